This design comes from an exercise in tuning for small area on the open sky130 flow, not from production work. Where RTL was checked, it was by simulation tests only, not by an equivalence proof against the original. Order is by start time. A run may have started before the one above it ended, and the first run may already hold edits. The series may have gaps, and a smaller design here may also do less where the tests do not look. Function not checked in runs 1 and 11: the RTL went through the layout flow alone. The clock cells of run 8 come from the design's own scripts or RTL, not from TritonCTS. No driver is modelled on the clock port, so clock power and skew are understated where the tree is cut down; a real chip needs a root buffer or a tree.

**design.v**
```verilog
module clkdiv(
  input mclk,  
  input rst,
  output reg clkout,  
  output reg clkout_2Hz,
  output tick_1Hz,    
  output tick_2Hz     
);
reg[19:0] rCnt;
reg[19:0] rCnt_2;
assign tick_1Hz = (rCnt[19:0] >= 20'h7_a120) & ~clkout;
assign tick_2Hz = (rCnt_2[19:0] >= 20'h3_d090) & ~clkout_2Hz;
always @(posedge mclk)	 
begin
  if (rst) begin
    rCnt[19:0] <= 20'h0_0000;
    clkout <= 1'b0;
  end
  else if (rCnt[19:0] >= 20'h7_a120) begin	 
    rCnt[19:0] <= 20'h0_0000;
    clkout <= ~clkout;
  end
else begin
  rCnt[19:0] <= rCnt[19:0] + 20'h0_0001;
     end
end
always @(posedge mclk)	 
begin
  if (rst) begin
    rCnt_2[19:0] <= 20'h0_0000;
    clkout_2Hz <= 1'b0;
  end
  else if (rCnt_2[19:0] >= 20'h3_d090) begin	 
    rCnt_2[19:0] <= 20'h0_0000;
    clkout_2Hz <= ~clkout_2Hz;
  end
else begin
  rCnt_2[19:0] <= rCnt_2[19:0] + 20'h0_0001;
     end
end
endmodule
module switch_interface(
input  mclk,
input  rst,
input [3:0]switch_in,
output reg [3:0] switch,
output [3:0] switch_rise	 
);
reg [3:0] dff1;
reg [3:0] dff2;
reg [3:0] dff3;
reg [3:0] switch_nxt;
wire [3:0] posswitch_DET;
wire [3:0] negswitch_DET;
always@(posedge mclk)
begin
 if (rst) begin
  dff1[3:0] <= 4'b0000;
  dff2[3:0] <= 4'b0000;
  dff3[3:0] <= 4'b0000;
 end
 else begin
  dff1[3:0] <= switch_in[3:0];
  dff2[3:0] <= dff1[3:0];
  dff3[3:0] <= dff2[3:0];
 end
end
assign posswitch_DET[3:0] = ~dff3[3:0] & dff2[3:0];  
assign negswitch_DET[3:0] = dff3[3:0] & ~dff2[3:0];  
always @(*)
begin
  switch_nxt = switch;
  if (posswitch_DET[0]) begin           
     switch_nxt[0] = 1'b1;
  end
  else if (posswitch_DET[1]) begin
     switch_nxt[1] = 1'b1;
  end
  else if (posswitch_DET[2]) begin
     switch_nxt[2] = 1'b1;
  end
  else if (posswitch_DET[3]) begin
     switch_nxt[3] = 1'b1;
  end
  else if (negswitch_DET[0]) begin
	  switch_nxt[0] = 1'b0;
  end
  else if (negswitch_DET[1]) begin
	  switch_nxt[1] = 1'b0;
  end
  else if (negswitch_DET[2]) begin
	  switch_nxt[2] = 1'b0;
  end
  else if (negswitch_DET[3]) begin
	  switch_nxt[3] = 1'b0;
  end
end
assign switch_rise = rst ? 4'b0000 : (switch_nxt & ~switch);
always @(posedge mclk)
begin
  if (rst)
    switch <= 4'b0000;
  else
    switch <= switch_nxt;
end
endmodule
module State_machine(
input  wire mclk,
input  wire rst,
input  wire [3:0] switch_rise,
output  [1:0] state
);
reg [1:0] STATE;
assign state[1:0] = STATE[1:0];
always @(posedge mclk)
begin
  if (rst)
    STATE[1:0] <= 2'b00;
  else if (switch_rise[0]) begin
  if (STATE[1:0] >= 2'b10) begin      
    STATE[1:0] <= 2'b00;
  end   
  else begin 
    STATE[1:0] <= STATE[1:0] + 2'b01;
  end
  end
end
endmodule
module counter(
input wire mclk,
input wire rst,
input wire tick,  
input wire[18:0] timeset,
input wire [1:0] state,
output [18:0] present_time
);
reg[3:0] sec;
reg[2:0] second10;
reg[3:0] minute;
reg[2:0] minute10;
reg[3:0] hour;
reg hour10;
assign present_time[18]    = hour10;
assign present_time[17:14] = hour[3:0];
assign present_time[13:11] = minute10[2:0];
assign present_time[10:7]  = minute[3:0];
assign present_time[6:4]   = second10[2:0];
assign present_time[3:0]   = sec[3:0];
always@(posedge mclk)
begin
if (rst) begin
sec      <= 4'b0000;
second10 <= 3'b000;
minute   <= 4'b0000;
minute10 <= 3'b000;
hour     <= 4'b0000;
hour10   <= 1'b0;
end
else if (tick) begin
if(state[1:0] == 2'b01) begin 
hour10        <= timeset[18];
hour[3:0]     <= timeset[17:14];
minute10[2:0] <= timeset[13:11];
minute[3:0]   <= timeset[10:7];
second10[2:0] <= timeset[6:4];
sec[3:0]      <= timeset[3:0];
end
else begin
if(state[1:0] == 2'b00) begin
sec <= sec + 4'b0001;
if (sec == 4'b1001) begin  
sec      <= 4'b0000;
second10 <= second10 + 3'b001;
end
if (second10 == 3'b101 && sec == 4'b1001) begin  
second10 <= 3'b000;
minute   <= minute + 4'b0001;
end
if (minute == 4'b1001 && second10 == 3'b101 && sec == 4'b1001) begin  
minute   <= 4'b0000;
minute10 <= minute10 + 3'b001;
end
if (minute10 == 3'b101 && minute == 4'b1001 && second10 == 3'b101 && sec == 4'b1001) begin  
minute10 <= 3'b000;
hour     <= hour + 4'b0001;
end
if (hour == 4'b1001 && minute10 == 3'b101 && minute == 4'b1001 && second10 == 3'b101 && sec == 4'b1001) begin  
hour     <= 4'b0000;
hour10   <= hour10 + 1'b1;
end
if (hour10==1'b1 && hour == 4'b0001 && minute10 == 3'b101 && minute == 4'b1001 && second10 == 3'b101 && sec == 4'b1001) begin  
sec      <= 4'b0000;
second10 <= 3'b000;
minute   <= 4'b0000;
minute10 <= 3'b000;
hour     <= 4'b0000;
hour10   <= 1'b0;
end
end
end
end
end
endmodule
module time_set(
input wire mclk,
input wire rst,
input wire [3:0] switch_rise,
input wire [1:0] STATE,
output [18:0] timeset,
output [2:0] set_state	 
);
reg[3:0] SET_sec;
reg[2:0] SET_second10;
reg[3:0] SET_min;
reg[2:0] SET_minute10;
reg[3:0] SET_hour;
reg  SET_hour10;
reg[2:0]  S_STATE;
assign timeset[3:0] = SET_sec[3:0];
assign timeset[6:4] = SET_second10[2:0];
assign timeset[10:7] = SET_min[3:0];
assign timeset[13:11] = SET_minute10[2:0];
assign timeset[17:14] = SET_hour[3:0];
assign timeset[18] = SET_hour10;
assign set_state[2:0] = S_STATE[2:0];
always @ (posedge mclk)	 
begin
  if (rst)
    S_STATE [2:0] <= 3'b000;
  else if(switch_rise[1] && STATE [1:0] == 2'b01)
    begin
      S_STATE [2:0] <= S_STATE [2:0] + 3'b001;
      if(S_STATE [2:0] == 3'b110)
        begin
          S_STATE [2:0] <= 3'b000;
        end
    end
end
always @ (posedge mclk)	 
  begin
    if (rst) begin
      SET_sec <= 4'b0000;
      SET_second10 <= 3'b000;
      SET_min <= 4'b0000;
      SET_minute10 <= 3'b000;
      SET_hour <= 4'b0000;
      SET_hour10 <= 1'b0;
    end
    else if(switch_rise[2] && STATE [1:0] == 2'b01)
      begin
        if(S_STATE == 3'b000)
          begin
            SET_sec <= SET_sec + 4'b0001;
            if(SET_sec == 4'b1001)     
               begin
                 SET_sec <= 4'b0000;
                 SET_second10 <= SET_second10 + 3'b001;          
            if(SET_second10 == 3'b101 && SET_sec == 4'b1001)	 
              begin
                SET_second10 <= 3'b000;
                SET_min <= SET_min + 4'b0001;             
            if(SET_min == 4'b1001)	 
              begin
                SET_min <= 4'b0000;
                SET_minute10 <= SET_minute10 + 3'b001;              
            if(SET_minute10 == 3'b101 && SET_min == 4'b1001)	 
              begin
                SET_minute10 <= 3'b000;
                SET_hour <= SET_hour + 4'b0001;              
            if(SET_hour == 4'b1001)	 
              begin
                SET_hour <= 4'b0000;
                SET_hour10 <= SET_hour10 + 1'b1;
              end
          else if(SET_hour10 == 1'b1 && SET_hour == 4'b0001)   
              begin
                SET_hour <= 4'b0000;
                SET_hour10 <= 1'b0;
              end
	   end
	   end
	   end
	   end
       end
      else if(S_STATE == 3'b001)
        begin
          SET_second10 <= SET_second10 + 3'b001;
            if(SET_second10 == 3'b101)
              begin
                SET_second10 <= 3'b000;
                SET_min <= SET_min + 4'b0001;
              if(SET_min == 4'b1001)	 
              begin
                SET_min <= 4'b0000;
                SET_minute10 <= SET_minute10 + 3'b001;              
              if(SET_minute10 == 3'b101 && SET_min == 4'b1001)	 
              begin
                SET_minute10 <= 3'b000;
                SET_hour <= SET_hour + 4'b0001;             
              if(SET_hour == 4'b1001)
              begin
                SET_hour <= 4'b0000;
                SET_hour10 <= SET_hour10 + 1'b1;
              end
             else if(SET_hour10 == 1'b1 && SET_hour == 4'b0001)   
              begin
                SET_hour <= 4'b0000;
                SET_hour10 <= 1'b0;
              end
	   end
	   end
	   end
        end
      else if(S_STATE == 3'b010)
        begin
          SET_min <= SET_min + 4'b0001;
            if(SET_min == 4'b1001)	 
              begin
                SET_min <= 4'b0000;
                SET_minute10 <= SET_minute10 + 3'b001;             
            if(SET_minute10 == 3'b101 && SET_min == 4'b1001)	 
              begin
                SET_minute10 <= 3'b000;
                SET_hour <= SET_hour + 4'b0001;       
            if(SET_hour == 4'b1001)	 
              begin
                SET_hour <= 4'b0000;
                SET_hour10 <= SET_hour10 + 1'b1;
              end
          else if(SET_hour10 == 1'b1 && SET_hour == 4'b0001)   
              begin
                SET_hour <= 4'b0000;
                SET_hour10 <= 1'b0;
              end
	end
	end
        end
      else if(S_STATE == 3'b011)
        begin
          SET_minute10 <= SET_minute10 + 3'b001;
          if(SET_minute10 == 3'b101)	 
              begin
                SET_minute10 <= 3'b000;
                SET_hour <= SET_hour + 4'b0001;              
            if(SET_hour == 4'b1001)	 
              begin
                SET_hour <= 4'b0000;
                SET_hour10 <= SET_hour10 + 1'b1;
              end
          else if(SET_hour10 == 1'b1 && SET_hour == 4'b0001)   
              begin
                SET_hour <= 4'b0000;
                SET_hour10 <= 1'b0;
              end
	end
        end
      else if(S_STATE == 3'b100)
        begin
          SET_hour <= SET_hour + 4'b0001;
          if(SET_hour == 4'b1001)	 
              begin
                SET_hour <= 4'b0000;
                SET_hour10 <= SET_hour10 + 1'b1;
              end
          else if(SET_hour10 == 1'b1 && SET_hour == 4'b0001)   
              begin
                SET_hour <= 4'b0000;
                SET_hour10 <= 1'b0;
              end
        end
      else if(S_STATE == 3'b101)
        begin
          SET_hour10 <= SET_hour10 + 1'b1;
        end
   end
end
endmodule
module ALARM(
input wire mclk,
input wire rst,
input wire [3:0] switch_rise,
input wire [1:0] STATE,
input wire [18:0] present_time,
output [18:0] AL_time,
output [2:0] set_state2,
output AL_switch,
output AL_ON
);
reg[3:0] AL_sec;
reg[2:0] AL_second10;
reg[3:0] AL_min;
reg[2:0] AL_minute10;
reg[3:0] AL_hour;
reg AL_hour10;
reg[2:0] S_STATE2;
reg Alarm_switch;
reg Alarm_on;
assign AL_time[3:0] = AL_sec[3:0];
assign AL_time[6:4] = AL_second10[2:0];
assign AL_time[10:7] = AL_min[3:0];
assign AL_time[13:11] = AL_minute10[2:0];
assign AL_time[17:14] = AL_hour[3:0];
assign AL_time[18] = AL_hour10;
assign set_state2 = S_STATE2;
assign AL_switch = Alarm_switch;
assign AL_ON = Alarm_on;
always @ (posedge mclk)	 
begin
  if (rst)
    S_STATE2 [2:0] <= 3'b000;
  else if(switch_rise[1] && STATE [1:0] == 2'b10)
    begin
      S_STATE2 [2:0] <= S_STATE2 [2:0] + 3'b001;
      if(S_STATE2 [2:0] == 3'b110)
        begin
          S_STATE2 [2:0] <= 3'b000;
        end
    end
end
always @ (posedge mclk)	 
  begin
    if (rst) begin
      AL_sec <= 4'b0000;
      AL_second10 <= 3'b000;
      AL_min <= 4'b0000;
      AL_minute10 <= 3'b000;
      AL_hour <= 4'b0000;
      AL_hour10 <= 1'b0;
    end
    else if(switch_rise[2] && STATE [1:0] == 2'b10)
      begin
        if(S_STATE2 == 3'b000)
          begin
            AL_sec <= AL_sec + 4'b0001;
            if(AL_sec == 4'b1001)     
               begin
                 AL_sec <= 4'b0000;
                 AL_second10 <= AL_second10 + 3'b001;           
            if(AL_second10 == 3'b101 && AL_sec == 4'b1001)	 
              begin
                AL_second10 <= 3'b000;
                AL_min <= AL_min + 4'b0001;              
            if(AL_min == 4'b1001)	 
              begin
                AL_min <= 4'b0000;
                AL_minute10 <= AL_minute10 + 3'b001;              
            if(AL_minute10 == 3'b101 && AL_min == 4'b1001)	 
              begin
                AL_minute10 <= 3'b000;
                AL_hour <= AL_hour + 4'b0001;              
            if(AL_hour == 4'b1001)	 
              begin
                AL_hour <= 4'b0000;
                AL_hour10 <= AL_hour10 + 1'b1;
              end
          else if(AL_hour10 == 1'b1 && AL_hour == 4'b0001)   
              begin
                AL_hour <= 4'b0000;
                AL_hour10 <= 1'b0;
              end
	end
	end
	end
	end
        end
      else if(S_STATE2 == 3'b001)
        begin
          AL_second10 <= AL_second10 + 3'b001;
            if(AL_second10 == 3'b101)	 
              begin
                AL_second10 <= 4'b0000;
                AL_min <= AL_min + 4'b0001;              
            if(AL_min == 4'b1001)	 
              begin
                AL_min <= 4'b0000;
                AL_minute10 <= AL_minute10 + 3'b001;              
            if(AL_minute10 == 3'b101 && AL_min == 4'b1001)	 
              begin
                AL_minute10 <= 3'b000;
                AL_hour <= AL_hour + 4'b0001;              
            if(AL_hour == 4'b1001)	 
              begin
                AL_hour <= 4'b0000;
                AL_hour10 <= AL_hour10 + 1'b1;
              end
          else if(AL_hour10 == 1'b1 && AL_hour == 4'b0001)   
              begin
                AL_hour <= 4'b0000;
                AL_hour10 <= 1'b0;
              end
	end
	end
	end
        end
      else if(S_STATE2 == 3'b010)
        begin
          AL_min <= AL_min + 4'b0001;
            if(AL_min == 4'b1001)	 
              begin
                AL_min <= 4'b0000;
                AL_minute10 <= AL_minute10 + 3'b001;             
            if(AL_minute10 == 3'b101 && AL_min == 4'b1001)	 
              begin
                AL_minute10 <= 3'b000;
                AL_hour <= AL_hour + 4'b0001;             
            if(AL_hour == 4'b1001)	 
              begin
                AL_hour <= 4'b0000;
                AL_hour10 <= AL_hour10 + 1'b1;
              end
          else if(AL_hour10 == 1'b1 && AL_hour == 4'b0001)   
              begin
                AL_hour <= 4'b0000;
                AL_hour10 <= 1'b0;
              end
	end
	end
        end
      else if(S_STATE2 == 3'b011)
        begin
          AL_minute10 <= AL_minute10 + 3'b001;
          if(AL_minute10 == 3'b101)	 
              begin
                AL_minute10 <= 3'b000;
                AL_hour <= AL_hour + 4'b0001;              
            if(AL_hour == 4'b1001)	 
              begin
                AL_hour <= 4'b0000;
                AL_hour10 <= AL_hour10 + 1'b1;
              end
          else if(AL_hour10 == 1'b1 && AL_hour == 4'b0001)   
              begin
                AL_hour <= 4'b0000;
                AL_hour10 <= 1'b0;
              end
	end
        end
      else if(S_STATE2 == 3'b100)
        begin
          AL_hour <= AL_hour + 4'b0001;
          if(AL_hour == 4'b1001)	 
              begin
                AL_hour <= 4'b0000;
                AL_hour10 <= AL_hour10 + 1'b1;
              end
          else if(AL_hour10 == 1'b1 && AL_hour == 4'b0001)   
              begin
                AL_hour <= 4'b0000;
                AL_hour10 <= 1'b0;
              end
        end
      else if(S_STATE2 == 3'b101)
        begin
          AL_hour10 <= AL_hour10 + 1'b1;
        end
    end
end
always @(posedge mclk)	 
begin
  if (rst)
    Alarm_switch <= 1'b0;
  else if (switch_rise[3])
    Alarm_switch <= Alarm_switch + 1'b1;
end
always @(*)
begin
  if(Alarm_switch == 1'b1 && 19'h0 <= present_time[18:0] - AL_time[18:0] && present_time[18:0] - AL_time[18:0] < 19'h10)
    Alarm_on = 1'b1;
  else
    Alarm_on = 1'b0;
end
endmodule
module LEDdriver(
input wire mclk,
input wire rst,
input wire [1:0] STATE,
input wire AL_ON,	 
input wire tick_2Hz,	 
input wire AL_switch,
output reg [7:0] LED
);
always@(*)
begin
  case(STATE[1:0])
    2'b00:  begin 
		LED[7] = 1'b0;
		LED[6] = 1'b0;   
	   end
    2'b01:  begin
		LED[7] = 1'b1;
		LED[6] = 1'b0;   
	   end
    2'b10:  begin
		LED[7] = 1'b0;
		LED[6] = 1'b1;   
	   end
    default: begin
		LED[7] = 1'b0;
		LED[6] = 1'b0;   
	   end
  endcase
  if(AL_switch == 1'b0)
    LED[5] = 1'b0;
  else
    LED[5] = 1'b1;
end
reg [4:0] blink;
always@(*)
begin
  LED[4:0] = blink[4:0];
end
always@(posedge mclk)     
begin 
  if (rst)
    blink[4:0] <= 5'b00000;
  else if (tick_2Hz) begin
  if(AL_ON == 1'b1)
  begin
    if(blink[4] != 1'b1)
      begin
        blink[4] <= 1'b1;
	blink[3] <= 1'b1;
  	blink[2] <= 1'b1;
	blink[1] <= 1'b1;
	blink[0] <= 1'b1;
      end
     else
      begin
        blink[4] <= 1'b0;
	blink[3] <= 1'b0;
        blink[2] <= 1'b0;
	blink[1] <= 1'b0;
	blink[0] <= 1'b0;    
      end
  end
  else
    begin
      blink[4] <= 1'b0;
      blink[3] <= 1'b0;
      blink[2] <= 1'b0;
      blink[1] <= 1'b0;
      blink[0] <= 1'b0; 
    end
  end
end
endmodule
module seg7dec (
input clk,   
input wire[18:0] timeset,
input wire[18:0] AL_time,
input wire[18:0] present_time,
input wire[2:0] S_STATE,
input wire[2:0] S_STATE2,
input wire[1:0] state,
output reg [0:6] SEG1,  
output reg [0:6] SEG2,  
output reg [0:6] SEG3,  
output reg [0:6] SEG4,  
output reg [0:6] SEG5,  
output reg [0:6] SEG6   
);
always @(*)
begin
SEG1[0:6] = 7'b000_0000;
SEG2[0:6] = 7'b000_0000;
SEG3[0:6] = 7'b000_0000;
SEG4[0:6] = 7'b000_0000;
SEG5[0:6] = 7'b000_0000;
SEG6[0:6] = 7'b000_0000;
if (state[1:0] == 2'b01) begin  
 case (timeset[18])  
 0: SEG1[0:6] = 7'b011_1111;
 1: SEG1[0:6] = 7'b000_0110;
 endcase
 case (timeset[17:14])  
 4'h0: SEG2[0:6] = 7'b011_1111;
 4'h1: SEG2[0:6] = 7'b000_0110;
 4'h2: SEG2[0:6] = 7'b101_1011;
 4'h3: SEG2[0:6] = 7'b100_1111;
 4'h4: SEG2[0:6] = 7'b110_0110;
 4'h5: SEG2[0:6] = 7'b110_1101;
 4'h6: SEG2[0:6] = 7'b111_1101;
 4'h7: SEG2[0:6] = 7'b000_0111;
 4'h8: SEG2[0:6] = 7'b111_1111;
 4'h9: SEG2[0:6] = 7'b110_1111;
endcase
case (timeset[13:11])  
 4'h0: SEG3[0:6] = 7'b011_1111;
 4'h1: SEG3[0:6] = 7'b000_0110;
 4'h2: SEG3[0:6] = 7'b101_1011;
 4'h3: SEG3[0:6] = 7'b100_1111;
 4'h4: SEG3[0:6] = 7'b110_0110;
 4'h5: SEG3[0:6] = 7'b110_1101;
endcase
case (timeset[10:7])  
 4'h0: SEG4[0:6] = 7'b011_1111;
 4'h1: SEG4[0:6] = 7'b000_0110;
 4'h2: SEG4[0:6] = 7'b101_1011;
 4'h3: SEG4[0:6] = 7'b100_1111;
 4'h4: SEG4[0:6] = 7'b110_0110;
 4'h5: SEG4[0:6] = 7'b110_1101;
 4'h6: SEG4[0:6] = 7'b111_1101;
 4'h7: SEG4[0:6] = 7'b000_0111;
 4'h8: SEG4[0:6] = 7'b111_1111;
 4'h9: SEG4[0:6] = 7'b110_1111;
endcase
case (timeset[6:4])  
 4'h0: SEG5[0:6] = 7'b011_1111;
 4'h1: SEG5[0:6] = 7'b000_0110;
 4'h2: SEG5[0:6] = 7'b101_1011;
 4'h3: SEG5[0:6] = 7'b100_1111;
 4'h4: SEG5[0:6] = 7'b110_0110;
 4'h5: SEG5[0:6] = 7'b110_1101;
endcase
case (timeset[3:0])  
 4'h0: SEG6[0:6] = 7'b011_1111;
 4'h1: SEG6[0:6] = 7'b000_0110;
 4'h2: SEG6[0:6] = 7'b101_1011;
 4'h3: SEG6[0:6] = 7'b100_1111;
 4'h4: SEG6[0:6] = 7'b110_0110;
 4'h5: SEG6[0:6] = 7'b110_1101;
 4'h6: SEG6[0:6] = 7'b111_1101;
 4'h7: SEG6[0:6] = 7'b000_0111;
 4'h8: SEG6[0:6] = 7'b111_1111;
 4'h9: SEG6[0:6] = 7'b110_1111;
endcase
if (S_STATE[2:0] == 3'b101 && clk == 1) begin
 case (timeset[18])  
 0: SEG1[0:6] = 7'b011_1111;
 1: SEG1[0:6] = 7'b000_0110;
 endcase
end
else if (S_STATE[2:0] == 3'b101 && clk == 0) begin
  SEG1[0:6] = 7'b000_0000;
end
if (S_STATE[2:0] == 3'b100 && clk == 1) begin
 case (timeset[17:14])  
 4'h0: SEG2[0:6] = 7'b011_1111;
 4'h1: SEG2[0:6] = 7'b000_0110;
 4'h2: SEG2[0:6] = 7'b101_1011;
 4'h3: SEG2[0:6] = 7'b100_1111;
 4'h4: SEG2[0:6] = 7'b110_0110;
 4'h5: SEG2[0:6] = 7'b110_1101;
 4'h6: SEG2[0:6] = 7'b111_1101;
 4'h7: SEG2[0:6] = 7'b000_0111;
 4'h8: SEG2[0:6] = 7'b111_1111;
 4'h9: SEG2[0:6] = 7'b110_1111;
endcase
end
else if (S_STATE[2:0] == 3'b100 && clk == 0) begin
  SEG2[0:6] = 7'b000_0000;
end
if (S_STATE[2:0] == 3'b011 && clk == 1) begin
 case (timeset[13:11])  
 4'h0: SEG3[0:6] = 7'b011_1111;
 4'h1: SEG3[0:6] = 7'b000_0110;
 4'h2: SEG3[0:6] = 7'b101_1011;
 4'h3: SEG3[0:6] = 7'b100_1111;
 4'h4: SEG3[0:6] = 7'b110_0110;
 4'h5: SEG3[0:6] = 7'b110_1101;
 endcase
end
else if (S_STATE[2:0] == 3'b011 && clk == 0) begin
  SEG3[0:6] = 7'b000_0000;
end
if (S_STATE[2:0] == 3'b010 && clk == 1) begin
case (timeset[10:7])  
 4'h0: SEG4[0:6] = 7'b011_1111;
 4'h1: SEG4[0:6] = 7'b000_0110;
 4'h2: SEG4[0:6] = 7'b101_1011;
 4'h3: SEG4[0:6] = 7'b100_1111;
 4'h4: SEG4[0:6] = 7'b110_0110;
 4'h5: SEG4[0:6] = 7'b110_1101;
 4'h6: SEG4[0:6] = 7'b111_1101;
 4'h7: SEG4[0:6] = 7'b000_0111;
 4'h8: SEG4[0:6] = 7'b111_1111;
 4'h9: SEG4[0:6] = 7'b110_1111;
endcase
end
else if (S_STATE[2:0] == 3'b010 && clk == 0) begin
  SEG4[0:6] = 7'b000_0000;
end
if (S_STATE[2:0] == 3'b001 && clk == 1) begin
case (timeset[6:4])  
 4'h0: SEG5[0:6] = 7'b011_1111;
 4'h1: SEG5[0:6] = 7'b000_0110;
 4'h2: SEG5[0:6] = 7'b101_1011;
 4'h3: SEG5[0:6] = 7'b100_1111;
 4'h4: SEG5[0:6] = 7'b110_0110;
 4'h5: SEG5[0:6] = 7'b110_1101;
endcase
end
else if (S_STATE[2:0] == 3'b001 && clk == 0) begin
  SEG5[0:6] = 7'b000_0000;
end
if (S_STATE[2:0] == 3'b000 && clk == 1) begin
case (timeset[3:0])  
 4'h0: SEG6[0:6] = 7'b011_1111;
 4'h1: SEG6[0:6] = 7'b000_0110;
 4'h2: SEG6[0:6] = 7'b101_1011;
 4'h3: SEG6[0:6] = 7'b100_1111;
 4'h4: SEG6[0:6] = 7'b110_0110;
 4'h5: SEG6[0:6] = 7'b110_1101;
 4'h6: SEG6[0:6] = 7'b111_1101;
 4'h7: SEG6[0:6] = 7'b000_0111;
 4'h8: SEG6[0:6] = 7'b111_1111;
 4'h9: SEG6[0:6] = 7'b110_1111;
endcase
end
else if (S_STATE[2:0] == 3'b000 && clk == 0) begin
  SEG6[0:6] = 7'b000_0000;
end
end
if (state[1:0] == 2'b10) begin
case (AL_time[18])  
 4'h0: SEG1[0:6] = 7'b011_1111;
 4'h1: SEG1[0:6] = 7'b000_0110;
endcase
case (AL_time[17:14])  
 4'h0: SEG2[0:6] = 7'b011_1111;
 4'h1: SEG2[0:6] = 7'b000_0110;
 4'h2: SEG2[0:6] = 7'b101_1011;
 4'h3: SEG2[0:6] = 7'b100_1111;
 4'h4: SEG2[0:6] = 7'b110_0110;
 4'h5: SEG2[0:6] = 7'b110_1101;
 4'h6: SEG2[0:6] = 7'b111_1101;
 4'h7: SEG2[0:6] = 7'b000_0111;
 4'h8: SEG2[0:6] = 7'b111_1111;
 4'h9: SEG2[0:6] = 7'b110_1111;
endcase
case (AL_time[13:11])  
 4'h0: SEG3[0:6] = 7'b011_1111;
 4'h1: SEG3[0:6] = 7'b000_0110;
 4'h2: SEG3[0:6] = 7'b101_1011;
 4'h3: SEG3[0:6] = 7'b100_1111;
 4'h4: SEG3[0:6] = 7'b110_0110;
 4'h5: SEG3[0:6] = 7'b110_1101;
endcase
case (AL_time[10:7])  
 4'h0: SEG4[0:6] = 7'b011_1111;
 4'h1: SEG4[0:6] = 7'b000_0110;
 4'h2: SEG4[0:6] = 7'b101_1011;
 4'h3: SEG4[0:6] = 7'b100_1111;
 4'h4: SEG4[0:6] = 7'b110_0110;
 4'h5: SEG4[0:6] = 7'b110_1101;
 4'h6: SEG4[0:6] = 7'b111_1101;
 4'h7: SEG4[0:6] = 7'b000_0111;
 4'h8: SEG4[0:6] = 7'b111_1111;
 4'h9: SEG4[0:6] = 7'b110_1111;
endcase
case (AL_time[6:4])  
 4'h0: SEG5[0:6] = 7'b011_1111;
 4'h1: SEG5[0:6] = 7'b000_0110;
 4'h2: SEG5[0:6] = 7'b101_1011;
 4'h3: SEG5[0:6] = 7'b100_1111;
 4'h4: SEG5[0:6] = 7'b110_0110;
 4'h5: SEG5[0:6] = 7'b110_1101;
endcase
case (AL_time[3:0])  
 4'h0: SEG6[0:6] = 7'b011_1111;
 4'h1: SEG6[0:6] = 7'b000_0110;
 4'h2: SEG6[0:6] = 7'b101_1011;
 4'h3: SEG6[0:6] = 7'b100_1111;
 4'h4: SEG6[0:6] = 7'b110_0110;
 4'h5: SEG6[0:6] = 7'b110_1101;
 4'h6: SEG6[0:6] = 7'b111_1101;
 4'h7: SEG6[0:6] = 7'b000_0111;
 4'h8: SEG6[0:6] = 7'b111_1111;
 4'h9: SEG6[0:6] = 7'b110_1111;
endcase
if (S_STATE2[2:0] == 3'b101 && clk == 1) begin
 case (AL_time[18])  
 0: SEG1[0:6] = 7'b011_1111;
 1: SEG1[0:6] = 7'b000_0110;
 endcase
end
else if (S_STATE2[2:0] == 3'b101 && clk == 0) begin
  SEG1[0:6] = 7'b000_0000;
end
if (S_STATE2[2:0] == 3'b100 && clk == 1) begin
 case (AL_time[17:14])  
 4'h0: SEG2[0:6] = 7'b011_1111;
 4'h1: SEG2[0:6] = 7'b000_0110;
 4'h2: SEG2[0:6] = 7'b101_1011;
 4'h3: SEG2[0:6] = 7'b100_1111;
 4'h4: SEG2[0:6] = 7'b110_0110;
 4'h5: SEG2[0:6] = 7'b110_1101;
 4'h6: SEG2[0:6] = 7'b111_1101;
 4'h7: SEG2[0:6] = 7'b000_0111;
 4'h8: SEG2[0:6] = 7'b111_1111;
 4'h9: SEG2[0:6] = 7'b110_1111;
endcase
end
else if (S_STATE2[2:0] == 3'b100 && clk == 0) begin
  SEG2[0:6] = 7'b000_0000;
end
if (S_STATE2[2:0] == 3'b011 && clk == 1) begin
 case (AL_time[13:11])  
 4'h0: SEG3[0:6] = 7'b011_1111;
 4'h1: SEG3[0:6] = 7'b000_0110;
 4'h2: SEG3[0:6] = 7'b101_1011;
 4'h3: SEG3[0:6] = 7'b100_1111;
 4'h4: SEG3[0:6] = 7'b110_0110;
 4'h5: SEG3[0:6] = 7'b110_1101;
 endcase
end
else if (S_STATE2[2:0] == 3'b011 && clk == 0) begin
  SEG3[0:6] = 7'b000_0000;
end
if (S_STATE2[2:0] == 3'b010 && clk == 1) begin
case (AL_time[10:7])  
 4'h0: SEG4[0:6] = 7'b011_1111;
 4'h1: SEG4[0:6] = 7'b000_0110;
 4'h2: SEG4[0:6] = 7'b101_1011;
 4'h3: SEG4[0:6] = 7'b100_1111;
 4'h4: SEG4[0:6] = 7'b110_0110;
 4'h5: SEG4[0:6] = 7'b110_1101;
 4'h6: SEG4[0:6] = 7'b111_1101;
 4'h7: SEG4[0:6] = 7'b000_0111;
 4'h8: SEG4[0:6] = 7'b111_1111;
 4'h9: SEG4[0:6] = 7'b110_1111;
endcase
end
else if (S_STATE2[2:0] == 3'b010 && clk == 0) begin
  SEG4[0:6] = 7'b000_0000;
end
if (S_STATE2[2:0] == 3'b001 && clk == 1) begin
case (AL_time[6:4])  
 4'h0: SEG5[0:6] = 7'b011_1111;
 4'h1: SEG5[0:6] = 7'b000_0110;
 4'h2: SEG5[0:6] = 7'b101_1011;
 4'h3: SEG5[0:6] = 7'b100_1111;
 4'h4: SEG5[0:6] = 7'b110_0110;
 4'h5: SEG5[0:6] = 7'b110_1101;
endcase
end
else if (S_STATE2[2:0] == 3'b001 && clk == 0) begin
  SEG5[0:6] = 7'b000_0000;
end
if (S_STATE2[2:0] == 3'b000 && clk == 1) begin
case (AL_time[3:0])  
 4'h0: SEG6[0:6] = 7'b011_1111;
 4'h1: SEG6[0:6] = 7'b000_0110;
 4'h2: SEG6[0:6] = 7'b101_1011;
 4'h3: SEG6[0:6] = 7'b100_1111;
 4'h4: SEG6[0:6] = 7'b110_0110;
 4'h5: SEG6[0:6] = 7'b110_1101;
 4'h6: SEG6[0:6] = 7'b111_1101;
 4'h7: SEG6[0:6] = 7'b000_0111;
 4'h8: SEG6[0:6] = 7'b111_1111;
 4'h9: SEG6[0:6] = 7'b110_1111;
endcase
end
else if (S_STATE2[2:0] == 3'b000 && clk == 0) begin
  SEG6[0:6] = 7'b000_0000;
end
end
if (state[1:0] == 2'b00) begin
case (present_time[18])  
 0: SEG1[0:6] = 7'b011_1111;
 1: SEG1[0:6] = 7'b000_0110;
endcase
case (present_time[17:14])  
 4'h0: SEG2[0:6] = 7'b011_1111;
 4'h1: SEG2[0:6] = 7'b000_0110;
 4'h2: SEG2[0:6] = 7'b101_1011;
 4'h3: SEG2[0:6] = 7'b100_1111;
 4'h4: SEG2[0:6] = 7'b110_0110;
 4'h5: SEG2[0:6] = 7'b110_1101;
 4'h6: SEG2[0:6] = 7'b111_1101;
 4'h7: SEG2[0:6] = 7'b000_0111;
 4'h8: SEG2[0:6] = 7'b111_1111;
 4'h9: SEG2[0:6] = 7'b110_1111;
endcase
case (present_time[13:11])  
 4'h0: SEG3[0:6] = 7'b011_1111;
 4'h1: SEG3[0:6] = 7'b000_0110;
 4'h2: SEG3[0:6] = 7'b101_1011;
 4'h3: SEG3[0:6] = 7'b100_1111;
 4'h4: SEG3[0:6] = 7'b110_0110;
 4'h5: SEG3[0:6] = 7'b110_1101;
endcase
case (present_time[10:7])  
 4'h0: SEG4[0:6] = 7'b011_1111;
 4'h1: SEG4[0:6] = 7'b000_0110;
 4'h2: SEG4[0:6] = 7'b101_1011;
 4'h3: SEG4[0:6] = 7'b100_1111;
 4'h4: SEG4[0:6] = 7'b110_0110;
 4'h5: SEG4[0:6] = 7'b110_1101;
 4'h6: SEG4[0:6] = 7'b111_1101;
 4'h7: SEG4[0:6] = 7'b000_0111;
 4'h8: SEG4[0:6] = 7'b111_1111;
 4'h9: SEG4[0:6] = 7'b110_1111;
endcase
case (present_time[6:4])  
 4'h0: SEG5[0:6] = 7'b011_1111;
 4'h1: SEG5[0:6] = 7'b000_0110;
 4'h2: SEG5[0:6] = 7'b101_1011;
 4'h3: SEG5[0:6] = 7'b100_1111;
 4'h4: SEG5[0:6] = 7'b110_0110;
 4'h5: SEG5[0:6] = 7'b110_1101;
endcase
case (present_time[3:0])  
 4'h0: SEG6[0:6] = 7'b011_1111;
 4'h1: SEG6[0:6] = 7'b000_0110;
 4'h2: SEG6[0:6] = 7'b101_1011;
 4'h3: SEG6[0:6] = 7'b100_1111;
 4'h4: SEG6[0:6] = 7'b110_0110;
 4'h5: SEG6[0:6] = 7'b110_1101;
 4'h6: SEG6[0:6] = 7'b111_1101;
 4'h7: SEG6[0:6] = 7'b000_0111;
 4'h8: SEG6[0:6] = 7'b111_1111;
 4'h9: SEG6[0:6] = 7'b110_1111;
endcase
end
end
endmodule
module top(
  input wire mclk,
  input wire rst,
  input wire [3:0] switch_in,
  output wire [6:0] SEG1,  
  output wire [6:0] SEG2,  
  output wire [6:0] SEG3,  
  output wire [6:0] SEG4,  
  output wire [6:0] SEG5,  
  output wire [6:0] SEG6,  
  output wire [7:0] LED
  );
  wire [3:0] switch;
  wire [3:0] switch_rise;
  wire clk;	 
  wire Clk_2Hz;	 
  wire tick_1Hz;
  wire tick_2Hz;
  wire [18:0] AL_time;	 
  wire [18:0] present_time;
  wire [18:0] timeset;
  wire AL_ON;
  wire AL_switch;
  wire [1:0] state;
  wire [2:0] set_state;
  wire [2:0] set_state2;
  clkdiv clkdiv_0 (.mclk(mclk), .rst(rst), .clkout(clk), .clkout_2Hz(Clk_2Hz), .tick_1Hz(tick_1Hz), .tick_2Hz(tick_2Hz));
  switch_interface switch_interface_0(.mclk(mclk), .rst(rst), .switch_in(switch_in[3:0]), .switch(switch[3:0]), .switch_rise(switch_rise[3:0]));
  State_machine State_machine_0 (.mclk(mclk), .rst(rst), .switch_rise(switch_rise[3:0]), .state(state[1:0]));
  counter counter_0 (.mclk(mclk), .rst(rst), .tick(tick_1Hz), .timeset(timeset[18:0]), .state(state[1:0]), .present_time(present_time[18:0]));
  ALARM ALARM_0 (.mclk(mclk), .rst(rst), .switch_rise(switch_rise[3:0]), .STATE(state[1:0]), .AL_time(AL_time[18:0]), .AL_switch(AL_switch), .present_time(present_time[18:0]), .AL_ON(AL_ON), .set_state2(set_state2[2:0]));
  seg7dec seg7dec_0 (.present_time(present_time[18:0]), .clk(Clk_2Hz), .S_STATE(set_state[2:0]), .S_STATE2(set_state2[2:0]), .state(state[1:0]), .AL_time(AL_time[18:0]), .timeset(timeset[18:0]), .SEG1(SEG1[6:0]), .SEG2(SEG2[6:0]), .SEG3(SEG3[6:0]), .SEG4(SEG4[6:0]), .SEG5(SEG5[6:0]), .SEG6(SEG6[6:0]));
  LEDdriver LEDdriver_0 (.mclk(mclk), .rst(rst), .STATE(state[1:0]), .AL_switch(AL_switch), .AL_ON(AL_ON), .tick_2Hz(tick_2Hz), .LED(LED[7:0]));
  time_set  time_set_0 (.mclk(mclk), .rst(rst), .switch_rise(switch_rise[3:0]), .STATE(state), .timeset(timeset[18:0]), .set_state(set_state[2:0]));
endmodule
```
**run.sh**
```bash
#!/bin/bash
# synth_recipe.tcl (not shown) runs the flow's synth.tcl, then flattens the netlist and writes it again
# the make line also repeats each setting of config.mk as NAME=value (left out here)
make -C /OpenROAD-flow-scripts/flow DESIGN_CONFIG=/design/flow/config.mk WORK_HOME=/design/flow/orfs CLKGATE_MAP_FILE= SYNTH_SCRIPT=/design/flow/synth_recipe.tcl finish
```
**config.mk**
```make
export PLATFORM = sky130hd
export DESIGN_NAME = top
export DESIGN_NICKNAME = top
export VERILOG_FILES = /design/flow/design.v
export SDC_FILE = /design/flow/constraint.sdc
export NUM_CORES = 4
export LEC_CHECK = 0
export CAP_MARGIN = 20
export CORE_MARGIN = 2
export CORE_UTILIZATION = 40
export SLEW_MARGIN = 20
```
**constraint.sdc**
```tcl
create_clock -name core_clock -period 10.0 [get_ports {mclk}]
set_input_delay 2.0000 -clock core_clock [delete_from_list [all_inputs] [get_ports {mclk}]]
set_output_delay 2.0000 -clock core_clock [all_outputs]
set_load 0.01 [all_outputs]
```
==> notes.md, run 1 <==
- The chip height is 171 um.
- The total of fill cells in the finished design is 2,786.
- The initial antenna violation count came to 1.
- Setup slack on the worst reg-to-reg path comes out at 6.30 ns.
- The capture instance of the worst register-to-register path is counter_0.minute10[2].
- The total of buffers placed on input and output ports is 54.
- The count of pins over their slew limit was 0.
- The most critical setup path has its startpoint at clkdiv_0.clkout_2Hz.
- The CTS tree is yes.
- The via count of the first global-routing pass is 9,419.
- For this block, the initial DRC count from the detailed router was 1,033.
- The number of buffers created by CTS is 17.
- The total clock sinks is 146.
- For this run, design rule violations remaining after detail routing come to 0.
- The synthesized design spends more area on one cell type than any other, namely dfxtp_1.
- The worst pin sits at a relative slew slack of 31.9%.
- The first detailed-routing pass ran for 6 iterations.
- The critical path is of the reg -> out type.
- After synthesis, the cell types taking the most area are dfxtp_1 26%, ha_1 12%, nor2_1 7.3%.
- For this run, the top clock speed supported by timing is 0.174 GHz.
- In the synthesized netlist the async set-or-reset flop fraction comes to 0%.
- Entering global routing, the biggest net connects 63 pins.
- From synthesis to final layout, the design area changed by 11.8%.
- The worst path required time is 8.00 ns.
- The unique cell type count in the Yosys netlist is 80.
- The number of instances in the synthesized netlist is 1,501.
- The maximum level of the CTS H-tree is 4.
- STA classifies the critical path endpoint as an output port.
- At the pin with the least slew margin, the transition time is 1.01 ns.
- A synthesized cell averages 7.46 um^2.
- The routability congestion estimate from global placement is 0.946.
- The count of endpoints failing hold in the final timing report is 0.
- Setup violations remaining at the end of the flow were counted as 0.
- The clock tree root buffer cell is clkbuf_16.
- The critical path launch point type is a flip-flop.
- The final setup skew is 0.0108 ns.
- The final critical delay including setup and external delays is 5.73 ns.
- Along the worst hold path, the cell count comes to 1.
- At the later pin of the worst-skew pair, clock insertion delay measures 0.44 ns.
- The final instance area is 12,500 um^2.
- The multi-input combinational cells in the finished layout cover a total of 7530 um^2.
- Dividing the detail-routed via count by the number of cells gives 5.63.
- The critical-path maximum fanout is 21.
- In this run the post-CTS setup repair buffer count came out at 0.
- In this run the biggest area consumer among cell types represents 26.1% of the synthesized area.
- Counting along the longest clock path gives a buffer depth of 2.
- The overall routed net length is 31.2 mm.
- The commonest cells after synthesis are 218 x nor2_1, 146 x dfxtp_1, 112 x a21oi_1.
- The worst hold path terminates at switch_interface_0.dff2[0].
- In this run, synthesis inferred 0 flip-flops with an integrated enable.
- The clock transition at the registers of the reported paths is 0.07 ns.
- For this design the top-level I/O count stands at 56.
- The die covers 29,300 um^2.
- The flow ran to the end and the layout has no timing, DRC or antenna violations.
- The post-detailed-placement cell area is 11,900 um^2.
- After detailed routing, the average wire length per cell comes to 16.6 um.
- The tightest min-delay check is of the reg -> reg type.
- Summing all flip-flop and latch instances after layout gives 2920 um^2.
- At the worst endpoint, the arrival time is 3.73 ns.
- Hold repair after CTS inserted 0 buffers.
- The number of gates resized after CTS was 0.
- The standard-cell row count is 61.
- The accumulated negative setup slack is 0 ns.
- The total global routing track utilization is 21.4%.
- Setup repair after global routing left no endpoint under its margin.
- From left edge to right edge, the die measures 171 um.
- The number of nets in the final layout is 1,606.
- Cells with a size suffix above 1 make up 4.24% of the layout.
- The final clock period utilization by the worst path is 57.3%.
- The most common cell in the synthesized netlist is nor2_1.
- The hold path startpoint is switch_interface_0.dff1[0].
- The share of the yosys chip area belonging to registers is 26.1%.
- The total overflow left after global routing is 0.
- The count of vias placed by the detailed router is 10,600.
- The post-synthesis register bit count is 146.
- The number of antenna diodes is 0.
- The detailed placer's ending HPWL is 23.0 mm.
- The max-capacitance violation count is 0.
- The reg-to-reg critical path startpoint is counter_0.second10[0].
- In this run the standard cell core region covers 27,600 um^2.
- The global-route wire length before repair is 50.1 mm.
- The initial standard-cell utilization of the core is 40.5%.
- The mapped cell area is 11,200 um^2.
- The main flop type after synthesis is dfxtp_1.
- For this run, the number of Yosys warnings is 8.
- The count of antenna-violating nets left after detailed routing is 0.
- The number of cells on the worst reg-to-reg path is 8.
-- stage by stage --
stage	cells	utilization, %	hold WS, ns	setup slack, ns
detailed placement	1854	43.0	0.423	4.71
CTS	1886	45.3	0.441	4.29
global route	1886	45.3	0.462	4.05
global placement	1854	43.0	0.417	4.75
finish	1886	45.3	0.437	4.27
floorplan	1504	-	0.414	5.84
-- kinds of logic (layout without fill, tap and decap cells) --
logic type | count (synthesis) | after routing | synth area share [%]
multiplexers | 34 | 34 | 3.06
XOR/XNOR | 53 | 53 | 4.15
other | 1 | 4 | 0.0335
AND/OR/NAND/NOR | 556 | 556 | 23.9
AO/OA/AOI/OAI | 420 | 420 | 24.2
flip-flops | 146 | 146 | 26.1
adder cells (fa/ha/maj) | 105 | 105 | 11.8
buffers and inverters | 186 | 190 | 6.71
-- layout make-up --
cell class,count,area share [%]
Clock buffer,17,3.40
Clock inverter,15,1.68
Inverter,98,2.94
Multi-Input combinational cell,1172,60.2
Sequential cell,146,23.4
Tap cell,378,3.78
Timing Repair Buffer,60,4.66
-- routing by layer --
metal	up-vias	global-route usage [%]	share of wire [%]
li1	5342	-	-
met1	4925	31.0	49
met2	320	32.9	43
met3	34	3.15	6.3
met4	0	6.12	1.8
met5	-	0	0
-- worst max-delay path by stage --
| stage | endpoint | cells past startpoint |
|---|---|---|
| after floorplan | flip-flop | 10 |
| after global placement | SEG4[6] | 5 |
| after detailed placement | SEG4[6] | 5 |
| after CTS | SEG4[6] | 5 |
| after global routing | SEG4[6] | 5 |
| final | SEG4[6] | 5 |
-- critical path, stage by stage, from the launching register on --
cell and delay, ns:
dfxtp_1 0.85, inv_1 0.57, a41oi_1 0.58, nand2_1 0.19, o32ai_1 0.48, clkdlybuf4s50_1 0.62
-- layout by cell type, fill, tap and decap left out, types with 10 or more instances in the layout --
cell type,instances
nand2b_1,16
nor2_1,218
a21oi_1,112
a22oi_1,20
dfxtp_1,146
inv_1,96
xor2_1,29
and3_1,22
nor4_1,15
or3_1,12
a21o_1,19
nand3_1,42
a31oi_1,19
nand2_1,97
clkdlybuf4s50_1,53
nor2b_1,28
nor3_1,40
o21ai_0,98
and2_1,13
nand4_1,12
clkbuf_16,17
a211oi_1,24
xnor2_1,24
ha_1,104
o211ai_1,15
o31ai_1,19
mux2i_1,32
o221ai_1,10
Power of run 1 is not shown: the default activity estimate is doubtful for this run.
==> inputs of run 2 (changes only) <==
==> design.v (replaced) <==
module top(
  input  wire       mclk,
  input  wire       rst,
  input  wire [3:0] switch_in,
  output wire [6:0] SEG1,  
  output wire [6:0] SEG2,  
  output wire [6:0] SEG3,  
  output wire [6:0] SEG4,  
  output wire [6:0] SEG5,  
  output wire [6:0] SEG6,  
  output wire [7:0] LED
);
reg [18:0] c1;
reg        h1;
reg [17:0] c2;
reg        h2;
wire t1 = (c1 == 19'h32971);
wire t2 = (c2 == 18'h01d62);
wire tick1 = t1 & ~h1;
wire tick2 = t2 & ~h2;
always @(posedge mclk) begin
  if (rst | t1) c1 <= 19'd0;
  else          c1 <= {c1[17:0], ~(c1[18] ^ c1[5])};
  if (rst | t2) c2 <= 18'd0;
  else          c2 <= {c2[16:0], ~(c2[17] ^ c2[6])};
  if (rst)     h1 <= 1'b0;
  else if (t1) h1 <= ~h1;
  if (rst)     h2 <= 1'b0;
  else if (t2) h2 <= ~h2;
end
reg [3:0] s1, s2, s3, B;
wire [3:0] rise = s2 & ~s3;
wire [3:0] fall = s3 & ~s2;
wire [3:0] rsel = {rise[3] & ~|rise[2:0], rise[2] & ~|rise[1:0], rise[1] & ~rise[0], rise[0]};
wire [3:0] fsel = {fall[3] & ~|fall[2:0], fall[2] & ~|fall[1:0], fall[1] & ~fall[0], fall[0]} & {4{~|rise}};
wire [3:0] press = rsel & ~B;
always @(posedge mclk) begin
  if (rst) begin
    s1 <= 4'd0; s2 <= 4'd0; s3 <= 4'd0; B <= 4'd0;
  end else begin
    s1 <= switch_in; s2 <= s1; s3 <= s2;
    B <= (B | rsel) & ~fsel;
  end
end
reg m1, m2;           
reg [2:0] ct, ca;     
reg E;
always @(posedge mclk) begin
  if (rst) begin
    m1 <= 1'b0; m2 <= 1'b0; ct <= 3'd0; ca <= 3'd0; E <= 1'b0;
  end else begin
    if (press[0]) begin m1 <= ~m1 & ~m2; m2 <= m1; end
    if (press[1] & m1) ct <= (ct == 3'd6) ? 3'd0 : ct + 3'd1;
    if (press[1] & m2) ca <= (ca == 3'd6) ? 3'd0 : ca + 3'd1;
    if (press[3]) E <= ~E;
  end
end
function [18:0] step;
  input [18:0] x;
  input [2:0]  c;
  reg [3:0] s, m, h;
  reg [2:0] s10, m10;
  reg h10, cy;
  begin
    {h10, h, m10, m, s10, s} = x;
    cy = (c == 3'd0);
    if (cy) begin if (s == 4'd9) s = 4'd0; else begin s = s + 4'd1; cy = 1'b0; end end
    cy = cy | (c == 3'd1);
    if (cy) begin if (s10 == 3'd5) s10 = 3'd0; else begin s10 = s10 + 3'd1; cy = 1'b0; end end
    cy = cy | (c == 3'd2);
    if (cy) begin if (m == 4'd9) m = 4'd0; else begin m = m + 4'd1; cy = 1'b0; end end
    cy = cy | (c == 3'd3);
    if (cy) begin if (m10 == 3'd5) m10 = 3'd0; else begin m10 = m10 + 3'd1; cy = 1'b0; end end
    cy = cy | (c == 3'd4);
    if (cy) begin
      if (h == 4'd9) begin h = 4'd0; h10 = ~h10; end
      else if (h10 & (h == 4'd1)) begin h = 4'd0; h10 = 1'b0; end
      else h = h + 4'd1;
    end
    if (c == 3'd5) h10 = ~h10;
    step = {h10, h, m10, m, s10, s};
  end
endfunction
reg [18:0] P, T, A;
always @(posedge mclk) begin
  if (rst) begin
    P <= 19'd0; T <= 19'd0; A <= 19'd0;
  end else begin
    if (tick1 & m1)        P <= T;
    else if (tick1 & ~m2)  P <= step(P, 3'd0);
    if (press[2] & m1) T <= step(T, ct);
    if (press[2] & m2) A <= step(A, ca);
  end
end
wire [7:0] dlo = {1'b0, P[6:0]} - {1'b0, A[6:0]};
wire ring = E & (P[18:7] == A[18:7]) & (dlo[7:4] == 4'd0);
reg K;
always @(posedge mclk) begin
  if (rst)        K <= 1'b0;
  else if (tick2) K <= ring & ~K;
end
assign LED = {m1, m2, E, {5{K}}};
wire [18:0] V = m1 ? T : (m2 ? A : P);
wire [2:0]  cur = m1 ? ct : ca;
wire        blk = ~h2 & (m1 | m2);
function [6:0] dec;
  input [3:0] d;
  case (d)
    4'd0: dec = 7'b0111111;
    4'd1: dec = 7'b0000110;
    4'd2: dec = 7'b1011011;
    4'd3: dec = 7'b1001111;
    4'd4: dec = 7'b1100110;
    4'd5: dec = 7'b1101101;
    4'd6: dec = 7'b1111101;
    4'd7: dec = 7'b0000111;
    4'd8: dec = 7'b1111111;
    4'd9: dec = 7'b1101111;
    default: dec = 7'b0000000;
  endcase
endfunction
assign SEG6 = (blk & (cur == 3'd0)) ? 7'd0 : dec(V[3:0]);
assign SEG5 = (blk & (cur == 3'd1)) ? 7'd0 : dec({1'b0, V[6:4]});
assign SEG4 = (blk & (cur == 3'd2)) ? 7'd0 : dec(V[10:7]);
assign SEG3 = (blk & (cur == 3'd3)) ? 7'd0 : dec({1'b0, V[13:11]});
assign SEG2 = (blk & (cur == 3'd4)) ? 7'd0 : dec(V[17:14]);
assign SEG1 = (blk & (cur == 3'd5)) ? 7'd0 : dec({3'b0, V[18]});
endmodule
==> run 2 against run 1 <==
Still clean on timing, DRC and antenna; via count shrank 41%; wire length fell by 43%; maximum frequency grew 3.0%; clock skew fell by 0.0034 ns; flip-flop and latch count is 24 lower; non-clock buffer count down 3; first-iteration DRC count shrank 58%; sequential share of layout area grew 5.2 points; setup slack gained 0.17 ns; cell count is 38% lower; critical path type unchanged.
==> notes.md, run 2 <==
- Yosys instantiated no cell more often than dfxtp_1.
- The worst-case register-to-register setup slack is 6.65 ns.
- Post-CTS timing repair inserted 0 buffers for setup.
- The number of vias per cell is 5.32.
- Setup repair after global routing left no endpoint under its margin.
- The unique cell type count in the Yosys netlist is 77.
- The synthesized design spends more area on one cell type than any other, namely dfxtp_1.
- Dividing the final minimum period by the clock period gives 55.7%.
- For this design, the CTS-stage hold fixing added 0 buffers.
- STA classifies the critical path startpoint as a flip-flop.
- After clock tree synthesis, the clock-pin slew on the worst setup and hold paths is 0.06 ns.
- The multi-input combinational cell area is 4490 um^2.
- The maximum number of buffers from clock root to sink is 2.
- The total global routing track utilization is 18.3%.
- The hold path startpoint is s1[3].
- For this run, design rule violations remaining after detail routing come to 0.
- The biggest cell delay along the critical path is 0.79 ns.
- The count of buffering cells on the critical path with inverters included is 3.
- The number of synthesized flops with an enable pin is 0.
- The final setup skew is 0.00740 ns.
- The cell family contributing the most delay on the critical path is buffers and inverters.
- The tree is rooted in a clkbuf_16.
- The run finished with no timing, DRC or antenna violations.
- The count of pins over their slew limit is 0.
- By count the netlist is led by 122 x dfxtp_1, 96 x nor2_1, 92 x a21oi_1.
- Summed over all layers, the routed wires come to 17.7 mm.
- Tracing the worst setup path back leads to its startpoint at m1.
- The total die area is 19,500 um^2.
- The chip height is 140 um.
- The worst register-to-register path has a depth of 6.
- After synthesis, flip-flops and latches occupy 33.1% of the total area.
- The async set or reset register ratio after synthesis is 0%.
- The critical path's slowest cell is dfxtp_2.
- Traced cell by cell, the critical path runs through buf_4 -> clkinv_1 -> nand3_1 -> a21oi_1 -> nor2b_1 -> or2_2 -> a31oi_1 -> clkdlybuf4s50_1.
- The worst hold path belongs to the class reg -> reg.
- The top cell type's share of synthesized area is 33.1%.
- Counting flops and latches in the post-synthesis netlist gives 122.
- 56 I/O pins were placed.
- In the final layout, the share of cells above drive strength 1 is 7.42%.
- The die span in x is 140 um.
- The first global-routing pass estimated 28.7 mm of wire.
- The critical-path maximum fanout is 41.
- Sorting the synthesized cells by area gives the leading types as dfxtp_1 33%, ha_1 6.6%, a21oi_1 6.2%.
- Compared with the post-synthesis result, the final layout area differs by 16.0%.
- Port buffering added 54 buffers.
- The routability congestion estimate from global placement is 0.867.
- The pin count of the biggest net entering global routing is 87.
- The total clock sinks is 122.
- The CTS tree is yes.
- After layout, the minimum clock period comes to 5.57 ns.
- The mapped netlist covers 7370 um^2.
- Setup violations remaining at the end of the flow were counted as 0.
- The maximum level of the CTS H-tree is 4.
- 0 antenna diodes ended up in the layout.
- The total area of sequential cells is 2440 um^2.
- Max-cap violations in this run came to 0.
- For this run, the detailed router's first-pass iteration total came to 5.
- The count of vias placed by the detailed router is 6,233.
- The average instance in the mapped netlist occupies 8.09 um^2.
- The capture instance of the worst register-to-register path is P[13].
- Once the floorplan was initialized, standard cells occupied 40.9% of the core.
- The most common cell after layout, fill and taps aside is dfxtp_1.
- The critical setup path kind is reg -> out.
- The detail-routed net length per standard cell is 15.1 um.
- Measured against its own limit, the worst slew margin works out to 32.9%.
- The number of buffers created by CTS is 17.
- The count of nets left with antenna violations once routing finished came out at 0.
- The via count of the first global-routing pass came to 5,573.
- Counting every instance in the synthesized netlist gives 912.
- The count of endpoints failing hold in the final timing report is 0.
- The worst setup path is captured at an output port.
- The total of fill cells in the finished design is 1,777.
- The accumulated negative setup slack is 0 ns.
- The number of nets in the final layout is 975.
- The core region is 18,000 um^2.
- The critical path arrival is 3.57 ns.
- The worst path required time is 8.00 ns.
- Static timing analysis puts the maximum clock frequency at 0.180 GHz.
- In this run the core area contains 49 standard-cell rows.
- At the later pin of the worst-skew pair, clock insertion delay measures 0.43 ns.
- For this run the aggregate overflow at the end of global routing stands at 0.
- Counting instances, the worst hold path has a depth of 1.
- Among all flip-flop cells after synthesis, the most frequent one is dfxtp_1.
- The startpoint identified for the worst register-to-register timing path is m1.
- In the layout the commonest cells are 120 x dfxtp_1, 96 x nor2_1, 92 x a21oi_1, 79 x nand2_1, 53 x clkdlybuf4s50_1.
- After clock tree synthesis, the repair step resized 0 gates.
- For this run, the number of Yosys warnings is 1.
- The detailed placer's ending HPWL is 12.8 mm.
- The initial antenna violation count is 0.
- The actual transition at the worst max-transition pin is 0.999 ns.
- The first-iteration detailed-routing DRC count is 430.
- The worst hold path endpoint is s2[3].
[run 2: cell count changes after synthesis, sizes merged, moves of 29 or more]
cell / change
o21ai: -58
inv: -54
nor2: -122
nor3: -29
clkbuf: -29
ha: -65
[run 2: worst reg2reg max path: stages, from the launching register on]
cell	delay (ns)
dfxtp_2	0.79
buf_4	0.43
clkinv_1	0.39
nor4_4	0.97
mux2_2	0.42
mux2i_1	0.13
nor3_1	0.07
[run 2: cell type report]
type                    instances  share of cell area, %
clock buffers                  18                   5.13
clock inverters                14                   2.02
inverters                      43                   1.89
multi-input cells             689                   52.5
flip-flops and latches        122                   28.6
well taps                     229                   3.35
repair buffers                 57                   6.55
[run 2: worst max-delay path by stage]
stage | cells past startpoint | slack (ns) | endpoint
final | 8 | 4.43 | SEG2[2]
after global routing | 8 | 4.26 | SEG2[1]
after CTS | 8 | 4.47 | SEG2[2]
after detailed placement | 8 | 4.95 | SEG2[2]
after global placement | 8 | 5.00 | SEG2[2]
after floorplan | 9 | 5.71 | SEG5[0]
[run 2: logic make-up (layout without fill, tap and decap cells)]
logic type	after synthesis	count (layout)	synth area share [%]
and+or+nand+nor	360	360	26.3
adders and majority gates	39	39	6.62
muxes	42	42	5.82
AOI/OAI and AO/OA	211	211	17.9
DFF	122	122	33.1
buffers and inverters	101	132	5.97
other	1	1	0.0509
xor gates and xnor gates	36	36	4.28
[run 2: stage by stage]
step / std cells / area [um^2] / worst slack, ns / hold slack, ns / utilization [%]
floorplan: 912 / 7370 / 5.71 / 0.414 / -
global placement: 1140 / 7950 / 5.00 / 0.419 / 44.1
detailed placement: 1140 / 7950 / 4.95 / 0.423 / 44.1
CTS: 1172 / 8560 / 4.47 / 0.444 / 47.5
global route: 1172 / 8560 / 4.26 / 0.456 / 47.5
finish: 1172 / 8560 / 4.43 / 0.438 / 47.5
[run 2: metal layers]
layer  share of wire (%)  vias to the layer above  GRT usage (%)
li1                    -                     3198              -
met1                  49                     2909           24.8
met2                  46                      108           29.3
met3                 3.7                       18           4.13
met4                 1.4                        0           4.79
met5                   0                        -              0
Power of run 2 is not shown: the default activity estimate is doubtful for this run.
==> inputs of run 3 (changes only) <==
==> design.v (replaced) <==
module top(
  input  wire       mclk,
  input  wire       rst,
  input  wire [3:0] switch_in,
  output wire [6:0] SEG1,  
  output wire [6:0] SEG2,  
  output wire [6:0] SEG3,  
  output wire [6:0] SEG4,  
  output wire [6:0] SEG5,  
  output wire [6:0] SEG6,  
  output wire [7:0] LED
);
localparam [18:0] POL1 = 19'h2aaaa;
localparam [17:0] POL2 = 18'h2aaaa;
reg [18:0] r1;
reg        h1;
reg [17:0] r2;
reg        h2;
wire [18:0] x1 = r1 ^ POL1;
wire [17:0] x2 = r2 ^ POL2;
wire t1 = (r1 == (19'h32971 ^ POL1));
wire t2 = (r2 == (18'h01d62 ^ POL2));
wire tick1 = t1 & ~h1;
wire tick2 = t2 & ~h2;
wire [18:0] n1 = (rst | t1) ? 19'd0 : {x1[17:0], ~(x1[18] ^ x1[5])};
wire [17:0] n2 = (rst | t2) ? 18'd0 : {x2[16:0], ~(x2[17] ^ x2[6])};
always @(posedge mclk) begin
  r1 <= n1 ^ POL1;
  r2 <= n2 ^ POL2;
  if (rst | t1) h1 <= ~rst & ~h1;
  if (rst | t2) h2 <= ~rst & ~h2;
end
reg [3:0] s1n, s2, s3n, B;
wire [3:0] rise = s2 & s3n;
wire [3:0] fall = ~s3n & ~s2;
wire [3:0] rsel = {rise[3] & ~|rise[2:0], rise[2] & ~|rise[1:0], rise[1] & ~rise[0], rise[0]};
wire [3:0] fsel = {fall[3] & ~|fall[2:0], fall[2] & ~|fall[1:0], fall[1] & ~fall[0], fall[0]} & {4{~|rise}};
wire [3:0] press = rsel & ~B;
always @(posedge mclk) begin
  if (rst) begin
    s1n <= 4'hf; s2 <= 4'd0; s3n <= 4'hf; B <= 4'd0;
  end else begin
    s1n <= ~switch_in; s2 <= ~s1n; s3n <= ~s2;
    B <= (B | rsel) & ~fsel;
  end
end
function [2:0] cinc;
  input [2:0] c;
  cinc = {(c[2] & ~c[1]) | (c[1] & c[0]), (c[0] & ~c[1]) | (c[1] & ~c[0] & ~c[2]), ~c[0] & ~(c[2] & c[1])};
endfunction
reg m1, m2;           
reg [2:0] ct, ca;     
reg E;
always @(posedge mclk) begin
  if (rst | press[0]) begin m1 <= ~rst & ~m1 & ~m2; m2 <= ~rst & m1; end
  if (rst | (press[1] & m1)) ct <= cinc(ct) & {3{~rst}};
  if (rst | (press[1] & m2)) ca <= cinc(ca) & {3{~rst}};
  if (rst | press[3]) E <= ~rst & ~E;
end
function [3:0] inc10;
  input [3:0] d;
  inc10 = {(d[3] & ~d[0]) | (d[2] & d[1] & d[0]), d[2] ^ (d[1] & d[0]), d[1] ^ (d[0] & ~d[3]), ~d[0]};
endfunction
function [2:0] inc6;
  input [2:0] d;
  inc6 = {(d[2] & ~d[0]) | (d[1] & d[0]), d[1] ^ (d[0] & ~d[2]), ~d[0]};
endfunction
function [18:0] step;
  input [18:0] x;
  input [2:0]  c;
  input        en;
  reg [3:0] s, m, h;
  reg [2:0] s10, m10;
  reg h10, cy;
  begin
    {h10, h, m10, m, s10, s} = x;
    cy = en & (c == 3'd0);
    if (cy) begin cy = s[3] & s[0]; s = inc10(s); end
    cy = cy | (en & (c == 3'd1));
    if (cy) begin cy = s10[2] & s10[0]; s10 = inc6(s10); end
    cy = cy | (en & (c == 3'd2));
    if (cy) begin cy = m[3] & m[0]; m = inc10(m); end
    cy = cy | (en & (c == 3'd3));
    if (cy) begin cy = m10[2] & m10[0]; m10 = inc6(m10); end
    cy = cy | (en & (c == 3'd4));
    if (cy) begin
      if (h[3] & h[0]) begin h = 4'd0; h10 = ~h10; end
      else if (h10 & ~h[3] & ~h[2] & ~h[1] & h[0]) begin h = 4'd0; h10 = 1'b0; end
      else h = inc10(h);
    end
    if (en & (c == 3'd5)) h10 = ~h10;
    step = {h10, h, m10, m, s10, s};
  end
endfunction
reg [18:0] P, T, A;
wire [18:0] V = m1 ? T : (m2 ? A : P);
wire [2:0]  scur = m1 ? ct : (m2 ? ca : 3'd0);
wire        sen = (m1 | m2) ? press[2] : tick1;
wire [18:0] W = step(V, scur, sen) & {19{~rst}};    
always @(posedge mclk) begin
  if (rst | (~m1 & ~m2)) P <= W;
  else if (tick1 & m1)   P <= V;
  if (rst | m1) T <= W;
  if (rst | m2) A <= W;
end
wire s_ge = (P[3] & ~A[3]) | (~(P[3] ^ A[3]) & ((P[2] & ~A[2]) | (~(P[2] ^ A[2]) &
            ((P[1] & ~A[1]) | (~(P[1] ^ A[1]) & (P[0] | ~A[0]))))));
wire ring = E & (P[18:7] == A[18:7]) & (s_ge ? (P[6:4] == A[6:4]) : (P[6:4] == {A[6] ^ (A[5] & A[4]), A[5] ^ A[4], ~A[4]}));
reg K;
always @(posedge mclk) begin
  if (rst | tick2) K <= ~rst & ring & ~K;
end
assign LED = {m1, m2, E, {5{K}}};
wire [2:0]  cur = m1 ? ct : ca;
wire        blk = ~h2 & (m1 | m2);
function [6:0] dec4;
  input [3:0] d;
  begin
  dec4[0] = (~d[0]&~d[2]) | (d[0]&~d[1]&d[2]) | (d[1]&~d[3]) | (~d[1]&d[3]);
  dec4[1] = (~d[0]&~d[1]) | (~d[2]) | (d[0]&d[1]&~d[3]);
  dec4[2] = (~d[1]) | (d[0]&~d[2]) | (d[2]&~d[3]);
  dec4[3] = ~((~d[0]&~d[1]&d[2]) | (d[0]&d[1]&d[2]) | (d[0]&~d[1]&~d[2]&~d[3]));
  dec4[4] = ~((d[0]) | (~d[1]&d[2]));
  dec4[5] = ~((d[0]&d[1]) | (d[1]&~d[2]) | (d[0]&~d[2]&~d[3]));
  dec4[6] = ~((d[0]&d[1]&d[2]) | (~d[1]&~d[2]&~d[3]));
  end
endfunction
function [6:0] dec3;
  input [2:0] d;
  begin
  dec3[0] = ~((~d[0]&d[2]) | (d[0]&~d[1]&~d[2]));
  dec3[1] = (~d[0]&~d[1]) | (~d[2]);
  dec3[2] = (d[0]) | (~d[1]);
  dec3[3] = ~((~d[0]&d[2]) | (d[0]&~d[1]&~d[2]));
  dec3[4] = (~d[0]&~d[2]);
  dec3[5] = ~((d[1]) | (d[0]&~d[2]));
  dec3[6] = (d[1]&~d[2]) | (~d[1]&d[2]);
  end
endfunction
wire [5:0] bd = {6{blk}} & {cur == 3'd5, cur == 3'd4, cur == 3'd3, cur == 3'd2, cur == 3'd1, cur == 3'd0};
assign SEG6 = dec4(V[3:0] | {4{bd[0]}});
assign SEG5 = dec3({V[6] | bd[1], V[5] | bd[1], V[4] & ~bd[1]});
assign SEG4 = dec4(V[10:7] | {4{bd[2]}});
assign SEG3 = dec3({V[13] | bd[3], V[12] | bd[3], V[11] & ~bd[3]});
assign SEG2 = dec4(V[17:14] | {4{bd[4]}});
assign SEG1 = {1'b0, {3{~V[18] & ~bd[5]}}, {2{~bd[5]}}, ~V[18] & ~bd[5]};
endmodule
==> flow/run.sh (new file) <==
#!/bin/bash
cp standard.sh standard_sh_copy.log
cp config.mk config_mk_copy.log
export BUFFER_PORTS_ARGS="-buffer_cell sky130_fd_sc_hd__buf_1"
bash standard.sh > standard.log 2>&1
==> standard.sh (new file) <==
#!/bin/bash
# synth_recipe.tcl (not shown) runs the flow's synth.tcl, then flattens the netlist and writes it again
# the make line also repeats each setting of config.mk as NAME=value (left out here)
make -C /OpenROAD-flow-scripts/flow DESIGN_CONFIG=/design/flow/config.mk WORK_HOME=/design/flow/orfs CLKGATE_MAP_FILE= SYNTH_SCRIPT=/design/flow/synth_recipe.tcl "${@:-finish}"
--- a/config.mk
+++ b/config.mk
@@ -5,7 +5,9 @@
 export SDC_FILE = /design/flow/constraint.sdc
 export NUM_CORES = 4
 export LEC_CHECK = 0
+export ABC_AREA = 1
 export CAP_MARGIN = 20
 export CORE_MARGIN = 2
 export CORE_UTILIZATION = 40
+export CTS_BUF_LIST = sky130_fd_sc_hd__clkbuf_8 sky130_fd_sc_hd__clkbuf_4
 export SLEW_MARGIN = 20
removed: run.sh
==> run 3 against run 2 <==
Still clean; utilization decreased by 1.6 points; design area down 22%; critical path depth is 5 higher; clock skew rose by 0.0039 ns; wire length shrank 19%; synthesized area is 18% lower; first-iteration DRC count fell by 29%; sequential share of layout area rose by 18 points; setup slack better by 0.20 ns; cell count is 18% lower; flip-flop and latch count stayed put.
==> notes.md, run 3 <==
- The standard-cell row count is 44.
- The startpoint identified for the worst hold timing path is s1n[1].
- The critical path arrival is 3.37 ns.
- By startpoint and endpoint, the worst setup path is classified as reg -> out.
- The main flop type after synthesis is edfxtp_1.
- Entering global routing, the biggest net connects 40 pins.
- The number of clock buffers added by TritonCTS is 17.
- The number of antenna diodes in the final layout is 0.
- The synthesized area divided by synthesized cell count is 8.46 um^2.
- In this run the remaining antenna-violating nets after routing total 0.
- After clock tree synthesis, the flow added hold-fix buffers numbering 0.
- The synthesized design contains 69 enable-type register cells.
- The floorplan step defined a die boundary enclosing 16,100 um^2.
- The worst setup path is captured at an output port.
- The critical path launch point type is a flip-flop.
- In this run the register-to-register setup slack is 6.85 ns.
- For the pin with the worst max-slew slack, the measured transition is 1.01 ns.
- The critical-path maximum fanout is 39.
- The cell count of the worst hold path is 1.
- Leaving out fill and tap cells, the most frequent cell in the layout is nand2_1.
- Cells with a size suffix above 1 make up 9.81% of the layout.
- The worst reg-to-reg path cell count is 16.
- The reg-to-reg critical path startpoint is m1.
- The initial antenna violation count is 0.
- The global-route wire length before repair is 23.0 mm.
- In the layout the commonest cells are 144 x nand2_1, 82 x inv_1, 82 x nor2_1, 69 x edfxtp_1, 54 x buf_1.
- After synthesis, the cell types taking the most area are edfxtp_1 34%, dfxtp_1 18%, nand2_1 8.9%.
- The critical path's slowest cell is inv_2.
- Counting both buffers and inverters, the worst setup path holds a total of 4.
- For this block, the initial DRC count from the detailed router was 306.
- Setup repair after global routing left no endpoint under its margin.
- The fraction of the core area covered by cells at the end of the flow is 45.8%.
- The detail-routed net length per standard cell is 14.9 um.
- The die span in x is 127 um.
- The number of nets in the final layout is 772.
- The max-capacitance violation count is 0.
- Clock-pin slew was measured on the worst setup and hold paths at 0.07 ns.
- After detailed routing, the number of vias per cell comes to 5.18.
- The standard cell core area is 14,600 um^2.
- After synthesis, flip-flops and latches occupy 51.7% of the total area.
- For this run, the slowest stage of the critical path takes 0.66 ns.
- Static timing analysis puts the maximum clock frequency at 0.186 GHz.
- The total global routing track utilization is 18.3%.
- The cell family contributing the most delay on the critical path is buffers and inverters.
- The boundary pin count is 56.
- For the worst-skew pair, the clock arrives at the later sink with an insertion delay of 0.43 ns.
- The dominant cell type by area after synthesis is edfxtp_1.
- Setup total negative slack on the finished layout was measured at 0 ns.
- The unique cell type count in the Yosys netlist is 44.
- The top cell type's share of synthesized area is 34.2%.
- The chip height is 127 um.
- The flow ran to the end and the layout has no timing, DRC or antenna violations.
- The final critical delay including setup and external delays is 5.37 ns.
- Summed over all layers, the routed wires come to 14.3 mm.
- Summing every instance area after synthesis gives 6050 um^2.
- The total of buffers placed on input and output ports is 54.
- The worst path required time is 8.00 ns.
- In the synthesized netlist, the cells that appear most often are 144 x nand2_1, 82 x inv_1, 82 x nor2_1.
- The count of endpoints failing hold in the final timing report came to 0.
- The final setup skew is 0.0113 ns.
- The type of the worst min-delay path is reg -> reg.
- The total overflow left after global routing is 0.
- The number of warning messages in the yosys log is 1.
- The initial utilization of the core area, before any placement, comes to 41.3%.
- The post-synthesis register bit count is 122.
- By instance count, the leading cell after synthesis is nand2_1.
- The clock tree root buffer cell is clkbuf_8.
- Of all flip-flops after synthesis, the portion carrying an async set or reset was 0%.
- The maximum number of buffers from clock root to sink is 2.
- The count of pins over their slew limit was 0.
- For this run, the number of standard cells in the final layout without fillers is 959.
- Synthesis produced a netlist whose cell count is 716.
- In this design, the critical path's most frequently occurring cell is nor2_1.
- The detailed placer's ending HPWL is 9.88 mm.
- The smallest hold slack is 0.379 ns.
- In this run the critical register-to-register path is captured at P[12].
- The via count of the first global-routing pass is 4,581.
- In this run the tightest slew margin relative to its limit is 32.4%.
- Including well taps, the total number of placed cells is 927.
- After detailed routing, the number of remaining DRC violations is 0.
- The worst hold path terminates at s2[1].
- The clock net in this run drives a total of 122 sinks.
- The maximum level of the CTS H-tree is 4.
- The length of the first detailed-routing pass in iterations is 5.
- From synthesis to final layout, the design area changed by 10.9%.
- Post-CTS timing repair inserted 0 buffers for setup.
- Dividing the final minimum period by the clock period gives 53.7%.
- The number of cells upsized or downsized after cts is 0.
- The congestion estimate from routability-driven global placement came to 0.856.
- The critical path goes through inv_2 -> nand2_1 -> nand2_4 -> inv_1 -> nor2_1 -> nand3_1 -> inv_1 -> nor2_1 -> nand2_1 -> nor2_1 -> a221oi_1 -> o21ai_0 -> buf_1.
- Detailed routing inserted a total of 4,965 vias.
- The CTS tree is yes.
- Setup violations remaining at the end of the flow were counted as 0.
==> run 3: cell families after synthesis <==
family | count (synthesis) | share of synthesized area [%]
adder cells (fa/ha/maj) | 4 | 0.827
flip-flops | 122 | 51.7
other | 1 | 0.0619
AND/OR/NAND/NOR | 311 | 22.6
XOR/XNOR | 13 | 1.88
buffers and inverters | 124 | 9.34
AO/OA/AOI/OAI | 141 | 13.5
==> run 3: metal layers <==
metal / up-vias / share of wire, % / global-route usage, %
met5: - / 0 / 0
met3: 25 / 5.7 / 5.15
met1: 2331 / 45 / 23.7
met2: 129 / 47 / 29.9
met4: 0 / 2.1 / 5.95
li1: 2480 / - / -
==> run 3: final cells by class <==
| cell class | count | area (um^2) |
|---|---|---|
| sequential | 122 | 3130 |
| fill | 1423 | 7930 |
| inverter | 92 | 345 |
| multi-input combinational | 470 | 2360 |
| clock buffer | 22 | 290 |
| timing repair buffer | 59 | 240 |
| tap | 184 | 230 |
| clock inverter | 10 | 114 |
==> run 3: worst max path at each step <==
stage | end | cells past startpoint | start
CTS | SEG2[3] | 12 | m1
finish | SEG2[0] | 13 | m1
global route | SEG2[3] | 12 | m1
global placement | SEG2[0] | 13 | m1
detailed placement | SEG2[3] | 12 | m1
floorplan | SEG5[3] | 13 | m1
==> run 3: through the flow <==
step / cell area, um^2 / worst slack [ns]
after detailed placement: 6310 / 5.11
after floorplan: 6050 / 6.03
after CTS: 6710 / 4.62
after global placement: 6310 / 5.20
after global routing: 6710 / 4.30
final: 6710 / 4.63
Power of run 3 is not shown: the default activity estimate is doubtful for this run.
==> inputs of run 4 (changes only) <==
==> flow/run.sh (replaced) <==
#!/bin/bash
export BUFFER_PORTS_ARGS="-buffer_cell sky130_fd_sc_hd__buf_1"
export CTS_ARGS="-sink_clustering_enable -repair_clock_nets -dont_use_dummy_load -sink_clustering_size 24 -sink_clustering_max_diameter 80 -buf_list {sky130_fd_sc_hd__clkbuf_8}"
bash standard.sh > standard.log 2>&1
--- a/config.mk
+++ b/config.mk
@@ -8,6 +8,5 @@
 export ABC_AREA = 1
 export CAP_MARGIN = 20
 export CORE_MARGIN = 2
-export CORE_UTILIZATION = 40
-export CTS_BUF_LIST = sky130_fd_sc_hd__clkbuf_8 sky130_fd_sc_hd__clkbuf_4
+export CORE_UTILIZATION = 60
 export SLEW_MARGIN = 20
==> run 4 against run 3 <==
Still clean on timing, DRC and antenna; via count is 0.44% lower; utilization is 20 points higher; cell count is 6.9% lower; critical endpoint is now SEG6[3]; highest routed layer unchanged.
==> notes.md, run 4 <==
- The flow ran to the end and the layout has no timing, DRC or antenna violations.
- The global route total overflow is 0.
- The share of the yosys chip area belonging to registers is 51.7%.
- Leaving out fill and tap cells, the most frequent cell in the layout is nand2_1.
- The maximum level of the CTS H-tree is 4.
- Post-CTS repair changed the size of 0 cells.
- The most common cell in the synthesized netlist is nand2_1.
- In the post-synthesis netlist, the biggest area contributors are edfxtp_1 34%, dfxtp_1 18%, nand2_1 8.9%.
- The worst setup path is of the reg -> out kind.
- In the routed design, unresolved DRC markers number 0.
- The critical-path maximum fanout is 39.
- The tree built by TritonCTS fans out to 122 sinks.
- The count of pins over their slew limit came to 0.
- The first-iteration detailed-routing DRC count is 409.
- Global routing used 25.6% of the available tracks across all layers.
- The number of antenna diodes in the final layout is 0.
- Hold repair after CTS inserted 0 buffers.
- For this run, the number of Yosys warnings is 1.
- Across the run, the number of max-cap violations was 0.
- The share of final-layout standard cells stronger than drive strength 1 is 8.03%.
- The kind of capture point of the worst setup path is an output port.
- The floorplan has 36 rows.
- Yosys mapped the design onto 44 distinct sky130hd cell types.
- Counting flops with a built-in enable in the synthesized netlist gives 69.
- Derived from the worst setup path, the maximum achievable clock frequency is 0.183 GHz.
- At the pin with the least slew margin, the transition time is 1.06 ns.
- After synthesis, the share of flip-flops with an asynchronous set or reset is 0%.
- Leaving out fill and tap cells, the most frequent cells in the layout are 144 x nand2_1, 82 x inv_1, 82 x nor2_1, 69 x edfxtp_1, 54 x buf_1.
- The via count of the first global-routing pass is 4,442.
- In this run the clock root is driven by a clkbuf_8.
- STA classifies the critical path startpoint as a flip-flop.
- The detailed placer's ending HPWL is 9.29 mm.
- The pin count of the biggest net entering global routing is 40.
- The routability congestion estimate from global placement is 0.867.
- The initial antenna violation count is 0.
- The CTS tree is yes.
- The dominant cell type by area after synthesis is edfxtp_1.
- The chip height is 104 um.
- The worst path required time is 8.00 ns.
- The initial standard-cell utilization of the core is 61.9%.
- After clock tree synthesis, the clock-pin slew on the worst setup and hold paths is 0.07 ns.
- The number of placed instances, taps included, is 876.
- In the synthesized netlist the dominant register cell turns out to be edfxtp_1.
- The worst max-slew margin expressed relative to the limit is 29.5%.
- The count of buffering cells on the critical path with inverters included is 3.
- The floorplan step defined a die boundary enclosing 10,900 um^2.
- The number of nets in the final layout is 772.
- By count the netlist is led by 144 x nand2_1, 82 x inv_1, 82 x nor2_1.
- Counting flops and latches in the post-synthesis netlist gives 122.
- The first global-routing pass estimated 21.7 mm of wire.
- The region available for standard cell placement spans 9770 um^2.
- Summed over all layers, the routed wires come to 13.4 mm.
- The length of the first detailed-routing pass in iterations is 5.
- The layout has 863 filler cells.
- The maximum number of buffers from clock root to sink is 2.
- The growth of design area from synthesis to finish is 7.03%.
- The critical path arrival is 3.46 ns.
- The finished layout holds 893 standard cells, fillers aside.
- The die span in x is 104 um.
- The count of antenna-violating nets left after detailed routing is 0.
- The insertion delay of the later-clocked pin in the worst-skew pair is 0.43 ns.
- The final setup skew is 0.0281 ns.
- Synthesis handed over a netlist of 716 instances.
- Buffers placed on the I/O ports in this run total 54.
- The critical path's slowest cell is inv_2.
- Setup repair after global routing left no endpoint under its margin.
- The count of endpoints failing hold in the final timing report is 0.
- The signal on the critical path passes through inv_2 -> nand2_1 -> nand2_4 -> nand3_2 -> nor2_1 -> nor2_2 -> inv_1 -> nand2_1 -> nor2_1 -> a31oi_1 -> a21oi_1 -> a21oi_1 -> buf_1.
- The tightest min-delay check is of the reg -> reg type.
- After synthesis the cells add up to 6050 um^2.
- The final critical path takes up 54.6% of the cycle.
- The synthesized area divided by synthesized cell count is 8.46 um^2.
- Setup total negative slack on the finished layout was measured at 0 ns.
- The boundary pin count is 56.
- The final critical delay including setup and external delays is 5.46 ns.
- Setup violations remaining at the end of the flow were counted as 0.
- The number of vias per cell is 5.54.
- Grouping stages by cell kind, the critical path spends the most delay in simple AND/OR/NAND/NOR gates.
- The number of buffers created by CTS is 17.
- After detailed routing, the average wire length per cell comes to 15.0 um.
- Of the post-synthesis cell area, the dominant cell type holds 34.2%.
- The number of buffers inserted to repair setup after CTS is 0.
- Summing over every cut layer, the via total after detailed routing is 4,943.
- The biggest cell delay along the critical path is 0.67 ns.
-- run 4: cell counts after synthesis --
No cell type changed its count.
-- run 4: metal layers --
| metal | routed length, um | global-route usage, % | part of all wire [%] |
|---|---|---|---|
| met3 | 719 | 5.20 | 5.4 |
| met2 | 6270 | 40.7 | 47 |
| met1 | 6200 | 34.7 | 46 |
| met5 | 0 | 0 | 0 |
| met4 | 232 | 9.46 | 1.7 |
-- run 4: cell families (layout without fill, tap and decap cells) --
kind of cell	Yosys count	in the layout	synth area share (%)
AO/OA/AOI/OAI	141	141	13.5
AND/OR/NAND/NOR	311	311	22.6
other	1	1	0.0619
buffers and inverters	124	168	9.34
adder cells (fa/ha/maj)	4	4	0.827
XOR/XNOR	13	13	1.88
flip-flops	122	122	51.7
-- run 4: final timing paths --
kind	cells past startpoint	to	slack [ns]	start
max	13	SEG6[3]	4.54	m1
min	1	s2[0]	0.37	s1n[0]
min reg2reg	1	s2[0]	0.37	s1n[0]
max reg2reg	18	P[18]	6.76	m1
-- run 4: through the flow --
step	utilization (%)	cell area [um^2]	worst slack, ns	hold WS, ns
2_1_floorplan	-	6050	6.03	0.363
3_3_place_gp	63.9	6250	5.20	0.365
3_5_place_dp	63.9	6250	5.02	0.367
4_1_cts	66.3	6480	4.56	0.369
5_1_grt	66.3	6480	4.31	0.386
6_report	66.3	6480	4.54	0.370
-- run 4: cell type report --
| cell class | count | area, um^2 | share of cell area [%] |
|---|---|---|---|
| Tap cell | 133 | 166 | 2.57 |
| Inverter | 92 | 345 | 5.33 |
| Timing Repair Buffer | 59 | 240 | 3.71 |
| Clock buffer | 17 | 234 | 3.61 |
| Multi-Input combinational cell | 470 | 2360 | 36.4 |
| Sequential cell | 122 | 3130 | 48.3 |
Power of run 4 is not shown: the default activity estimate is doubtful for this run.
==> inputs of run 5 (changes only) <==
==> flow/run.sh (replaced) <==
#!/bin/bash
export BUFFER_PORTS_ARGS="-buffer_cell sky130_fd_sc_hd__buf_1"
export CTS_ARGS="-sink_clustering_enable -repair_clock_nets -dont_use_dummy_load -buf_list {sky130_fd_sc_hd__clkbuf_8 sky130_fd_sc_hd__clkbuf_4}"
bash standard.sh > standard.log 2>&1
--- a/config.mk
+++ b/config.mk
@@ -8,5 +8,5 @@
 export ABC_AREA = 1
 export CAP_MARGIN = 20
 export CORE_MARGIN = 2
-export CORE_UTILIZATION = 60
+export CORE_UTILIZATION = 40
 export SLEW_MARGIN = 20
==> run 5 against run 4 <==
Critical endpoint is now SEG2[0]; highest routed layer unchanged; register-to-register slack better by 0.10 ns; utilization down 22 points; still clean; synthesized cell count unchanged; hold slack better by 0.0032 ns.
==> notes.md, run 5 <==
- The max-capacitance violation count is 0.
- In this run, post-CTS hold repair placed 0 buffers.
- The flow ran to the end and the layout has no timing, DRC or antenna violations.
- The global-route wire length before repair is 22.7 mm.
- The library cells used most frequently in the layout, excluding fill and tap cells, are 144 x nand2_1, 82 x inv_1, 82 x nor2_1, 69 x edfxtp_1, 54 x buf_1.
- The final critical delay including setup and external delays is 5.37 ns.
- After global routing the overflow that remains totals 0.
- The count of pins over their slew limit is 0.
- For this block, the routed nets add up to 14.2 mm of wire.
- The number of buffers inserted to repair setup after CTS is 0.
- For this run, the post-layout net count is 772.
- Summing all placed instances gives a cell area of 6310 um^2.
- In this run, synthesis produced a sequential element count of 122.
- The number of warning messages in the yosys log is 1.
- The initial antenna violation count is 0.
- In the global route stage, overall resource usage came out at 18.1%.
- The number of instances in the synthesized netlist is 716.
- Of all flip-flops after synthesis, the portion carrying an async set or reset was 0%.
- The total of buffers placed on input and output ports is 54.
- The length of the first detailed-routing pass in iterations is 5.
- The critical-path maximum fanout is 39.
- The count of antenna-violating nets left after detailed routing is 0.
- The count of endpoints failing hold in the final timing report is 0.
- Leaving out fill and tap cells, the most frequent cell in the layout is nand2_1.
- The largest total area in the synthesized netlist belongs to edfxtp_1.
- The most used flip-flop cell after synthesis is edfxtp_1.
- The post-route netlist has 8.03% of its cells at a drive strength greater than 1.
- Summing the sequential cell areas from Yosys gives 51.7% of the chip area.
- The detail-routed net length per standard cell is 15.0 um.
- The worst max-slew margin expressed relative to the limit is 33.3%.
- In this run the horizontal extent of the chip is 127 um.
- The clock tree root buffer cell is clkbuf_8.
- The count of vias placed by the detailed router is 4,947.
- The clock reaches the later pin of the worst-skew pair after 0.43 ns.
- In this run the vertical extent of the chip is 127 um.
- Yosys instantiated no cell more often than nand2_1.
- The CTS tree is yes.
- After clock tree synthesis, the clock-pin slew on the worst setup and hold paths is 0.06 ns.
- The routability congestion estimate from global placement is 0.856.
- STA puts the critical path data required time at 8.00 ns.
- The critical setup path kind is reg -> out.
- The initial utilization of the core area, before any placement, comes to 41.3%.
- The region available for standard cell placement spans 14,600 um^2.
- The pin count of the biggest net entering global routing is 40.
- The growth of design area from synthesis to finish is 8.08%.
- The tightest min-delay check is of the reg -> reg type.
- Sorting the synthesized cells by area gives the leading types as edfxtp_1 34%, dfxtp_1 18%, nand2_1 8.9%.
- The mapped netlist covers 6050 um^2.
- The worst-case register-to-register setup slack is 6.86 ns.
- Across all setup checks in the final design, the least slack found is 4.63 ns.
- The final clock period utilization by the worst path is 53.7%.
- The unique cell type count in the Yosys netlist is 44.
- The number of antenna diodes is 0.
- The kind of capture point of the worst setup path is an output port.
- Setup repair after global routing left no endpoint under its margin.
- In the routed design, unresolved DRC markers number 0.
- The smallest hold slack is 0.374 ns.
- The boundary pin count is 56.
- The number of cells upsized or downsized after cts is 0.
- The longest clock path from root to sink contains 2 buffers.
- STA classifies the critical path startpoint as a flip-flop.
- Setup violations remaining at the end of the flow were counted as 0.
- Static timing analysis puts the maximum clock frequency at 0.186 GHz.
- In this run the mean area of a mapped cell was 8.46 um^2.
- The post-placement worst setup slack is 5.11 ns.
- The number of vias per cell is 5.24.
- The final setup skew is 0.0233 ns.
- The top cell type by area accounts for 34.2% of the synthesized area.
- Once layout is done, the placed cells without fillers occupy 6540 um^2.
- In this run the number of H-tree levels came out at 4.
- In the final timing run, aggregate negative setup slack is 0 ns.
- The via count of the first global-routing pass is 4,530.
- Counting flops with a built-in enable in the synthesized netlist gives 69.
- The standard-cell row count is 44.
- The die covers 16,100 um^2.
- The clock drives 122 sinks.
- For the pin with the worst max-slew slack, the measured transition is 0.998 ns.
- The number of clock buffers added by TritonCTS is 17.
- The detailed placer's ending HPWL is 9.88 mm.
- The first-iteration detailed-routing DRC count is 310.
- Data arrives at the worst endpoint at 3.37 ns.
- Ranked by instance count, the synthesized netlist is headed by 144 x nand2_1, 82 x inv_1, 82 x nor2_1.
==> run 5: cell counts after synthesis <==
No cell type changed its count.
==> run 5: final timing paths <==
kind	endpoint	start	depth (start not counted)
max	SEG2[0]	m1	13
min	r2[13]	r2[12]	1
max reg2reg	P[12]	m1	16
min reg2reg	r2[13]	r2[12]	1
==> run 5: critical path: stages, from the launching register on <==
cell and delay [ns]:
edfxtp_1 0.61, inv_2 0.67, nand2_1 0.20, nand2_4 0.14, inv_1 0.07, nor2_1 0.14
nand3_1 0.22, inv_1 0.21, nor2_1 0.09, nand2_1 0.08, nor2_1 0.04, a221oi_1 0.21
o21ai_0 0.12, buf_1 0.14
==> run 5: kinds of logic (layout without fill, tap and decap cells) <==
kind of cell	count (synthesis)	count (layout)	share of synthesized area (%)
flops	122	122	51.7
other cells	1	1	0.0619
compound gates	141	141	13.5
buf+inv	124	168	9.34
fa+ha+maj	4	4	0.827
simple gates	311	311	22.6
xor+xnor	13	13	1.88
==> run 5: layout make-up <==
cell class | count | area [um^2]
clock buffers | 17 | 234
fillers | 1432 | 8100
inverters | 92 | 345
repair buffers | 59 | 240
well taps | 184 | 230
multi-input cells | 470 | 2360
flip-flops and latches | 122 | 3130
==> run 5: stage by stage <==
stage / std cells / util (%)
5_1_grt: 944 / 44.7
4_1_cts: 944 / 44.7
3_3_place_gp: 927 / 43.1
3_5_place_dp: 927 / 43.1
2_1_floorplan: 716 / -
6_report: 944 / 44.7
==> run 5: routing by layer <==
layer	wire, um	vias up	track usage (%)	share of wire, %
li1	-	2469	-	-
met1	6360	2319	23.5	45
met2	6640	136	29.3	47
met3	879	23	4.65	6.2
met4	285	0	6.85	2.0
met5	0	-	0	0
Power of run 5 is not shown: the default activity estimate is doubtful for this run.
==> inputs of run 6 (changes only) <==
==> flow/run.sh (replaced) <==
#!/bin/bash
export BUFFER_PORTS_ARGS="-buffer_cell sky130_fd_sc_hd__buf_1"
export CTS_ARGS="-sink_clustering_enable -repair_clock_nets -dont_use_dummy_load -buf_list {sky130_fd_sc_hd__clkbuf_16} -root_buf sky130_fd_sc_hd__clkbuf_16 -sink_clustering_size 40 -sink_clustering_max_diameter 150"
bash standard.sh > standard.log 2>&1
==> run 6 against run 5 <==
Flip-flop and latch count unchanged; maximum frequency grew 0.59%; highest routed layer unchanged; critical endpoint unchanged; critical path depth unchanged; synthesized cell count unchanged; die area did not move.
==> notes.md, run 6 <==
- Global routing used 18.2% of the available tracks.
- The source of the critical timing path is m1.
- The routability congestion estimate from global placement is 0.856.
- Data on the critical path arrives at its endpoint at 3.34 ns.
- After detailed routing, the number of remaining DRC violations is 0.
- Setup repair after global routing left no endpoint under its margin.
- After the last flow step, the layout net total stands at 772.
- Cells with a size suffix above 1 make up 8.03% of the layout.
- The via count of the first global-routing pass is 4,543.
- The first TritonRoute pass finished after 5 iterations.
- The number of buffers created by CTS is 17.
- The final layout contains routed wiring with a total length of 14.2 mm.
- Dividing the detail-routed via count by the number of cells gives 5.18.
- Summed over its instances, the top area cell type makes up 34.2% of the synthesized netlist area.
- The critical path ends at SEG2[0].
- The commonest cells after synthesis are 144 x nand2_1, 82 x inv_1, 82 x nor2_1.
- The post-synthesis register bit count is 122.
- For the worst setup path, the data required time is 8.00 ns.
- The kind of capture point of the worst setup path is an output port.
- The count of antenna-violating nets left after detailed routing is 0.
- In this run, synthesis inferred 69 flip-flops with an integrated enable.
- The initial antenna violation count is 0.
- The standard-cell row count is 44.
- In this run the tool buffered the top-level ports with 54 buffer cells.
- The detailed placer's ending HPWL is 9.88 mm.
- The number of cells upsized or downsized after cts is 0.
- The pin count of the biggest net entering global routing is 40.
- The maximum number of buffers from clock root to sink is 2.
- In the post-synthesis netlist, the biggest area contributors are edfxtp_1 34%, dfxtp_1 18%, nand2_1 8.9%.
- The clock period could shrink to 5.34 ns.
- The growth of design area from synthesis to finish is 11.2%.
- The most common cell in the synthesized netlist is nand2_1.
- The max-capacitance violation count is 0.
- The mapped cell area is 6050 um^2.
- The insertion delay of the later-clocked pin in the worst-skew pair is 0.41 ns.
- The critical setup path kind is reg -> out.
- The top cell types in the final layout, fill and taps aside, are 144 x nand2_1, 82 x inv_1, 82 x nor2_1, 69 x edfxtp_1, 54 x buf_1.
- The most common cell after layout, fill and taps aside is nand2_1.
- Measured in cells, the most critical reg-to-reg path has a length of 16.
- For this design, the CTS-stage hold fixing added 0 buffers.
- The boundary pin count is 56.
- Synthesis handed over a netlist of 716 instances.
- The netlist uses 44 different library cells.
- The final setup skew is 0.0189 ns.
- The number of antenna diodes is 0.
- The share of the yosys chip area belonging to registers is 51.7%.
- Summed over all layers, the global routing overflow is 0.
- The average instance in the mapped netlist occupies 8.46 um^2.
- The die span in x is 127 um.
- For this run, the number of Yosys warnings is 1.
- The flow ran to the end and the layout has no timing, DRC or antenna violations.
- In this run the clock root is driven by a clkbuf_16.
- The worst-case register-to-register setup slack is 6.89 ns.
- The initial utilization of the core area, before any placement, comes to 41.3%.
- The highest achievable clock rate is 0.187 GHz.
- Buffers added to address setup during post-CTS repair amount to 0.
- The worst register-to-register path begins at m1.
- The detailed router finished its first iteration with 319 violations.
- The total die area is 16,100 um^2.
- The number of setup violations in the final report is 0.
- The tightest min-delay check is of the reg -> reg type.
- The standard cell core area is 14,600 um^2.
- After detailed routing, the average wire length per cell comes to 15.0 um.
- The final clock period utilization by the worst path is 53.4%.
- In this run the critical register-to-register path is captured at P[12].
- The async set or reset register ratio after synthesis is 0%.
- The critical path launch point type is a flip-flop.
- The fraction of the core area covered by cells at the end of the flow is 46.0%.
- The actual transition at the worst max-transition pin is 1.02 ns.
- Along the worst path, the maximum fanout reaches 39.
- The accumulated negative setup slack is 0 ns.
- The maximum level of the CTS H-tree is 4.
- TritonCTS built the clock tree.
- The global-route wire length before repair is 22.8 mm.
- The count of endpoints failing hold in the final timing report is 0.
- The count of vias placed by the detailed router is 4,893.
- Clock-pin slew was measured on the worst setup and hold paths at 0.05 ns.
- The chip height is 127 um.
- The total clock sinks is 122.
- The dominant cell type by area after synthesis is edfxtp_1.
- The worst max-slew margin expressed relative to the limit is 32.1%.
- The count of pins over their slew limit is 0.
- The main flop type after synthesis is edfxtp_1.
-- run 6: cell types whose count changed in the layout (fill, tap and decap cells not counted) --
cell       previous run  this run
clkbuf_8             17         0
clkbuf_16             0        17
-- run 6: how the worst min path moves through the flow --
stage / startpoint / end / slack (ns) / cells after the start
4_1_cts: s1n[2] / s2[2] / 0.38 / 1
5_1_grt: s1n[0] / s2[0] / 0.39 / 1
3_5_place_dp: s1n[2] / s2[2] / 0.37 / 1
2_1_floorplan: s1n[0] / s2[0] / 0.36 / 1
6_report: s1n[1] / s2[1] / 0.38 / 1
3_3_place_gp: s1n[2] / s2[2] / 0.37 / 1
-- run 6: final cells by class --
cell class | count | area (um^2)
Timing Repair Buffer | 59 | 240
Fill cell | 1429 | 7910
Sequential cell | 122 | 3130
Multi-Input combinational cell | 470 | 2360
Tap cell | 184 | 230
Inverter | 92 | 345
Clock buffer | 17 | 425
-- run 6: kinds of logic (layout without fill, tap and decap cells) --
group / count (synthesis) / in the layout / synth area share [%]
XOR/XNOR: 13 / 13 / 1.88
adder cells (fa/ha/maj): 4 / 4 / 0.827
AND/OR/NAND/NOR: 311 / 311 / 22.6
other: 1 / 1 / 0.0619
AO/OA/AOI/OAI: 141 / 141 / 13.5
buffers and inverters: 124 / 168 / 9.34
flip-flops: 122 / 122 / 51.7
-- run 6: worst max-delay path, cell delays in order (launching register included) --
cell	delay, ns
edfxtp_1	0.60
inv_2	0.66
nand2_1	0.20
nand2_4	0.14
inv_1	0.07
nor2_1	0.14
nand3_1	0.23
inv_1	0.22
nor2_1	0.09
nand2_1	0.08
nor2_1	0.04
a221oi_1	0.21
o21ai_0	0.12
buf_1	0.14
-- run 6: metrics by stage --
stage	hold slack (ns)	std cells	instance area (um^2)	worst slack (ns)
floorplan	0.363	716	6050	6.03
global placement	0.368	927	6310	5.20
detailed placement	0.369	927	6310	5.11
CTS	0.376	944	6740	4.67
global route	0.395	944	6740	4.37
finish	0.376	944	6740	4.66
-- run 6: routing by layer --
metal / vias to the layer above / global-route usage (%) / routed length [um]
li1: 2468 / - / -
met1: 2252 / 23.4 / 6240
met2: 153 / 29.5 / 6660
met3: 20 / 4.86 / 1030
met4: 0 / 6.66 / 257
met5: - / 0 / 0
Power of run 6 is not shown: the default activity estimate is doubtful for this run.
==> inputs of run 7 (changes only) <==
==> flow/run.sh (replaced) <==
#!/bin/bash
export BUFFER_PORTS_ARGS="-buffer_cell sky130_fd_sc_hd__buf_1"
export CTS_ARGS="-sink_clustering_enable -repair_clock_nets -dont_use_dummy_load -buf_list {sky130_fd_sc_hd__clkbuf_4} -root_buf sky130_fd_sc_hd__clkbuf_8"
bash standard.sh > standard.log 2>&1
==> run 7 against run 6 <==
Utilization shrank 2.0 points; first-iteration DRC count grew 2.8%; non-clock buffer count is the same; hold slack lost 0.0089 ns; largest cell class unchanged; synthesized area is the same; cell count is the same; maximum frequency is essentially flat; sequential share of layout area grew 2.1 points; clock skew grew 0.020 ns.
==> notes.md, run 7 <==
- The detailed placer's ending HPWL is 9.88 mm.
- The flow ran to the end and the layout has no timing, DRC or antenna violations.
- The worst path required time is 8.00 ns.
- Static timing analysis puts the maximum clock frequency at 0.187 GHz.
- The critical path's slowest cell is inv_2.
- The critical path contains buffers and inverters numbering 4 combined.
- The dominant cell type by area after synthesis is edfxtp_1.
- For this design the top-level I/O count stands at 56.
- Entering global routing, the biggest net connects 40 pins.
- The overall routed net length is 14.1 mm.
- Setup repair after global routing left no endpoint under its margin.
- The clock period could shrink to 5.34 ns.
- The final instance area is 6440 um^2.
- The total overflow left after global routing is 0.
- The async set or reset register ratio after synthesis is 0%.
- The critical setup path kind is reg -> out.
- In this run the vertical extent of the chip is 127 um.
- The initial standard-cell utilization of the core is 41.3%.
- In the final timing run, aggregate negative setup slack is 0 ns.
- The total of fill cells in the finished design is 1,453.
- The number of DRC violations after detailed routing is 0.
- Leaving out fill and tap cells, the most frequent cells in the layout are 144 x nand2_1, 82 x inv_1, 82 x nor2_1, 69 x edfxtp_1, 54 x buf_1.
- The critical path launch point type is a flip-flop.
- In this run the deepest clock path goes through 2 buffers.
- The actual transition at the worst max-transition pin is 0.998 ns.
- The worst max-slew margin expressed relative to the limit is 33.3%.
- Of the synthesized area, sequential elements account for 51.7%.
- The via count of the first global-routing pass was 4,540.
- The die span in x is 127 um.
- The global-route wire length before repair is 22.7 mm.
- Along the worst path, the maximum fanout reaches 39.
- The number of instances in the synthesized netlist is 716.
- The insertion delay of the later-clocked pin in the worst-skew pair is 0.42 ns.
- The routability congestion estimate from global placement is 0.856.
- Traced cell by cell, the critical path runs through inv_2 -> nand2_1 -> nand2_4 -> inv_1 -> nor2_1 -> nand3_1 -> inv_1 -> nor2_1 -> nand2_1 -> nor2_1 -> a221oi_1 -> o21ai_0 -> buf_1.
- For this run, the number of Yosys warnings is 1.
- The most common cell in the synthesized netlist is nand2_1.
- The floorplan has 44 rows.
- After clock tree synthesis, the setup repair step added 0 buffers.
- In this run, synthesis inferred 69 flip-flops with an integrated enable.
- The first routing iteration left 328 violations.
- The path class of the tightest hold or removal check is reg -> reg.
- The number of hold-repair buffers added at the cts stage is 0.
- The share of final-layout standard cells stronger than drive strength 1 is 8.03%.
- The most numerous cell type found on the critical path is nor2_1.
- The initial antenna violation count is 0.
- The worst setup path is captured at an output port.
- In this run the mean area of a mapped cell was 8.46 um^2.
- The CTS tree is yes.
- The growth of design area from synthesis to finish is 6.43%.
- The netlist uses 44 different library cells.
- The count of endpoints failing hold in the final timing report is 0.
- The length of the first detailed-routing pass in iterations is 4.
- The number of vias per cell is 5.25.
- Among all flip-flop cells after synthesis, the most frequent one is edfxtp_1.
- The cell family contributing the most delay on the critical path is buffers and inverters.
- In the global route stage, overall resource usage came out at 18.1%.
- The critical path arrival is 3.34 ns.
- The max-capacitance violation count is 0.
- Sorting the synthesized cells by how often they occur yields 144 x nand2_1, 82 x inv_1, 82 x nor2_1.
- The die covers 16,100 um^2.
- Setup violations remaining at the end of the flow were counted as 0.
- The biggest cell delay along the critical path is 0.67 ns.
- The count of pins over their slew limit is 0.
- The mapped cell area is 6050 um^2.
- In this run, post-CTS repair resized a total of 0 instances.
- The standard cell core area is 14,600 um^2.
- The maximum level of the CTS H-tree is 4.
- The post-detailed-placement cell area is 6310 um^2.
- After detailed routing, the average wire length per cell comes to 15.0 um.
- Input and output buffers added on the ports amount to 54.
- After clock tree synthesis, the clock-pin slew on the worst setup and hold paths is 0.09 ns.
- The library cell used most frequently in the layout, excluding fill and tap cells, is nand2_1.
- For this design, the sink count on the clock tree is 122.
- The number of nets in the final layout is 772.
- The number of antenna diodes in the final layout is 0.
- Of the available clock period, the critical path in the final layout requires 53.4%.
- The clock tree root buffer cell is clkbuf_8.
- The clock arrives with 0.0392 ns of skew.
- TritonCTS created 17 clock buffers.
- The count of antenna-violating nets left after detailed routing is 0.
- The top cell type's share of synthesized area is 34.2%.
- The count of vias placed by the detailed router is 4,956.
- In the post-synthesis netlist, the biggest area contributors are edfxtp_1 34%, dfxtp_1 18%, nand2_1 8.9%.
- The post-synthesis register bit count is 122.
[run 7: cell types whose count changed in the layout (fill, tap and decap cells not counted)]
cell | previous run | this run
clkbuf_16 | 17 | 0
clkbuf_8 | 0 | 1
clkbuf_4 | 0 | 16
[run 7: cell type report]
type | count | area, um^2 | share of cell area (%)
sequential | 122 | 3130 | 48.6
clock buffer | 17 | 134 | 2.08
timing repair buffer | 59 | 240 | 3.73
inverter | 92 | 345 | 5.36
tap | 184 | 230 | 3.57
multi-input combinational | 470 | 2360 | 36.6
[run 7: through the flow]
step / setup slack (ns) / std cells / utilization, % / hold slack (ns)
after floorplan: 6.03 / 716 / - / 0.363
after global placement: 5.20 / 927 / 43.1 / 0.368
after detailed placement: 5.11 / 927 / 43.1 / 0.369
after CTS: 4.67 / 944 / 44.0 / 0.380
after global routing: 4.35 / 944 / 44.0 / 0.393
final: 4.66 / 944 / 44.0 / 0.368
[run 7: worst reg2reg max path, cell delays in order, from the launching register on]
cell	delay [ns]
edfxtp_1	0.62
inv_2	0.67
nand2_1	0.20
nand2_4	0.14
nand3_2	0.09
nand2_2	0.10
nand3_2	0.08
nand2_2	0.08
nand3_2	0.08
nand2_2	0.13
nand2_2	0.08
nand2_4	0.09
nand2_4	0.07
nand2_4	0.12
nand2_1	0.08
nand2_1	0.06
nand2_1	0.06
nand4_1	0.07
nand2_1	0.07
[run 7: cell families after synthesis]
logic type	Yosys count	share of synthesized area [%]
flops	122	51.7
compound gates	141	13.5
simple gates	311	22.6
buf+inv	124	9.34
xor+xnor	13	1.88
fa+ha+maj	4	0.827
other cells	1	0.0619
[run 7: per-layer routing]
| layer | vias up | routed length (um) | track usage [%] |
|---|---|---|---|
| met4 | 0 | 265 | 6.08 |
| met1 | 2328 | 6420 | 23.5 |
| li1 | 2466 | - | - |
| met3 | 23 | 862 | 5.03 |
| met5 | - | 0 | 0 |
| met2 | 139 | 6570 | 29.4 |
[run 7: final timing paths]
path	from	end	slack (ns)	cells past startpoint
max	m1	SEG2[0]	4.66	13
min	r2[12]	r2[13]	0.37	1
max reg2reg	m1	P[18]	6.87	18
min reg2reg	r2[12]	r2[13]	0.37	1
Power of run 7 is not shown: the default activity estimate is doubtful for this run.
==> inputs of run 8 (changes only) <==
==> flow/run.sh (replaced) <==
#!/bin/bash
# The standard layout, with two changes:
#  - each port gets the smallest buffer cell (buf_1) as its port buffer;
#  - the clock tree is one level of four clkbuf_16, each driving one
#    placement cluster of registers (flow/manual_cts.tcl), in place of the
#    H-tree that clock_tree_synthesis builds.
# All of make's output goes to standard.log in this folder.
here=$(pwd)
export BUFFER_PORTS_ARGS="-buffer_cell sky130_fd_sc_hd__buf_1"
export PRE_CTS_TCL="$here/flow/manual_cts.tcl"
export MANUAL_CTS_NBUF=4
export MANUAL_CTS_BUF=sky130_fd_sc_hd__clkbuf_16
bash standard.sh > standard.log 2>&1
==> flow/manual_cts.tcl (new file) <==
# Clock tree of one level: the clock port drives a few clock buffers, each
# feeding the registers of one placement cluster. Sourced as the PRE_CTS hook;
# it stands in for clock_tree_synthesis, and the rest of the CTS step (placement
# legalisation, timing repair) runs unchanged.
proc manual_clock_tree {nbuf bufname} {
  set block [ord::get_db_block]
  set net [$block findNet mclk]
  set master [[ord::get_db] findMaster $bufname]
  set sinks {}
  foreach it [$net getITerms] {
    lappend sinks $it
  }
  # positions
  set pts {}
  foreach it $sinks {
    set bb [[$it getInst] getBBox]
    lappend pts [list [expr {([$bb xMin] + [$bb xMax]) / 2.0}] [expr {([$bb yMin] + [$bb yMax]) / 2.0}]]
  }
  set n [llength $pts]
  # k-means, seeded by sorting on x then splitting evenly
  set order [lsort -real -index 0 $pts]
  set cents {}
  for {set k 0} {$k < $nbuf} {incr k} {
    set idx [expr {int(($k + 0.5) * $n / $nbuf)}]
    lappend cents [lindex $order $idx]
  }
  set cap [expr {int(ceil(double($n) / $nbuf)) + 2}]
  for {set iter 0} {$iter < 30} {incr iter} {
    # balanced assignment: greedy by distance with capacity
    set pairs {}
    for {set i 0} {$i < $n} {incr i} {
      set p [lindex $pts $i]
      for {set k 0} {$k < $nbuf} {incr k} {
        set c [lindex $cents $k]
        set d [expr {abs([lindex $p 0] - [lindex $c 0]) + abs([lindex $p 1] - [lindex $c 1])}]
        lappend pairs [list $d $i $k]
      }
    }
    set pairs [lsort -real -index 0 $pairs]
    set assign [lrepeat $n -1]
    set cnt [lrepeat $nbuf 0]
    foreach pr $pairs {
      lassign $pr d i k
      if {[lindex $assign $i] >= 0} continue
      if {[lindex $cnt $k] >= $cap} continue
      lset assign $i $k
      lset cnt $k [expr {[lindex $cnt $k] + 1}]
    }
    set sx [lrepeat $nbuf 0.0]; set sy [lrepeat $nbuf 0.0]
    for {set i 0} {$i < $n} {incr i} {
      set k [lindex $assign $i]; set p [lindex $pts $i]
      lset sx $k [expr {[lindex $sx $k] + [lindex $p 0]}]
      lset sy $k [expr {[lindex $sy $k] + [lindex $p 1]}]
    }
    set cents {}
    for {set k 0} {$k < $nbuf} {incr k} {
      set c [expr {max(1, [lindex $cnt $k])}]
      lappend cents [list [expr {[lindex $sx $k] / $c}] [expr {[lindex $sy $k] / $c}]]
    }
  }
  for {set k 0} {$k < $nbuf} {incr k} {
    set inst [odb::dbInst_create $block $master "clkbuf_leaf_$k"]
    set onet [odb::dbNet_create $block "clknet_leaf_$k"]
    $onet setSigType CLOCK
    [$inst findITerm A] connect $net
    [$inst findITerm X] connect $onet
    set c [lindex $cents $k]
    $inst setLocation [expr {int([lindex $c 0])}] [expr {int([lindex $c 1])}]
    $inst setPlacementStatus PLACED
    set bufs($k) $onet
  }
  for {set i 0} {$i < $n} {incr i} {
    set it [lindex $sinks $i]
    $it disconnect
    $it connect $bufs([lindex $assign $i])
  }
  puts "manual clock tree: $n sinks, $nbuf buffers ($bufname), cluster sizes $cnt"
  global_connect
  set_propagated_clock [all_clocks]
}

rename clock_tree_synthesis orfs_clock_tree_synthesis
proc clock_tree_synthesis {args} {
  manual_clock_tree $::env(MANUAL_CTS_NBUF) $::env(MANUAL_CTS_BUF)
}
==> run 8 against run 7 <==
Global-route usage is 1.3 points lower; via count is 1.9% lower; design area is 0.52% lower; first-iteration DRC count is 0.91% higher; register-to-register slack hardly changed; critical path type unchanged; utilization is 0.23 points lower; maximum frequency is 3.9% higher; critical path depth stayed put; flip-flop and latch count stayed put; hold slack better by 0.017 ns.
==> notes.md, run 8 <==
- The first detailed-routing pass took 4 iterations.
- The startpoint identified for the worst hold timing path is s1n[1].
- The number of antenna diodes is 0.
- Entering global routing, the biggest net connects 40 pins.
- Relative to the synthesized area, the layout overhead comes to 5.87%.
- The final clock period utilization by the worst path is 51.4%.
- The number of warning messages in the yosys log is 1.
- The worst register-to-register path has a setup slack of 6.86 ns.
- The standard cell core area is 14,600 um^2.
- In the synthesized netlist, the number of instances is 716.
- In this run the cell area measured after placement is 6310 um^2.
- Setup repair after global routing left no endpoint under its margin.
- Once placement completed, the tool counted placed cells totaling 927.
- In this run, synthesis inferred 69 flip-flops with an integrated enable.
- The number of buffers inserted to repair setup after CTS is 0.
- The worst hold path belongs to the class reg -> reg.
- The final instance area is 6410 um^2.
- The global route total overflow is 0.
- The number of setup violations in the final report is 0.
- The capture instance of the worst register-to-register path is P[12].
- In this run the count of I/O pins placed on the die edge is 56.
- The synthesized design spends more area on one cell type than any other, namely edfxtp_1.
- For this block, the via count after detailed routing is 4,862.
- At the end of the flow, the number of nets in the layout was 759.
- The detail-routed net length per standard cell is 14.9 um.
- The overall routed net length is 13.9 mm.
- After synthesis, the cell types taking the most area are edfxtp_1 34%, dfxtp_1 18%, nand2_1 8.9%.
- The first global-routing pass estimated 22.4 mm of wire.
- Across the routed clock network, the largest skew measured is 0.0126 ns.
- The count of endpoints failing hold in the final timing report was 0.
- For this run, the leading register cell type out of synthesis is edfxtp_1.
- The kind of capture point of the worst setup path is an output port.
- The mapped netlist covers 6050 um^2.
- Cells with a size suffix above 1 make up 6.43% of the layout.
- The critical path launch point type is a flip-flop.
- Leaving out fill and tap cells, the most frequent cells in the layout are 144 x nand2_1, 82 x inv_1, 82 x nor2_1, 69 x edfxtp_1, 54 x buf_1.
- The routed design uses 816 um of met3 wire.
- Data arrives at the worst endpoint at 3.14 ns.
- The worst max-slew margin expressed relative to the limit is 33.3%.
- In this run the tool buffered the top-level ports with 54 buffer cells.
- The insertion delay of the later-clocked pin in the worst-skew pair is 0.18 ns.
- The detailed route wirelength on metal2 is 6.53 mm.
- nand2_1 is the most common cell in the netlist.
- The share of the yosys chip area belonging to registers is 51.7%.
- From left edge to right edge, the die measures 127 um.
- The count of pins over their slew limit is 0.
- The actual transition at the worst max-transition pin is 0.999 ns.
- The number of DRC violations after detailed routing is 0.
- The critical path in this run is classified as reg -> out.
- The met1 layer wirelength in the final routing is 6.28 mm.
- The worst reg-to-reg path cell count is 17.
- The highest achievable clock rate is 0.195 GHz.
- Global routing used 16.8% of the available tracks.
- The clock transition at the registers of the reported paths is 0.12 ns.
- The standard-cell row count is 44.
- The die covers 16,100 um^2.
- Counting instances, the worst hold path has a depth of 1.
- Data on the critical path is required at its endpoint by 8.00 ns.
- The congestion estimate from routability-driven global placement came to 0.856.
- The unique cell type count in the Yosys netlist is 44.
- The final critical delay including setup and external delays is 5.14 ns.
- Dividing the detail-routed via count by the number of cells gives 5.22.
- The count of nets left with antenna violations once routing finished came out at 0.
- The first-iteration detailed-routing DRC count is 331.
- Buffers inserted to repair hold after CTS numbered 0.
- The top cell type's share of synthesized area is 34.2%.
- The number of cells in the finished layout apart from fillers is 931.
- After synthesis, the share of flip-flops with an asynchronous set or reset is 0%.
- The max-capacitance violation count is 0.
- The smallest hold slack is 0.384 ns.
- The library cell used most frequently in the layout, excluding fill and tap cells, is nand2_1.
- The worst hold path endpoint is s2[1].
- The number of gates resized after CTS was 0.
- The via count of the first global-routing pass is 4,429.
- For this configuration, the core starts out at a cell density of 41.3%.
- In this run the vertical extent of the chip is 127 um.
- The initial antenna violation count came to 0.
- The accumulated negative setup slack is 0 ns.
- The synthesized design contains 122 register bits.
- After synthesis, the most frequently instantiated cells are 144 x nand2_1, 82 x inv_1, 82 x nor2_1.
- The detailed placer's ending HPWL is 9.88 mm.
- The worst register-to-register path begins at m1.
- In this run the mean area of a mapped cell was 8.46 um^2.
- The flow ran to the end and the layout has no timing, DRC or antenna violations.
- Along the worst path, the maximum fanout reaches 39.
- The uppermost metal layer occupied by signal nets is met4.
-- run 8: worst max path at each step --
stage	slack, ns	cells past startpoint	endpoint	from
3_3_place_gp	5.20	13	SEG2[0]	m1
3_5_place_dp	5.11	12	SEG2[3]	m1
2_1_floorplan	6.03	13	SEG5[3]	m1
6_report	4.86	13	SEG2[0]	m1
4_1_cts	4.90	12	SEG2[3]	m1
5_1_grt	4.57	12	SEG2[3]	m1
-- run 8: logic make-up after synthesis --
| group | Yosys count | synth area share, % |
|---|---|---|
| xor+xnor | 13 | 1.88 |
| flops | 122 | 51.7 |
| simple gates | 311 | 22.6 |
| buf+inv | 124 | 9.34 |
| compound gates | 141 | 13.5 |
| other cells | 1 | 0.0619 |
| fa+ha+maj | 4 | 0.827 |
-- run 8: layer usage --
metal | GRT usage (%) | up-vias
met5 | 0 | -
met4 | 2.84 | 0
met3 | 1.72 | 18
met2 | 29.4 | 127
met1 | 23.0 | 2276
li1 | - | 2441
-- run 8: worst max-delay path: stages, from the launching register on --
cell	delay, ns
edfxtp_1	0.63
inv_2	0.66
nand2_1	0.20
nand2_4	0.13
inv_1	0.07
nor2_1	0.13
nand3_1	0.23
inv_1	0.22
nor2_1	0.09
nand2_1	0.08
nor2_1	0.04
a221oi_1	0.21
o21ai_0	0.12
buf_1	0.14
-- run 8: area by class of cell --
class	instances	area, um^2
Tap cell	184	230
Timing Repair Buffer	59	240
Inverter	92	345
Buffer	4	100
Sequential cell	122	3130
Fill cell	1455	8230
Multi-Input combinational cell	470	2360
-- run 8: stage by stage --
| step | worst slack, ns | util, % |
|---|---|---|
| global route | 4.57 | 43.8 |
| detailed placement | 5.11 | 43.1 |
| floorplan | 6.03 | - |
| global placement | 5.20 | 43.1 |
| CTS | 4.90 | 43.8 |
| finish | 4.86 | 43.8 |
Power of run 8 is not shown: the default activity estimate is doubtful for this run.
==> inputs of run 9 (changes only) <==
--- a/design.v
+++ b/design.v
@@ -57,46 +57,33 @@
   if (rst | (press[1] & m2)) ca <= cinc(ca) & {3{~rst}};
   if (rst | press[3]) E <= ~rst & ~E;
 end
-function [3:0] inc10;
-  input [3:0] d;
-  inc10 = {(d[3] & ~d[0]) | (d[2] & d[1] & d[0]), d[2] ^ (d[1] & d[0]), d[1] ^ (d[0] & ~d[3]), ~d[0]};
-endfunction
-function [2:0] inc6;
-  input [2:0] d;
-  inc6 = {(d[2] & ~d[0]) | (d[1] & d[0]), d[1] ^ (d[0] & ~d[2]), ~d[0]};
-endfunction
-function [18:0] step;
-  input [18:0] x;
-  input [2:0]  c;
-  input        en;
-  reg [3:0] s, m, h;
-  reg [2:0] s10, m10;
-  reg h10, cy;
-  begin
-    {h10, h, m10, m, s10, s} = x;
-    cy = en & (c == 3'd0);
-    if (cy) begin cy = s[3] & s[0]; s = inc10(s); end
-    cy = cy | (en & (c == 3'd1));
-    if (cy) begin cy = s10[2] & s10[0]; s10 = inc6(s10); end
-    cy = cy | (en & (c == 3'd2));
-    if (cy) begin cy = m[3] & m[0]; m = inc10(m); end
-    cy = cy | (en & (c == 3'd3));
-    if (cy) begin cy = m10[2] & m10[0]; m10 = inc6(m10); end
-    cy = cy | (en & (c == 3'd4));
-    if (cy) begin
-      if (h[3] & h[0]) begin h = 4'd0; h10 = ~h10; end
-      else if (h10 & ~h[3] & ~h[2] & ~h[1] & h[0]) begin h = 4'd0; h10 = 1'b0; end
-      else h = inc10(h);
-    end
-    if (en & (c == 3'd5)) h10 = ~h10;
-    step = {h10, h, m10, m, s10, s};
-  end
-endfunction
 reg [18:0] P, T, A;
-wire [18:0] V = m1 ? T : (m2 ? A : P);
-wire [2:0]  scur = m1 ? ct : (m2 ? ca : 3'd0);
-wire        sen = (m1 | m2) ? press[2] : tick1;
-wire [18:0] W = step(V, scur, sen) & {19{~rst}};    
+wire        m0 = ~m1 & ~m2;
+wire [18:0] V = ({19{m1}} & T) | ({19{m2}} & A) | ({19{m0}} & P);
+wire [2:0]  cur = ({3{m1}} & ct) | ({3{m2}} & ca);    
+wire        sen = m0 ? tick1 : press[2];
+wire [5:0]  sel = {6{sen}} & {cur == 3'd5, cur == 3'd4, cur == 3'd3, cur == 3'd2, cur == 3'd1, cur == 3'd0};
+wire [3:0] vs = V[3:0];
+wire [2:0] vs10 = V[6:4];
+wire [3:0] vm = V[10:7];
+wire [2:0] vm10 = V[13:11];
+wire [3:0] vh = V[17:14];
+wire       vh10 = V[18];
+wire e0 = sel[0];
+wire e1 = (e0 & vs[3] & vs[0]) | sel[1];
+wire e2 = (e1 & vs10[2] & vs10[0]) | sel[2];
+wire e3 = (e2 & vm[3] & vm[0]) | sel[3];
+wire e4 = (e3 & vm10[2] & vm10[0]) | sel[4];
+wire h9 = vh[3] & vh[0];
+wire h11 = vh10 & ~vh[3] & ~vh[2] & ~vh[1] & vh[0];
+wire [18:0] tog = {
+  (e4 & (h9 | h11)) | sel[5],
+  e4 & vh[0] & (vh[3] | (vh[2] & vh[1])), e4 & vh[1] & vh[0], e4 & vh[0] & ~vh[3] & ~h11, e4,
+  e3 & vm10[0] & (vm10[1] | vm10[2]), e3 & vm10[0] & ~vm10[2], e3,
+  e2 & vm[0] & (vm[3] | (vm[2] & vm[1])), e2 & vm[1] & vm[0], e2 & vm[0] & ~vm[3], e2,
+  e1 & vs10[0] & (vs10[1] | vs10[2]), e1 & vs10[0] & ~vs10[2], e1,
+  e0 & vs[0] & (vs[3] | (vs[2] & vs[1])), e0 & vs[1] & vs[0], e0 & vs[0] & ~vs[3], e0};
+wire [18:0] W = (V ^ tog) & {19{~rst}};    
 always @(posedge mclk) begin
   if (rst | (~m1 & ~m2)) P <= W;
   else if (tick1 & m1)   P <= V;
@@ -111,7 +98,6 @@
   if (rst | tick2) K <= ~rst & ring & ~K;
 end
 assign LED = {m1, m2, E, {5{K}}};
-wire [2:0]  cur = m1 ? ct : ca;
 wire        blk = ~h2 & (m1 | m2);
 function [6:0] dec4;
   input [3:0] d;
==> flow/run.sh (replaced) <==
#!/bin/bash
# The standard layout (standard.sh), with two changes made through the
# variables ORFS reads:
#  - each port gets the smallest buffer cell (buf_1) as its port buffer;
#  - clock tree synthesis uses clkbuf_4 (clkbuf_8 at the root) and inserts no
#    dummy loads.
# All of make's output goes to standard.log in this folder.
export BUFFER_PORTS_ARGS="-buffer_cell sky130_fd_sc_hd__buf_1"
export CTS_ARGS="-sink_clustering_enable -repair_clock_nets -dont_use_dummy_load -buf_list {sky130_fd_sc_hd__clkbuf_4} -root_buf sky130_fd_sc_hd__clkbuf_8"
bash standard.sh > standard.log 2>&1
removed: flow/manual_cts.tcl
==> run 9 against run 8 <==
Synthesized area up 2.8%; critical endpoint is now SEG6[3]; highest routed layer unchanged; sequential share of layout area decreased by 1.1 points; cell count up 2.0%.
==> notes.md, run 9 <==
- The number of nets in the final layout is 779.
- The total of buffers placed on input and output ports is 54.
- After synthesis, flip-flops and latches occupy 50.4% of the total area.
- The number of vias per cell is 5.26.
- For this run, the detailed router's first-pass iteration total came to 6.
- Once the clock tree was built, the resizer swapped 0 gates to a different size.
- The critical-path maximum fanout is 29.
- For this design, the slowest cell found on the critical path is edfxtp_1.
- After detailed routing, the number of remaining DRC violations is 0.
- The die covers 16,600 um^2.
- In the layout the commonest cells are 175 x nand2_1, 92 x inv_1, 70 x nor2_1, 69 x edfxtp_1, 54 x buf_1.
- After detailed routing, the total wire length is 14.0 mm.
- The die span in x is 129 um.
- The global-route wire length before repair is 22.6 mm.
- Summing the areas of all compound-gate instances in the mapped netlist gives 12.8% of the synthesized area.
- The initial standard-cell utilization of the core is 40.9%.
- For this run, the leading register cell type out of synthesis is edfxtp_1.
- Static timing analysis puts the maximum clock frequency at 0.194 GHz.
- The accumulated negative setup slack is 0 ns.
- In this run the count of I/O pins placed on the die edge is 56.
- The final clock period utilization by the worst path is 51.5%.
- The total clock sinks is 122.
- The top cell type's share of synthesized area is 33.3%.
- For met2 alone, demand over resource in global routing was 29.0%.
- The unique cell type count in the Yosys netlist is 51.
- edfxtp_1 takes more of the synthesized area than any other cell.
- Clock tree synthesis inserted a total of 17 buffers.
- The via count of the first global-routing pass is 4,670.
- The mapped cell area is 6220 um^2.
- The biggest cell delay along the critical path is 0.86 ns.
- In this run the most used layer during global routing was met2.
- By area the synthesized netlist is led by edfxtp_1 33%, dfxtp_1 17%, nand2_1 11%.
- The number of setup violations in the final report is 0.
- The final setup skew is 0.0361 ns.
- The count of vias placed by the detailed router is 4,994.
- The later pin in the worst-skew pair is clocked with a latency of 0.41 ns.
- The synthesized design contains 69 enable-type register cells.
- The run finished with no timing, DRC or antenna violations.
- In the post-synthesis netlist, the cell with the most instances is nand2_1.
- The share of final-layout standard cells stronger than drive strength 1 is 9.19%.
- The HPWL after detailed placement is 9.80 mm.
- The growth of design area from synthesis to finish is 5.47%.
- Setup repair after global routing left no endpoint under its margin.
- The global route total overflow is 0.
- The CTS tree is yes.
- The share of synthesized cell area in full adder, half adder and majority cells is 1.81%.
- In this design, the critical path's most frequently occurring cell is nand2_1.
- Counting flops and latches in the post-synthesis netlist gives 122.
- At the worst endpoint, the required time is 8.00 ns.
- The number of buffers inserted to repair setup after CTS is 0.
- The detail route stage leaves a number of antenna-violating nets equal to 0.
- Of the total synthesized cell area, the portion taken by XOR and XNOR cells is 1.55%.
- The clock tree root buffer cell is clkbuf_8.
- The critical path arrival is 3.15 ns.
- The critical path launch point type is a flip-flop.
- The standard-cell row count is 45.
- For met3 alone, demand over resource in global routing was 4.49%.
- The initial antenna violation count is 0.
- For this run, the number of Yosys warnings is 1.
- The final critical delay including setup and external delays is 5.15 ns.
- For the pin with the worst max-slew slack, the measured transition is 1.14 ns.
- The routability congestion estimate from global placement is 0.895.
- Counting along the longest clock path gives a buffer depth of 2.
- Measured against its own limit, the worst slew margin works out to 23.7%.
- The first routing iteration left 375 violations.
- The count of endpoints failing hold in the final timing report is 0.
- The core region is 15,200 um^2.
- The maximum level of the CTS H-tree is 4.
- In the synthesized netlist, the number of instances is 720.
- The combinational family with the most area after synthesis is simple AND/OR/NAND/NOR gates.
- The max-capacitance violation count is 0.
- The detail-routed net length per standard cell is 14.8 um.
- Leaving out fill and tap cells, the most frequent cell in the layout is nand2_1.
- The critical setup path kind is reg -> out.
- The number of hold buffers added after CTS was 0.
- Global routing used 17.4% of the available tracks across all layers.
- The async set or reset register ratio after synthesis is 0%.
- Entering global routing, the biggest net connects 32 pins.
- The number of antenna diodes is 0.
- The mux cell area share after synthesis is 0%.
- By count the netlist is led by 175 x nand2_1, 92 x inv_1, 70 x nor2_1.
- Summing the areas of all and, or, nand and nor instances in the mapped netlist gives 23.1% of the synthesized area.
- In the global route stage, met1 resource usage came out at 22.6%.
- After synthesis, the mean cell area works out to 8.64 um^2.
- The least setup slack across all paths after layout is 4.85 ns.
- After clock tree synthesis, the clock-pin slew on the worst setup and hold paths is 0.12 ns.
- The floorplan step set the die height to 129 um.
- The count of pins over their slew limit came to 0.
- The tightest min-delay check is of the reg -> reg type.
- The post-placement worst setup slack is 5.30 ns.
- STA classifies the critical path endpoint as an output port.
- Walking the worst path, the cells encountered are nor2_8 -> nand2_1 -> nand2_1 -> inv_1 -> or2_2 -> a31oi_1 -> a21oi_1 -> buf_1.
- The filler cells instantiated in the layout total 1,518.
[run 9: cell types whose count changed in the layout (fill, tap and decap cells not counted), moves of 12 or more]
cell,previous run,this run
clkbuf_4,0,16
nand2_1,144,175
nand3_1,30,18
nor2_1,82,70
[run 9: cell type report]
| type | instances | area, um^2 | area share, % |
|---|---|---|---|
| clock buffer | 17 | 134 | 2.04 |
| inverter | 101 | 387 | 5.89 |
| multi-input combinational | 465 | 2450 | 37.3 |
| sequential | 122 | 3130 | 47.7 |
| tap | 188 | 235 | 3.58 |
| timing repair buffer | 57 | 225 | 3.43 |
[run 9: final timing paths]
path	from	endpoint	slack, ns	depth (start not counted)
worst max-delay path	m1	SEG6[3]	4.85	8
worst min-delay path	r2[12]	r2[13]	0.37	1
worst max register to register	m1	P[12]	6.22	17
worst min register to register	r2[12]	r2[13]	0.37	1
[run 9: logic make-up after synthesis]
| group | after synthesis |
|---|---|
| and+or+nand+nor | 319 |
| buffers and inverters | 133 |
| AOI/OAI and AO/OA | 125 |
| DFF | 122 |
| xor gates and xnor gates | 11 |
| adders and majority gates | 9 |
| other | 1 |
[run 9: layer usage]
layer	routed length (um)	vias up
met5	0	-
met4	200	0
met3	854	19
met2	6790	150
met1	6190	2379
li1	-	2446
[run 9: worst max-delay path, delay by kind of cell (launching register included)]
| family | cells | cell delay, ns |
|---|---|---|
| and+or+nand+nor | 4 | 1.43 |
| buffers and inverters | 2 | 0.23 |
| AOI/OAI and AO/OA | 2 | 0.23 |
| DFF | 1 | 0.86 |
[run 9: through the flow]
step	util [%]	std cells	hold WS, ns	instance area, um^2
3_3_place_gp	42.3	933	0.364	6430
2_1_floorplan	-	720	0.363	6220
6_report	43.2	950	0.366	6560
3_5_place_dp	42.3	933	0.368	6430
5_1_grt	43.2	950	0.361	6560
4_1_cts	43.2	950	0.364	6560
Power of run 9 is not shown: the default activity estimate is doubtful for this run.
==> inputs of run 10 (changes only) <==
--- a/config.mk
+++ b/config.mk
@@ -5,7 +5,7 @@
 export SDC_FILE = /design/flow/constraint.sdc
 export NUM_CORES = 4
 export LEC_CHECK = 0
-export ABC_AREA = 1
+export ABC_AREA = 0
 export CAP_MARGIN = 20
 export CORE_MARGIN = 2
 export CORE_UTILIZATION = 40
==> run 10 against run 9 <==
Hold slack lost 0.014 ns; via count shrank 10%; cell count shrank 13%; still clean on timing, DRC and antenna; sequential share of layout area is 1.2 points higher; critical path depth is the same; global-route usage shrank 0.36 points; design area decreased by 2.5%; utilization increased by 0.54 points; synthesized area fell by 3.1%; first-iteration DRC count is 8.3% lower; non-clock buffer count is 3 higher.
==> notes.md, run 10 <==
- After synthesis, the largest family of logic cells by area is compound AO/OA/AOI/OAI gates.
- The synthesized netlist devotes 4.07% of its cell area to XOR and XNOR gates.
- The number of DRC violations after detailed routing is 0.
- Among all cell types in the netlist, the one instantiated most often is nor2_1.
- Max-cap violations in this run came to 0.
- Summing the areas of all compound-gate instances in the mapped netlist gives 17.9% of the synthesized area.
- The number of setup violations in the final report is 0.
- The highest achievable clock rate is 0.197 GHz.
- The critical path contains buffers and inverters numbering 3 combined.
- Sorting the synthesized cells by how often they occur yields 89 x nor2_1, 69 x edfxtp_1, 60 x a21oi_1.
- The congestion estimate from routability-driven global placement came to 0.806.
- The reg-to-reg critical path startpoint is m2.
- The detailed placer's ending HPWL is 8.99 mm.
- The type of the worst min-delay path is reg -> reg.
- The capturing instance or port of the critical path is SEG4[3].
- The capture instance of the worst register-to-register path is P[15].
- The count of cell instances traversed by the critical path is 8.
- In the layout the commonest cells are 88 x nor2_1, 69 x edfxtp_1, 60 x a21oi_1, 57 x nand2_1.
- The CTS tree is yes.
- The growth of design area from synthesis to finish is 6.12%.
- The total clock sinks is 122.
- The share of synthesized cell area in full adder, half adder and majority cells is 1.87%.
- By area the synthesized netlist is led by edfxtp_1 34%, dfxtp_1 18%, nor2_1 5.5%.
- In this run the most critical hold path is launched from r1[8].
- Entering global routing, the biggest net connects 35 pins.
- The count of antenna-violating nets left after detailed routing is 0.
- The total of buffers placed on input and output ports is 54.
- Leaving out fill and tap cells, the most frequent cell in the layout is nor2_1.
- The critical-path maximum fanout is 32.
- STA classifies the critical path endpoint as an output port.
- The total global routing track utilization is 17.0%.
- The standard cell core area is 14,600 um^2.
- The unique cell type count in the Yosys netlist is 67.
- The number of nets in the final layout is 660.
- For this block, the via count after detailed routing is 4,487.
- The cell family contributing the most delay on the critical path is simple AND/OR/NAND/NOR gates.
- The die span in x is 127 um.
- At the pin with the least slew margin, the transition time is 0.794 ns.
- The source of the critical timing path is m2.
- The setup path with the least slack is of type reg -> out.
- In this run, synthesis inferred 69 flip-flops with an integrated enable.
- For this design the top-level I/O count stands at 56.
- After synthesis the cells add up to 6030 um^2.
- Of the available clock period, the critical path in the final layout requires 50.7%.
- For this run, asynchronously set or reset flops after synthesis account for 0%.
- In this run the biggest area consumer among cell types represents 34.3% of the synthesized area.
- Measured against its own limit, the worst slew margin works out to 47.0%.
- The accumulated negative setup slack is 0 ns.
- The largest individual stage delay along the critical path comes from the cell nor2_4.
- In the routed layout, each cell is associated on average with a via count of 5.43.
- Summed over all layers, the routed wires come to 13.2 mm.
- The count of endpoints failing hold in the final timing report is 0.
- The mux cell area share after synthesis is 1.02%.
- The die covers 16,100 um^2.
- The number of hold-repair buffers added at the cts stage is 0.
- For the final database, setup skew stands at 0.0388 ns.
- The number of cells in the finished layout apart from fillers is 827.
- The biggest cell delay along the critical path is 0.45 ns.
- The global route total overflow is 0.
- Once the clock tree was built, the setup fixing pass inserted 0 buffers.
- The via count of the first global-routing pass came to 4,374.
- The clock tree synthesis step divided the H-tree into 4 levels.
- Setup repair after global routing left no endpoint under its margin.
- The final critical delay including setup and external delays is 5.07 ns.
- Gates resized during post-CTS repair numbered 0.
- The clock transition at the registers of the reported paths is 0.10 ns.
- The worst setup path is launched from a flip-flop.
- Counting cells, the worst reg-to-reg path comes to 13.
- From bottom edge to top edge, the die measures 127 um.
- TritonCTS created 17 clock buffers.
- The first global-routing pass estimated 21.7 mm of wire.
- The clock tree root buffer cell is clkbuf_8.
- The first-iteration detailed-routing DRC count is 344.
- The initial utilization of the core area, before any placement, comes to 41.2%.
- The initial antenna violation count is 0.
- The dominant cell type by area after synthesis is edfxtp_1.
- The post-synthesis register bit count is 122.
- The share of final-layout standard cells stronger than drive strength 1 is 7.47%.
- Before antenna repair, the detailed router went through 4 iterations.
- The count of placed standard cells including taps is 810.
- The share of the yosys chip area belonging to registers is 51.9%.
- A synthesized cell averages 9.95 um^2.
- The flow ran to the end and the layout has no timing, DRC or antenna violations.
- The insertion delay of the later-clocked pin in the worst-skew pair is 0.40 ns.
- The worst path required time is 8.00 ns.
- Across all register-to-register paths, the minimum setup slack is 6.24 ns.
- The number of instances in the synthesized netlist is 606.
- The number of warning messages in the yosys log is 1.
- Counting along the longest clock path gives a buffer depth of 2.
- The detail-routed net length per standard cell is 16.0 um.
- The main flop type after synthesis is edfxtp_1.
- The standard-cell row count is 44.
- The number of antenna diodes is 0.
- Traced cell by cell, the critical path runs through buf_4 -> nor2_4 -> buf_4 -> a21oi_1 -> and3_1 -> or3_1 -> a21oi_1 -> buf_1.
- The critical path arrival is 3.07 ns.
- The simple-gate share of the synthesized area is 17.8%.
- The count of pins over their slew limit is 0.
-- run 10: area by class of cell --
cell class | instances | area [um^2]
Multi-Input combinational cell | 425 | 2580
Timing Repair Buffer | 60 | 249
Inverter | 19 | 71.3
Fill cell | 1414 | 8240
Sequential cell | 122 | 3130
Clock buffer | 17 | 134
Tap cell | 184 | 230
-- run 10: worst min path at each step --
stage                   to  cells after the start
finish               r1[9]                      1
global route         r1[9]                      1
CTS                  r1[9]                      1
detailed placement   r1[5]                      1
global placement    r1[17]                      1
floorplan            r2[5]                      1
-- run 10: per-stage QoR --
stage | utilization [%] | hold WS [ns] | instance area [um^2] | worst slack [ns]
2_1_floorplan | - | 0.353 | 6030 | 5.89
3_3_place_gp | 42.8 | 0.360 | 6270 | 5.37
3_5_place_dp | 42.8 | 0.365 | 6270 | 5.33
4_1_cts | 43.7 | 0.352 | 6400 | 4.90
5_1_grt | 43.7 | 0.353 | 6400 | 4.63
6_report | 43.7 | 0.353 | 6400 | 4.93
-- run 10: cell families after synthesis --
logic type | count (synthesis)
AO/OA/AOI/OAI | 158
XOR/XNOR | 28
adder cells (fa/ha/maj) | 9
buffers and inverters | 59
flip-flops | 122
multiplexers | 6
other | 1
AND/OR/NAND/NOR | 223
-- run 10: metal layers --
metal | GRT usage [%] | up-vias | routed length, um
met2 | 27.9 | 106 | 6130
met4 | 4.33 | 0 | 193
met1 | 22.7 | 2129 | 6260
met5 | 0 | - | 0
met3 | 4.18 | 15 | 618
li1 | - | 2237 | -
Power of run 10 is not shown: the default activity estimate is doubtful for this run.
==> inputs of run 11 (changes only) <==
--- a/design.v
+++ b/design.v
@@ -85,8 +85,7 @@
   e0 & vs[0] & (vs[3] | (vs[2] & vs[1])), e0 & vs[1] & vs[0], e0 & vs[0] & ~vs[3], e0};
 wire [18:0] W = (V ^ tog) & {19{~rst}};    
 always @(posedge mclk) begin
-  if (rst | (~m1 & ~m2)) P <= W;
-  else if (tick1 & m1)   P <= V;
+  P <= ({19{rst | m0}} & W) | ({19{~rst & m1 & tick1}} & V) | ({19{~rst & ~m0 & ~(m1 & tick1)}} & P);
   if (rst | m1) T <= W;
   if (rst | m2) A <= W;
 end
==> run 11 against run 10 <==
Sequential share of layout area down 2.6 points; clock skew up 0.0088 ns; synthesized cell count up 5.3%; utilization down 0.14 points; non-clock buffer count unchanged; count of clock-buffer cells in the layout unchanged.
==> notes.md, run 11 <==
- Clock-pin slew was measured on the worst setup and hold paths at 0.12 ns.
- Post-CTS timing repair inserted 0 buffers for setup.
- Global routing consumed, over all layers together, 18.2% of the routing resources.
- The reg-to-reg critical path startpoint is m1.
- The run finished with no timing, DRC or antenna violations.
- The die span in x is 127 um.
- After detailed routing, the number of remaining DRC violations is 0.
- Compared with the post-synthesis result, the final layout area differs by 5.88%.
- The die is 127 um tall.
- The number of cells upsized or downsized after cts is 0.
- Yosys instantiated no cell more often than nor2_1.
- The first global-routing pass estimated 23.0 mm of wire.
- The main flop type after synthesis is dfxtp_1.
- The insertion delay of the later-clocked pin in the worst-skew pair is 0.43 ns.
- For the worst flop-to-flop path, the logic depth is 9.
- Routability-driven placement finished with a final weighted congestion of 0.813.
- For this run the aggregate overflow at the end of global routing stands at 0.
- The endpoint identified for the worst register-to-register timing path is T[18].
- The standard-cell row count is 44.
- The critical path's slowest cell is a21oi_1.
- Including well taps, the total number of placed cells is 837.
- The HPWL after detailed placement is 9.75 mm.
- The count of endpoints failing hold in the final timing report was 0.
- Pin placement for this block handled 56 I/O pins.
- The most common cell after layout, fill and taps aside is nor2_1.
- Along the worst hold path, the cell count comes to 1.
- The biggest cell delay along the critical path is 0.79 ns.
- The type of the worst min-delay path is reg -> reg.
- Of all cell types, the one taking the most synthesized area is edfxtp_1.
- In this run, the number of DRC markers left after iteration 0 of detailed routing was 317.
- Synthesis inferred 122 register bits.
- The count of pins over their slew limit is 0.
- The total die area is 16,000 um^2.
- Counting distinct cell types in the post-synthesis netlist gives 68.
- 0 antenna diodes ended up in the layout.
- The count of antenna-violating nets left after detailed routing is 0.
- The worst path required time is 8.00 ns.
- Counting every sink on the clock net gives 122.
- Dividing the detail-routed via count by the number of cells gives 5.66.
- Excluding fillers, the count of instances in the completed layout stands at 854.
- The initial standard-cell utilization of the core is 41.1%.
- The share of the yosys chip area belonging to registers is 49.0%.
- Yosys mapped a number of flops with a built-in enable equal to 50.
- The final route contains 4,835 vias.
- Setup repair after global routing left no endpoint under its margin.
- The initial antenna violation count is 0.
- The pre-antenna-repair detailed-routing pass consisted of 5 iterations.
- The overall routed net length is 14.0 mm.
- STA classifies the critical path startpoint as a flip-flop.
- The clock tree root buffer cell is clkbuf_8.
- The synthesized area divided by synthesized cell count is 9.41 um^2.
- The total of buffers placed on input and output ports is 54.
- Of the cells placed in the final design, the portion with a size suffix greater than 1 is 7.01%.
- The critical path arrival is 3.37 ns.
- In this run the worst path has a maximum fanout of 35.
- The CTS tree is yes.
- The via count of the first global-routing pass came to 4,583.
- The detail-routed net length per standard cell is 16.4 um.
- The worst pin sits at a relative slew slack of 35.9%.
- For the pin with the worst max-slew slack, the measured transition is 0.961 ns.
- CTS built an H-tree with a depth of 4.
- The highest achievable clock rate is 0.186 GHz.
- By area the synthesized netlist is led by edfxtp_1 25%, dfxtp_1 24%, nor2_1 5.9%.
- The pin count of the biggest net entering global routing is 49.
- Leaving out fill and tap cells, the most frequent cells in the layout are 95 x nor2_1, 80 x nand2_1, 72 x dfxtp_1, 53 x buf_1, 51 x a21oi_1.
- The accumulated negative setup slack is 0 ns.
- The signal on the critical path passes through buf_4 -> nor2_4 -> buf_4 -> a21oi_1 -> nor2_1 -> or3_1 -> a21oi_1 -> buf_1.
- The critical setup path kind is reg -> out.
- In the finished design, the share of the clock period the worst path needs comes to 53.7%.
- The number of instances in the synthesized netlist is 638.
- STA classifies the critical path endpoint as an output port.
- The worst-case register-to-register setup slack is 6.64 ns.
- After layout, the minimum clock period comes to 5.37 ns.
- For this run, asynchronously set or reset flops after synthesis account for 0%.
- The worst hold path endpoint is r1[12].
- The mapped cell area is 6000 um^2.
- The number of buffers created by CTS is 17.
- The maximum number of buffers from clock root to sink is 2.
- Setup violations remaining at the end of the flow were counted as 0.
- For this run, the number of Yosys warnings is 1.
- The commonest cells after synthesis are 95 x nor2_1, 80 x nand2_1, 72 x dfxtp_1.
- For this design, the CTS-stage hold fixing added 0 buffers.
- The standard cell core area is 14,600 um^2.
- The max-capacitance violation count is 0.
- In this run the biggest area consumer among cell types represents 25.0% of the synthesized area.
- The startpoint identified for the worst hold timing path is r1[11].
- At the end of the flow, the number of nets in the layout was 687.
- The final setup skew is 0.0475 ns.
-- run 11: kinds of logic after synthesis --
kind of cell             count (synthesis)  share of synthesized area (%)
AND/OR/NAND/NOR                        260                           21.0
multiplexers                             5                          0.834
buffers and inverters                   62                           5.40
flip-flops                             122                           49.0
adder cells (fa/ha/maj)                  9                           1.88
AO/OA/AOI/OAI                          155                           18.3
XOR/XNOR                                24                           3.50
other                                    1                         0.0625
-- run 11: critical path, delay by kind of cell, from the launching register on --
family	cells	cell delay, ns
DFF	1	0.34
and+or+nand+nor	3	0.79
buffers and inverters	3	0.82
AOI/OAI and AO/OA	2	0.95
-- run 11: worst max-delay path by stage --
stage / start / end / slack (ns) / cells after the start
2_1_floorplan: m1 / SEG4[3] / 5.80 / 10
3_3_place_gp: m1 / SEG2[3] / 5.29 / 8
3_5_place_dp: m1 / SEG2[3] / 5.14 / 8
4_1_cts: m1 / SEG2[3] / 4.65 / 8
5_1_grt: m1 / SEG2[3] / 4.42 / 8
6_report: m1 / SEG2[3] / 4.63 / 8
-- run 11: metrics by stage --
step | worst slack [ns] | hold WS, ns | utilization, % | cell area, um^2
2_1_floorplan | 5.80 | 0.353 | - | 6000
3_3_place_gp | 5.29 | 0.364 | 42.7 | 6220
3_5_place_dp | 5.14 | 0.368 | 42.7 | 6220
4_1_cts | 4.65 | 0.382 | 43.6 | 6360
5_1_grt | 4.42 | 0.395 | 43.6 | 6360
6_report | 4.63 | 0.376 | 43.6 | 6360
-- run 11: final cells by class --
class	instances	area [um^2]
fillers	1445	8230
flip-flops and latches	122	2940
multi-input cells	454	2740
repair buffers	60	249
well taps	184	230
clock buffers	17	134
inverters	17	63.8
-- run 11: metal layers --
metal	vias to the layer above	share of wire [%]	global-route usage, %
met3	18	5.6	4.93
met5	-	0	0
li1	2331	-	-
met1	2348	46	23.6
met4	0	1.8	6.72
met2	138	47	29.2
Power of run 11 is not shown: the default activity estimate is doubtful for this run.
==> inputs of run 12 (changes only) <==
--- a/design.v
+++ b/design.v
@@ -62,7 +62,8 @@
 wire [18:0] V = ({19{m1}} & T) | ({19{m2}} & A) | ({19{m0}} & P);
 wire [2:0]  cur = ({3{m1}} & ct) | ({3{m2}} & ca);    
 wire        sen = m0 ? tick1 : press[2];
-wire [5:0]  sel = {6{sen}} & {cur == 3'd5, cur == 3'd4, cur == 3'd3, cur == 3'd2, cur == 3'd1, cur == 3'd0};
+wire [5:0]  cdec = {cur[2] & cur[0], cur[2] & ~cur[1] & ~cur[0], cur[1] & cur[0], ~cur[2] & cur[1] & ~cur[0], ~cur[2] & ~cur[1] & cur[0], ~cur[2] & ~cur[1] & ~cur[0]};
+wire [5:0]  sel = {6{sen}} & cdec;
 wire [3:0] vs = V[3:0];
 wire [2:0] vs10 = V[6:4];
 wire [3:0] vm = V[10:7];
@@ -85,7 +86,7 @@
   e0 & vs[0] & (vs[3] | (vs[2] & vs[1])), e0 & vs[1] & vs[0], e0 & vs[0] & ~vs[3], e0};
 wire [18:0] W = (V ^ tog) & {19{~rst}};    
 always @(posedge mclk) begin
-  P <= ({19{rst | m0}} & W) | ({19{~rst & m1 & tick1}} & V) | ({19{~rst & ~m0 & ~(m1 & tick1)}} & P);
+  P <= ({19{rst | m0}} & W) | ({19{~rst & m1 & tick1}} & T) | ({19{~rst & ~m0 & ~(m1 & tick1)}} & P);
   if (rst | m1) T <= W;
   if (rst | m2) A <= W;
 end
@@ -122,7 +123,7 @@
   dec3[6] = (d[1]&~d[2]) | (~d[1]&d[2]);
   end
 endfunction
-wire [5:0] bd = {6{blk}} & {cur == 3'd5, cur == 3'd4, cur == 3'd3, cur == 3'd2, cur == 3'd1, cur == 3'd0};
+wire [5:0] bd = {6{blk}} & cdec;
 assign SEG6 = dec4(V[3:0] | {4{bd[0]}});
 assign SEG5 = dec3({V[6] | bd[1], V[5] | bd[1], V[4] & ~bd[1]});
 assign SEG4 = dec4(V[10:7] | {4{bd[2]}});
==> run 12 against run 11 <==
Still clean on timing, DRC and antenna; critical path depth up 1; via count shrank 5.0%; flip-flop and latch count stayed put; critical endpoint unchanged.
==> notes.md, run 12 <==
- The detailed placer's ending HPWL is 9.35 mm.
- After global routing the overflow that remains totals 0.
- Leaving out fill and tap cells, the most frequent cells in the layout are 85 x nor2_1, 72 x dfxtp_1, 70 x nand2_1, 53 x buf_1, 50 x edfxtp_1.
- The top cell type's share of synthesized area is 26.1%.
- Data on the critical path is required at its endpoint by 8.00 ns.
- The maximum level of the CTS H-tree is 4.
- Pin placement for this block handled 56 I/O pins.
- Buffers inserted during clock tree synthesis total 17.
- Row generation in the floorplan step produced 43 rows.
- Once layout is done, the placed cells without fillers occupy 6140 um^2.
- STA classifies the critical path endpoint as an output port.
- The initial antenna violation count is 0.
- The final clock period utilization by the worst path is 53.7%.
- The insertion delay of the later-clocked pin in the worst-skew pair is 0.42 ns.
- The count of pins over their slew limit is 0.
- Averaged over all synthesized cells, the footprint is 9.59 um^2.
- The count of endpoints failing hold in the final timing report is 0.
- The via count of the first global-routing pass is 4,501.
- The first global-routing pass estimated 21.9 mm of wire.
- The die span in x is 124 um.
- The clock transition at the registers of the reported paths is 0.11 ns.
- The count of antenna-violating nets left after detailed routing is 0.
- The maximum number of buffers from clock root to sink is 2.
- For this run, the number of Yosys warnings is 1.
- Setup violations remaining at the end of the flow were counted as 0.
- The worst max-slew margin expressed relative to the limit is 33.4%.
- After the last flow step, the layout net total stands at 655.
- Compared with the post-synthesis result, the final layout area differs by 6.62%.
- The run finished with no timing, DRC or antenna violations.
- In this run the critical register-to-register path is launched from m1.
- The type of the worst min-delay path is reg -> reg.
- Summed over all failing endpoints, the final setup total negative slack is 0 ns.
- The worst register-to-register path ends at P[15].
- The async set or reset register ratio after synthesis is 0%.
- The die covers 15,400 um^2.
- The count of vias placed by the detailed router is 4,592.
- The worst-case register-to-register setup slack is 6.08 ns.
- The routed design could run at a clock period as short as 5.37 ns.
- The pin count of the biggest net entering global routing is 54.
- The highest achievable clock rate is 0.186 GHz.
- The final setup skew is 0.0420 ns.
- The critical path arrival is 3.37 ns.
- The routed design has 13.6 mm of wire.
- The die is 124 um tall.
- The tree is rooted in a clkbuf_8.
- The first routing iteration left 361 violations.
- After synthesis the netlist holds a flip-flop and latch count of 122.
- By count the netlist is led by 86 x nor2_1, 72 x dfxtp_1, 70 x nand2_1.
- Buffers inserted to repair hold after CTS numbered 0.
- The multi-input combinational cell area is 2550 um^2.
- Once placement finished, the instance area stood at 6010 um^2.
- The share of the yosys chip area belonging to registers is 51.1%.
- Leaving out fill and tap cells, the most frequent cell in the layout is nor2_1.
- At the end of the flow the core is filled with cells to 43.9%.
- The total area of sequential cells is 2940 um^2.
- nor2_1 is the most common cell in the netlist.
- Sorting the synthesized cells by area gives the leading types as edfxtp_1 26%, dfxtp_1 25%, nor2_1 5.6%.
- In this run the post-CTS setup repair buffer count came out at 0.
- The worst register-to-register path has a depth of 13.
- By startpoint and endpoint, the worst setup path is classified as reg -> out.
- The unique cell type count in the Yosys netlist is 58.
- At the pin with the least slew margin, the transition time is 0.998 ns.
- The detail-routed net length per standard cell is 16.6 um.
- The total global routing track utilization is 18.7%.
- After technology mapping, the gate count stands at 601.
- The largest total area in the synthesized netlist belongs to edfxtp_1.
- The total area inside the core boundary comes to 14,000 um^2.
- The number of vias per cell is 5.61.
- The total of buffers placed on input and output ports is 54.
- Yosys mapped a number of flops with a built-in enable equal to 50.
- The share of final-layout standard cells stronger than drive strength 1 is 5.96%.
- Setup repair after global routing left no endpoint under its margin.
- The routability congestion estimate from global placement is 0.791.
- The worst setup path is launched from a flip-flop.
- TritonCTS built the clock tree.
- The number of cells upsized or downsized after cts is 0.
- The mapped netlist covers 5760 um^2.
- Across the run, the number of max-cap violations was 0.
- The number of DRC violations after detailed routing is 0.
- In this run the most critical hold path is launched from r2[12].
- The first detailed-routing pass ran for 6 iterations.
- The tree built by TritonCTS fans out to 122 sinks.
- The worst hold path endpoint is r2[13].
- The main flop type after synthesis is dfxtp_1.
- Counting instances, the worst hold path has a depth of 1.
- The layout has 1,381 filler cells.
- The critical-path maximum fanout is 38.
- The number of antenna diodes is 0.
- For this configuration, the core starts out at a cell density of 41.2%.
==> run 12: cell count changes in the layout (fill, tap and decap cells not counted), moves of 5 or more <==
cell | before | now
a22oi_1 | 7 | 14
nand2_1 | 80 | 70
a21oi_1 | 51 | 46
nor2_1 | 95 | 85
==> run 12: cell type report <==
type | count | area share, %
inverter | 15 | 0.916
clock buffer | 17 | 2.18
sequential | 122 | 47.9
timing repair buffer | 58 | 3.81
tap | 180 | 3.67
multi-input combinational | 426 | 41.5
==> run 12: worst max path at each step <==
stage | from | endpoint | slack (ns) | cells after the start
after detailed placement | m1 | SEG2[3] | 5.11 | 9
after CTS | m1 | SEG2[3] | 4.69 | 9
after floorplan | m1 | SEG4[3] | 5.91 | 8
final | m1 | SEG2[3] | 4.63 | 9
after global placement | m1 | SEG2[3] | 5.22 | 9
after global routing | m1 | SEG2[3] | 4.38 | 9
==> run 12: kinds of logic (layout without fill, tap and decap cells) <==
| logic type | after synthesis | after routing | synth area share, % |
|---|---|---|---|
| AO/OA/AOI/OAI | 158 | 158 | 19.1 |
| XOR/XNOR | 26 | 26 | 3.95 |
| adder cells (fa/ha/maj) | 9 | 9 | 1.95 |
| buffers and inverters | 53 | 90 | 4.93 |
| flip-flops | 122 | 122 | 51.1 |
| multiplexers | 3 | 3 | 0.521 |
| other | 1 | 1 | 0.0651 |
| AND/OR/NAND/NOR | 229 | 229 | 18.5 |
==> run 12: worst max-delay path: stages (launching register included) <==
cell	delay, ns
edfxtp_1	0.67
buf_4	0.36
nor2_2	0.06
buf_4	0.28
a21oi_1	0.75
nor2_1	0.20
nor2_1	0.15
nor2_1	0.05
a211oi_1	0.25
buf_1	0.18
==> run 12: routing by layer <==
| layer | vias up | global-route usage, % | share of wire, % |
|---|---|---|---|
| met5 | - | 0 | 0 |
| met4 | 0 | 8.15 | 1.6 |
| met3 | 18 | 4.72 | 5.2 |
| met2 | 133 | 29.9 | 47 |
| met1 | 2209 | 24.1 | 46 |
| li1 | 2232 | - | - |
==> run 12: per-stage QoR <==
step                      setup WS, ns  hold WS (ns)  std cells
final                             4.63         0.355        818
after detailed placement          5.11         0.364        801
after CTS                         4.69         0.356        818
after global placement            5.22         0.360        801
after floorplan                   5.91         0.353        601
after global routing              4.38         0.376        818
Power of run 12 is not shown: the default activity estimate is doubtful for this run.
==> inputs of run 13 (changes only) <==
--- a/flow/run.sh
+++ b/flow/run.sh
@@ -6,5 +6,5 @@
 #    dummy loads.
 # All of make's output goes to standard.log in this folder.
 export BUFFER_PORTS_ARGS="-buffer_cell sky130_fd_sc_hd__buf_1"
-export CTS_ARGS="-sink_clustering_enable -repair_clock_nets -dont_use_dummy_load -buf_list {sky130_fd_sc_hd__clkbuf_4} -root_buf sky130_fd_sc_hd__clkbuf_8"
+export CTS_ARGS="-sink_clustering_enable -repair_clock_nets -dont_use_dummy_load -buf_list {sky130_fd_sc_hd__clkbuf_2 sky130_fd_sc_hd__clkbuf_4} -root_buf sky130_fd_sc_hd__clkbuf_8"
 bash standard.sh > standard.log 2>&1
==> run 13 against run 12 <==
Register-to-register slack about the same; sequential share of layout area unchanged; global-route usage unchanged; design area unchanged; first-iteration DRC count unchanged; die area unchanged; setup slack unchanged; non-clock buffer count unchanged; cell count unchanged; flip-flop and latch count unchanged; clock skew unchanged; maximum frequency unchanged; largest cell class unchanged.
==> notes.md, run 13 <==
- The run finished with no timing, DRC or antenna violations.
- The top cell types in the final layout, fill and taps aside, are 85 x nor2_1, 72 x dfxtp_1, 70 x nand2_1, 53 x buf_1, 50 x edfxtp_1.
- The final setup skew is 0.0420 ns.
- Dividing the detail-routed via count by the number of cells gives 5.61.
- The top cell type by area accounts for 26.1% of the synthesized area.
- The final layout contains routed wiring with a total length of 13.6 mm.
- The post-placement worst setup slack is 5.11 ns.
- Across every metal layer, demand over resource in global routing totals 18.7%.
- The routability congestion estimate from global placement is 0.791.
- The critical setup path kind is reg -> out.
- The max-capacitance violation count is 0.
- The first-iteration detailed-routing DRC count is 361.
- After synthesis, the mean cell area works out to 9.59 um^2.
- The clock transition at the registers of the reported paths is 0.11 ns.
- The total area inside the core boundary comes to 14,000 um^2.
- The clock tree synthesis step divided the H-tree into 4 levels.
- The count of antenna-violating nets left after detailed routing is 0.
- The number of antenna diodes is 0.
- The number of instances in the synthesized netlist is 601.
- The global route total overflow is 0.
- The critical path arrival is 3.37 ns.
- The signal on the critical path passes through buf_4 -> nor2_2 -> buf_4 -> a21oi_1 -> nor2_1 -> nor2_1 -> nor2_1 -> a211oi_1 -> buf_1.
- The count of placed standard cells including taps is 801.
- Counting flops and latches in the post-synthesis netlist gives 122.
- The maximum number of buffers from clock root to sink is 2.
- The standard-cell row count is 43.
- After clock tree synthesis, the flow added hold-fix buffers numbering 0.
- Input and output buffers added on the ports amount to 54.
- The total of fill cells in the finished design is 1,381.
- The cell family contributing the most delay on the critical path is compound AO/OA/AOI/OAI gates.
- The final critical delay including setup and external delays is 5.37 ns.
- The final critical path takes up 53.7% of the cycle.
- The number of buffers created by CTS is 17.
- The chip height is 124 um.
- In the synthesized netlist the dominant register cell turns out to be dfxtp_1.
- The accumulated negative setup slack is 0 ns.
- In this run the horizontal extent of the chip is 124 um.
- In the synthesized netlist the async set-or-reset flop fraction comes to 0%.
- Setup repair after global routing left no endpoint under its margin.
- Clock tree synthesis found a total of 122 sinks.
- The via count of the first global-routing pass is 4,501.
- TritonCTS built the clock tree.
- The number of buffers inserted to repair setup after CTS is 0.
- The share of final-layout standard cells stronger than drive strength 1 is 5.96%.
- The boundary pin count is 56.
- In this run the clock root is driven by a clkbuf_8.
- Setup violations remaining at the end of the flow were counted as 0.
- Yosys attributes the largest share of cell area to edfxtp_1 26%, dfxtp_1 25%, nor2_1 5.6%.
- The number of DRC violations after detailed routing is 0.
- The initial antenna violation count came to 0.
- The highest achievable clock rate is 0.186 GHz.
- The type of the worst min-delay path is reg -> reg.
- Yosys mapped the design onto 58 distinct sky130hd cell types.
- The critical-path maximum fanout is 38.
- The initial standard-cell utilization of the core is 41.2%.
- The number of cells in the finished layout apart from fillers is 818.
- The biggest cell delay along the critical path is 0.75 ns.
- For flop-to-flop paths, the worst setup slack is 6.08 ns.
- Yosys instantiated no cell more often than nor2_1.
- STA classifies the critical path endpoint as an output port.
- The most common cell after layout, fill and taps aside is nor2_1.
- In this run the tightest slew margin relative to its limit is 33.4%.
- The global-route wire length before repair is 21.9 mm.
- The synthesized netlist occupies a cell area of 5760 um^2.
- The count of endpoints failing hold in the final timing report is 0.
- The number of nets in the final layout is 655.
- The count of pins over their slew limit is 0.
- The detailed placer's ending HPWL is 9.35 mm.
- The worst setup path is launched from a flip-flop.
- The growth of design area from synthesis to finish is 6.62%.
- The insertion delay of the later-clocked pin in the worst-skew pair is 0.42 ns.
- The floorplan step defined a die boundary enclosing 15,400 um^2.
- The count of vias placed by the detailed router is 4,592.
- The worst path meets setup with 4.63 ns of slack.
- The share of the yosys chip area belonging to registers is 51.1%.
- After detailed routing, the average wire length per cell comes to 16.6 um.
- Among the stages of the critical path, the cell type that occurs most often is nor2_1.
- Post-CTS repair changed the size of 0 cells.
- For this run, the number of Yosys warnings is 1.
- The length of the first detailed-routing pass in iterations is 6.
- The dominant cell type by area after synthesis is edfxtp_1.
- The pin count of the biggest net entering global routing is 54.
- The slowest stage of the critical path belongs to the cell a21oi_1.
- Counting both buffers and inverters, the worst setup path holds a total of 3.
- Counting flops with a built-in enable in the synthesized netlist gives 50.
- Data on the critical path is required at its endpoint by 8.00 ns.
- For the pin with the worst max-slew slack, the measured transition is 0.998 ns.
- After synthesis, the most frequently instantiated cells are 86 x nor2_1, 72 x dfxtp_1, 70 x nand2_1.
run 13: cell counts in the layout (fill, tap and decap cells not counted):
Identical to the previous run, type by type.
run 13: worst reg2reg max path, stage by stage, from the launching register on:
cell and delay [ns]:
edfxtp_1 0.61, buf_4 0.32, nor2_2 0.13, buf_4 0.40, a21oi_1 0.37, or4_1 0.62
a211oi_2 0.42, or2_2 0.19, ha_1 0.20, a21oi_1 0.09, a31oi_1 0.16, nor2_1 0.09
a22oi_1 0.17, nand2_1 0.07
run 13: layout make-up:
class | count | area, um^2 | area share, %
sequential | 122 | 2940 | 47.9
multi-input combinational | 426 | 2550 | 41.5
timing repair buffer | 58 | 234 | 3.81
tap | 180 | 225 | 3.67
clock buffer | 17 | 134 | 2.18
inverter | 15 | 56.3 | 0.916
run 13: per-layer routing:
layer | vias to the layer above | global-route usage, % | routed length (um)
met5 | - | 0 | 0
met3 | 18 | 4.72 | 706
met1 | 2209 | 24.1 | 6300
met4 | 0 | 8.15 | 215
li1 | 2232 | - | -
met2 | 133 | 29.9 | 6360
run 13: cell families after synthesis:
| kind of cell | after synthesis | synth area share, % |
|---|---|---|
| AOI/OAI and AO/OA | 158 | 19.1 |
| DFF | 122 | 51.1 |
| adders and majority gates | 9 | 1.95 |
| xor gates and xnor gates | 26 | 3.95 |
| muxes | 3 | 0.521 |
| buffers and inverters | 53 | 4.93 |
| other | 1 | 0.0651 |
| and+or+nand+nor | 229 | 18.5 |
run 13: final timing paths:
path              startpoint  endpoint  cells after the start
setup reg to reg          m1     P[15]                     13
hold / removal        r2[12]    r2[13]                      1
hold reg to reg       r2[12]    r2[13]                      1
setup / recovery          m1   SEG2[3]                      9
run 13: per-stage QoR:
step	instance area (um^2)	hold WS (ns)	util, %
after global placement	6010	0.360	43.0
final	6140	0.355	43.9
after floorplan	5760	0.353	-
after CTS	6140	0.356	43.9
after detailed placement	6010	0.364	43.0
after global routing	6140	0.376	43.9
Power of run 13 is not shown: the default activity estimate is doubtful for this run.
==> inputs of run 14 (changes only) <==
--- a/flow/run.sh
+++ b/flow/run.sh
@@ -6,5 +6,6 @@
 #    dummy loads.
 # All of make's output goes to standard.log in this folder.
 export BUFFER_PORTS_ARGS="-buffer_cell sky130_fd_sc_hd__buf_1"
-export CTS_ARGS="-sink_clustering_enable -repair_clock_nets -dont_use_dummy_load -buf_list {sky130_fd_sc_hd__clkbuf_2 sky130_fd_sc_hd__clkbuf_4} -root_buf sky130_fd_sc_hd__clkbuf_8"
+export CTS_ARGS="-sink_clustering_enable -repair_clock_nets -dont_use_dummy_load -buf_list {sky130_fd_sc_hd__clkbuf_4} -root_buf sky130_fd_sc_hd__clkbuf_8"
+export RECOVER_POWER=100
 bash standard.sh > standard.log 2>&1
==> run 14 against run 13 <==
Now fails the layout checks on max-capacitance violations, max-slew violations; critical path depth up 1; setup slack got worse by 1.2 ns; clock skew rose by 0.00077 ns; flip-flop and latch count unchanged; cell count stayed put; via count rose by 0.30%; utilization is 0.22 points lower; register-to-register slack got worse by 1.5 ns; count of clock-buffer cells in the layout stayed put; non-clock buffer count did not move; die area unchanged; largest cell class unchanged.
==> notes.md, run 14 <==
- The run finished, with violations left.
- The layout checks failed on max-capacitance violations, max-slew violations.
- The initial antenna violation count was 0.
- Summed over all instances, the cell type with the most area after synthesis is edfxtp_1.
- The clock transition at the registers of the reported paths is 0.11 ns.
- Across the run, the number of max-cap violations was 5.
- The share of final-layout standard cells stronger than drive strength 1 is 4.55%.
- The detail-routed net length per standard cell is 16.6 um.
- In this run, the number of DRC markers left after iteration 0 of detailed routing was 320.
- Summing the areas of all xor and xnor instances in the mapped netlist gives 3.95% of the synthesized area.
- The min-delay analysis places its worst path in the category reg -> reg.
- The cell that appears most often on the critical path is nor2_1.
- The critical path's slowest cell is clkbuf_1.
- The post-synthesis register bit count is 122.
- The simple-gate share of the synthesized area is 18.5%.
- The number of cells in the finished layout apart from fillers is 818.
- The global-route wire length before repair is 21.9 mm.
- The number of synthesized flops with an enable pin is 50.
- STA puts the critical path data arrival time at 4.56 ns.
- For this configuration, the core starts out at a cell density of 41.2%.
- The overall routed net length is 13.6 mm.
- The count of pins over their slew limit is 153.
- Entering global routing, the biggest net connects 54 pins.
- After clock tree synthesis, the repair step resized 0 gates.
- The mapped netlist covers 5760 um^2.
- The cell count of the worst hold path is 1.
- The most common cell after layout, fill and taps aside is nor2_1.
- The global route total overflow is 0.
- The CTS tree is yes.
- The number of warning messages in the yosys log is 1.
- The critical-path maximum fanout is 38.
- The share of the Yosys chip area taken by registers is 51.1%.
- The worst max-slew margin expressed relative to the limit is -82.2%.
- The top cell type's share of synthesized area is 26.1%.
- In this run the clock root is driven by a clkbuf_8.
- The compound-gate portion of the synthesized area is 19.1%.
- The via count of the first global-routing pass is 4,501.
- Once layout is complete, the utilization of the core stands at 43.7%.
- Clock latency on the worst-skew pair, taken at its later pin, is 0.42 ns.
- The placed instances occupy a cell area of 6010 um^2.
- After detailed placement, the design holds a cell count of 801.
- The number of buffers inserted to repair setup after CTS is 0.
- The clock drives 122 sinks.
- The critical path launch point type is a flip-flop.
- In this run the number of H-tree levels came out at 4.
- The critical path goes through clkbuf_1 -> nor2_2 -> clkbuf_1 -> a21oi_1 -> nand2_1 -> nor2_1 -> nor2_1 -> nor2_1 -> a211oi_1 -> buf_1.
- In the finished design, the share of the clock period the worst path needs comes to 65.6%.
- Summed over all nets, the half-perimeter wirelength after detailed placement is 9.35 mm.
- Buffers placed on the I/O ports in this run total 54.
- After synthesis, the mean cell area works out to 9.59 um^2.
- By area the synthesized netlist is led by edfxtp_1 26%, dfxtp_1 25%, nor2_1 5.6%.
- The unique cell type count in the Yosys netlist is 58.
- The async set or reset register ratio after synthesis is 0%.
- The main flop type after synthesis is dfxtp_1.
- The mux cell area share after synthesis is 0.521%.
- By count the netlist is led by 86 x nor2_1, 72 x dfxtp_1, 70 x nand2_1.
- The clock passes through at most 2 buffers.
- The die span in x is 124 um.
- The count of endpoints failing hold in the final timing report came to 0.
- After synthesis, the largest family of logic cells by area is compound AO/OA/AOI/OAI gates.
- Buffers inserted to repair hold after CTS numbered 0.
- The floorplan has 43 rows.
- Setup violations remaining at the end of the flow were counted as 0.
- The first detailed-routing pass took 6 iterations.
- Setup repair after global routing left no endpoint under its margin.
- In the global route stage, overall resource usage came out at 18.7%.
- Subtracting the final worst setup slack from the clock period gives 6.56 ns.
- The number of instances in the synthesized netlist is 601.
- The chip height is 124 um.
- The growth of design area from synthesis to finish is 6.08%.
- Routability-driven placement finished with a final weighted congestion of 0.791.
- Pin placement for this block handled 56 I/O pins.
- The highest achievable clock rate is 0.152 GHz.
- The final route contains 4,606 vias.
- The biggest cell delay along the critical path is 1.27 ns.
- The critical setup path kind is reg -> out.
- The accumulated negative setup slack is 0 ns.
- Across the routed clock network, the largest skew measured is 0.0428 ns.
- The kind of capture point of the worst setup path is an output port.
- For the worst setup path, the data required time is 8.00 ns.
- In this run, CTS created clock tree buffers numbering 17.
- The library cells used most frequently in the layout, excluding fill and tap cells, are 85 x nor2_1, 72 x dfxtp_1, 70 x nand2_1, 53 x buf_1, 50 x edfxtp_1.
- The finished cells cover 6110 um^2.
- The die covers 15,400 um^2.
- The number of antenna diodes is 0.
- Counting cells, the worst reg-to-reg path comes to 13.
- The count of antenna-violating nets left after detailed routing is 0.
- The standard cell core area is 14,000 um^2.
- The number of vias per cell is 5.63.
- Of the total synthesized cell area, the portion taken by full adders, half adders and majority gates is 1.95%.
- The number of nets in the final layout is 655.
- The number of DRC violations after detailed routing is 0.
- The most common cell in the synthesized netlist is nor2_1.
- For the pin with the worst max-slew slack, the measured transition is 2.72 ns.
run 14: cell counts after synthesis:
No cell type changed its count.
run 14: final timing paths:
path / from / to / slack [ns]
max: m1 / SEG2[3] / 3.44
min: r2[12] / r2[13] / 0.36
max reg2reg: m1 / P[15] / 4.54
min reg2reg: r2[12] / r2[13] / 0.36
run 14: kinds of logic (layout without fill, tap and decap cells):
group / count (synthesis) / count (layout)
buf+inv: 53 / 90
other cells: 1 / 1
simple gates: 229 / 229
xor+xnor: 26 / 26
fa+ha+maj: 9 / 9
flops: 122 / 122
mux: 3 / 3
compound gates: 158 / 158
run 14: critical path, delay by kind of cell, from the launching register on:
kind	cells	cell delay, ns
buf+inv	3	1.96
flops	1	0.59
compound gates	2	0.91
simple gates	5	0.67
run 14: final cells by class:
| class | count | area, um^2 |
|---|---|---|
| fill | 1391 | 7880 |
| sequential | 122 | 2940 |
| tap | 180 | 225 |
| multi-input combinational | 426 | 2540 |
| timing repair buffer | 58 | 219 |
| clock buffer | 17 | 134 |
| inverter | 15 | 56.3 |
run 14: routing by layer:
layer / wire length [um] / track usage (%) / vias up
met3: 782 / 4.72 / 19
li1: - / - / 2235
met2: 6380 / 29.9 / 152
met1: 6230 / 24.1 / 2200
met4: 209 / 8.15 / 0
met5: 0 / 0 / -
run 14: stage by stage:
stage                     hold slack (ns)  worst slack [ns]
after global routing                0.376              3.12
after floorplan                     0.353              5.91
after detailed placement            0.364              5.11
after CTS                           0.356              4.69
final                               0.356              3.44
after global placement              0.360              5.22
Power of run 14 is not shown: the default activity estimate is doubtful for this run.
==> inputs of run 15 (changes only) <==
--- a/flow/run.sh
+++ b/flow/run.sh
@@ -6,6 +6,5 @@
 #    dummy loads.
 # All of make's output goes to standard.log in this folder.
 export BUFFER_PORTS_ARGS="-buffer_cell sky130_fd_sc_hd__buf_1"
-export CTS_ARGS="-sink_clustering_enable -repair_clock_nets -dont_use_dummy_load -buf_list {sky130_fd_sc_hd__clkbuf_4} -root_buf sky130_fd_sc_hd__clkbuf_8"
-export RECOVER_POWER=100
+export CTS_ARGS="-sink_clustering_enable -repair_clock_nets -dont_use_dummy_load -buf_list {sky130_fd_sc_hd__clkbuf_4} -root_buf sky130_fd_sc_hd__clkbuf_4"
 bash standard.sh > standard.log 2>&1
==> run 15 against run 14 <==
Now clean on timing, DRC and antenna; register-to-register slack improved by 1.6 ns; design area rose by 0.45%; utilization rose by 0.20 points; maximum frequency rose by 20%; critical endpoint unchanged.
==> notes.md, run 15 <==
- The flow ran to the end and the layout has no timing, DRC or antenna violations.
- Cells with a size suffix above 1 make up 5.96% of the layout.
- In this run the most critical hold path is launched from r2[12].
- The detailed router finished its first iteration with 377 violations.
- The count of antenna-violating nets left after detailed routing is 0.
- The number of nets in the final layout is 655.
- The growth of design area from synthesis to finish is 6.56%.
- The worst path uses 54.8% of the clock period.
- Once layout is complete, the utilization of the core stands at 43.9%.
- The critical-path maximum fanout is 38.
- The overall routed net length is 13.6 mm.
- The standard-cell row count is 43.
- The global-route wire length before repair is 21.9 mm.
- The pin count of the biggest net entering global routing is 54.
- The global route total overflow is 0.
- The via count of the first global-routing pass came to 4,501.
- The initial antenna violation count is 1.
- The die is 124 um tall.
- The top cell type by area accounts for 26.1% of the synthesized area.
- The wire-length estimate of the detail-placed layout is 9.35 mm.
- Once the clock tree was built, the setup fixing pass inserted 0 buffers.
- In this run the critical register-to-register path is launched from m1.
- Hold repair after CTS inserted 0 buffers.
- The number of setup violations in the final report is 0.
- The count of pins over their slew limit is 0.
- Leaving out fill and tap cells, the most frequent cells in the layout are 85 x nor2_1, 72 x dfxtp_1, 70 x nand2_1, 53 x buf_1, 50 x edfxtp_1.
- For this configuration, the core starts out at a cell density of 41.2%.
- The capture instance of the worst register-to-register path is P[15].
- Routability-driven placement finished with a final weighted congestion of 0.791.
- The clock transition at the registers of the reported paths is 0.11 ns.
- Post-CTS repair changed the size of 0 cells.
- In this run the count of I/O pins placed on the die edge is 56.
- The smallest hold slack is 0.355 ns.
- The synthesized design contains 122 register bits.
- Global routing used 18.7% of the available tracks across all layers.
- After synthesis, the share of flip-flops with an asynchronous set or reset is 0%.
- For the worst setup path, the data arrival time is 3.48 ns.
- The final setup skew is 0.0431 ns.
- CTS placed an instance of clkbuf_4 at the clock tree root.
- STA classifies the critical path startpoint as a flip-flop.
- After detailed placement, the design holds a cell count of 801.
- The CTS tree is yes.
- Ranked by total cell area, the synthesized netlist is headed by edfxtp_1 26%, dfxtp_1 25%, nor2_1 5.6%.
- STA classifies the critical path endpoint as an output port.
- Yosys mapped the design onto 58 distinct sky130hd cell types.
- The number of vias per cell is 5.61.
- Counting cells, the worst reg-to-reg path comes to 13.
- The worst max-slew margin expressed relative to the limit is 33.6%.
- The count of endpoints failing hold in the final timing report is 0.
- For this run, the leading register cell type out of synthesis is dfxtp_1.
- The number of cells in the finished layout apart from fillers is 819.
- Sequential cells were found to cover 51.1% of the synthesized design area.
- At the pin with the least slew margin, the transition time is 0.994 ns.
- The clock drives 122 sinks.
- The number of instances in the synthesized netlist is 601.
- The highest achievable clock rate is 0.183 GHz.
- The synthesized area divided by synthesized cell count is 9.59 um^2.
- The critical setup path kind is reg -> out.
- The detail-routed net length per standard cell is 16.6 um.
- The clock passes through at most 2 buffers.
- The dominant cell type by area after synthesis is edfxtp_1.
- The library cell used most frequently in the layout, excluding fill and tap cells, is nor2_1.
- Setup repair after global routing left no endpoint under its margin.
- The number of synthesized flops with an enable pin is 50.
- The max-capacitance violation count is 0.
- The worst path required time is 8.00 ns.
- The total die area is 15,400 um^2.
- The floorplan step set the die width to 124 um.
- The floorplan step defined a core boundary enclosing 14,000 um^2.
- The final critical delay including setup and external delays is 5.48 ns.
- The total of buffers placed on input and output ports is 54.
- The number of DRC violations after detailed routing is 0.
- The capturing instance or port of the critical path is SEG2[3].
- For the final routed database, the setup TNS stands at 0 ns.
- Ranked by instance count, the synthesized netlist is headed by 86 x nor2_1, 72 x dfxtp_1, 70 x nand2_1.
- The most common cell in the synthesized netlist is nor2_1.
- The first TritonRoute pass finished after 5 iterations.
- The number of warning messages in the yosys log is 1.
- The count of vias placed by the detailed router is 4,597.
- In this run the register-to-register setup slack is 6.10 ns.
- The source of the critical timing path is m1.
- CTS built an H-tree with a depth of 4.
- The mapped cell area is 5760 um^2.
- The insertion delay of the later-clocked pin in the worst-skew pair is 0.53 ns.
- The type of the worst min-delay path is reg -> reg.
- Clock tree synthesis inserted a total of 17 buffers.
## run 15: cell counts after synthesis
Identical to the previous run, type by type.
## run 15: cell families (layout without fill, tap and decap cells)
logic type	count (synthesis)	count (layout)	share of synthesized area, %
xor+xnor	26	26	3.95
fa+ha+maj	9	9	1.95
compound gates	158	158	19.1
other cells	1	2	0.0651
buf+inv	53	90	4.93
flops	122	122	51.1
mux	3	3	0.521
simple gates	229	229	18.5
## run 15: routing by layer
| layer | share of wire [%] | vias up | global-route usage (%) |
|---|---|---|---|
| li1 | - | 2234 | - |
| met1 | 46 | 2214 | 24.1 |
| met2 | 48 | 132 | 29.9 |
| met3 | 5.2 | 17 | 4.72 |
| met4 | 1.4 | 0 | 8.15 |
| met5 | 0 | - | 0 |
## run 15: worst max-delay path, stage by stage (launching register included)
cell and delay, ns:
edfxtp_1 0.67, buf_4 0.35, nor2_2 0.06, buf_4 0.28, a21oi_1 0.76, nor2_1 0.20, nor2_1 0.15, nor2_1 0.05
a211oi_1 0.25, buf_1 0.18
## run 15: layout make-up
cell class | instances | area, um^2
Inverter | 15 | 56.3
Clock buffer | 17 | 128
Sequential cell | 122 | 2940
Timing Repair Buffer | 58 | 234
Tap cell | 180 | 225
Antenna cell | 1 | 2.50
Multi-Input combinational cell | 426 | 2550
Fill cell | 1382 | 7850
## run 15: how the worst min path moves through the flow
stage,slack (ns),cells after the start,endpoint
floorplan,0.35,1,r2[5]
global placement,0.36,1,r1[1]
finish,0.35,1,r2[13]
global route,0.38,1,r2[13]
detailed placement,0.36,1,r2[13]
CTS,0.36,1,r2[13]
## run 15: metrics by stage
step                worst slack [ns]  area, um^2
detailed placement              5.11        6010
CTS                             4.56        6140
finish                          4.52        6140
global placement                5.22        6010
global route                    4.24        6140
floorplan                       5.91        5760
Power of run 15 is not shown: the default activity estimate is doubtful for this run.
==> inputs of run 16 (changes only) <==
--- a/flow/run.sh
+++ b/flow/run.sh
@@ -6,5 +6,5 @@
 #    dummy loads.
 # All of make's output goes to standard.log in this folder.
 export BUFFER_PORTS_ARGS="-buffer_cell sky130_fd_sc_hd__buf_1"
-export CTS_ARGS="-sink_clustering_enable -repair_clock_nets -dont_use_dummy_load -buf_list {sky130_fd_sc_hd__clkbuf_4} -root_buf sky130_fd_sc_hd__clkbuf_4"
+export CTS_ARGS="-sink_clustering_enable -repair_clock_nets -dont_use_dummy_load -buf_list {sky130_fd_sc_hd__clkbuf_4} -root_buf sky130_fd_sc_hd__clkbuf_4 -sink_clustering_levels 1 -sink_clustering_size 30 -sink_clustering_max_diameter 100"
 bash standard.sh > standard.log 2>&1
==> run 16 against run 15 <==
Still clean on timing, DRC and antenna; critical path depth stayed put; sequential share of layout area stayed put; global-route usage stayed put; critical path type unchanged; highest routed layer unchanged.
==> notes.md, run 16 <==
- The flow ran to the end and the layout has no timing, DRC or antenna violations.
- The number of buffers created by CTS is 17.
- The final setup skew is 0.0431 ns.
- The worst setup path is captured at an output port.
- By instance count, the leading cell after synthesis is nor2_1.
- Leaving out fill and tap cells, the most frequent cell in the layout is nor2_1.
- The share of the yosys chip area belonging to registers is 51.1%.
- The synthesized netlist occupies a cell area of 5760 um^2.
- The capture instance of the worst register-to-register path is P[15].
- From left edge to right edge, the die measures 124 um.
- Gates resized during post-CTS repair numbered 0.
- At the worst endpoint, the arrival time is 3.48 ns.
- Summed over all layers, the global routing overflow is 0.
- The number of nets in the final layout is 655.
- The via count of the first global-routing pass was 4,501.
- The worst path required time is 8.00 ns.
- The main flop type after synthesis is dfxtp_1.
- Counting every instance in the synthesized netlist gives 601.
- The standard-cell row count is 43.
- The cell sitting at the root of the clock tree is a clkbuf_4.
- For the final routed database, the setup TNS stands at 0 ns.
- The first global-routing pass estimated 21.9 mm of wire.
- The CTS tree is yes.
- The maximum number of buffers from clock root to sink is 2.
- Relative to the synthesized area, the layout overhead comes to 6.56%.
- The unique cell type count in the Yosys netlist is 58.
- The count of vias placed by the detailed router is 4,597.
- The H-tree was split into 4 levels.
- The worst hold path endpoint is r2[13].
- The actual transition at the worst max-transition pin is 0.994 ns.
- Setup repair after global routing left no endpoint under its margin.
- The worst reg-to-reg path cell count is 13.
- Along the worst path, the maximum fanout reaches 38.
- The overall routed net length is 13.6 mm.
- The count of pins over their slew limit was 0.
- The number of hold-repair buffers added at the cts stage is 0.
- The layout has 1,382 filler cells.
- The number of buffers inserted to repair setup after CTS is 0.
- The initial antenna violation count is 1.
- The total of buffers placed on input and output ports is 54.
- The biggest area contributor in the post-synthesis netlist is edfxtp_1.
- The critical path launch point type is a flip-flop.
- In this run, synthesis inferred 50 flip-flops with an integrated enable.
- The count of endpoints failing hold in the final timing report is 0.
- In this run the mean area of a mapped cell was 9.59 um^2.
- The standard cell core area is 14,000 um^2.
- The insertion delay of the later-clocked pin in the worst-skew pair is 0.53 ns.
- Setup violations remaining at the end of the flow were counted as 0.
- The count of antenna-violating nets left after detailed routing is 0.
- The initial standard-cell utilization of the core is 41.2%.
- The top cell types in the final layout, fill and taps aside, are 85 x nor2_1, 72 x dfxtp_1, 70 x nand2_1, 53 x buf_1, 50 x edfxtp_1.
- The first detailed-routing pass ran for 5 iterations.
- The worst setup path is of the reg -> out kind.
- In the final layout, the share of cells above drive strength 1 is 5.96%.
- Synthesis inferred 122 register bits.
- Clock tree synthesis found a total of 122 sinks.
- The detail-routed net length per standard cell is 16.6 um.
- The boundary pin count is 56.
- The max-capacitance violation count is 0.
- For flop-to-flop paths, the worst setup slack is 6.10 ns.
- The worst path needs 5.48 ns of the cycle, external delays included.
- The die covers 15,400 um^2.
- For this run, the number of Yosys warnings is 1.
- Across all hold checks on the routed design, the worst slack comes to 0.355 ns.
- Of all flip-flops after synthesis, the portion carrying an async set or reset was 0%.
- Routability-driven placement finished with a final weighted congestion of 0.791.
- The worst max-slew margin expressed relative to the limit is 33.6%.
- The post-detailed-placement cell area is 6010 um^2.
- Along the worst hold path, the cell count comes to 1.
- The startpoint identified for the worst register-to-register timing path is m1.
- Clock-pin slew was measured on the worst setup and hold paths at 0.11 ns.
- The final clock period utilization by the worst path is 54.8%.
- By count the netlist is led by 86 x nor2_1, 72 x dfxtp_1, 70 x nand2_1.
- The floorplan step set the die height to 124 um.
- The number of vias per cell is 5.61.
- Yosys attributes the largest share of cell area to edfxtp_1 26%, dfxtp_1 25%, nor2_1 5.6%.
- The top cell type's share of synthesized area is 26.1%.
- The highest achievable clock rate is 0.183 GHz.
- The pin count of the biggest net entering global routing is 54.
- The number of DRC violations after detailed routing is 0.
- The detailed router finished its first iteration with 377 violations.
- The detailed placer's ending HPWL is 9.35 mm.
- The type of the worst min-delay path is reg -> reg.
- The startpoint identified for the worst hold timing path is r2[12].
- The final instance area is 6140 um^2.
- The total global routing track utilization is 18.7%.
-- run 16: cell counts after synthesis --
Identical to the previous run, type by type.
-- run 16: through the flow --
| stage | instances | utilization, % | setup WS, ns |
|---|---|---|---|
| floorplan | 601 | - | 5.91 |
| finish | 819 | 43.9 | 4.52 |
| global placement | 801 | 43.0 | 5.22 |
| detailed placement | 801 | 43.0 | 5.11 |
| CTS | 818 | 43.9 | 4.56 |
| global route | 819 | 43.9 | 4.24 |
-- run 16: area by class of cell --
class	count	area, um^2	area share [%]
Antenna cell	1	2.50	0.0407
Clock buffer	17	128	2.08
Inverter	15	56.3	0.917
Multi-Input combinational cell	426	2550	41.6
Sequential cell	122	2940	47.9
Tap cell	180	225	3.67
Timing Repair Buffer	58	234	3.81
-- run 16: logic make-up (layout without fill, tap and decap cells) --
logic type | count (synthesis) | in the layout | synth area share (%)
AOI/OAI and AO/OA | 158 | 158 | 19.1
xor gates and xnor gates | 26 | 26 | 3.95
adders and majority gates | 9 | 9 | 1.95
buffers and inverters | 53 | 90 | 4.93
DFF | 122 | 122 | 51.1
muxes | 3 | 3 | 0.521
other | 1 | 2 | 0.0651
and+or+nand+nor | 229 | 229 | 18.5
-- run 16: metal layers --
layer / track usage (%) / part of all wire, % / vias up
li1: - / - / 2234
met4: 8.15 / 1.4 / 0
met3: 4.72 / 5.2 / 17
met5: 0 / 0 / -
met2: 29.9 / 48 / 132
met1: 24.1 / 46 / 2214
-- run 16: worst max-delay path: stages (launching register included) --
cell and delay, ns:
edfxtp_1 0.67, buf_4 0.35, nor2_2 0.06, buf_4 0.28, a21oi_1 0.76, nor2_1 0.20, nor2_1 0.15, nor2_1 0.05
a211oi_1 0.25, buf_1 0.18
-- run 16: how the worst max path moves through the flow --
stage / to / cells past startpoint / slack [ns] / startpoint
6_report: SEG2[3] / 9 / 4.52 / m1
5_1_grt: SEG2[3] / 9 / 4.24 / m1
4_1_cts: SEG2[3] / 9 / 4.56 / m1
3_5_place_dp: SEG2[3] / 9 / 5.11 / m1
3_3_place_gp: SEG2[3] / 9 / 5.22 / m1
2_1_floorplan: SEG4[3] / 8 / 5.91 / m1
Power of run 16 is not shown: the default activity estimate is doubtful for this run.
==> inputs of run 17 (changes only) <==
==> flow/run.sh (replaced) <==
#!/bin/bash
# The standard layout (standard.sh), with two changes made through the
# variables ORFS reads:
#  - each port gets the smallest buffer cell (buf_1) as its port buffer;
#  - clock tree synthesis uses clkbuf_4 (clkbuf_8 at the root) and inserts no
#    dummy loads.
# All of make's output goes to standard.log in this folder.
export BUFFER_PORTS_ARGS="-buffer_cell sky130_fd_sc_hd__buf_1"
export CTS_ARGS="-sink_clustering_enable -repair_clock_nets -dont_use_dummy_load -buf_list {sky130_fd_sc_hd__clkbuf_4} -root_buf sky130_fd_sc_hd__clkbuf_4"
export POST_FLOORPLAN_TCL="$(pwd)/flow/downsize.tcl"
bash standard.sh > standard.log 2>&1
==> flow/downsize.tcl (new file) <==
# POST_FLOORPLAN hook: give every combinational cell the smallest-area drive
# strength of its own cell family (same function and pins). Placement's
# repair_design, which runs later in the standard flow, sizes back up or
# buffers whatever then needs more drive for slew or capacitance.
set dont_use_pats {}
if {[info exists ::env(DONT_USE_CELLS)]} { set dont_use_pats $::env(DONT_USE_CELLS) }
proc ds_dont_use {name pats} {
  foreach p $pats { if {[string match $p $name]} { return 1 } }
  return 0
}
set db [ord::get_db]
set block [ord::get_db_block]
set changed 0
set before 0.0
set after 0.0
foreach inst [$block getInsts] {
  set m [$inst getMaster]
  set name [$m getName]
  if {![regexp {^(sky130_fd_sc_hd__[a-z0-9]+)_([0-9]+)$} $name -> base drive]} { continue }
  if {[$m isSequential] || [$inst isFixed]} { continue }
  if {[regexp {clkbuf|clkinv|dly|conb|tap|fill|decap|diode} $base]} { continue }
  set best $m
  set barea [expr {double([$m getWidth]) * [$m getHeight]}]
  foreach d {0 1 2 3 4 6 8} {
    if {$d >= $drive} { break }
    set c [$db findMaster "${base}_$d"]
    if {$c == "NULL" || $c == ""} { continue }
    if {[ds_dont_use [$c getName] $dont_use_pats]} { continue }
    set a [expr {double([$c getWidth]) * [$c getHeight]}]
    if {$a < $barea} { set best $c; set barea $a }
  }
  if {$best != $m} {
    set before [expr {$before + double([$m getWidth]) * [$m getHeight]}]
    set after [expr {$after + $barea}]
    replace_cell [$inst getName] [$best getName]
    incr changed
  }
}
puts [format "downsize: %d cells resized, %.1f um2 -> %.1f um2" $changed [expr {$before / 1e6}] [expr {$after / 1e6}]]
==> run 17 against run 16 <==
Wire length grew 0.25%; critical path depth unchanged; maximum frequency grew 2.8%; critical path type unchanged; count of clock-buffer cells in the layout stayed put; still clean on timing, DRC and antenna; design area fell by 0.49%; largest cell class unchanged; die area unchanged; sequential share of layout area up 0.24 points; flip-flop and latch count stayed put; clock skew down 0.011 ns; synthesized cell count did not move; first-iteration DRC count fell by 1.9%; utilization shrank 0.21 points; critical endpoint unchanged.
==> notes.md, run 17 <==
- The final clock period utilization by the worst path is 53.3%.
- The critical path arrival is 3.33 ns.
- Cells with a size suffix above 1 make up 5.02% of the layout.
- The number of vias per cell is 5.58.
- The routed layout has 4,568 vias.
- The worst-case register-to-register setup slack is 6.04 ns.
- The mapped netlist covers 5760 um^2.
- The floorplan step set the die height to 124 um.
- In this run the number of H-tree levels came out at 4.
- The critical path launch point type is a flip-flop.
- Leaving out fill and tap cells, the most frequent cell in the layout is nor2_1.
- The synthesized area divided by synthesized cell count is 9.59 um^2.
- For this run, the number of Yosys warnings is 1.
- In this run the worst path has a maximum fanout of 38.
- The final critical delay including setup and external delays is 5.33 ns.
- Sequential cells were found to cover 51.1% of the synthesized design area.
- The number of setup violations in the final report is 0.
- The first detailed-routing pass ran for 4 iterations.
- The growth of design area from synthesis to finish is 6.04%.
- The top cell types in the final layout, fill and taps aside, are 85 x nor2_1, 72 x dfxtp_1, 70 x nand2_1, 53 x buf_1, 50 x edfxtp_1.
- The worst hold path belongs to the class reg -> reg.
- The worst setup path is captured at an output port.
- After synthesis, the cell types taking the most area are edfxtp_1 26%, dfxtp_1 25%, nor2_1 5.6%.
- Setup repair after global routing left no endpoint under its margin.
- The most numerous cell type found on the critical path is nor2_1.
- The initial standard-cell utilization of the core is 41.2%.
- The initial antenna violation count is 1.
- The actual transition at the worst max-transition pin is 1.03 ns.
- Routability-driven placement finished with a final weighted congestion of 0.819.
- The async set or reset register ratio after synthesis is 0%.
- Counting instances, the worst hold path has a depth of 1.
- The total die area is 15,400 um^2.
- The boundary pin count is 56.
- After detailed routing, the average wire length per cell comes to 16.6 um.
- Entering global routing, the biggest net connects 54 pins.
- For this design, the sink count on the clock tree is 122.
- The count of pins over their slew limit was 0.
- The count of antenna-violating nets left after detailed routing is 0.
- The detailed placer's ending HPWL is 9.34 mm.
- The number of hold-repair buffers added at the cts stage is 0.
- The via count of the first global-routing pass is 4,252.
- The top cell type's share of synthesized area is 26.1%.
- The post-synthesis register bit count is 122.
- The total of buffers placed on input and output ports is 54.
- The global-route wire length before repair is 21.8 mm.
- At the end of the flow, the number of nets in the layout was 655.
- The die span in x is 124 um.
- The reg-to-reg critical path startpoint is m2.
- The number of setup buffers added after CTS is 0.
- For the worst setup path, the data required time is 8.00 ns.
- The core region is 14,000 um^2.
- At the later pin of the worst-skew pair, clock insertion delay measures 0.54 ns.
- Summed over all layers, the routed wires come to 13.6 mm.
- The flow ran to the end and the layout has no timing, DRC or antenna violations.
- The CTS tree is yes.
- For this block, the initial DRC count from the detailed router was 370.
- The worst setup path is of the reg -> out kind.
- The tool flagged a number of max-cap violations equal to 0.
- The critical path crosses 9 cells after its start point.
- Clock-pin slew was measured on the worst setup and hold paths at 0.11 ns.
- The critical path's slowest cell is a21oi_1.
- Clock skew on the completed layout was measured at 0.0324 ns.
- The global route total overflow is 0.
- In this run the worst setup path begins at m2.
- The number of synthesized flops with an enable pin is 50.
- The number of DRC violations after detailed routing is 0.
- The biggest cell delay along the critical path is 0.71 ns.
- In the synthesized netlist the dominant register cell turns out to be dfxtp_1.
- The count of endpoints failing hold in the final timing report was 0.
- Together, buffers and inverters on the worst path number 3.
- In this run, distinct cell masters in the synthesized netlist total 58.
- The number of buffers created by CTS is 17.
- Measured in cells, the most critical reg-to-reg path has a length of 13.
- The worst max-slew margin expressed relative to the limit is 31.2%.
- By instance count, the leading cell after synthesis is nor2_1.
- Summed over all failing endpoints, the final setup total negative slack is 0 ns.
- The capturing instance or port of the critical path is SEG2[3].
- The critical path goes through buf_4 -> nor2_2 -> buf_4 -> a21oi_1 -> nor2_1 -> nor2_1 -> nor2_1 -> a211oi_1 -> buf_1.
- The cell family contributing the most delay on the critical path is compound AO/OA/AOI/OAI gates.
- The total global routing track utilization is 18.9%.
- The dominant cell type by area after synthesis is edfxtp_1.
- For this run, the top clock speed supported by timing is 0.188 GHz.
- Synthesis produced 601 cells.
- The cell sitting at the root of the clock tree is a clkbuf_4.
- In the synthesized netlist, the cells that appear most often are 86 x nor2_1, 72 x dfxtp_1, 70 x nand2_1.
- Post-CTS repair changed the size of 0 cells.
- The standard-cell row count is 43.
- No sink is reached through more buffers than the 2 on the longest clock path.
- The capture instance of the worst register-to-register path is P[15].
## run 17: cell counts after synthesis
Identical to the previous run, type by type.
## run 17: metal layers
| layer | GRT usage, % | share of wire [%] |
|---|---|---|
| met1 | 25.2 | 47 |
| met2 | 29.6 | 45 |
| met3 | 5.08 | 5.9 |
| met4 | 6.53 | 1.4 |
| met5 | 0 | 0 |
## run 17: kinds of logic (layout without fill, tap and decap cells)
group	Yosys count	after routing	share of synthesized area (%)
AND/OR/NAND/NOR	229	229	18.5
XOR/XNOR	26	26	3.95
other	1	2	0.0651
multiplexers	3	3	0.521
flip-flops	122	122	51.1
adder cells (fa/ha/maj)	9	9	1.95
AO/OA/AOI/OAI	158	158	19.1
buffers and inverters	53	90	4.93
## run 17: final cells by class
cell class	count	area (um^2)
inverter	15	56.3
clock buffer	17	128
antenna	1	2.50
multi-input combinational	426	2520
sequential	122	2940
timing repair buffer	58	234
fill	1380	7880
tap	180	225
## run 17: worst min path at each step
stage          startpoint  endpoint  slack, ns
2_1_floorplan       r2[4]     r2[5]       0.35
3_3_place_gp        r1[0]     r1[1]       0.36
3_5_place_dp        r1[0]     r1[1]       0.37
4_1_cts            s1n[2]     s2[2]       0.35
5_1_grt            s1n[2]     s2[2]       0.36
6_report           s1n[2]     s2[2]       0.35
## run 17: stage by stage
| stage | cell area, um^2 | worst slack (ns) | hold WS, ns | std cells | utilization [%] |
|---|---|---|---|---|---|
| floorplan | 5760 | 5.91 | 0.353 | 601 | - |
| global placement | 5980 | 5.29 | 0.364 | 801 | 42.8 |
| detailed placement | 5980 | 5.23 | 0.365 | 801 | 42.8 |
| CTS | 6110 | 4.62 | 0.352 | 818 | 43.7 |
| global route | 6110 | 4.36 | 0.360 | 819 | 43.7 |
| finish | 6110 | 4.67 | 0.352 | 819 | 43.7 |
Power of run 17 is not shown: the default activity estimate is doubtful for this run.
==> inputs of run 18 (changes only) <==
--- a/config.mk
+++ b/config.mk
@@ -6,7 +6,7 @@
 export NUM_CORES = 4
 export LEC_CHECK = 0
 export ABC_AREA = 0
-export CAP_MARGIN = 20
+export CAP_MARGIN = 0
 export CORE_MARGIN = 2
 export CORE_UTILIZATION = 40
-export SLEW_MARGIN = 20
+export SLEW_MARGIN = 0
==> run 18 against run 17 <==
Still clean; via count did not move; maximum frequency is the same; hold slack unchanged; die area did not move; design area unchanged; sequential share of layout area is the same; synthesized cell count stayed put; flip-flop and latch count stayed put.
==> notes.md, run 18 <==
- The async set or reset register ratio after synthesis is 0%.
- Summing the areas of all compound-gate instances in the mapped netlist gives 19.1% of the synthesized area.
- The insertion delay of the later-clocked pin in the worst-skew pair is 0.54 ns.
- The share of final-layout standard cells stronger than drive strength 1 is 5.02%.
- The standard-cell row count is 43.
- In this run the critical register-to-register path is captured at P[15].
- Dividing the detail-routed via count by the number of cells gives 5.58.
- The synthesized netlist devotes 3.95% of its cell area to XOR and XNOR gates.
- The most common cell in the synthesized netlist is nor2_1.
- STA puts the critical path data arrival time at 3.33 ns.
- Routability-driven placement finished with a final weighted congestion of 0.819.
- During placement, the flow inserted port buffers numbering 54.
- The CTS tree is yes.
- The mapped cell area is 5760 um^2.
- The worst max-slew margin expressed relative to the limit is 31.2%.
- The initial utilization of the core area, before any placement, comes to 41.2%.
- A synthesized cell averages 9.59 um^2.
- In the synthesized netlist, mux cells make up 0.521% of the area.
- Summed over all instances, the cell type with the most area after synthesis is edfxtp_1.
- After synthesis, flip-flops and latches occupy 51.1% of the total area.
- The critical path's slowest cell is a21oi_1.
- The number of warning messages in the yosys log is 1.
- Global routing finished with a remaining overflow of 0.
- The run finished with no timing, DRC or antenna violations.
- The total of fill cells in the finished design is 1,380.
- The kind of capture point of the worst setup path is an output port.
- Setup repair after global routing left no endpoint under its margin.
- Setup slack closes at 4.67 ns.
- By count the netlist is led by 86 x nor2_1, 72 x dfxtp_1, 70 x nand2_1.
- The actual transition at the worst max-transition pin is 1.03 ns.
- The detailed placer's ending HPWL is 9.34 mm.
- The critical setup path kind is reg -> out.
- After clock tree synthesis, the setup repair step added 0 buffers.
- The number of DRC violations after detailed routing is 0.
- The first global-routing pass estimated 21.8 mm of wire.
- The top cell type's share of synthesized area is 26.1%.
- The number of nets in the final layout is 655.
- The floorplan step defined a die boundary enclosing 15,400 um^2.
- The number of buffers created by CTS is 17.
- The detail-routed net length per standard cell is 16.6 um.
- The library cells used most frequently in the layout, excluding fill and tap cells, are 85 x nor2_1, 72 x dfxtp_1, 70 x nand2_1, 53 x buf_1, 50 x edfxtp_1.
- The hold path startpoint is s1n[2].
- The tightest min-delay check is of the reg -> reg type.
- Counting along the longest clock path gives a buffer depth of 2.
- For this design, the CTS-stage hold fixing added 0 buffers.
- Sorting the synthesized cells by area gives the leading types as edfxtp_1 26%, dfxtp_1 25%, nor2_1 5.6%.
- The detailed router placed 4,568 vias in this run.
- 56 I/O pins were placed.
- The via count of the first global-routing pass came to 4,252.
- The number of cells on the worst reg-to-reg path is 13.
- After Yosys synthesis, full adders, half adders and majority gates account for 1.95% of the synthesized area.
- At the end of the flow the core is filled with cells to 43.7%.
- The first TritonRoute pass finished after 4 iterations.
- For this design, the sink count on the clock tree is 122.
- The unique cell type count in the Yosys netlist is 58.
- The pin count of the biggest net entering global routing is 54.
- The cell type with the highest occurrence count on the critical path is nor2_1.
- The number of cells upsized or downsized after cts is 0.
- Compared with the post-synthesis result, the final layout area differs by 6.04%.
- The count of pins over their slew limit is 0.
- The initial antenna violation count is 1.
- Synthesis produced a netlist whose cell count is 601.
- The final setup skew is 0.0324 ns.
- The most common cell after layout, fill and taps aside is nor2_1.
- The biggest cell delay along the critical path is 0.71 ns.
- The H-tree was split into 4 levels.
- After Yosys synthesis, and, or, nand and nor cells account for 18.5% of the synthesized area.
- The standard cell core area is 14,000 um^2.
- Walking the worst path, the cells encountered are buf_4 -> nor2_2 -> buf_4 -> a21oi_1 -> nor2_1 -> nor2_1 -> nor2_1 -> a211oi_1 -> buf_1.
- The worst hold path endpoint is s2[2].
- Global routing consumed, over all layers together, 18.9% of the routing resources.
- The accumulated negative setup slack is 0 ns.
- The chip height is 124 um.
- Setup violations remaining at the end of the flow were counted as 0.
- Synthesis inferred 122 register bits.
- At the worst endpoint, the required time is 8.00 ns.
- Yosys mapped a number of flops with a built-in enable equal to 50.
- For this block, the initial DRC count from the detailed router was 370.
- The final clock period utilization by the worst path is 53.3%.
- Timing would allow up to 0.188 GHz.
- For the finished layout, the period the worst path requires is 5.33 ns.
- The final layout contains routed wiring with a total length of 13.6 mm.
- The main flop type after synthesis is dfxtp_1.
- The worst register-to-register path has a setup slack of 6.04 ns.
- The count of endpoints failing hold in the final timing report was 0.
- The combinational family with the most area after synthesis is compound AO/OA/AOI/OAI gates.
- The critical path launch point type is a flip-flop.
- The cell count of the worst hold path is 1.
- The post-placement worst setup slack is 5.23 ns.
- Clock-pin slew was measured on the worst setup and hold paths at 0.11 ns.
- The die span in x is 124 um.
- Max-cap violations in this run came to 0.
- The reg-to-reg critical path startpoint is m2.
- The count of antenna-violating nets left after detailed routing is 0.
- The clock tree root buffer cell is clkbuf_4.
- The critical-path maximum fanout is 38.
[run 18: cell counts in the layout (fill, tap and decap cells not counted)]
No cell type changed its count.
[run 18: metal layers]
metal | vias up | wire (um) | global-route usage (%) | share of wire, %
met4 | 0 | 188 | 6.53 | 1.4
met5 | - | 0 | 0 | 0
met2 | 135 | 6170 | 29.6 | 45
met3 | 19 | 803 | 5.08 | 5.9
met1 | 2180 | 6460 | 25.2 | 47
li1 | 2234 | - | - | -
[run 18: per-stage QoR]
| step | std cells | hold WS [ns] | cell area [um^2] |
|---|---|---|---|
| final | 819 | 0.352 | 6110 |
| after global routing | 819 | 0.360 | 6110 |
| after CTS | 818 | 0.352 | 6110 |
| after detailed placement | 801 | 0.365 | 5980 |
| after global placement | 801 | 0.364 | 5980 |
| after floorplan | 601 | 0.353 | 5760 |
[run 18: final cells by class]
cell class              count  area, um^2  share of cell area [%]
clock buffers              17         128                    2.09
well taps                 180         225                    3.69
multi-input cells         426        2520                    41.3
repair buffers             58         234                    3.83
inverters                  15        56.3                   0.921
diodes                      1        2.50                  0.0410
flip-flops and latches    122        2940                    48.2
[run 18: how the worst max path moves through the flow]
| stage | start | end | cells after the start |
|---|---|---|---|
| 2_1_floorplan | m1 | SEG4[3] | 8 |
| 3_3_place_gp | m1 | SEG2[6] | 6 |
| 3_5_place_dp | m2 | SEG2[3] | 9 |
| 4_1_cts | m2 | SEG2[3] | 9 |
| 5_1_grt | m2 | SEG2[3] | 9 |
| 6_report | m2 | SEG2[3] | 9 |
[run 18: worst max-delay path: cells and delay by family, from the launching register on]
family,cells,cell delay [ns]
flip-flops,1,0.51
AND/OR/NAND/NOR,4,0.45
buffers and inverters,3,0.81
AO/OA/AOI/OAI,2,0.98
[run 18: cells by family after synthesis]
group,count (synthesis)
AOI/OAI and AO/OA,158
xor gates and xnor gates,26
adders and majority gates,9
buffers and inverters,53
DFF,122
muxes,3
other,1
and+or+nand+nor,229
Power of run 18 is not shown: the default activity estimate is doubtful for this run.
==> inputs of run 19 (changes only) <==
==> flow/run.sh (replaced) <==
#!/bin/bash
# The standard layout (standard.sh), with three changes made through the
# variables ORFS reads:
#  - each port gets the smallest buffer cell (buf_1) as its port buffer;
#  - clock tree synthesis uses clkbuf_4 buffers and inserts no dummy loads;
#  - after floorplanning, flow/downsize.tcl gives each combinational cell the
#    smallest drive strength of its family; placement's repair_design then
#    sizes up or buffers whatever needs more drive.
# All of make's output goes to standard.log in this folder.
export BUFFER_PORTS_ARGS="-buffer_cell sky130_fd_sc_hd__buf_1"
export CTS_ARGS="-sink_clustering_enable -repair_clock_nets -dont_use_dummy_load -buf_list {sky130_fd_sc_hd__clkbuf_4} -root_buf sky130_fd_sc_hd__clkbuf_4"
export POST_FLOORPLAN_TCL="$(pwd)/flow/downsize.tcl"
bash standard.sh > standard.log 2>&1
--- a/config.mk
+++ b/config.mk
@@ -6,7 +6,7 @@
 export NUM_CORES = 4
 export LEC_CHECK = 0
 export ABC_AREA = 0
-export CAP_MARGIN = 0
+export CAP_MARGIN = 20
 export CORE_MARGIN = 2
 export CORE_UTILIZATION = 40
-export SLEW_MARGIN = 0
+export SLEW_MARGIN = 20
==> run 19 against run 18 <==
Still clean; hold slack unchanged; sequential share of layout area unchanged; count of clock-buffer cells in the layout unchanged; maximum frequency unchanged; critical endpoint unchanged.
==> notes.md, run 19 <==
- After clock tree synthesis, the flow added hold-fix buffers numbering 0.
- The first TritonRoute pass finished after 4 iterations.
- The critical-path maximum fanout is 38.
- The cell family contributing the most delay on the critical path is compound AO/OA/AOI/OAI gates.
- The number of cells upsized or downsized after cts is 0.
- The count of vias placed by the detailed router is 4,568.
- For this run, design rule violations remaining after detail routing come to 0.
- The count of endpoints failing hold in the final timing report is 0.
- The pin count of the biggest net entering global routing is 54.
- The most common cell after layout, fill and taps aside is nor2_1.
- The most used flip-flop cell after synthesis is dfxtp_1.
- In this run the post-CTS setup repair buffer count came out at 0.
- Yosys attributes the largest share of cell area to edfxtp_1 26%, dfxtp_1 25%, nor2_1 5.6%.
- TritonCTS built the clock tree.
- The floorplan has 43 rows.
- Leaving out fill and tap cells, the most frequent cells in the layout are 85 x nor2_1, 72 x dfxtp_1, 70 x nand2_1, 53 x buf_1, 50 x edfxtp_1.
- In this run the tool buffered the top-level ports with 54 buffer cells.
- Sequential elements use 51.1% of the synthesized area.
- The count of pins over their slew limit is 0.
- The total die area is 15,400 um^2.
- The critical path goes through buf_4 -> nor2_2 -> buf_4 -> a21oi_1 -> nor2_1 -> nor2_1 -> nor2_1 -> a211oi_1 -> buf_1.
- The critical path launch point type is a flip-flop.
- The flow ran to the end and the layout has no timing, DRC or antenna violations.
- The number of nets in the final layout is 655.
- At the later pin of the worst-skew pair, clock insertion delay measures 0.54 ns.
- The root buffer cell chosen for the clock tree is clkbuf_4.
- The synthesized design contains 50 enable-type register cells.
- The least setup slack across all paths after layout is 4.67 ns.
- The share of final-layout standard cells stronger than drive strength 1 is 5.02%.
- Summing every instance area after synthesis gives 5760 um^2.
- The kind of capture point of the worst setup path is an output port.
- After detailed routing, the total wire length is 13.6 mm.
- Compared with the post-synthesis result, the final layout area differs by 6.04%.
- The via count of the first global-routing pass came to 4,252.
- The first global-routing pass estimated 21.8 mm of wire.
- The actual transition at the worst max-transition pin is 1.03 ns.
- 56 I/O pins were placed.
- In this run, the number of DRC markers left after iteration 0 of detailed routing was 370.
- The detailed placer's ending HPWL is 9.34 mm.
- Counting every sink on the clock net gives 122.
- The dominant cell type by area after synthesis is edfxtp_1.
- The biggest cell delay along the critical path is 0.71 ns.
- The async set or reset register ratio after synthesis is 0%.
- The netlist uses 58 different library cells.
- The tool flagged a number of max-cap violations equal to 0.
- The synthesized design contains 122 register bits.
- After routing, the total negative slack on setup checks comes to 0 ns.
- In this run the vertical extent of the chip is 124 um.
- The initial antenna violation count is 1.
- The most numerous cell type found on the critical path is nor2_1.
- The count of buffering cells on the critical path with inverters included is 3.
- The number of setup violations in the final report is 0.
- The maximum level of the CTS H-tree is 4.
- Once the floorplan was initialized, standard cells occupied 41.2% of the core.
- The clock transition at the registers of the reported paths is 0.11 ns.
- Setup repair after global routing left no endpoint under its margin.
- The number of buffers created by CTS is 17.
- The commonest cells after synthesis are 86 x nor2_1, 72 x dfxtp_1, 70 x nand2_1.
- The worst pin sits at a relative slew slack of 31.2%.
- STA puts the critical path data required time at 8.00 ns.
- The floorplan step set the die width to 124 um.
- Each instance of the synthesized netlist takes up on average 9.59 um^2.
- The clock arrives with 0.0324 ns of skew.
- In this run the worst hold path is classified as reg -> reg.
- STA puts the critical path data arrival time at 3.33 ns.
- The global route total overflow is 0.
- The number of warning messages in the yosys log is 1.
- The post-placement worst setup slack is 5.23 ns.
- The worst path uses 53.3% of the clock period.
- The maximum number of buffers from clock root to sink is 2.
- The count of antenna-violating nets left after detailed routing is 0.
- The detail-routed net length per standard cell is 16.6 um.
- The standard cell core area is 14,000 um^2.
- The final critical delay including setup and external delays is 5.33 ns.
- The number of instances in the synthesized netlist is 601.
- The critical path's slowest cell is a21oi_1.
- The total global routing track utilization is 18.9%.
- nor2_1 is the most common cell in the netlist.
- The highest achievable clock rate is 0.188 GHz.
- After detailed routing, the number of vias per cell comes to 5.58.
- The synthesized design devotes to its leading area cell type 26.1% of total area.
- The worst setup path is of the reg -> out kind.
- At the end of routability-driven placement, the weighted congestion stood at 0.819.
## run 19: final timing paths
| check | startpoint | to | slack, ns | cells past startpoint |
|---|---|---|---|---|
| setup reg to reg | m2 | P[15] | 6.04 | 13 |
| hold / removal | s1n[2] | s2[2] | 0.35 | 1 |
| setup / recovery | m2 | SEG2[3] | 4.67 | 9 |
| hold reg to reg | s1n[2] | s2[2] | 0.35 | 1 |
## run 19: final cells by class
type | count | area, um^2
antenna | 1 | 2.50
fill | 1380 | 7880
clock buffer | 17 | 128
multi-input combinational | 426 | 2520
sequential | 122 | 2940
inverter | 15 | 56.3
tap | 180 | 225
timing repair buffer | 58 | 234
## run 19: cells by family after synthesis
| group | after synthesis | synth area share (%) |
|---|---|---|
| simple gates | 229 | 18.5 |
| compound gates | 158 | 19.1 |
| flops | 122 | 51.1 |
| buf+inv | 53 | 4.93 |
| xor+xnor | 26 | 3.95 |
| fa+ha+maj | 9 | 1.95 |
| mux | 3 | 0.521 |
| other cells | 1 | 0.0651 |
## run 19: worst register-to-register path, stage by stage (launching register included)
cell and delay (ns):
edfxtp_1 0.52, buf_4 0.28, nor2_2 0.10, buf_4 0.40, a21oi_1 0.37, or4_1 0.61
a211oi_1 0.58, or2_2 0.22, ha_1 0.21, a21oi_1 0.08, a31oi_1 0.16, nor2_1 0.09
a22oi_1 0.17, nand2_1 0.06
## run 19: through the flow
step                      cells  instance area, um^2  hold WS [ns]  util [%]
after floorplan             601                 5760         0.353         -
after global placement      801                 5980         0.364      42.8
after detailed placement    801                 5980         0.365      42.8
after CTS                   818                 6110         0.352      43.7
after global routing        819                 6110         0.360      43.7
final                       819                 6110         0.352      43.7
## run 19: layer usage
layer / GRT usage [%] / wire (um)
met5: 0 / 0
met4: 6.53 / 188
met3: 5.08 / 803
met2: 29.6 / 6170
met1: 25.2 / 6460
Power of run 19 is not shown: the default activity estimate is doubtful for this run.

-- re-timing with driven ports --
The flow's constraints put no driver on any port. The routed layouts listed below were extracted and timed again, unchanged, in two steps.
Step 1: set_driving_cell puts a clkbuf_16 on mclk and a buf_2 on each other input, an assumption about the parent block.
Step 2 moves the port delays by t, midway between the first and last clock arrival at a register: inputs arrive t later, outputs are due t later. That takes back most of the time a late clock gives input paths.
a / b / c = ideal ports / drivers / drivers and shift; a / b = the first two.
| run | t (ns) | setup WS [ns] | worst setup path after step 2 | latest minus earliest clock arrival (ns) |
|---|---|---|---|---|
| run 1 | 0.485 | 4.269 / 4.222 / 4.707 | register to output | 0.012 / 0.012 |
| run 2 | 0.467 | 4.434 / 4.391 / 4.858 | register to output | 0.008 / 0.008 |
| run 3 | 0.463 | 4.632 / 4.597 / 5.059 | register to output | 0.013 / 0.013 |
| run 4 | 0.452 | 4.543 / 4.509 / 4.960 | register to output | 0.028 / 0.029 |
| run 5 | 0.454 | 4.632 / 4.597 / 5.051 | register to output | 0.026 / 0.026 |
| run 6 | 0.440 | 4.663 / 4.625 / 5.065 | register to output | 0.020 / 0.020 |
| run 7 | 0.430 | 4.662 / 4.624 / 5.055 | register to output | 0.043 / 0.043 |
| run 8 | 0.259 | 4.860 / 4.773 / 5.032 | register to output | 0.012 / 0.013 |
| run 9 | 0.431 | 4.854 / 4.817 / 5.249 | register to output | 0.047 / 0.047 |
| run 10 | 0.417 | 4.928 / 4.894 / 5.311 | register to output | 0.044 / 0.045 |
| run 11 | 0.444 | 4.635 / 4.597 / 5.041 | register to output | 0.048 / 0.048 |
| run 12 | 0.434 | 4.631 / 4.597 / 5.031 | register to output | 0.042 / 0.042 |
| run 13 | 0.434 | 4.631 / 4.597 / 5.031 | register to output | 0.042 / 0.042 |
| run 14 | 0.433 | 3.438 / 3.404 / 3.837 | register to output | 0.043 / 0.043 |
| run 15 | 0.542 | 4.521 / 4.484 / 5.027 | register to output | 0.043 / 0.043 |
| run 16 | 0.542 | 4.521 / 4.484 / 5.027 | register to output | 0.043 / 0.043 |
| run 17 | 0.561 | 4.669 / 4.633 / 5.194 | register to output | 0.036 / 0.037 |
| run 18 | 0.561 | 4.669 / 4.633 / 5.194 | register to output | 0.036 / 0.037 |
| run 19 | 0.561 | 4.669 / 4.633 / 5.194 | register to output | 0.036 / 0.037 |
